What follows belongs to an exercise in optimizing a design on an open flow for small area; a production flow would make more cautious choices. RTL that was checked went through simulation tests only; none was proved equivalent to the original. Order is by start time. A run may have started before the one above it ended, and the first run may already hold edits. The series may have gaps, and a smaller design here may also do less where the tests do not look. No functional check of the RTL was part of runs 5 and 6. Power is estimated from default activity; no workload was simulated.

==> flow/design.v <==
`timescale 1ns/1ps
module icache_l1_mem ( rst, clk, mem_en, rd_wr, addr, data_in, data_out);
parameter DEPTH=16;			 
parameter WIDTH=16;			 
parameter ADDR_WIDTH=32;	 
localparam AW = (DEPTH > 1) ? $clog2(DEPTH) : 1;
input						rst;
input						clk;
input						mem_en;		 
input						rd_wr;		 
input	[ADDR_WIDTH - 1:0]	addr;		 
input	[WIDTH-1:0]			data_in;	 
output 	[WIDTH-1:0]			data_out;	 
reg 	[WIDTH-1:0]			data_out;
reg 	[WIDTH-1:0]			mem [DEPTH-1:0];	 
integer i;
always @(posedge clk or negedge rst) begin
	if (~rst) begin
		for(i=0;i<DEPTH;i=i+1) begin
			mem[i] <= 0;
		end
	end
	else if (mem_en && rd_wr) begin  
		mem[addr[AW-1:0]] <= data_in;
	end
end
always @(posedge clk or negedge rst) begin
	if (~rst) begin
		data_out <= 0;
	end
	else if (mem_en && ~rd_wr) begin  
		data_out <= mem[addr[AW-1:0]];
	end
end
endmodule
`timescale 1ns/1ps
module mem_valid ( rst, clk, mem_en, rd_wr, addr, data_in, data_out);
input									rst;
input									clk;
input									mem_en;			 
input									rd_wr;			 
input	[31:0]							addr;			 
input	[4'd8 - 1:0]				data_in;		 
output	[4'd8 - 1:0]				data_out;		 
icache_l1_mem #(.DEPTH(1), .WIDTH(4'd8)) mem_valid ( rst, clk, mem_en, rd_wr, addr, data_in, data_out);
endmodule
`timescale 1ns/1ps
module mem_tag (rst, clk, mem_en, rd_wr, addr, data_in, data_out);
input								rst;
input								clk;
input								mem_en;			 
input								rd_wr;			 
input	[31:0]						addr;			 
input	[32*4'd8 - 1:0]			data_in;		 
output	[32*4'd8 - 1:0]			data_out;		 
genvar i;
generate
for(i = 0; i < 4'd8; i = i + 1)
	begin: mem_tag
		icache_l1_mem #(.DEPTH(1), .WIDTH(32)) mem_tag_0 (rst, clk, mem_en, rd_wr, addr, data_in[32*(i+1)-1:32*i], data_out[32*(i+1)-1:32*i]);
	end
endgenerate
endmodule
`timescale 1ns/1ps
module mem_dat ( 	rst, clk,
					mem_en,
					rd_wr,
					addr,
					data_in,
					data_out,
					way_index);
parameter DATA_WDT  = 64;
parameter LINE_SIZE = 512 / DATA_WDT;
parameter SET       = 1;	 
input								rst;
input								clk;
input								mem_en;			 
input								rd_wr;			 
input		[31 : 0]				addr;			 
input		[DATA_WDT-1 : 0]		data_in;		 
output	reg [DATA_WDT-1 : 0]		data_out;		 
input		[2 : 0]					way_index;		 
wire 	[DATA_WDT*8-1 : 0]			data_out_0;
reg 	[2 : 0]						way_index_reg;
always @(posedge clk or negedge rst) begin
	if(~rst) begin
		way_index_reg <= 0;
	end
	else begin
		way_index_reg <= way_index;
	end
end
always @(*) begin
	case (way_index_reg)
		3'd0 : data_out  = data_out_0[DATA_WDT*1-1:DATA_WDT*0];
		3'd1 : data_out  = data_out_0[DATA_WDT*2-1:DATA_WDT*1];
		3'd2 : data_out  = data_out_0[DATA_WDT*3-1:DATA_WDT*2];
		3'd3 : data_out  = data_out_0[DATA_WDT*4-1:DATA_WDT*3];
		3'd4 : data_out  = data_out_0[DATA_WDT*5-1:DATA_WDT*4];
		3'd5 : data_out  = data_out_0[DATA_WDT*6-1:DATA_WDT*5];
		3'd6 : data_out  = data_out_0[DATA_WDT*7-1:DATA_WDT*6];
		3'd7 : data_out  = data_out_0[DATA_WDT*8-1:DATA_WDT*7];
	 default : data_out  = data_out_0[DATA_WDT*1-1:DATA_WDT*0];
	endcase
end
generate
	genvar i;
	for(i = 0; i < 8; i = i + 1) begin: mem_dat_way
		icache_l1_mem #(.DEPTH(SET*LINE_SIZE), .WIDTH(DATA_WDT)) mem_dat_0 (rst, clk, mem_en && (way_index == i), rd_wr, addr, data_in, data_out_0[DATA_WDT*(i+1)-1:DATA_WDT*i]);
	end
endgenerate
endmodule
`timescale 1ns/10ps
module cache_l1
	#(
		parameter DATA_WDT  = 64,
		parameter LINE_SIZE = 512 / DATA_WDT
	)
	(
		input								clk, 					 
		input								rst_n, 					 
		input								th_cgra_cache_flush, 	 
		input		[32 - 1 : 0]			agent_req_addr, 		 
		input								agent_req_en, 			 
		input								agent_req_wr, 			 
		input		[DATA_WDT - 1 : 0]		agent_req_wr_data, 		 
		output reg 							agent_req_done, 		 
		output reg							agent_req_hit, 			 
		output reg							agent_req_miss, 		 
		output reg							agent_req_block, 		 
		output reg	[DATA_WDT - 1:0]		agent_req_data, 		 
		input								mem_read_valid, 		 
		input		[DATA_WDT - 1 : 0]		mem_read_data, 			 
		output reg							mem_req_en, 			 
		output 		[32 - 1 : 0]			mem_req_addr, 			 
		input		[31 : 0]				i_coherence_addr_1, i_coherence_addr_2, i_coherence_addr_3, 		 
		input 								i_coherence_valid_1, i_coherence_valid_2, i_coherence_valid_3, 		 
		output reg							o_coherence_valid_1, o_coherence_valid_2, o_coherence_valid_3, 		 
		input 								i_coherence_ack_1, i_coherence_ack_2, i_coherence_ack_3, 			 
		output reg							o_coherence_ack_1, o_coherence_ack_2, o_coherence_ack_3, 			 
		output reg 	[31 : 0]				o_coherence_addr 													 
	);
reg  [6 : 0]						mem_lru				[1-1 : 0];
wire [6 : 0]						lru_data_out;
reg  [6 : 0]						lru_in_reg;
reg  [6 : 0]						lru_out_reg;
reg  [32 -1 : 0]					agent_req_addr_reg;
reg  [32 -1 : 0]					agent_req_addr_reg_reg;
reg 								agent_req_en_reg;
reg 								agent_req_en_reg_reg;
reg 								agent_req_wr_reg;
reg 								agent_req_wr_reg_reg;
reg  [DATA_WDT - 1 : 0]				agent_req_wr_data_reg;
reg  [DATA_WDT - 1 : 0]				agent_req_wr_data_reg_reg;
wire [32 - 1 : 0]					i_coherence_addr;
reg  [32 - 1 : 0]					i_coherence_addr_reg;
reg  [32 - 1 : 0]					i_coherence_addr_reg_reg;
wire 								i_coherence_valid;
reg  								i_coherence_valid_reg;
reg  								i_coherence_valid_reg_reg;
reg  [2 : 0]						current_state;
reg  [2 : 0]						next_state;
integer 							i;
reg									cache_hit;
reg									cache_hit_reg;
reg 								cache_miss;
reg  [4'd8 : 0]					cache_hit_tmp;
reg  [2:0] 							cache_hit_index;
reg  [2:0] 							cache_hit_index_reg;
reg  [2:0]							cache_hit_index_tmp	[4'd8 : 0];
reg  [2:0]							way_index;
reg  [2:0]							way_index_reg;
reg  [2:0]							way_index_tmp		[4'd8 : 0];
wire								req_hit;
reg									req_hit_reg;
reg									req_hit_reg_reg;
wire								coherence_hit;
reg									coherence_hit_reg;
wire [31-6-0 : 0]			tag_index;	 
wire [31 : 0]						set_index;
wire [31 : 0]						data_addr;
wire [31 : 0]						data_wr_addr;
wire 								valid_mem_en;
wire 								valid_rd_wr;
wire [31 : 0]						valid_addr;
wire [4'd8 -1 : 0]				valid_data_in;
wire [4'd8 -1 : 0]				valid_data_out;
wire [4'd8 -1 : 0]				valid_out_w;
reg  [4'd8 -1 : 0]				valid_out_reg;
reg  [4'd8 -1 : 0]				valid_in_reg;
wire 								tag_mem_en;
wire 								tag_rd_wr;
wire [31 : 0]						tag_addr;
wire [4'd8*32 -1 : 0]			tag_data_in;
wire [4'd8*32 -1 : 0]			tag_data_out;
wire [32 -1 : 0]					tag_out_w 		[4'd8-1 : 0];
reg  [32 -1 : 0]					tag_out_reg		[4'd8-1 : 0];
reg  [32 -1 : 0]					tag_in_reg		[4'd8-1 : 0];
wire 								dat_mem_en;
wire 								dat_rd_wr;
wire [31 : 0]						dat_addr;
wire [DATA_WDT -1 : 0]				dat_data_in;
wire [DATA_WDT -1 : 0]				dat_data_out;
reg  [DATA_WDT -1 : 0]				dat_in_reg;
reg  [7 : 0]						reset_cnt;
reg  [2 : 0]						miss_valid_cnt;
reg  [2 : 0]						mem_req_addr_cnt;
always @(posedge clk or negedge rst_n) begin
	if(~rst_n) begin
		agent_req_en_reg <= 0;
		agent_req_en_reg_reg <= 0;
	end
	else begin
		agent_req_en_reg_reg <= agent_req_en_reg;
		agent_req_en_reg <= agent_req_en;
	end
end
always @(posedge clk or negedge rst_n) begin
	if(~rst_n) begin
		agent_req_addr_reg <= 0;
		agent_req_addr_reg_reg <= 0;
	end
	else begin
		agent_req_addr_reg_reg <= agent_req_addr_reg;
		if(agent_req_en)
			agent_req_addr_reg <= agent_req_addr;
		else
			agent_req_addr_reg <= agent_req_addr_reg;
	end
end
always @(posedge clk or negedge rst_n) begin
	if(~rst_n) begin
		agent_req_wr_reg <= 0;
		agent_req_wr_reg_reg <= 0;
	end
	else begin
		agent_req_wr_reg_reg <= agent_req_wr_reg;
		agent_req_wr_reg <= agent_req_wr;
	end
end
always @(posedge clk or negedge rst_n) begin
	if(~rst_n) begin
		agent_req_wr_data_reg <= 0;
		agent_req_wr_data_reg_reg <= 0;
	end
	else begin
		agent_req_wr_data_reg_reg <= agent_req_wr_data_reg;
		if(agent_req_wr)
			agent_req_wr_data_reg <= agent_req_wr_data;
		else
			agent_req_wr_data_reg <= agent_req_wr_data_reg;
	end
end
always @(posedge clk or negedge rst_n) begin
	if(~rst_n) begin
		i_coherence_addr_reg <= 0;
		i_coherence_addr_reg_reg <= 0;
	end
	else begin
		i_coherence_addr_reg_reg <= i_coherence_addr_reg;
		if(i_coherence_valid)
			i_coherence_addr_reg <= i_coherence_addr;
		else
			i_coherence_addr_reg <= i_coherence_addr_reg;
	end
end
always @(posedge clk or negedge rst_n) begin
	if(~rst_n) begin
		i_coherence_valid_reg <= 0;
		i_coherence_valid_reg_reg <= 0;
	end
	else begin
		i_coherence_valid_reg <= i_coherence_valid;
		i_coherence_valid_reg_reg <= i_coherence_valid_reg;
	end
end
always @(posedge clk or negedge rst_n) begin
	if(~rst_n) begin
		agent_req_miss <= 0;
	end
	else begin
		agent_req_miss <= current_state == 1 && agent_req_en_reg && cache_miss;  
	end
end
always @(posedge clk or negedge rst_n) begin
	if(~rst_n) begin
		agent_req_hit <= 0;
	end
	else begin
		agent_req_hit <= req_hit_reg_reg;
	end
end
always @(posedge clk or negedge rst_n) begin
	if(~rst_n) begin
		agent_req_block <= 0;
	end
	else begin
		agent_req_block <= next_state == 5 || next_state == 2 || next_state == 3;  
	end
end
always @(posedge clk or negedge rst_n) begin
	if(~rst_n) begin
		agent_req_data <= 0;
		agent_req_done <= 0;
	end
	else if(req_hit_reg_reg) begin
		agent_req_done <= 1;
		agent_req_data <= dat_data_out;
	end
	else if((current_state == 2) && mem_read_valid && (data_addr == data_wr_addr)) begin
		agent_req_data <= mem_read_data;
		agent_req_done <= 1;
	end
	else begin
		agent_req_data <= agent_req_data;
		agent_req_done <= 0;
	end
end
always @(posedge clk or negedge rst_n) begin
	if(~rst_n) begin
		mem_req_en <= 0;
	end
	else if(mem_req_addr_cnt == LINE_SIZE - 1) begin
		mem_req_en <= 0;
	end
	else begin
		mem_req_en <= (next_state == 2) || (next_state == 3);
	end
end
assign mem_req_addr = (agent_req_addr_reg / 64 * LINE_SIZE) + mem_req_addr_cnt;
always @(posedge clk or negedge rst_n) begin
	if(~rst_n) begin
		mem_req_addr_cnt <= 0;
	end
	else if(mem_req_en) begin
		mem_req_addr_cnt <= mem_req_addr_cnt + 1;
	end
	else if(mem_req_addr_cnt == LINE_SIZE - 1) begin
		mem_req_addr_cnt <= 0;
	end
	else begin
		mem_req_addr_cnt <= mem_req_addr_cnt;
	end
end
always @(posedge clk or negedge rst_n) begin
	if(~rst_n) begin
		o_coherence_valid_1 <= 0;
		o_coherence_valid_2 <= 0;
		o_coherence_valid_3 <= 0;
	end
	else begin
		if(agent_req_en && agent_req_wr) begin
			o_coherence_valid_1 <= 1;
			o_coherence_valid_2 <= 1;
			o_coherence_valid_3 <= 1;
		end
		else begin
			if(i_coherence_ack_1)
				o_coherence_valid_1 <= 0;
			else
				o_coherence_valid_1 <= o_coherence_valid_1;
			if(i_coherence_ack_2)
				o_coherence_valid_2 <= 0;
			else
				o_coherence_valid_2 <= o_coherence_valid_2;
			if(i_coherence_ack_3)
				o_coherence_valid_3 <= 0;
			else
				o_coherence_valid_3 <= o_coherence_valid_3;
		end
	end
end
always @(posedge clk or negedge rst_n)begin
	if(~rst_n) begin
		o_coherence_ack_1 <= 0;
		o_coherence_ack_2 <= 0;
		o_coherence_ack_3 <= 0;
	end
	else begin
		if(i_coherence_valid_1) begin
			o_coherence_ack_1 <= current_state == 5 && next_state == 0;
			o_coherence_ack_2 <= 0;
			o_coherence_ack_3 <= 0;
		end
		else if(i_coherence_valid_2) begin
			o_coherence_ack_1 <= 0;
			o_coherence_ack_2 <= current_state == 5 && next_state == 0;
			o_coherence_ack_3 <= 0;
		end
		else if(i_coherence_valid_3) begin
			o_coherence_ack_1 <= 0;
			o_coherence_ack_2 <= 0;
			o_coherence_ack_3 <= current_state == 5 && next_state == 0;
		end
		else begin
			o_coherence_ack_1 <= 0;
			o_coherence_ack_2 <= 0;
			o_coherence_ack_3 <= 0;
		end
	end
end
always @(posedge clk or negedge rst_n) begin
	if(~rst_n) begin
		o_coherence_addr <= 0;
	end
	else if(agent_req_en && agent_req_wr) begin
		o_coherence_addr <= agent_req_addr;
	end
	else begin
		o_coherence_addr <= o_coherence_addr;
	end
end
assign tag_index = agent_req_en_reg ? agent_req_addr_reg[31 : 6+0] : i_coherence_valid_reg ? i_coherence_addr_reg[31 : 6+0] : 0;  
assign set_index  = agent_req_en ? {31'b0, (1'b0)} : i_coherence_valid ? {31'b0, (1'b0)} : 0;  
assign data_addr  = agent_req_addr_reg_reg / (DATA_WDT/8) % (1*LINE_SIZE);
assign data_wr_addr = (1'b0) * LINE_SIZE + miss_valid_cnt;
assign i_coherence_valid = i_coherence_valid_1 || i_coherence_valid_2 || i_coherence_valid_3;
assign i_coherence_addr = i_coherence_valid_1 ? i_coherence_addr_1 : i_coherence_valid_2 ? i_coherence_addr_2 : i_coherence_valid_3 ? i_coherence_addr_3 : 0;
always @(*) begin
	if(agent_req_en_reg || (current_state == 5 && i_coherence_valid_reg)) begin
		cache_hit_tmp[0] = 0;
		cache_hit_index_tmp[0] = 0;
		for(i = 0; i < 4'd8; i = i + 1) begin
			if ((tag_index == tag_out_w[i][31 : 6+0]) && valid_data_out[i]) begin  
				cache_hit_tmp[i+1] = 1;
				cache_hit_index_tmp[i+1] = i;
			end
			else begin
				cache_hit_tmp[i+1] = 0;
				cache_hit_index_tmp[i+1] = cache_hit_index_tmp[i];
			end
		end
		cache_hit_index = cache_hit_index_tmp[4'd8];  
		cache_hit = |cache_hit_tmp;  
		cache_miss = ~cache_hit;  
	end
	else begin
		cache_miss = 0;
		cache_hit = 0;
		cache_hit_index = 0;
		for(i = 0;i < 4'd8 + 1;i = i + 1) begin
			cache_hit_tmp[i] = 0;
			cache_hit_index_tmp[i] = 0;
		end
	end
	if(agent_req_en_reg_reg || (current_state == 5 && i_coherence_valid_reg_reg)) begin
		for(i = 0;i < 4'd8 + 1;i = i + 1) begin
			way_index_tmp[i] = 0;
		end
		if(~cache_hit_reg) begin  
			way_index_tmp[0] = 0;
			if(&valid_out_reg) begin
				way_index = lru_out_reg[6] ?
							(lru_out_reg[5] ? (lru_out_reg[3] ? 7 : 6) : (lru_out_reg[2] ? 5 : 4)) :
							(lru_out_reg[4] ? (lru_out_reg[1] ? 3 : 2) : (lru_out_reg[0] ? 1 : 0));
			end
			else begin
				for(i = 0; i < 4'd8; i = i + 1) begin
					if(~valid_out_reg[i]) way_index_tmp[i+1] = i;
					else 				  way_index_tmp[i+1] = way_index_tmp[i];
				end
				way_index = way_index_tmp[4'd8];
			end
		end
		else begin  
			for(i = 0;i < 4'd8 + 1;i = i + 1) begin
				way_index_tmp[i] = 0;
			end
			way_index = cache_hit_index_reg;
		end
	end
	else begin
		for(i = 0;i < 4'd8 + 1;i = i + 1) begin
			way_index_tmp[i] = 0;
		end
		way_index  = 0;
	end
end
always @(posedge clk or negedge rst_n) begin
	if(~rst_n) begin
		way_index_reg <= 0;
	end
	else if(agent_req_en_reg_reg) begin
		way_index_reg <= way_index;
	end
	else begin
		way_index_reg <= way_index_reg;
	end
end
always @(posedge clk or negedge rst_n) begin
	if(~rst_n) begin
		cache_hit_reg <= 0;
		cache_hit_index_reg <= 0;
	end
	else begin
		cache_hit_reg <= cache_hit;
		cache_hit_index_reg <= cache_hit_index;
	end
end
assign req_hit = agent_req_en_reg && cache_hit;
always @(posedge clk or negedge rst_n) begin
	if(~rst_n) begin
		req_hit_reg <= 0;
		req_hit_reg_reg <= 0;
	end
	else begin
		req_hit_reg <= req_hit;
		req_hit_reg_reg <= req_hit_reg;
	end
end
assign coherence_hit = (current_state == 5) && cache_hit;
always @(posedge clk or negedge rst_n) begin
	if(~rst_n) begin
		coherence_hit_reg <= 0;
	end
	else begin
		coherence_hit_reg <= coherence_hit;
	end
end
always @(posedge clk or negedge rst_n) begin
	if (~rst_n) begin
		current_state <= 4;
	end
	else begin
		current_state <= next_state;
	end
end
always @(*) begin
	case (current_state)
		0: begin
			if(agent_req_en)
				next_state = 1;
			else if(i_coherence_valid)
				next_state = 5;
			else
				if(th_cgra_cache_flush) 
					next_state = 4;
				else	
					next_state = 0;
		end
		1: begin
			if(cache_miss)
				if (agent_req_wr_reg)
					next_state = 3;
				else
					next_state = 2;
			else
				next_state = 1;
		end
		2: begin
			if(miss_valid_cnt == LINE_SIZE - 1)
				next_state = 0;
			else
				next_state = 2;
		end
		3: begin
			if(miss_valid_cnt == LINE_SIZE - 1)
				next_state = 0;
			else
				next_state = 3;
		end
		4: begin
			if(reset_cnt == 1 - 1)
				next_state = 0;
			else
				next_state = 4;
		end
		5: begin
			if(i_coherence_valid_reg_reg) 
				next_state = 0;
			else if(cache_miss)
				next_state = 0;
			else
				next_state = 5;
		end
		default: begin
			next_state = 0;
		end
	endcase
end
mem_valid
u_mem_valid(
	.rst				(rst_n),
	.clk				(clk),
	.mem_en				(valid_mem_en),
	.rd_wr				(valid_rd_wr),
	.addr				(valid_addr),
	.data_in			(valid_data_in),
	.data_out			(valid_data_out)
);
mem_tag
u_mem_tag(
	.rst				(rst_n),
	.clk				(clk),
	.mem_en				(tag_mem_en),
	.rd_wr				(tag_rd_wr),
	.addr				(tag_addr),
	.data_in			(tag_data_in),
	.data_out			(tag_data_out)
);
mem_dat
	#(
	.DATA_WDT	(DATA_WDT),
	.LINE_SIZE	(LINE_SIZE)
	)
u_mem_dat(
	.rst		(rst_n),
	.clk		(clk),
	.mem_en		(dat_mem_en),
	.rd_wr		(dat_rd_wr),
	.addr		(dat_addr),
	.data_in	(dat_data_in),
	.data_out	(dat_data_out),
	.way_index	(mem_read_valid ? way_index_reg : way_index)
);
genvar k, j;
generate
	for(k = 0;k < 4'd8; k = k + 1) begin: data_out_w
		assign tag_out_w[k] = tag_data_out[32*(k+1)-1 : 32* k];
		assign valid_out_w[k] = valid_data_out[k];
	end
	for(k = 0;k < 4'd8;k = k + 1) begin: data_out_reg
		always @(posedge clk or negedge rst_n) begin
			if (~rst_n) begin
				tag_out_reg[k] <= 0;
				valid_out_reg[k] <= 0;
			end
			else begin
				tag_out_reg[k] <= tag_out_w[k];
				valid_out_reg[k] <= valid_out_w[k];
			end
		end
	end
endgenerate
always @(*) begin
	if(agent_req_wr_reg_reg && req_hit_reg) begin  
		for(i = 0; i < 4'd8; i = i + 1) begin
			valid_in_reg[i] = 0;
		 	tag_in_reg[i] 	= 0;
		end
		dat_in_reg = agent_req_wr_data_reg_reg;
	end
	else if(coherence_hit_reg) begin  
		for(i = 0; i < 4'd8; i = i + 1) begin
			valid_in_reg[i] = (way_index == i) ? 0 : valid_out_reg[i];
			tag_in_reg[i] 	= 0;
		end
		dat_in_reg 	= 0;
	end
	else if(current_state == 2 || current_state == 3) begin  
		for(i = 0; i < 4'd8; i = i + 1) begin
			valid_in_reg[i] = (way_index == i) ? 1 : valid_out_reg[i];
			tag_in_reg[i] 	= (way_index == i) ? agent_req_addr_reg_reg : tag_out_reg[i];
		end
		dat_in_reg 	= ((current_state == 2) || (mem_read_valid && (data_addr != data_wr_addr))) ? mem_read_data : agent_req_wr_data_reg_reg;
	end
	else begin
		for(i = 0; i < 4'd8; i = i + 1) begin
			valid_in_reg[i] = 0;
		 	tag_in_reg[i] 	= 0;
		end
		dat_in_reg 	= 0;
	end
end
always @(posedge clk or negedge rst_n) begin
	if(~rst_n) begin
		reset_cnt <= 0;
	end 
	else begin
		if(current_state == 4)
			if(reset_cnt != 1)
				reset_cnt <= reset_cnt + 1;
			else
				reset_cnt <= 0;
		else
			reset_cnt <= 0;
	end
end
assign valid_mem_en = current_state == 4 || agent_req_en || i_coherence_valid || valid_rd_wr;
assign valid_rd_wr = current_state == 4 || coherence_hit_reg || agent_req_miss;
assign valid_addr = current_state == 4 ? reset_cnt : coherence_hit_reg ? {31'b0, (1'b0)} : agent_req_miss ? {31'b0, (1'b0)} : set_index;
assign valid_data_in = current_state == 4 ? 0 : valid_in_reg;
assign tag_mem_en = agent_req_en || i_coherence_valid || agent_req_miss;
assign tag_rd_wr  = agent_req_miss;
assign tag_addr   = agent_req_miss ? {31'b0, (1'b0)} : set_index;
generate
	for(k = 0; k < 4'd8; k = k + 1) begin: data_in
		assign tag_data_in[32*(k+1)-1 : 32*k] = tag_in_reg[k];
	end
endgenerate
always @(posedge clk or negedge rst_n) begin
	if (~rst_n) begin
		miss_valid_cnt <= 0;
	end
	else if(miss_valid_cnt == LINE_SIZE - 1) begin
		miss_valid_cnt <= 0;
	end
	else if(mem_read_valid) begin
		miss_valid_cnt <= miss_valid_cnt + 1;
	end
	else begin
		miss_valid_cnt <= miss_valid_cnt;
	end
end
assign dat_mem_en = (current_state == 1 && agent_req_en_reg_reg) || mem_read_valid;
assign dat_rd_wr  = (current_state == 1 && agent_req_en_reg_reg && agent_req_wr_reg_reg) || mem_read_valid;
assign dat_addr   = mem_read_valid ? ((1'b0) * LINE_SIZE + miss_valid_cnt) : (agent_req_addr_reg_reg / (DATA_WDT/8) % (1*LINE_SIZE));
assign dat_data_in = dat_in_reg;
assign lru_data_out = (agent_req_en_reg_reg && ((1'b0) == (1'b0))) ? lru_in_reg : mem_lru[(1'b0)];  
always @(posedge clk or negedge rst_n) begin
	if(~rst_n) begin
		lru_out_reg <= 0;
	end
	else begin
		lru_out_reg <= lru_data_out;
	end
end
always @(*) begin
	case (way_index)
		3'd0 : begin lru_in_reg[6] = 1;
					 lru_in_reg[5] = lru_out_reg[5];
					 lru_in_reg[4] = 1;
					 lru_in_reg[3] = lru_out_reg[3];
					 lru_in_reg[2] = lru_out_reg[2];
					 lru_in_reg[1] = lru_out_reg[1];
					 lru_in_reg[0] = 1;
				end
		3'd1 : begin lru_in_reg[6] = 1;
					 lru_in_reg[5] = lru_out_reg[5];
					 lru_in_reg[4] = 1;
					 lru_in_reg[3] = lru_out_reg[3];
					 lru_in_reg[2] = lru_out_reg[2];
					 lru_in_reg[1] = lru_out_reg[1];
					 lru_in_reg[0] = 0;
				end
		3'd2 : begin lru_in_reg[6] = 1;
					 lru_in_reg[5] = lru_out_reg[5];
					 lru_in_reg[4] = 0;
					 lru_in_reg[3] = lru_out_reg[3];
					 lru_in_reg[2] = lru_out_reg[2];
					 lru_in_reg[1] = 1;
					 lru_in_reg[0] = lru_out_reg[0];
				end
		3'd3 : begin lru_in_reg[6] = 1;
					 lru_in_reg[5] = lru_out_reg[5];
					 lru_in_reg[4] = 0;
					 lru_in_reg[3] = lru_out_reg[3];
					 lru_in_reg[2] = lru_out_reg[2];
					 lru_in_reg[1] = 0;
					 lru_in_reg[0] = lru_out_reg[0];
				end
		3'd4 : begin lru_in_reg[6] = 0;
					 lru_in_reg[5] = 1;
					 lru_in_reg[4] = lru_out_reg[4];
					 lru_in_reg[3] = lru_out_reg[3];
					 lru_in_reg[2] = 1;
					 lru_in_reg[1] = lru_out_reg[1];
					 lru_in_reg[0] = lru_out_reg[0];
				end
		3'd5 : begin lru_in_reg[6] = 0;
					 lru_in_reg[5] = 1;
					 lru_in_reg[4] = lru_out_reg[4];
					 lru_in_reg[3] = lru_out_reg[3];
					 lru_in_reg[2] = 0;
					 lru_in_reg[1] = lru_out_reg[1];
					 lru_in_reg[0] = lru_out_reg[0];
				end
		3'd6 : begin lru_in_reg[6] = 0;
					 lru_in_reg[5] = 0;
					 lru_in_reg[4] = lru_out_reg[4];
					 lru_in_reg[3] = 1;
					 lru_in_reg[2] = lru_out_reg[2];
					 lru_in_reg[1] = lru_out_reg[1];
					 lru_in_reg[0] = lru_out_reg[0];
				end
		3'd7 : begin lru_in_reg[6] = 0;
					 lru_in_reg[5] = 0;
					 lru_in_reg[4] = lru_out_reg[4];
					 lru_in_reg[3] = 0;
					 lru_in_reg[2] = lru_out_reg[2];
					 lru_in_reg[1] = lru_out_reg[1];
					 lru_in_reg[0] = lru_out_reg[0];
				end
		default : begin lru_in_reg[6] = 0;
					 	lru_in_reg[5] = 0;
					 	lru_in_reg[4] = 0;
					 	lru_in_reg[3] = 0;
					 	lru_in_reg[2] = 0;
					 	lru_in_reg[1] = 0;
					 	lru_in_reg[0] = 0;
				end
	endcase
end
always @(posedge clk or negedge rst_n) begin
	if(~rst_n) begin
		for (i = 0; i < 1; i = i + 1) begin
			mem_lru[i] <= 0;
		end
	end
	else if(agent_req_en_reg_reg) begin
		mem_lru[(1'b0)] <= lru_in_reg;
	end
	else begin
		for (i = 0; i < 1; i = i + 1) begin
			mem_lru[i] <= mem_lru[i];
		end
	end
end
endmodule
==> flow/run.sh <==
#!/bin/bash
# synth_recipe.tcl (not shown) runs the flow's synth.tcl, then flattens the netlist and writes it again
# the make line also repeats each setting of config.mk as NAME=value (left out here)
make -C /OpenROAD-flow-scripts/flow DESIGN_CONFIG=/design/flow/config.mk WORK_HOME=/design/flow/orfs CLKGATE_MAP_FILE= SYNTH_SCRIPT=/design/flow/synth_recipe.tcl finish
==> flow/config.mk <==
export PLATFORM = sky130hd
export DESIGN_NAME = cache_l1
export DESIGN_NICKNAME = cache_l1
export VERILOG_FILES = /design/flow/design.v
export SDC_FILE = /design/flow/constraint.sdc
export NUM_CORES = 4
export LEC_CHECK = 0
export CAP_MARGIN = 20
export CORE_MARGIN = 2
export CORE_UTILIZATION = 45
export SLEW_MARGIN = 20
==> flow/constraint.sdc <==
create_clock -name core_clock -period 10.0 [get_ports {clk}]
set_input_delay 2.0000 -clock core_clock [delete_from_list [all_inputs] [get_ports {clk}]]
set_output_delay 2.0000 -clock core_clock [all_outputs]
set_load 0.01 [all_outputs]
==> results of run 1 <==
critical path, cell delays in order:
cell and delay, ps:
clkdlybuf4s50_1 470, buf_4 350, mux2_8 450, nand2_1 560
nor2_1 1090, nand2_4 950, buf_4 720, nand2_1 190
o21ai_0 100
cells in the final DEF (no fill, tap or decap), types with 150 or more instances in the layout:
master / instances
clkbuf_1: 152
a21oi_1: 3207
o32ai_1: 177
dfrtp_1: 5610
nand3_1: 173
and3_1: 184
a311oi_1: 232
inv_1: 298
o21ai_0: 2960
mux4_2: 150
mux2_2: 324
clkbuf_16: 613
buf_4: 367
nor2_1: 2769
clkdlybuf4s50_1: 382
o22ai_1: 522
nand2_1: 4873
mux2i_1: 336
kinds of logic after synthesis:
kind of cell | count (synthesis)
AOI/OAI and AO/OA | 7757
xor gates and xnor gates | 148
adders and majority gates | 7
buffers and inverters | 2713
DFF | 5618
muxes | 816
other | 1
and+or+nand+nor | 8293
routing by layer:
| metal | up-vias | part of all wire (%) | global-route usage (%) |
|---|---|---|---|
| li1 | 84440 | - | - |
| met1 | 96750 | 42 | 46.47 |
| met2 | 9285 | 44 | 49.61 |
| met3 | 1685 | 9.9 | 7.010 |
| met4 | 18 | 4.0 | 11.35 |
| met5 | - | 0.012 | 0 |
worst paths after layout:
check,startpoint,cells past startpoint,to
worst max-delay path,mem_read_valid,9,u_mem_dat.mem_dat_way[7].mem_dat_0.mem[2][28]
worst min-delay path,agent_req_wr_data_reg[43],0,agent_req_wr_data_reg_reg[43]
worst max register to register,lru_out_reg[6],12,u_mem_dat.mem_dat_way[7].mem_dat_0.mem[4][43]
worst min register to register,agent_req_wr_data_reg[43],0,agent_req_wr_data_reg_reg[43]
max in group asynchronous,rst_n,3,u_mem_dat.mem_dat_way[6].mem_dat_0.mem[3][11]
min in group asynchronous,rst_n,1,u_mem_dat.mem_dat_way[1].mem_dat_0.data_out[39]
power by group through the flow:
| stage | combinational [W] | sequential, W | clock (W) |
|---|---|---|---|
| after global routing | 0.0257 | 0.0355 | 0.0241 |
| final | 0.0236 | 0.0347 | 0.0230 |
| after global placement | 0.0227 | 0.0347 | 0 |
| after CTS | 0.0232 | 0.0346 | 0.0232 |
| after detailed placement | 0.0231 | 0.0349 | 0 |
| after floorplan | 0.0153 | 0.0335 | 0 |
area by class of cell:
| cell class | instances | share of cell area, % |
|---|---|---|
| antenna | 28 | 0.02615 |
| clock buffer | 913 | 6.697 |
| clock inverter | 171 | 0.8628 |
| inverter | 306 | 0.4314 |
| multi-input combinational | 17020 | 33.07 |
| sequential | 5618 | 52.47 |
| tap | 6994 | 3.265 |
| timing repair buffer | 846 | 3.173 |
metrics by stage:
step / worst slack [ps] / instance area, um^2 / total power, W / cells
2_1_floorplan: 5304 / 238500 / 0.04882 / 25360
3_3_place_gp: 3002 / 247600 / 0.05735 / 30790
3_5_place_dp: 2954 / 247600 / 0.05802 / 30790
4_1_cts: 4076 / 267800 / 0.08090 / 31870
5_1_grt: 3826 / 267900 / 0.08540 / 31870
6_report: 3867 / 268000 / 0.08126 / 31900
==> reports/summary.txt, run 1 <==
Final Cycle Share: 61.33%
io pins: 407
synthesized instance count: 25350
Syn Area/Cell: 9.408 um^2
dpl hpwl: 504.1 mm
CTS Buf Count: 607
Reg area: 0.1406 mm^2
max reg flops: 4096
Post-CTS Setup Repair Bufs: 0
Clock Power Share: 28.3%
Synth Area in XOR/XNOR: 0.5435%
Commonest cells post-synth: 5617 x dfrtp_1, 4913 x nand2_1, 3207 x a21oi_1, 2967 x o21ai_0, 2808 x nor2_1
crit path capture type: flip-flop
final setup vio count: 0
Longest Clk Path Bufs: 4
antenna-violating nets left: 0
CTS Hold Bufs: 0
WP data required: 10930 ps
largest net degree at the start of global routing: 187
count of different cell masters after synthesis: 87
crit-path max FO: 66
largest family of logic cells by synthesized area: compound AO/OA/AOI/OAI gates
Starting Density: 45.13%
status: complete, no violations
max_cap viols: 0
Area contributors post-synth: dfrtp_1 59%, nand2_1 7.7%, a21oi_1 6.7%
Slew Viols, Final: 0
simple-gate area share of the yosys netlist: 13.59%
WS Path Type: in -> reg
number of enable flip-flop cells after synthesis: 0
fmax: 163.0 MHz
share of layout cells above drive strength 1: 8.409%
die height: 732.0 um
hold crit path type: reg -> reg
Reg power frac: 42.8%
Avg WL per Cell: 28.01 um
Final min period: 6133 ps
headroom to the max-slew limit: 12.01%
post-synthesis compound-gate area fraction: 18.10%
sequential area share after synthesis: 58.94%
Setup crit start kind: input port
root buf cell: clkbuf_16
I/O Buffers: 385
power share of the combinational group: 29.0%
first-pass GRT wire length: 1298 mm
number of synthesized register bits: 5618
Yosys warning count: 13
Core Box Area: 0.5285 mm^2
H-tree lvl count: 6
Pleak: 117.3 nW
DRT Pass-1 Iters: 6
setup TNS: 0 ps
top_reg_cell synth: dfrtp_1
internal power: 0.05127 W
area grow syn2layout: 12.36%
multi-input logic area: 0.08863 mm^2
post-synthesis mux area share: 4.383%
pwr/cell area: 303.2 mW/mm^2
via-per-instance ratio: 6.024
crit path DAT: 7060 ps
DIE AREA: 0.5359 mm^2
Post-Synth Adder-Cell Area: 0.03672%
fin nets: 24680
grt ovf: 0
clock tree from TritonCTS: yes
Sw Share: 36.90%
fraction of registers with async set/reset: 100.0%
count leader, synth: dfrtp_1
Synth area leader: dfrtp_1
Die X-Extent: 732.0 um
# clock sinks: 5618
# fillers: 48540
Worst-Margin Slew: 1317 ps
Hold Worst Slack: 364.8 ps
setup slack, reg-to-reg: 4230 ps
Resize count post-CTS: 0
Reg clk slew, reported paths: 60 ps
cell area after synthesis: 0.2385 mm^2
DR iter-0 viols: 23970
unrepaired setup endpoints after global routing: no
Row Count: 267
number of global-route vias before repair: 180900
Max rail drop VDD: 219.7 uV
Worst Clk Skew: 86.44 ps
initial antenna violation count: 37
Synth top area share: 58.93%
clk latency of the worst-skew pair: 1140 ps
Vias: 192200
Layout Utilization: 50.71%
gr usage total: 32.64%
Switch Pwr: 0.02999 W
final hold violations: 0
gpl congestion: 0.9352
DRT Wirelength: 893.4 mm
DRC: 0
==> inputs of run 2 (changes only) <==
==> flow/design.v (replaced) <==
`timescale 1ns/10ps
module cache_l1
	#(
		parameter DATA_WDT  = 64,
		parameter LINE_SIZE = 512 / DATA_WDT
	)
	(
		input								clk,
		input								rst_n,
		input								th_cgra_cache_flush,
		input		[32 - 1 : 0]			agent_req_addr,
		input								agent_req_en,
		input								agent_req_wr,
		input		[DATA_WDT - 1 : 0]		agent_req_wr_data,
		output reg 							agent_req_done,
		output reg							agent_req_hit,
		output reg							agent_req_miss,
		output reg							agent_req_block,
		output 		[DATA_WDT - 1:0]		agent_req_data,
		input								mem_read_valid,
		input		[DATA_WDT - 1 : 0]		mem_read_data,
		output reg							mem_req_en,
		output 		[32 - 1 : 0]			mem_req_addr,
		input		[31 : 0]				i_coherence_addr_1, i_coherence_addr_2, i_coherence_addr_3,
		input 								i_coherence_valid_1, i_coherence_valid_2, i_coherence_valid_3,
		output reg							o_coherence_valid_1, o_coherence_valid_2, o_coherence_valid_3,
		input 								i_coherence_ack_1, i_coherence_ack_2, i_coherence_ack_3,
		output reg							o_coherence_ack_1, o_coherence_ack_2, o_coherence_ack_3,
		output reg 	[31 : 0]				o_coherence_addr
	);
integer i;
reg 			en1, en2;		 
reg 			wr1, wr2;		 
reg  [31:3]		req_addr;		 
reg  [63:0]		wr_data;		 
reg  [31:6]		coh_addr;		 
reg 			cv1, cv2;		 
wire 			i_coherence_valid = i_coherence_valid_1 || i_coherence_valid_2 || i_coherence_valid_3;
wire [31:6]		i_coherence_addr  = i_coherence_valid_1 ? i_coherence_addr_1[31:6] : i_coherence_valid_2 ? i_coherence_addr_2[31:6] : i_coherence_addr_3[31:6];
always @(posedge clk or negedge rst_n) begin
	if(~rst_n) begin
		en1 <= 0; en2 <= 0;
		wr1 <= 0; wr2 <= 0;
		cv1 <= 0; cv2 <= 0;
	end
	else begin
		en1 <= agent_req_en; en2 <= en1;
		wr1 <= agent_req_wr; wr2 <= wr1;
		cv1 <= i_coherence_valid; cv2 <= cv1;
	end
end
always @(posedge clk) begin
	if(agent_req_en)
		req_addr <= agent_req_addr[31:3];
	if(agent_req_wr)
		wr_data <= agent_req_wr_data;
	if(i_coherence_valid)
		coh_addr <= i_coherence_addr;
	if(agent_req_en && agent_req_wr)
		o_coherence_addr <= agent_req_addr;
end
reg  [2:0]		current_state;
reg  [2:0]		next_state;
reg  [2:0]		miss_valid_cnt;
reg  [2:0]		mem_req_addr_cnt;
reg  [7:0]		valid_mem;		 
reg  [7:0]		valid_dout;		 
reg  [7:0]		valid_out_reg;	 
reg  [6:0]		lru;			 
reg  [31:6]		tag [0:7];
reg  [63:0]		dat [0:63];		 
reg 			cache_hit_reg;
reg  [2:0]		cache_hit_index_reg;
reg  [2:0]		way_index_reg;
reg  [2:0]		rd_word;		 
reg 			req_hit_reg, req_hit_reg_reg;
reg 			coherence_hit_reg;
wire st_idle  = current_state == 0;
wire st_work  = current_state == 1;
wire st_rmiss = current_state == 2;
wire st_wmiss = current_state == 3;
wire st_reset = current_state == 4;
wire st_coh   = current_state == 5;
wire [31:6]		tag_index = en1 ? req_addr[31:6] : coh_addr;
wire 			lookup = en1 || (st_coh && cv1);
reg  [7:0]		match;
reg 			cache_hit;
reg  [2:0]		cache_hit_index;
always @(*) begin
	cache_hit_index = 0;
	for(i = 0; i < 8; i = i + 1) begin
		match[i] = lookup && valid_dout[i] && (tag[i] == tag_index);
		if(match[i]) cache_hit_index = i;
	end
	cache_hit = |match;
end
wire cache_miss = lookup && !cache_hit;
reg  [2:0]		way_index;
reg  [2:0]		inv_index;
always @(*) begin
	inv_index = 0;
	for(i = 0; i < 8; i = i + 1)
		if(~valid_out_reg[i]) inv_index = i;
	if(en2 || (st_coh && cv2)) begin
		if(~cache_hit_reg)
			way_index = (&valid_out_reg) ? (lru[6] ? (lru[5] ? (lru[3] ? 3'd7 : 3'd6) : (lru[2] ? 3'd5 : 3'd4)) :
			                                         (lru[4] ? (lru[1] ? 3'd3 : 3'd2) : (lru[0] ? 3'd1 : 3'd0)))
			                             : inv_index;
		else
			way_index = cache_hit_index_reg;
	end
	else
		way_index = 0;
end
always @(*) begin
	case (current_state)
		0:
			if(agent_req_en)                next_state = 1;
			else if(i_coherence_valid)      next_state = 5;
			else if(th_cgra_cache_flush)    next_state = 4;
			else                            next_state = 0;
		1:
			if(cache_miss)                  next_state = wr1 ? 3 : 2;
			else                            next_state = 1;
		2:                         next_state = (miss_valid_cnt == 7) ? 0 : 2;
		3:                        next_state = (miss_valid_cnt == 7) ? 0 : 3;
		5:
			if(cv2 || cache_miss)           next_state = 0;
			else                            next_state = 5;
		default:                            next_state = 0;
	endcase
end
wire next_ack = st_coh && (next_state == 0);
always @(posedge clk or negedge rst_n) begin
	if(~rst_n) begin
		current_state <= 4;
		agent_req_miss <= 0;
		agent_req_hit <= 0;
		agent_req_block <= 0;
		agent_req_done <= 0;
		mem_req_en <= 0;
		mem_req_addr_cnt <= 0;
		miss_valid_cnt <= 0;
		o_coherence_valid_1 <= 0; o_coherence_valid_2 <= 0; o_coherence_valid_3 <= 0;
		o_coherence_ack_1 <= 0; o_coherence_ack_2 <= 0; o_coherence_ack_3 <= 0;
		cache_hit_reg <= 0;
		cache_hit_index_reg <= 0;
		way_index_reg <= 0;
		req_hit_reg <= 0;
		req_hit_reg_reg <= 0;
		coherence_hit_reg <= 0;
		lru <= 0;
	end
	else begin
		current_state <= next_state;
		agent_req_miss <= st_work && en1 && cache_miss;
		agent_req_hit <= req_hit_reg_reg;
		agent_req_block <= next_state == 5 || next_state == 2 || next_state == 3;
		agent_req_done <= req_hit_reg_reg || (st_rmiss && mem_read_valid && (rd_word == miss_valid_cnt));
		if(mem_req_addr_cnt == 7)
			mem_req_en <= 0;
		else
			mem_req_en <= next_state == 2 || next_state == 3;
		if(mem_req_en)
			mem_req_addr_cnt <= mem_req_addr_cnt + 1;
		else if(mem_req_addr_cnt == 7)
			mem_req_addr_cnt <= 0;
		if(miss_valid_cnt == 7)
			miss_valid_cnt <= 0;
		else if(mem_read_valid)
			miss_valid_cnt <= miss_valid_cnt + 1;
		if(agent_req_en && agent_req_wr) begin
			o_coherence_valid_1 <= 1; o_coherence_valid_2 <= 1; o_coherence_valid_3 <= 1;
		end
		else begin
			if(i_coherence_ack_1) o_coherence_valid_1 <= 0;
			if(i_coherence_ack_2) o_coherence_valid_2 <= 0;
			if(i_coherence_ack_3) o_coherence_valid_3 <= 0;
		end
		o_coherence_ack_1 <= i_coherence_valid_1 && next_ack;
		o_coherence_ack_2 <= !i_coherence_valid_1 && i_coherence_valid_2 && next_ack;
		o_coherence_ack_3 <= !i_coherence_valid_1 && !i_coherence_valid_2 && i_coherence_valid_3 && next_ack;
		cache_hit_reg <= cache_hit;
		cache_hit_index_reg <= cache_hit_index;
		if(en2) way_index_reg <= way_index;
		req_hit_reg <= en1 && cache_hit;
		req_hit_reg_reg <= req_hit_reg;
		coherence_hit_reg <= st_coh && cache_hit;
		if(en2) lru <= lru_in;
	end
end
always @(posedge clk)
	if(en2) rd_word <= req_addr[5:3];
assign mem_req_addr = {3'b0, req_addr[31:6], mem_req_addr_cnt};
reg  [7:0]		valid_in;
always @(*) begin
	for(i = 0; i < 8; i = i + 1) begin
		if(st_reset || (wr2 && req_hit_reg))
			valid_in[i] = 0;
		else if(coherence_hit_reg)
			valid_in[i] = (way_index == i) ? 1'b0 : valid_out_reg[i];
		else if(st_rmiss || st_wmiss)
			valid_in[i] = (way_index == i) ? 1'b1 : valid_out_reg[i];
		else
			valid_in[i] = 0;
	end
end
wire valid_wr = st_reset || coherence_hit_reg || agent_req_miss;
wire valid_rd = (agent_req_en || i_coherence_valid) && !valid_wr;
always @(posedge clk or negedge rst_n) begin
	if(~rst_n) begin
		valid_mem <= 0;
		valid_dout <= 0;
		valid_out_reg <= 0;
	end
	else begin
		if(valid_wr) valid_mem <= valid_in;
		if(valid_rd) valid_dout <= valid_mem;
		valid_out_reg <= valid_dout;
	end
end
always @(posedge clk)
	for(i = 0; i < 8; i = i + 1)
		if(agent_req_miss && way_index == i)
			tag[i] <= req_addr[31:6];
wire 			dat_we   = (st_work && en2 && wr2) || mem_read_valid;
wire [2:0]		dat_way  = mem_read_valid ? way_index_reg : way_index;
wire [2:0]		dat_word = mem_read_valid ? miss_valid_cnt : req_addr[5:3];
wire [63:0]		dat_in   = (st_rmiss || (st_wmiss && miss_valid_cnt != req_addr[5:3])) ? mem_read_data : wr_data;
always @(posedge clk)
	if(dat_we)
		dat[{dat_way, dat_word}] <= dat_in;
assign agent_req_data = dat[{way_index_reg, rd_word}];
reg  [6:0]		lru_in;
always @(*) begin
	lru_in = lru;
	case (way_index)
		3'd0 : begin lru_in[6] = 1; lru_in[4] = 1; lru_in[0] = 1; end
		3'd1 : begin lru_in[6] = 1; lru_in[4] = 1; lru_in[0] = 0; end
		3'd2 : begin lru_in[6] = 1; lru_in[4] = 0; lru_in[1] = 1; end
		3'd3 : begin lru_in[6] = 1; lru_in[4] = 0; lru_in[1] = 0; end
		3'd4 : begin lru_in[6] = 0; lru_in[5] = 1; lru_in[2] = 1; end
		3'd5 : begin lru_in[6] = 0; lru_in[5] = 1; lru_in[2] = 0; end
		3'd6 : begin lru_in[6] = 0; lru_in[5] = 0; lru_in[3] = 1; end
		default : begin lru_in[6] = 0; lru_in[5] = 0; lru_in[3] = 0; end
	endcase
end
endmodule
==> reports/summary.txt, run 2 <==
initial antenna violation count: 10
M1 wire length: 181.2 mm
DRT Wirelength: 457.7 mm
largest net degree at the start of global routing: 145
Row Count: 227
H-tree lvl count: 5
unrepaired setup endpoints after global routing: no
pwr/cell area: 232.4 mW/mm^2
antenna-violating nets left: 0
RR Startpoint: current_state[0]
WP data required: 8000 ps
die height: 624.2 um
number of enable flip-flop cells after synthesis: 4458
dpl hpwl: 232.1 mm
cell area after synthesis: 0.1731 mm^2
setup TNS: 0 ps
grt ovf: 0
gr usage total: 23.40%
number of global-route vias before repair: 81630
max reg flops: 4096
# clock sinks: 4525
highest metal used: met4
count of different cell masters after synthesis: 60
fin cells: 13110
Worst Clk Skew: 56.39 ps
max_cap viols: 0
Die X-Extent: 624.2 um
Core Box Area: 0.3826 mm^2
hold path startpoint: cv1
biggest regs: dat x4096, tag x208, wr_data x64
met3 WL post-DR: 36.40 mm
most frequent cells in the layout: 4458 x edfxtp_1, 1344 x mux4_2, 459 x clkbuf_16, 382 x clkdlybuf4s50_1, 204 x xnor2_1
Area contributors post-synth: edfxtp_1 77%, mux4_2 17%, xnor2_1 1.0%
Reg clk slew, reported paths: 60 ps
Largest Register: dat
total design power: 0.04637 W
Placed Instance Area: 0.1845 mm^2
WS Path Type: reg -> out
headroom to the max-slew limit: 22.10%
crit path from: rd_word[1]
DRT Pass-1 Iters: 5
root buf cell: clkbuf_16
Resize count post-CTS: 0
crit-path max FO: 144
Worst-Margin Slew: 1168 ps
gpl congestion: 0.7762
CTS Buf Count: 457
area grow syn2layout: 15.26%
final hold violations: 0
Commonest cells post-synth: 4458 x edfxtp_1, 1344 x mux4_2, 229 x clkbuf_1, 204 x xnor2_1, 97 x nor2_1
DRC: 0
Synth area leader: edfxtp_1
first-pass GRT wire length: 636.8 mm
crit path capture type: output pin
count leader, synth: edfxtp_1
I/O Buffers: 385
via-per-instance ratio: 6.130
Yosys warning count: 2
Vias: 80340
# fillers: 28990
final setup vio count: 0
Design Area, Final: 0.1995 mm^2
setup slack, reg-to-reg: 4320 ps
Max rail drop VDD: 260.4 uV
Hold Path Stages: 0
commonest non-fill, non-tap cell in the layout: edfxtp_1
DR iter-0 viols: 9853
Synth top area share: 77.34%
top_reg_cell synth: edfxtp_1
met2 WL: 228.9 mm
RR Endpoint: dat[57][7]
CTS Hold Bufs: 0
clk latency of the worst-skew pair: 1000 ps
Post-CTS Setup Repair Bufs: 0
Final min period: 7174 ps
end of the worst hold path: cv2
status: complete, no violations
Layout Utilization: 52.15%
Final Cycle Share: 71.74%
clock tree from TritonCTS: yes
sequential area share after synthesis: 78.31%
fin nets: 7952
hold crit path type: reg -> reg
Starting Density: 45.24%
Slew Viols, Final: 0
share of layout cells above drive strength 1: 29.64%
number of synthesized register bits: 4525
Avg WL per Cell: 34.92 um
cell total after placement: 12250
io pins: 407
DIE AREA: 0.3896 mm^2
Longest Clk Path Bufs: 4
synthesized instance count: 6985
fraction of registers with async set/reset: 1.481%
fmax: 139.4 MHz
Worst R2R Path Depth: 7
crit path DAT: 5170 ps
Syn Area/Cell: 24.78 um^2
Setup crit start kind: flip-flop
Pleak: 61.62 nW
run 2: cell type report:
type	count	area, um^2	share of cell area [%]
clock inverter	295	2880	1.444
inverter	19	78.83	0.03951
tap	5038	6304	3.160
antenna	6	15.01	0.007526
multi-input combinational	2082	36630	18.36
timing repair buffer	595	6228	3.122
clock buffer	547	11820	5.923
sequential	4525	135600	67.95
run 2: metal layers:
layer / track usage [%] / vias up
li1: - / 31560
met1: 32.56 / 44430
met2: 38.99 / 3701
met3: 3.967 / 648
met4: 5.319 / 0
met5: 0 / -
run 2: worst max-delay path by stage:
stage / end / depth (start not counted)
detailed placement: dat[19][38] / 7
global placement: dat[37][10] / 7
global route: agent_req_data[28] / 6
CTS: agent_req_data[45] / 6
floorplan: dat[55][0] / 6
finish: agent_req_data[12] / 6
run 2: through the flow:
stage	hold WS [ps]	setup WS, ps
6_report	378.4	2826
3_3_place_gp	359.1	3035
5_1_grt	384.4	2680
3_5_place_dp	361.5	3142
2_1_floorplan	347.5	3848
4_1_cts	376.5	2601
run 2: critical path: stages (launching register included):
cell and delay (ps):
edfxtp_1 380, buf_12 680, buf_12 750, mux4_2 460, mux4_2 540, mux4_2 590
clkdlybuf4s50_1 520
run 2: kinds of logic (layout without fill, tap and decap cells):
family                   count (synthesis)  in the layout  synth area share, %
multiplexers                          1481           1481                18.50
XOR/XNOR                               215            215                1.088
AND/OR/NAND/NOR                        282            282               0.7937
AO/OA/AOI/OAI                           97             97               0.3492
buffers and inverters                  380           1456               0.9289
flip-flops                            4525           4525                78.31
adder cells (fa/ha/maj)                  4              4              0.02892
other                                    1              9             0.002167
run 2: report_power, final:
part,switching (W),internal (W)
sequential,0.000270,0.0234
clock,0.00724,0.00961
combinational,0.00397,0.00189
total,0.0115,0.0349
==> inputs of run 3 (changes only) <==
--- a/flow/design.v
+++ b/flow/design.v
@@ -68,7 +68,6 @@
 reg  [7:0]		valid_out_reg;	 
 reg  [6:0]		lru;			 
 reg  [31:6]		tag [0:7];
-reg  [63:0]		dat [0:63];		 
 reg 			cache_hit_reg;
 reg  [2:0]		cache_hit_index_reg;
 reg  [2:0]		way_index_reg;
@@ -223,14 +222,53 @@
 	for(i = 0; i < 8; i = i + 1)
 		if(agent_req_miss && way_index == i)
 			tag[i] <= req_addr[31:6];
-wire 			dat_we   = (st_work && en2 && wr2) || mem_read_valid;
-wire [2:0]		dat_way  = mem_read_valid ? way_index_reg : way_index;
-wire [2:0]		dat_word = mem_read_valid ? miss_valid_cnt : req_addr[5:3];
-wire [63:0]		dat_in   = (st_rmiss || (st_wmiss && miss_valid_cnt != req_addr[5:3])) ? mem_read_data : wr_data;
+reg 			tgl;				 
+reg  [7:0]		phase;				 
+reg  [63:0]		wr_data_d;			 
+reg 			wr_late;			 
+reg  [63:0]		pr0 [0:31];			 
+reg  [63:0]		pr1 [0:31];			 
+always @(posedge clk or negedge rst_n) begin
+	if(~rst_n) begin
+		tgl <= 0;
+		wr_late <= 0;
+	end
+	else begin
+		tgl <= ~tgl;
+		wr_late <= st_work && en2 && wr2 && !(tgl ^ phase[way_index] ^ req_addr[3]);
+	end
+end
+always @(posedge clk) begin
+	wr_data_d <= wr_data;
+	if(mem_read_valid && miss_valid_cnt == 0)
+		phase[way_index_reg] <= ~tgl;
+end
+wire 			wr_now   = st_work && en2 && wr2 && (tgl ^ phase[way_index] ^ req_addr[3]);
+wire 			dat_we   = wr_now || wr_late || mem_read_valid;
+wire [2:0]		dat_way  = wr_now ? way_index : way_index_reg;
+wire [2:1]		dat_pair = mem_read_valid ? miss_valid_cnt[2:1] : wr_now ? req_addr[5:4] : rd_word[2:1];
+wire [63:0]		dat_in   = wr_late ? wr_data_d :
+						   (st_rmiss || (st_wmiss && miss_valid_cnt != req_addr[5:3])) ? mem_read_data : wr_data;
+genvar g;
+generate
+	for(g = 0; g < 32; g = g + 1) begin: pair
+		always @(posedge clk) begin
+			pr1[g] <= pr0[g];
+			pr0[g] <= (dat_we && {dat_way, dat_pair} == g) ? dat_in : pr1[g];
+		end
+	end
+endgenerate
+wire [4:0]		rd_pair = {way_index_reg, rd_word[2:1]};
+reg  [63:0]		rd_data;
+reg  [63:0]		rd_cap;
+always @(*) begin
+	rd_data = 0;
+	for(i = 0; i < 32; i = i + 1)
+		rd_data = rd_data | ({64{rd_pair == i[4:0]}} & pr0[i]);
+end
 always @(posedge clk)
-	if(dat_we)
-		dat[{dat_way, dat_word}] <= dat_in;
-assign agent_req_data = dat[{way_index_reg, rd_word}];
+	rd_cap <= rd_data;
+assign agent_req_data = (tgl ^ phase[way_index_reg] ^ rd_word[0]) ? rd_cap : rd_data;
 reg  [6:0]		lru_in;
 always @(*) begin
 	lru_in = lru;
==> reports/summary.txt, run 3 <==
Syn Area/Cell: 14.43 um^2
DRT Wirelength: 432.9 mm
Worst R2R Path Depth: 13
Starting Density: 45.18%
cell total after placement: 13810
RR Startpoint: current_state[2]
grt ovf: 0
total design power: 0.05389 W
WP data required: 8000 ps
hold path startpoint: pr0[3][60]
I/O Buffers: 385
initial antenna violation count: 13
hold crit path type: reg -> reg
antenna-violating nets left: 0
Row Count: 205
gpl congestion: 0.7845
H-tree lvl count: 5
Setup crit start kind: flip-flop
fin nets: 10400
synthesized instance count: 9749
Resize count post-CTS: 0
unrepaired setup endpoints after global routing: no
Pleak: 65.38 nW
RR Endpoint: pr0[21][56]
most frequent cells in the layout: 4224 x dfxtp_1, 1881 x mux2_2, 605 x a22oi_1, 465 x clkbuf_16, 380 x clkdlybuf4s50_1
top_reg_cell synth: dfxtp_1
Placed Instance Area: 0.1497 mm^2
largest net degree at the start of global routing: 70
DRT Pass-1 Iters: 5
root buf cell: clkbuf_16
CTS Hold Bufs: 0
setup slack, reg-to-reg: 3710 ps
number of synthesized register bits: 4663
number of global-route vias before repair: 84940
Worst-Margin Slew: 1185 ps
area grow syn2layout: 17.54%
clk latency of the worst-skew pair: 980 ps
pwr/cell area: 325.9 mW/mm^2
Die X-Extent: 563.2 um
Area contributors post-synth: dfxtp_1 60%, mux2_2 15%, edfxtp_1 7.9%
Post-CTS Setup Repair Bufs: 0
Commonest cells post-synth: 4224 x dfxtp_1, 1881 x mux2_2, 605 x a22oi_1, 443 x clkbuf_1, 370 x edfxtp_1
status: complete, no violations
dpl hpwl: 220.7 mm
share of layout cells above drive strength 1: 28.39%
Synth top area share: 60.10%
crit-path max FO: 26
gr usage total: 26.58%
sequential area share after synthesis: 69.23%
crit path DAT: 5630 ps
Worst Clk Skew: 61.05 ps
commonest non-fill, non-tap cell in the layout: dfxtp_1
biggest regs: pr0 x2048, pr1 x2048, tag x208
first-pass GRT wire length: 612.3 mm
max_cap viols: 0
Final Cycle Share: 76.30%
via-per-instance ratio: 5.593
Avg WL per Cell: 29.54 um
CTS Buf Count: 449
Slew Viols, Final: 0
crit path capture type: output pin
Max rail drop VDD: 172.1 uV
io pins: 407
fraction of registers with async set/reset: 1.480%
Yosys warning count: 4
die height: 563.2 um
Design Area, Final: 0.1654 mm^2
Final min period: 7630 ps
end of the worst hold path: pr1[3][60]
number of enable flip-flop cells after synthesis: 370
Vias: 81950
DIE AREA: 0.3171 mm^2
DR iter-0 viols: 6900
setup TNS: 0 ps
# clock sinks: 4663
fmax: 131.1 MHz
WS Path Type: reg -> out
Reg clk slew, reported paths: 70 ps
cell area after synthesis: 0.1407 mm^2
fin cells: 14650
clock tree from TritonCTS: yes
Longest Clk Path Bufs: 4
count of different cell masters after synthesis: 74
count leader, synth: dfxtp_1
Core Box Area: 0.3114 mm^2
headroom to the max-slew limit: 20.63%
DRC: 0
final setup vio count: 0
Synth area leader: dfxtp_1
Hold Path Stages: 0
final hold violations: 0
run 3: cell types whose count changed in the layout (fill, tap and decap cells not counted), moves of 208 or more:
cell      previous run  this run
mux4_2            1344         2
mux2_2              34      1881
a221oi_1             2       210
edfxtp_1          4458       370
a22o_1               9       222
dfxtp_1              0      4224
a22oi_1              0       605
mux2_1               0       244
run 3: final cells by class:
| type | count | area (um^2) |
|---|---|---|
| Antenna cell | 7 | 17.52 |
| Clock buffer | 680 | 13480 |
| Clock inverter | 154 | 2043 |
| Fill cell | 25490 | 146000 |
| Inverter | 20 | 75.07 |
| Multi-Input combinational cell | 4384 | 41280 |
| Sequential cell | 4663 | 97400 |
| Tap cell | 4140 | 5180 |
| Timing Repair Buffer | 605 | 5891 |
run 3: layer usage:
metal | vias to the layer above | GRT usage (%) | routed length [um]
li1 | 35960 | - | -
met1 | 42670 | 36.68 | 194000
met2 | 2671 | 43.73 | 203000
met3 | 639 | 3.792 | 24510
met4 | 6 | 7.004 | 11350
met5 | - | 0 | 39
run 3: cells by family after synthesis:
group | synth area share, %
flops | 69.23
mux | 17.93
compound gates | 6.663
buf+inv | 2.081
simple gates | 2.638
xor+xnor | 1.382
fa+ha+maj | 0.08004
other cells | 0.002665
run 3: how the worst max path moves through the flow:
| stage | slack (ps) | cells after the start | endpoint | start |
|---|---|---|---|---|
| 2_1_floorplan | 5060 | 12 | agent_req_data[43] | way_index_reg[0] |
| 4_1_cts | 2290 | 12 | agent_req_data[59] | way_index_reg[1] |
| 3_3_place_gp | 3300 | 10 | agent_req_data[31] | way_index_reg[0] |
| 5_1_grt | 2150 | 12 | agent_req_data[59] | way_index_reg[1] |
| 6_report | 2370 | 12 | agent_req_data[18] | way_index_reg[1] |
| 3_5_place_dp | 3350 | 12 | agent_req_data[59] | way_index_reg[1] |
run 3: where the power goes:
part | leakage (nW) | internal, W | switching, W
clock network | 7.63 | 0.0102 | 0.00732
logic | 18.4 | 0.00380 | 0.00393
registers | 39.4 | 0.0259 | 0.00272
total | 65.4 | 0.0399 | 0.0140
run 3: critical path, stage by stage (launching register included):
cell and delay, ps:
dfrtp_1 500, inv_1 220, ha_1 270, nand2_1 270, nor2_4 570, buf_4 480
buf_4 680, a22o_1 240, a221oi_1 60, nand4_1 140, or3_1 410, mux2_2 250
clkdlybuf4s50_1 550
run 3: per-stage QoR:
stage / hold WS (ps) / utilization [%] / setup WS (ps)
after floorplan: 330.8 / - / 5060
after global placement: 336.1 / 48.02 / 3297
after detailed placement: 335.5 / 48.07 / 3349
after CTS: 302.1 / 53.05 / 2286
after global routing: 307.5 / 53.10 / 2149
final: 299.3 / 53.11 / 2370
==> inputs of run 4 (changes only) <==
--- a/flow/config.mk
+++ b/flow/config.mk
@@ -7,5 +7,7 @@
 export LEC_CHECK = 0
 export CAP_MARGIN = 20
 export CORE_MARGIN = 2
-export CORE_UTILIZATION = 45
+export CORE_UTILIZATION = 65
+export CTS_BUF_LIST = sky130_fd_sc_hd__clkbuf_4
+export CTS_CLUSTER_SIZE = 30
 export SLEW_MARGIN = 20
==> reports/summary.txt, run 4 <==
number of global-route vias before repair: 91300
Setup crit start kind: flip-flop
# fillers: 14040
end of the worst hold path: pr1[28][15]
io pins: 407
fraction of registers with async set/reset: 1.480%
post-synthesis mux area share: 17.93%
setup TNS: 0 ps
most frequent cells in the layout: 4224 x dfxtp_1, 1881 x mux2_2, 1583 x clkbuf_4, 605 x a22oi_1, 382 x clkdlybuf4s50_1
dpl hpwl: 218.8 mm
final setup vio count: 0
clock tree from TritonCTS: yes
simple-gate area share of the yosys netlist: 2.638%
slowest stage delay, CP: 870 ps
cell area after synthesis: 0.1407 mm^2
hold crit path type: reg -> reg
Post-Synth Adder-Cell Area: 0.08004%
via-per-instance ratio: 6.079
Row Count: 170
I/O Buffers: 385
Yosys warning count: 4
H-tree lvl count: 7
# clock sinks: 4663
DIE AREA: 0.2202 mm^2
Final min period: 8838 ps
count leader, synth: dfxtp_1
synthesized instance count: 9749
WP buf/inv: 4
WP data required: 8000 ps
crit-path max FO: 30
DRT Wirelength: 420.6 mm
Avg WL per Cell: 29.24 um
number of enable flip-flop cells after synthesis: 370
top_reg_cell synth: dfxtp_1
Area contributors post-synth: dfxtp_1 60%, mux2_2 15%, edfxtp_1 7.9%
Starting Density: 65.49%
Worst Clk Skew: 90.54 ps
RR Endpoint: pr0[20][4]
share of layout cells above drive strength 1: 34.17%
worst-path cell chain: inv_1 > ha_1 > nand2_1 > nor2_4 > buf_4 > buf_4 > a221oi_1 > nand4_1 > or3_1 > mux2_2 > clkdlybuf4s50_1
first-pass GRT wire length: 605.9 mm
final hold violations: 0
CTS Buf Count: 1127
Max rail drop VDD: 202.4 uV
area grow syn2layout: 14.82%
Reg clk slew, reported paths: 70 ps
die height: 469.2 um
Hold Path Stages: 0
Longest Clk Path Bufs: 4
post-synthesis compound-gate area fraction: 6.663%
largest family of logic cells by synthesized area: multiplexers
CTS Hold Bufs: 0
crit path DAT: 6840 ps
commonest non-fill, non-tap cell in the layout: dfxtp_1
initial antenna violation count: 6
Slowest-stage cell, CP: nor2_4
gr usage total: 37.29%
status: complete, no violations
DR iter-0 viols: 8261
Worst path most repeated cell: buf_4
CP top delay family: buffers and inverters
Layout Utilization: 75.20%
Worst-Margin Slew: 1239 ps
Synth area leader: dfxtp_1
Die X-Extent: 469.2 um
WS Path Type: reg -> out
hold path startpoint: pr0[28][15]
sequential area share after synthesis: 69.23%
largest net degree at the start of global routing: 62
Core Box Area: 0.2148 mm^2
Commonest cells post-synth: 4224 x dfxtp_1, 1881 x mux2_2, 605 x a22oi_1, 443 x clkbuf_1, 370 x edfxtp_1
DRC: 0
count of different cell masters after synthesis: 74
Slew Viols, Final: 0
Final Cycle Share: 88.38%
fmax: 113.1 MHz
DRT Pass-1 Iters: 7
antenna-violating nets left: 0
Resize count post-CTS: 0
max_cap viols: 0
crit path capture type: output pin
Post-CTS Setup Repair Bufs: 0
Vias: 87450
root buf cell: clkbuf_4
grt ovf: 0
RR Startpoint: current_state[2]
clk latency of the worst-skew pair: 1440 ps
pwr/cell area: 317.6 mW/mm^2
Worst R2R Path Depth: 13
number of synthesized register bits: 4663
gpl congestion: 0.8343
Pleak: 65.82 nW
headroom to the max-slew limit: 17.22%
unrepaired setup endpoints after global routing: no
biggest regs: pr0 x2048, pr1 x2048, tag x208
Synth top area share: 60.10%
Synth Area in XOR/XNOR: 1.382%
fin nets: 11100
setup slack, reg-to-reg: 3740 ps
Syn Area/Cell: 14.43 um^2
[run 4: cell types whose count changed in the layout (fill, tap and decap cells not counted), sizes merged]
cell and delta:
buf +24, bufinv -16, clkbuf +903, clkdlybuf4s50 +2, clkinv +89, clkinvlp +6, diode +4, inv +22
[run 4: report_power, final]
group	total, W	leakage [nW]	switching [W]	internal (W)
registers	0.0287	39.4	0.00278	0.0259
clock network	0.0150	8.03	0.00722	0.00775
logic	0.00769	18.4	0.00389	0.00380
total	0.0513	65.8	0.0139	0.0374
[run 4: worst reg2reg max path, delay by kind of cell, from the launching register on]
kind	cells	cell delay [ps]
and+or+nand+nor	7	2470
muxes	2	740
buffers and inverters	2	1550
DFF	1	660
AOI/OAI and AO/OA	2	720
[run 4: kinds of logic (layout without fill, tap and decap cells)]
kind of cell             count (synthesis)  after routing
flip-flops                            4663           4663
multiplexers                          2251           2251
AO/OA/AOI/OAI                         1217           1217
buffers and inverters                  704           2489
AND/OR/NAND/NOR                        682            682
XOR/XNOR                               222            222
adder cells (fa/ha/maj)                  9              9
other                                    1             14
[run 4: through the flow]
step | cell area [um^2] | power, W | hold slack (ps) | setup WS, ps | cells
2_1_floorplan | 140700 | 0.03299 | 330.8 | 5060 | 9751
3_3_place_gp | 147800 | 0.03557 | 335.2 | 2833 | 12530
3_5_place_dp | 148000 | 0.03635 | 335.6 | 2748 | 12540
4_1_cts | 161400 | 0.05126 | 281.7 | 1222 | 14370
5_1_grt | 161500 | 0.05346 | 310.8 | 1133 | 14380
6_report | 161600 | 0.05131 | 305.7 | 1162 | 14390
[run 4: layer usage]
layer	track usage, %	vias up	routed length, um
met1	50.46	44660	176600
li1	-	37910	-
met3	6.243	775	32510
met4	14.35	2	13130
met5	0	-	16
met2	60.31	4098	198300
[run 4: worst max-delay path by stage]
stage | start | to | slack (ps) | cells after the start
2_1_floorplan | way_index_reg[0] | agent_req_data[43] | 5060 | 12
3_3_place_gp | way_index_reg[0] | agent_req_data[35] | 2830 | 11
3_5_place_dp | way_index_reg[0] | agent_req_data[35] | 2750 | 11
4_1_cts | way_index_reg[0] | agent_req_data[35] | 1220 | 11
5_1_grt | way_index_reg[0] | agent_req_data[35] | 1130 | 11
6_report | way_index_reg[0] | agent_req_data[35] | 1160 | 11
[run 4: final cells by class]
type                    count  area [um^2]  share of cell area (%)
clock inverters           255         1568                  0.9704
repair buffers            631         5809                   3.596
inverters                  20        75.07                 0.04647
multi-input cells        4384        41230                   25.52
diodes                     11        27.53                 0.01704
well taps                2838         3551                   2.198
clock buffers            1583        11880                   7.356
flip-flops and latches   4663        97400                   60.29
==> inputs of run 5 (changes only) <==
--- a/flow/design.v
+++ b/flow/design.v
@@ -222,53 +222,73 @@
 	for(i = 0; i < 8; i = i + 1)
 		if(agent_req_miss && way_index == i)
 			tag[i] <= req_addr[31:6];
-reg 			tgl;				 
-reg  [7:0]		phase;				 
+reg  [1:0]		tcnt;				 
+reg  [1:0]		ph [0:7];			 
 reg  [63:0]		wr_data_d;			 
 reg 			wr_late;			 
 reg  [63:0]		pr0 [0:31];			 
 reg  [63:0]		pr1 [0:31];			 
+reg  [31:0]		ins_r;				 
+reg  [31:0]		keep_r;				 
+reg 			pol_r;				 
+reg 			late_r;				 
+wire [1:0]		aw    = tcnt - ph[way_index] - req_addr[4:3];
+wire 			wr_hit = st_work && en2 && wr2;
 always @(posedge clk or negedge rst_n) begin
 	if(~rst_n) begin
-		tgl <= 0;
+		tcnt <= 0;
 		wr_late <= 0;
 	end
 	else begin
-		tgl <= ~tgl;
-		wr_late <= st_work && en2 && wr2 && !(tgl ^ phase[way_index] ^ req_addr[3]);
-	end
-end
+		tcnt <= tcnt + 1'b1;
+		wr_late <= wr_hit && !aw[0];
+	end
+end
+wire [1:0]		nx_aw   = tcnt + 1'b1 - ph[cache_hit_index] - req_addr[4:3];
+wire 			nx_now  = (next_state == 1) && en1 && wr1 && nx_aw[0];
+wire 			nx_late = wr_hit && !aw[0];
+wire 			nx_fill = mem_req_en;
+wire [2:0]		nx_cnt  = (miss_valid_cnt == 7) ? 3'd0 : mem_read_valid ? miss_valid_cnt + 1'b1 : miss_valid_cnt;
+wire [4:0]		nx_pair = nx_fill ? {(en2 ? way_index : way_index_reg), nx_cnt[2:1]} :
+						  nx_now  ? {cache_hit_index, req_addr[5:4]} :
+						            {way_index, req_addr[5:4]};
+wire 			nx_we   = nx_fill || nx_now || nx_late;
 always @(posedge clk) begin
 	wr_data_d <= wr_data;
 	if(mem_read_valid && miss_valid_cnt == 0)
-		phase[way_index_reg] <= ~tgl;
-end
-wire 			wr_now   = st_work && en2 && wr2 && (tgl ^ phase[way_index] ^ req_addr[3]);
-wire 			dat_we   = wr_now || wr_late || mem_read_valid;
-wire [2:0]		dat_way  = wr_now ? way_index : way_index_reg;
-wire [2:1]		dat_pair = mem_read_valid ? miss_valid_cnt[2:1] : wr_now ? req_addr[5:4] : rd_word[2:1];
-wire [63:0]		dat_in   = wr_late ? wr_data_d :
-						   (st_rmiss || (st_wmiss && miss_valid_cnt != req_addr[5:3])) ? mem_read_data : wr_data;
+		ph[way_index_reg] <= tcnt + 1'b1;
+	for(i = 0; i < 32; i = i + 1) begin
+		ins_r[i]  <= nx_we && (nx_pair == i);
+		keep_r[i] <= !(nx_we && (nx_pair == i));
+	end
+	pol_r  <= nx_now ? (nx_aw != 2'd3) : nx_late ? (aw == 2'd0) : 1'b0;
+	late_r <= nx_late;
+end
+wire [63:0]		dat_in  = late_r ? wr_data_d :
+						  (st_rmiss || (st_wmiss && miss_valid_cnt != req_addr[5:3])) ? mem_read_data : wr_data;
+wire [63:0]		din_bus = dat_in ^ {64{pol_r}};
 genvar g;
 generate
 	for(g = 0; g < 32; g = g + 1) begin: pair
 		always @(posedge clk) begin
 			pr1[g] <= pr0[g];
-			pr0[g] <= (dat_we && {dat_way, dat_pair} == g) ? dat_in : pr1[g];
+			pr0[g] <= ~((pr1[g] | {64{ins_r[g]}}) & (din_bus | {64{keep_r[g]}}));
 		end
 	end
 endgenerate
 wire [4:0]		rd_pair = {way_index_reg, rd_word[2:1]};
-reg  [63:0]		rd_data;
+wire [1:0]		ra      = tcnt - ph[way_index_reg] - rd_word[1:0];
+reg  [63:0]		rd_raw;
 reg  [63:0]		rd_cap;
 always @(*) begin
-	rd_data = 0;
+	rd_raw = 0;
 	for(i = 0; i < 32; i = i + 1)
-		rd_data = rd_data | ({64{rd_pair == i[4:0]}} & pr0[i]);
-end
+		rd_raw = rd_raw | ({64{rd_pair == i[4:0]}} & pr0[i]);
+end
+wire [63:0]		rd_fix = rd_raw ^ {64{ra == 2'd0}};
 always @(posedge clk)
-	rd_cap <= rd_data;
-assign agent_req_data = (tgl ^ phase[way_index_reg] ^ rd_word[0]) ? rd_cap : rd_data;
+	rd_cap <= rd_fix;
+assign agent_req_data = ra[0] ? rd_cap : rd_fix;
 reg  [6:0]		lru_in;
 always @(*) begin
 	lru_in = lru;
--- a/flow/config.mk
+++ b/flow/config.mk
@@ -7,7 +7,8 @@
 export LEC_CHECK = 0
 export CAP_MARGIN = 20
 export CORE_MARGIN = 2
-export CORE_UTILIZATION = 65
-export CTS_BUF_LIST = sky130_fd_sc_hd__clkbuf_4
+export CORE_UTILIZATION = 45
+export CTS_BUF_LIST = sky130_fd_sc_hd__clkbuf_16
+export CTS_CLUSTER_DIAMETER = 60
 export CTS_CLUSTER_SIZE = 30
 export SLEW_MARGIN = 20
==> reports/summary.txt, run 5 <==
status: complete, no violations
Yosys warning count: 4
RR Startpoint: en1
number of global-route vias before repair: 92390
Max rail drop VDD: 187.1 uV
synthesized instance count: 10260
Die X-Extent: 551.0 um
dpl hpwl: 263.2 mm
Setup crit start kind: flip-flop
Avg WL per Cell: 36.44 um
I/O Buffers: 385
Pleak: 56.76 nW
area grow syn2layout: 13.26%
Final Cycle Share: 79.03%
# fillers: 24990
max_cap viols: 0
Reg clk slew, reported paths: 110 ps
pwr/cell area: 353.9 mW/mm^2
grt ovf: 0
WS Path Type: reg -> out
hold crit path type: reg -> reg
first-pass GRT wire length: 719.0 mm
crit path capture type: output pin
Vias: 95310
count of different cell masters after synthesis: 76
Worst R2R Path Depth: 19
Worst Clk Skew: 78.36 ps
Hold Path Stages: 0
Longest Clk Path Bufs: 4
largest net degree at the start of global routing: 71
crit-path max FO: 34
top_reg_cell synth: dfxtp_1
count leader, synth: dfxtp_1
power share of the combinational group: 18.9%
fraction of registers with async set/reset: 1.457%
clock tree from TritonCTS: yes
sequential area share after synthesis: 73.50%
Synth top area share: 63.79%
# clock sinks: 4737
Sw Share: 32.07%
Commonest cells post-synth: 4290 x dfxtp_1, 2049 x o22ai_1, 802 x clkbuf_1, 563 x a22oi_1, 378 x edfxtp_1
cell area after synthesis: 0.1346 mm^2
Core Box Area: 0.2973 mm^2
setup slack, reg-to-reg: 2320 ps
Clock Power Share: 24.2%
share of layout cells above drive strength 1: 9.789%
final hold violations: 0
Reg power frac: 56.9%
Layout Utilization: 51.29%
headroom to the max-slew limit: 11.95%
DIE AREA: 0.3036 mm^2
DRC: 0
Reg area: 0.09921 mm^2
Syn Area/Cell: 13.12 um^2
fin nets: 10500
initial antenna violation count: 15
final setup vio count: 0
DRT Wirelength: 524.0 mm
CTS Buf Count: 273
Synth area leader: dfxtp_1
hold path startpoint: pr0[16][37]
Post-CTS Setup Repair Bufs: 0
fmax: 126.5 MHz
WP data required: 8000 ps
root buf cell: clkbuf_16
end of the worst hold path: pr1[16][37]
DRT Pass-1 Iters: 6
number of enable flip-flop cells after synthesis: 378
gr usage total: 33.26%
Final Worst Setup Slack: 2097 ps
setup TNS: 0 ps
biggest regs: pr0 x2048, pr1 x2048, tag x208
crit path DAT: 5900 ps
multi-input logic area: 0.03270 mm^2
io pins: 407
via-per-instance ratio: 6.629
H-tree lvl count: 5
internal power: 0.03666 W
number of synthesized register bits: 4737
Resize count post-CTS: 0
Slew Viols, Final: 0
Worst-Margin Slew: 1321 ps
antenna-violating nets left: 0
DR iter-0 viols: 14780
Place WS: 2415 ps
Switch Pwr: 0.01730 W
commonest non-fill, non-tap cell in the layout: dfxtp_1
most frequent cells in the layout: 4224 x dfxtp_1, 2049 x o22ai_1, 563 x a22oi_1, 380 x clkdlybuf4s50_1, 378 x edfxtp_1
die height: 551.0 um
gpl congestion: 0.8094
CTS Hold Bufs: 0
Final min period: 7903 ps
Starting Density: 45.29%
clk latency of the worst-skew pair: 970 ps
unrepaired setup endpoints after global routing: no
Row Count: 200
RR Endpoint: keep_r[13]
Area contributors post-synth: dfxtp_1 64%, o22ai_1 9.5%, edfxtp_1 8.4%
run 5: changes by cell type after synthesis, moves of 66 or more:
cell      previous run  this run
o22ai_1              0      2049
xor2_1              25       141
clkbuf_1           443       802
buf_2               99         7
mux2_2            1881        81
dfxtp_1           4224      4290
mux2_1             244         0
run 5: cell families after synthesis:
logic type | count (synthesis) | synth area share [%]
AO/OA/AOI/OAI | 3263 | 16.55
XOR/XNOR | 355 | 2.309
buffers and inverters | 973 | 2.831
AND/OR/NAND/NOR | 706 | 2.739
multiplexers | 215 | 1.939
flip-flops | 4737 | 73.50
other | 1 | 0.002785
adder cells (fa/ha/maj) | 12 | 0.1282
run 5: how the worst max path moves through the flow:
stage,startpoint,end
floorplan,way_index_reg[0],agent_req_data[10]
global route,en1,keep_r[12]
global placement,en1,keep_r[15]
detailed placement,en1,keep_r[13]
CTS,rd_word[1],agent_req_data[42]
finish,rd_word[2],agent_req_data[17]
run 5: layout make-up:
| type | count | area share, % |
|---|---|---|
| Tap cell | 3939 | 3.232 |
| Antenna cell | 10 | 0.01641 |
| Clock inverter | 203 | 1.702 |
| Sequential cell | 4737 | 65.06 |
| Multi-Input combinational cell | 4554 | 21.44 |
| Clock buffer | 284 | 4.661 |
| Inverter | 26 | 0.06400 |
| Timing Repair Buffer | 626 | 3.819 |
run 5: power groups by stage:
stage / clock, W / combinational, W / sequential, W
final: 0.0130 / 0.0102 / 0.0307
after global routing: 0.0137 / 0.0108 / 0.0312
after CTS: 0.0131 / 0.0100 / 0.0304
after detailed placement: 0 / 0.00997 / 0.0308
after global placement: 0 / 0.00970 / 0.0304
after floorplan: 0 / 0.00643 / 0.0290
run 5: routing by layer:
metal / vias to the layer above / GRT usage (%) / share of wire (%)
met5: - / 0.2033 / 0.025
met4: 8 / 15.73 / 5.3
met3: 1617 / 8.144 / 12
met2: 7168 / 49.81 / 43
met1: 48300 / 45.24 / 39
li1: 38220 / - / -
run 5: per-stage QoR:
stage               power, W  area, um^2  hold WS (ps)  cells
floorplan            0.03545      134600         330.8  10260
global placement     0.04009      142700         334.3  13880
detailed placement   0.04073      142700         335.5  13880
CTS                  0.05354      152400         309.4  14370
global route         0.05566      152500         318.7  14370
finish               0.05396      152500         311.4  14380
run 5: critical path, stage by stage, from the launching register on:
cell and delay (ps):
edfxtp_1 550, nand2b_1 630, nor2_4 1050, buf_4 920, a22o_1 270, a221oi_1 60, nand4_1 250, nor3_1 70
buf_4 170, xnor2_1 140, mux2_2 310, clkdlybuf4s50_1 520
==> inputs of run 6 (changes only) <==
--- a/flow/config.mk
+++ b/flow/config.mk
@@ -8,7 +8,7 @@
 export CAP_MARGIN = 20
 export CORE_MARGIN = 2
 export CORE_UTILIZATION = 45
-export CTS_BUF_LIST = sky130_fd_sc_hd__clkbuf_16
-export CTS_CLUSTER_DIAMETER = 60
-export CTS_CLUSTER_SIZE = 30
+export CTS_BUF_LIST = sky130_fd_sc_hd__clkbuf_8
+export CTS_CLUSTER_DIAMETER = 50
+export CTS_CLUSTER_SIZE = 20
 export SLEW_MARGIN = 20
==> reports/summary.txt, run 6 <==
status: complete, no violations
Row Count: 200
Pleak: 56.84 nW
gr usage total: 33.41%
Final Cycle Share: 81.29%
Max rail drop VDD: 184.8 uV
synthesized instance count: 10260
DR iter-0 viols: 14310
commonest non-fill, non-tap cell in the layout: dfxtp_1
first-pass GRT wire length: 723.2 mm
hold crit path type: reg -> reg
Avg WL per Cell: 36.01 um
fin cells: 14630
cell total after placement: 13880
Post-CTS Setup Repair Bufs: 0
Design Area, Final: 0.1522 mm^2
final setup vio count: 0
final hold violations: 0
die height: 551.0 um
setup slack, reg-to-reg: 2340 ps
antenna-violating nets left: 0
count leader, synth: dfxtp_1
clock tree from TritonCTS: yes
root buf cell: clkbuf_8
grt ovf: 0
via-per-instance ratio: 6.567
crit path capture type: output pin
pwr/cell area: 351.9 mW/mm^2
slowest stage delay, CP: 990 ps
WP buf/inv: 2
CTS Buf Count: 401
DRT Wirelength: 526.9 mm
fin nets: 10630
Hold Path Stages: 0
Setup crit start kind: flip-flop
Slowest-stage cell, CP: nor3_1
number of enable flip-flop cells after synthesis: 378
# clock sinks: 4737
Slew Viols, Final: 0
I/O Buffers: 385
dpl hpwl: 263.2 mm
number of synthesized register bits: 4737
CP top delay family: simple AND/OR/NAND/NOR gates
DRC: 0
Resize count post-CTS: 0
critical path depth: 10
clk latency of the worst-skew pair: 1180 ps
Yosys warning count: 4
Longest Clk Path Bufs: 4
Syn Area/Cell: 13.12 um^2
number of global-route vias before repair: 93900
initial antenna violation count: 11
cell area after synthesis: 0.1346 mm^2
DIE AREA: 0.3036 mm^2
Worst Clk Skew: 113.9 ps
Area contributors post-synth: dfxtp_1 64%, o22ai_1 9.5%, edfxtp_1 8.4%
worst-path cell chain: nand2b_1 > nor2_4 > buf_4 > a22o_1 > a221oi_1 > nand4_1 > nor3_1 > xnor2_1 > mux2_2 > clkdlybuf4s50_1
Worst-Margin Slew: 1340 ps
Reg clk slew, reported paths: 100 ps
WP data required: 8000 ps
Starting Density: 45.29%
Placed Instance Area: 0.1427 mm^2
Worst R2R Path Depth: 19
Final min period: 8129 ps
area grow syn2layout: 13.05%
crit-path max FO: 34
Synth area leader: dfxtp_1
most frequent cells in the layout: 4224 x dfxtp_1, 2049 x o22ai_1, 563 x a22oi_1, 417 x clkbuf_8, 380 x clkdlybuf4s50_1
top_reg_cell synth: dfxtp_1
setup TNS: 0 ps
headroom to the max-slew limit: 10.64%
WS Path Type: reg -> out
DRT Pass-1 Iters: 8
Synth top area share: 63.79%
max_cap viols: 0
largest net degree at the start of global routing: 71
Die X-Extent: 551.0 um
gpl congestion: 0.8094
CTS Hold Bufs: 0
biggest regs: pr0 x2048, pr1 x2048, tag x208
Commonest cells post-synth: 4290 x dfxtp_1, 2049 x o22ai_1, 802 x clkbuf_1, 563 x a22oi_1, 378 x edfxtp_1
share of layout cells above drive strength 1: 11.96%
H-tree lvl count: 5
unrepaired setup endpoints after global routing: no
sequential area share after synthesis: 73.50%
count of different cell masters after synthesis: 76
Vias: 96080
Core Box Area: 0.2973 mm^2
# fillers: 25160
fraction of registers with async set/reset: 1.457%
fmax: 123.0 MHz
io pins: 407
crit path DAT: 6130 ps
==> run 6: kinds of logic (layout without fill, tap and decap cells) <==
logic type / Yosys count / count (layout) / synth area share (%)
muxes: 215 / 215 / 1.939
AOI/OAI and AO/OA: 3263 / 3263 / 16.55
buffers and inverters: 973 / 1395 / 2.831
DFF: 4737 / 4737 / 73.50
xor gates and xnor gates: 355 / 355 / 2.309
other: 1 / 10 / 0.002785
adders and majority gates: 12 / 12 / 0.1282
and+or+nand+nor: 706 / 706 / 2.739
==> run 6: through the flow <==
| stage | hold slack [ps] | utilization, % | total power [W] | setup slack (ps) |
|---|---|---|---|---|
| final | 296.2 | 51.20 | 0.05355 | 1871 |
| after global routing | 298.1 | 51.19 | 0.05527 | 1878 |
| after CTS | 285.8 | 51.16 | 0.05309 | 1996 |
| after detailed placement | 335.5 | 47.99 | 0.04073 | 2415 |
| after global placement | 334.3 | 47.99 | 0.04009 | 2459 |
| after floorplan | 330.8 | - | 0.03545 | 4346 |
==> run 6: area by class of cell <==
type,instances,area (um^2),area share [%]
Inverter,26,97.59,0.06412
Multi-Input combinational cell,4554,32690,21.48
Clock inverter,326,3684,2.420
Antenna cell,7,17.52,0.01151
Sequential cell,4737,99210,65.18
Timing Repair Buffer,626,5831,3.831
Clock buffer,417,5739,3.771
Tap cell,3939,4928,3.238
==> run 6: worst reg2reg max path: stages (launching register included) <==
cell and delay [ps]:
dfrtp_4 930, buf_4 400, mux2i_2 770, xnor2_1 140
nor4_1 590, nand4_1 200, or2_2 310, a21o_1 240
a21oi_2 320, o21ai_0 130, o211ai_1 120, o211ai_1 110
a2bb2oi_1 290, fa_1 520, or4_1 560, a21oi_1 330
nor4b_1 480, o31a_1 940, nor2_1 170, nand2_1 120
==> run 6: path summary, 6_finish.rpt <==
path,start,to
max,rd_word[2],agent_req_data[42]
min,pr0[28][18],pr1[28][18]
max reg2reg,en1,keep_r[13]
min reg2reg,pr0[28][18],pr1[28][18]
max in group asynchronous,rst_n,en1
min in group asynchronous,rst_n,mem_req_addr_cnt[2]
==> run 6: report_power, final <==
part | switching [W] | internal (W)
logic | 0.00607 | 0.00416
clock network | 0.00746 | 0.00515
registers | 0.00398 | 0.0267
total | 0.0175 | 0.0360
==> run 6: per-layer routing <==
layer	wire length, um	GRT usage [%]
met5	96	0
met4	28390	16.02
met3	64470	8.610
met2	227400	49.99
met1	206600	45.14
==> inputs of run 7 (changes only) <==
--- a/flow/design.v
+++ b/flow/design.v
@@ -67,7 +67,7 @@
 reg  [7:0]		valid_dout;		 
 reg  [7:0]		valid_out_reg;	 
 reg  [6:0]		lru;			 
-reg  [31:6]		tag [0:7];
+reg  [31:6]		tagp [0:7];		 
 reg 			cache_hit_reg;
 reg  [2:0]		cache_hit_index_reg;
 reg  [2:0]		way_index_reg;
@@ -83,12 +83,15 @@
 wire [31:6]		tag_index = en1 ? req_addr[31:6] : coh_addr;
 wire 			lookup = en1 || (st_coh && cv1);
 reg  [7:0]		match;
+reg  [7:0]		mpos;			 
 reg 			cache_hit;
 reg  [2:0]		cache_hit_index;
 always @(*) begin
 	cache_hit_index = 0;
+	for(i = 0; i < 8; i = i + 1)
+		mpos[i] = tagp[i] == tag_index;
 	for(i = 0; i < 8; i = i + 1) begin
-		match[i] = lookup && valid_dout[i] && (tag[i] == tag_index);
+		match[i] = lookup && valid_dout[i] && mpos[(i + trot) % 8];
 		if(match[i]) cache_hit_index = i;
 	end
 	cache_hit = |match;
@@ -218,13 +221,30 @@
 		valid_out_reg <= valid_dout;
 	end
 end
-always @(posedge clk)
-	for(i = 0; i < 8; i = i + 1)
-		if(agent_req_miss && way_index == i)
-			tag[i] <= req_addr[31:6];
+reg  [2:0]		trot;
+reg 			tpend;		 
+reg  [2:0]		tway;		 
+wire [2:0]		tw      = agent_req_miss ? way_index : tway;
+wire 			tins    = (agent_req_miss || tpend) && (tw + trot == 3'd7);
+always @(posedge clk or negedge rst_n) begin
+	if(~rst_n) begin
+		trot <= 0;
+		tpend <= 0;
+	end
+	else begin
+		trot <= trot + 1'b1;
+		tpend <= (agent_req_miss || tpend) && !tins;
+	end
+end
+always @(posedge clk) begin
+	if(agent_req_miss)
+		tway <= way_index;
+	for(i = 1; i < 8; i = i + 1)
+		tagp[i] <= tagp[i-1];
+	tagp[0] <= tins ? req_addr[31:6] : tagp[7];
+end
 reg  [1:0]		tcnt;				 
 reg  [1:0]		ph [0:7];			 
-reg  [63:0]		wr_data_d;			 
 reg 			wr_late;			 
 reg  [63:0]		pr0 [0:31];			 
 reg  [63:0]		pr1 [0:31];			 
@@ -232,6 +252,7 @@
 reg  [31:0]		keep_r;				 
 reg 			pol_r;				 
 reg 			late_r;				 
+reg  [63:0]		rd_cap;				 
 wire [1:0]		aw    = tcnt - ph[way_index] - req_addr[4:3];
 wire 			wr_hit = st_work && en2 && wr2;
 always @(posedge clk or negedge rst_n) begin
@@ -254,7 +275,6 @@
 						            {way_index, req_addr[5:4]};
 wire 			nx_we   = nx_fill || nx_now || nx_late;
 always @(posedge clk) begin
-	wr_data_d <= wr_data;
 	if(mem_read_valid && miss_valid_cnt == 0)
 		ph[way_index_reg] <= tcnt + 1'b1;
 	for(i = 0; i < 32; i = i + 1) begin
@@ -264,7 +284,7 @@
 	pol_r  <= nx_now ? (nx_aw != 2'd3) : nx_late ? (aw == 2'd0) : 1'b0;
 	late_r <= nx_late;
 end
-wire [63:0]		dat_in  = late_r ? wr_data_d :
+wire [63:0]		dat_in  = late_r ? rd_cap :
 						  (st_rmiss || (st_wmiss && miss_valid_cnt != req_addr[5:3])) ? mem_read_data : wr_data;
 wire [63:0]		din_bus = dat_in ^ {64{pol_r}};
 genvar g;
@@ -279,7 +299,6 @@
 wire [4:0]		rd_pair = {way_index_reg, rd_word[2:1]};
 wire [1:0]		ra      = tcnt - ph[way_index_reg] - rd_word[1:0];
 reg  [63:0]		rd_raw;
-reg  [63:0]		rd_cap;
 always @(*) begin
 	rd_raw = 0;
 	for(i = 0; i < 32; i = i + 1)
@@ -287,7 +306,7 @@
 end
 wire [63:0]		rd_fix = rd_raw ^ {64{ra == 2'd0}};
 always @(posedge clk)
-	rd_cap <= rd_fix;
+	rd_cap <= nx_late ? wr_data : rd_fix;
 assign agent_req_data = ra[0] ? rd_cap : rd_fix;
 reg  [6:0]		lru_in;
 always @(*) begin
--- a/flow/config.mk
+++ b/flow/config.mk
@@ -8,7 +8,7 @@
 export CAP_MARGIN = 20
 export CORE_MARGIN = 2
 export CORE_UTILIZATION = 45
-export CTS_BUF_LIST = sky130_fd_sc_hd__clkbuf_8
-export CTS_CLUSTER_DIAMETER = 50
-export CTS_CLUSTER_SIZE = 20
+export CTS_BUF_LIST = sky130_fd_sc_hd__clkbuf_8 sky130_fd_sc_hd__clkbuf_16
+export CTS_CLUSTER_DIAMETER = 55
+export CTS_CLUSTER_SIZE = 25
 export SLEW_MARGIN = 20
==> reports/summary.txt, run 7 <==
total design power: 0.05732 W
crit path capture type: flip-flop
synthesized instance count: 10540
Synth top area share: 66.66%
count leader, synth: dfxtp_1
biggest regs: pr0 x2048, pr1 x2048, tagp x208
die height: 548.2 um
number of global-route vias before repair: 95840
initial antenna violation count: 13
count of different cell masters after synthesis: 86
gr usage total: 33.84%
hold crit path type: reg -> reg
Pleak: 57.80 nW
CTS Hold Bufs: 0
DRC: 0
clock tree from TritonCTS: yes
dpl hpwl: 265.4 mm
cell area after synthesis: 0.1333 mm^2
Yosys warning count: 4
fmax: 116.7 MHz
DR iter-0 viols: 13970
commonest non-fill, non-tap cell in the layout: dfxtp_1
DIE AREA: 0.3005 mm^2
grt ovf: 0
final hold violations: 0
Reg clk slew, reported paths: 100 ps
pwr/cell area: 373.9 mW/mm^2
WS Path Type: reg -> reg
sequential area share after synthesis: 71.86%
crit-path max FO: 23
largest net degree at the start of global routing: 65
Commonest cells post-synth: 4437 x dfxtp_1, 2050 x o22ai_1, 831 x clkbuf_1, 434 x a22oi_1, 305 x a22o_1
status: complete, no violations
Worst Clk Skew: 103.1 ps
cell total after placement: 14100
Slew Viols, Final: 0
area grow syn2layout: 15.04%
gpl congestion: 0.8749
unrepaired setup endpoints after global routing: no
io pins: 407
final setup vio count: 0
DRT Wirelength: 529.5 mm
setup TNS: 0 ps
fraction of registers with async set/reset: 1.560%
Area contributors post-synth: dfxtp_1 67%, o22ai_1 9.6%, edfxtp_1 3.8%
via-per-instance ratio: 6.604
I/O Buffers: 385
CTS Buf Count: 332
max_cap viols: 0
Resize count post-CTS: 0
Syn Area/Cell: 12.65 um^2
fin cells: 14720
crit path DAT: 9390 ps
share of layout cells above drive strength 1: 10.37%
fin nets: 10800
root buf cell: clkbuf_16
Setup crit start kind: flip-flop
Final Cycle Share: 85.68%
Hold Worst Slack: 287.7 ps
Max rail drop VDD: 192.2 uV
headroom to the max-slew limit: 10.29%
H-tree lvl count: 5
Vias: 97190
WP data required: 10820 ps
Core Box Area: 0.2943 mm^2
Worst-Margin Slew: 1342 ps
Layout Utilization: 52.09%
Avg WL per Cell: 35.98 um
Post-CTS Setup Repair Bufs: 0
Longest Clk Path Bufs: 4
Starting Density: 45.28%
Die X-Extent: 548.2 um
top_reg_cell synth: dfxtp_1
DRT Pass-1 Iters: 8
Row Count: 199
number of synthesized register bits: 4680
first-pass GRT wire length: 731.4 mm
Final min period: 8568 ps
number of enable flip-flop cells after synthesis: 170
antenna-violating nets left: 0
clk latency of the worst-skew pair: 990 ps
# clock sinks: 4680
most frequent cells in the layout: 4371 x dfxtp_1, 2050 x o22ai_1, 434 x a22oi_1, 380 x clkdlybuf4s50_1, 335 x clkbuf_16
Synth area leader: dfxtp_1
==> run 7: report_power, final <==
part / total (W) / switching [W] / internal, W
Sequential: 0.0314 / 0.00452 / 0.0269
Combinational: 0.0111 / 0.00663 / 0.00447
Clock: 0.0148 / 0.00780 / 0.00700
Total: 0.0573 / 0.0189 / 0.0384
==> run 7: routing by layer <==
layer / vias up / track usage, % / part of all wire, %
li1: 39280 / - / -
met1: 49060 / 44.89 / 39
met2: 7171 / 51.68 / 44
met3: 1662 / 8.453 / 11
met4: 12 / 16.33 / 5.6
met5: - / 0 / 0.015
==> run 7: stage by stage <==
| stage | setup WS, ps | cell area [um^2] |
|---|---|---|
| detailed placement | 1508 | 141300 |
| global route | 931.3 | 153300 |
| floorplan | 3912 | 133300 |
| global placement | 1342 | 141200 |
| CTS | 1465 | 153300 |
| finish | 1432 | 153300 |
==> run 7: layout make-up <==
| cell class | instances | area (um^2) |
|---|---|---|
| multi-input combinational | 4846 | 34390 |
| clock inverter | 258 | 3437 |
| fill | 24810 | 141000 |
| sequential | 4680 | 96010 |
| clock buffer | 349 | 8576 |
| antenna | 7 | 17.52 |
| timing repair buffer | 626 | 5841 |
| tap | 3919 | 4903 |
| inverter | 31 | 116.4 |
==> run 7: worst paths after layout <==
check	depth (start not counted)	end	from	slack (ps)
max	23	keep_r[18]	en1	1430
min	0	pr1[16][21]	pr0[16][21]	290
max reg2reg	23	keep_r[18]	en1	1430
min reg2reg	0	pr1[16][21]	pr0[16][21]	290
max in group asynchronous	2	valid_out_reg[6]	rst_n	7990
min in group asynchronous	1	trot[1]	rst_n	1070
==> run 7: kinds of logic after synthesis <==
group                      after synthesis  share of synthesized area, %
AOI/OAI and AO/OA                     3411                         17.48
xor gates and xnor gates               360                         2.366
adders and majority gates               16                        0.1728
buffers and inverters                 1014                         2.958
DFF                                   4680                         71.86
muxes                                  188                         1.804
other                                    1                      0.002814
and+or+nand+nor                        868                         3.360
==> run 7: critical path, stage by stage, from the launching register on <==
cell and delay [ps]:
dfrtp_4 980, mux2i_4 620, xnor2_1 160, nor4_1 620
nand4_1 370, nor4_1 680, nor3_1 190, o32ai_2 560
nor2b_1 130, a211oi_1 470, nor2_1 220, and3_1 230
a311oi_1 230, mux2_2 190, a21oi_1 80, fa_1 500
nor2_1 60, o21a_1 90, a32o_2 230, o211ai_4 180
mux2i_1 400, o211ai_1 420, buf_4 320, or4_1 490
==> inputs of run 8 (changes only) <==
==> flow/flow/run.sh (new file) <==
#!/bin/bash
# Standard layout, but with a small buffer on every input and output port.
set -e
export BUFFER_PORTS_ARGS="-buffer_cell sky130_fd_sc_hd__buf_1"
bash standard.sh > standard.log 2>&1
==> flow/standard.sh (new file) <==
#!/bin/bash
# synth_recipe.tcl (not shown) runs the flow's synth.tcl, then flattens the netlist and writes it again
# the make line also repeats each setting of config.mk as NAME=value (left out here)
make -C /OpenROAD-flow-scripts/flow DESIGN_CONFIG=/design/flow/config.mk WORK_HOME=/design/flow/orfs CLKGATE_MAP_FILE= SYNTH_SCRIPT=/design/flow/synth_recipe.tcl "${@:-finish}"
--- a/flow/config.mk
+++ b/flow/config.mk
@@ -8,7 +8,7 @@
 export CAP_MARGIN = 20
 export CORE_MARGIN = 2
 export CORE_UTILIZATION = 45
-export CTS_BUF_LIST = sky130_fd_sc_hd__clkbuf_8 sky130_fd_sc_hd__clkbuf_16
-export CTS_CLUSTER_DIAMETER = 55
-export CTS_CLUSTER_SIZE = 25
+export CTS_BUF_LIST = sky130_fd_sc_hd__clkbuf_16
+export CTS_CLUSTER_DIAMETER = 60
+export CTS_CLUSTER_SIZE = 30
 export SLEW_MARGIN = 20
removed: flow/run.sh
==> reports/summary.txt, run 8 <==
DRT Wirelength: 526.4 mm
DRC: 0
Vias: 96380
unrepaired setup endpoints after global routing: no
largest net degree at the start of global routing: 130
pwr/cell area: 370.7 mW/mm^2
worst-path cell chain: buf_4 > mux2i_4 > xnor2_1 > nor4_1 > nand3_1 > nor3_1 > o311ai_1 > a2111oi_0 > nor2_1 > a211oi_1 > nor2_1 > and3_1 > a311oi_1 > mux2_2 > a21oi_1 > fa_1 > nor2_1 > o21a_1 > a32o_2 > o211ai_4 > mux2i_1 > and4bb_1 > or4b_1
# clock sinks: 4680
DR iter-0 viols: 14180
crit-path max FO: 17
gr usage total: 33.63%
CP Capture Point: keep_r[22]
fin nets: 10740
area grow syn2layout: 11.54%
post-synthesis compound-gate area fraction: 17.48%
Post-Synth Adder-Cell Area: 0.1728%
crit path capture type: flip-flop
clk latency of the worst-skew pair: 960 ps
biggest regs: pr0 x2048, pr1 x2048, tagp x208
largest family of logic cells by synthesized area: compound AO/OA/AOI/OAI gates
cell total after placement: 14100
crit path from: en1
total design power: 0.05510 W
fin cells: 14590
RR Endpoint: keep_r[22]
Starting Density: 45.28%
initial antenna violation count: 18
Worst path most repeated cell: nor2_1
Longest Clk Path Bufs: 4
Final min period: 8719 ps
Post-CTS Setup Repair Bufs: 0
final setup vio count: 0
commonest non-fill, non-tap cell in the layout: dfxtp_1
clock tree from TritonCTS: yes
Placed Instance Area: 0.1389 mm^2
CP top delay family: simple AND/OR/NAND/NOR gates
CTS Buf Count: 267
CTS Hold Bufs: 0
antenna-violating nets left: 0
status: complete, no violations
Worst-Margin Slew: 1287 ps
first-pass GRT wire length: 726.7 mm
fmax: 114.7 MHz
setup TNS: 0 ps
Synth top area share: 66.66%
Final Cycle Share: 87.19%
top_reg_cell synth: dfxtp_1
Design Area, Final: 0.1486 mm^2
final hold violations: 0
critical path depth: 23
die height: 548.2 um
number of enable flip-flop cells after synthesis: 170
max_cap viols: 0
gpl congestion: 0.8590
Core Box Area: 0.2943 mm^2
fraction of registers with async set/reset: 1.560%
share of layout cells above drive strength 1: 9.309%
Synth area leader: dfxtp_1
crit path DAT: 9510 ps
slowest stage delay, CP: 860 ps
number of synthesized register bits: 4680
Synth Area in XOR/XNOR: 2.366%
Pleak: 55.67 nW
synthesized instance count: 10540
Avg WL per Cell: 36.08 um
Reg clk slew, reported paths: 110 ps
io pins: 407
WP buf/inv: 1
RR Startpoint: en1
Slowest-stage cell, CP: dfrtp_4
H-tree lvl count: 5
WS Path Type: reg -> reg
I/O Buffers: 385
count of different cell masters after synthesis: 86
post-synthesis mux area share: 1.804%
hold crit path type: reg -> reg
setup slack, reg-to-reg: 1280 ps
Yosys warning count: 4
Area contributors post-synth: dfxtp_1 67%, o22ai_1 9.6%, edfxtp_1 3.8%
cell area after synthesis: 0.1333 mm^2
Die X-Extent: 548.2 um
number of global-route vias before repair: 94250
DRT Pass-1 Iters: 6
sequential area share after synthesis: 71.86%
headroom to the max-slew limit: 14.17%
count leader, synth: dfxtp_1
Worst Clk Skew: 81.72 ps
Syn Area/Cell: 12.65 um^2
# fillers: 25180
Setup crit start kind: flip-flop
Worst R2R Path Depth: 23
Layout Utilization: 50.50%
root buf cell: clkbuf_16
WP data required: 10790 ps
Resize count post-CTS: 0
Commonest cells post-synth: 4437 x dfxtp_1, 2050 x o22ai_1, 831 x clkbuf_1, 434 x a22oi_1, 305 x a22o_1
DIE AREA: 0.3005 mm^2
most frequent cells in the layout: 4371 x dfxtp_1, 2050 x o22ai_1, 434 x a22oi_1, 380 x buf_1, 305 x a22o_1
Slew Viols, Final: 0
via-per-instance ratio: 6.606
Max rail drop VDD: 203.6 uV
dpl hpwl: 268.2 mm
Row Count: 199
grt ovf: 0
simple-gate area share of the yosys netlist: 3.360%
==> run 8: stage by stage <==
stage / hold slack, ps / setup WS, ps
6_report: 314.0 / 1281
5_1_grt: 316.3 / 892.2
4_1_cts: 313.6 / 1426
3_5_place_dp: 335.5 / 1511
3_3_place_gp: 334.7 / 1347
2_1_floorplan: 330.8 / 3912
==> run 8: where the power goes <==
group | internal (W) | leakage, nW | switching, W
Sequential | 0.0269 | 39.6 | 0.00442
Combinational | 0.00408 | 11.4 | 0.00669
Clock | 0.00586 | 4.70 | 0.00716
==> run 8: worst min-delay path by stage <==
stage	depth (start not counted)	slack [ps]	start	endpoint
after floorplan	0	330	pr0[0][14]	pr1[0][14]
after global placement	0	330	pr0[0][9]	pr1[0][9]
after detailed placement	0	340	pr0[12][15]	pr1[12][15]
after CTS	0	310	pr0[18][32]	pr1[18][32]
after global routing	0	320	pr0[18][32]	pr1[18][32]
final	0	310	pr0[18][32]	pr1[18][32]
==> run 8: per-layer routing <==
| metal | up-vias | wire length [um] | global-route usage, % |
|---|---|---|---|
| met5 | - | 54 | 0 |
| met4 | 8 | 32480 | 18.00 |
| met3 | 1721 | 59450 | 7.875 |
| met2 | 6978 | 230800 | 51.48 |
| met1 | 48610 | 203600 | 44.18 |
| li1 | 39070 | - | - |
==> run 8: kinds of logic after synthesis <==
family | Yosys count
AOI/OAI and AO/OA | 3411
xor gates and xnor gates | 360
buffers and inverters | 1014
adders and majority gates | 16
and+or+nand+nor | 868
DFF | 4680
other | 1
muxes | 188
==> run 8: area by class of cell <==
type | count | area, um^2 | area share, %
Antenna cell | 5 | 12.51 | 0.008418
Tap cell | 3919 | 4903 | 3.299
Inverter | 31 | 116.4 | 0.07829
Clock buffer | 275 | 6882 | 4.630
Multi-Input combinational cell | 4846 | 34440 | 23.17
Timing Repair Buffer | 629 | 3461 | 2.328
Clock inverter | 206 | 2803 | 1.886
Sequential cell | 4680 | 96010 | 64.60
==> inputs of run 9 (changes only) <==
==> flow/run.sh (new file) <==
#!/bin/bash
# synth_recipe.tcl (not shown) runs the flow's synth.tcl, then flattens the netlist and writes it again
# the make line also repeats each setting of config.mk as NAME=value (left out here)
make -C /OpenROAD-flow-scripts/flow DESIGN_CONFIG=/design/flow/config.mk WORK_HOME=/design/flow/orfs CLKGATE_MAP_FILE= SYNTH_SCRIPT=/design/flow/synth_recipe.tcl finish
--- a/flow/config.mk
+++ b/flow/config.mk
@@ -7,8 +7,9 @@
 export LEC_CHECK = 0
 export CAP_MARGIN = 20
 export CORE_MARGIN = 2
-export CORE_UTILIZATION = 45
+export CORE_UTILIZATION = 60
 export CTS_BUF_LIST = sky130_fd_sc_hd__clkbuf_16
 export CTS_CLUSTER_DIAMETER = 60
 export CTS_CLUSTER_SIZE = 30
+export PLACE_DENSITY = 0.75
 export SLEW_MARGIN = 20
removed: flow/flow/run.sh
removed: flow/standard.sh
==> reports/summary.txt, run 9 <==
pwr/cell area: 360.6 mW/mm^2
cell area after synthesis: 0.1333 mm^2
Layout Utilization: 66.65%
first-pass GRT wire length: 681.8 mm
Worst-Margin Slew: 1306 ps
headroom to the max-slew limit: 12.91%
commonest non-fill, non-tap cell in the layout: dfxtp_1
grt ovf: 0
initial antenna violation count: 15
antenna-violating nets left: 0
sequential area share after synthesis: 71.86%
clock tree from TritonCTS: yes
top_reg_cell synth: dfxtp_1
Area contributors post-synth: dfxtp_1 67%, o22ai_1 9.6%, edfxtp_1 3.8%
DRT Pass-1 Iters: 10
RR Startpoint: en1
max_cap viols: 0
CTS Hold Bufs: 0
number of enable flip-flop cells after synthesis: 170
Post-CTS Setup Repair Bufs: 0
DIE AREA: 0.2259 mm^2
Setup crit start kind: flip-flop
Reg clk slew, reported paths: 110 ps
H-tree lvl count: 4
Slew Viols, Final: 0
final hold violations: 0
die height: 475.3 um
number of synthesized register bits: 4680
io pins: 407
CTS Buf Count: 205
crit path from: en1
Worst path most repeated cell: nor2_1
Vias: 98010
fraction of registers with async set/reset: 1.560%
Synth top area share: 66.66%
WS Path Type: reg -> reg
Core Box Area: 0.2202 mm^2
biggest regs: pr0 x2048, pr1 x2048, tagp x208
count of different cell masters after synthesis: 86
Starting Density: 60.53%
crit path DAT: 9340 ps
unrepaired setup endpoints after global routing: no
worst-path cell chain: buf_4 > mux2i_4 > xnor2_1 > nor4_1 > nand4_1 > nor3_2 > o32ai_1 > a2111oi_0 > nor2_1 > a211oi_1 > nor2_1 > and3_1 > a311oi_1 > mux2_2 > a21oi_1 > fa_1 > nor2_1 > o21a_1 > a32o_2 > o211ai_4 > mux2i_1 > and4bb_1 > or4b_1
Final min period: 8535 ps
number of global-route vias before repair: 94880
area grow syn2layout: 10.12%
fin nets: 10660
fmax: 117.2 MHz
crit-path max FO: 22
Longest Clk Path Bufs: 3
gr usage total: 41.82%
clk latency of the worst-skew pair: 950 ps
Yosys warning count: 4
DRC: 0
count leader, synth: dfxtp_1
Slowest-stage cell, CP: dfrtp_4
Avg WL per Cell: 36.29 um
I/O Buffers: 385
largest net degree at the start of global routing: 74
# clock sinks: 4680
Pleak: 55.19 nW
root buf cell: clkbuf_16
hold path startpoint: pr0[18][50]
gpl congestion: 0.8698
Syn Area/Cell: 12.65 um^2
Commonest cells post-synth: 4437 x dfxtp_1, 2050 x o22ai_1, 831 x clkbuf_1, 434 x a22oi_1, 305 x a22o_1
Synth area leader: dfxtp_1
dpl hpwl: 247.6 mm
Row Count: 172
hold crit path type: reg -> reg
share of layout cells above drive strength 1: 7.809%
status: complete, no violations
final setup vio count: 0
Max rail drop VDD: 274.5 uV
slowest stage delay, CP: 880 ps
WP data required: 10810 ps
DRT Wirelength: 488.3 mm
synthesized instance count: 10540
setup TNS: 0 ps
Worst Clk Skew: 60.21 ps
via-per-instance ratio: 7.285
crit path capture type: flip-flop
Final Cycle Share: 85.35%
DR iter-0 viols: 16800
Die X-Extent: 475.3 um
most frequent cells in the layout: 4371 x dfxtp_1, 2050 x o22ai_1, 434 x a22oi_1, 380 x clkdlybuf4s50_1, 305 x a22o_1
Resize count post-CTS: 0
## run 9: logic make-up (layout without fill, tap and decap cells)
| kind of cell | Yosys count | in the layout | synth area share, % |
|---|---|---|---|
| fa+ha+maj | 16 | 16 | 0.1728 |
| xor+xnor | 360 | 360 | 2.366 |
| other cells | 1 | 11 | 0.002814 |
| flops | 4680 | 4680 | 71.86 |
| buf+inv | 1014 | 962 | 2.958 |
| compound gates | 3411 | 3411 | 17.48 |
| simple gates | 868 | 868 | 3.360 |
| mux | 188 | 188 | 1.804 |
## run 9: path summary, 6_finish.rpt
| kind | endpoint | slack (ps) | cells past startpoint |
|---|---|---|---|
| hold / removal | pr1[18][50] | 310 | 0 |
| max in group asynchronous | en1 | 8350 | 1 |
| setup reg to reg | keep_r[20] | 1460 | 23 |
| hold reg to reg | pr1[18][50] | 310 | 0 |
| min in group asynchronous | mem_req_addr_cnt[1] | 1080 | 1 |
| setup / recovery | keep_r[20] | 1460 | 23 |
## run 9: metal layers
metal,vias up,GRT usage (%),share of wire [%]
li1,38750,-,-
met1,47900,54.10,36
met2,8873,60.05,41
met3,2467,14.49,15
met4,20,26.13,7.7
met5,-,0.1493,0.031
## run 9: power breakdown
part	switching [W]	internal, W
logic	0.00672	0.00446
registers	0.00444	0.0269
clock network	0.00620	0.00422
## run 9: per-stage QoR
step	total power, W	hold slack [ps]	cell area [um^2]	instances	setup slack (ps)
after floorplan	0.03657	330.8	133300	10540	3912
after global placement	0.04113	335.1	139900	13120	1472
after detailed placement	0.04195	336.2	139900	13120	1478
after CTS	0.05209	314.0	146600	13440	1424
after global routing	0.05440	310.0	146700	13450	1012
final	0.05292	308.7	146700	13450	1465
## run 9: worst max-delay path, delay by kind of cell, from the launching register on
family | cells | cell delay, ps
AOI/OAI and AO/OA | 8 | 2290
adders and majority gates | 1 | 540
muxes | 3 | 1100
and+or+nand+nor | 9 | 2940
buffers and inverters | 1 | 380
xor gates and xnor gates | 1 | 230
DFF | 1 | 880
## run 9: cell type report
class                   instances  area, um^2
inverters                      31       116.4
clock inverters               110        1425
clock buffers                 211        5280
flip-flops and latches       4680       96010
fillers                     15490       73420
multi-input cells            4846       34400
repair buffers                610        5779
diodes                          8       20.02
well taps                    2958        3701
==> inputs of run 10 (changes only) <==
--- a/flow/config.mk
+++ b/flow/config.mk
@@ -7,9 +7,9 @@
 export LEC_CHECK = 0
 export CAP_MARGIN = 20
 export CORE_MARGIN = 2
-export CORE_UTILIZATION = 60
+export CORE_UTILIZATION = 72
 export CTS_BUF_LIST = sky130_fd_sc_hd__clkbuf_16
 export CTS_CLUSTER_DIAMETER = 60
 export CTS_CLUSTER_SIZE = 30
-export PLACE_DENSITY = 0.75
+export PLACE_DENSITY = 0.85
 export SLEW_MARGIN = 20
==> reports/summary.txt, run 10 <==
dpl hpwl: 250.4 mm
DRC: 0
Placed Instance Area: 0.1392 mm^2
slowest stage delay, CP: 1120 ps
pwr/cell area: 363.9 mW/mm^2
status: complete, no violations
Vias: 101500
fin nets: 10660
# clock sinks: 4680
Longest Clk Path Bufs: 3
crit path DAT: 9370 ps
WS Path Type: reg -> reg
fraction of registers with async set/reset: 1.560%
largest net degree at the start of global routing: 71
Area contributors post-synth: dfxtp_1 67%, o22ai_1 9.6%, edfxtp_1 3.8%
Post-CTS Setup Repair Bufs: 0
Max rail drop VDD: 255.1 uV
worst-path cell chain: mux2i_4 > xnor2_1 > nor4_1 > nand4_1 > nor3_1 > a211oi_1 > o32ai_2 > nor2b_1 > a211oi_1 > nor2_1 > and3_1 > a311oi_1 > mux2_2 > a21oi_1 > fa_1 > nor2_1 > o21a_1 > a32o_2 > o211ai_4 > mux2i_1 > o211ai_1 > or4_1
Design Area, Final: 0.1458 mm^2
most frequent cells in the layout: 4371 x dfxtp_1, 2050 x o22ai_1, 434 x a22oi_1, 380 x clkdlybuf4s50_1, 305 x a22o_1
top_reg_cell synth: dfxtp_1
Starting Density: 72.63%
headroom to the max-slew limit: 8.884%
I/O Buffers: 385
biggest regs: pr0 x2048, pr1 x2048, tagp x208
crit-path max FO: 30
max_cap viols: 0
Worst-Margin Slew: 1367 ps
via-per-instance ratio: 7.818
setup TNS: 0 ps
Synth area leader: dfxtp_1
DRT Pass-1 Iters: 12
Worst Clk Skew: 60.41 ps
fmax: 116.4 MHz
Avg WL per Cell: 37.52 um
multi-input logic area: 0.03439 mm^2
Slew Viols, Final: 0
Setup crit start kind: flip-flop
final setup vio count: 0
DRT Wirelength: 487.0 mm
Final min period: 8592 ps
Yosys warning count: 4
Die X-Extent: 434.2 um
CTS Hold Bufs: 0
Syn Area/Cell: 12.65 um^2
H-tree lvl count: 4
DIE AREA: 0.1885 mm^2
crit path capture type: flip-flop
hold crit path type: reg -> reg
RR Startpoint: en1
RR Endpoint: keep_r[18]
CP Capture Point: keep_r[18]
area grow syn2layout: 9.393%
io pins: 407
initial antenna violation count: 28
number of enable flip-flop cells after synthesis: 170
number of global-route vias before repair: 98760
# fillers: 10190
Core Box Area: 0.1835 mm^2
Row Count: 157
clk latency of the worst-skew pair: 950 ps
clock tree from TritonCTS: yes
Reg area: 0.09601 mm^2
count leader, synth: dfxtp_1
share of layout cells above drive strength 1: 7.730%
DR iter-0 viols: 20550
final hold violations: 0
commonest non-fill, non-tap cell in the layout: dfxtp_1
first-pass GRT wire length: 681.7 mm
antenna-violating nets left: 0
unrepaired setup endpoints after global routing: no
Slowest-stage cell, CP: dfrtp_4
Resize count post-CTS: 0
gr usage total: 50.18%
cell area after synthesis: 0.1333 mm^2
synthesized instance count: 10540
Reg clk slew, reported paths: 110 ps
WP data required: 10780 ps
Commonest cells post-synth: 4437 x dfxtp_1, 2050 x o22ai_1, 831 x clkbuf_1, 434 x a22oi_1, 305 x a22o_1
gpl congestion: 0.8947
grt ovf: 0
Final Cycle Share: 85.92%
root buf cell: clkbuf_16
count of different cell masters after synthesis: 86
setup slack, reg-to-reg: 1410 ps
Worst R2R Path Depth: 22
Synth top area share: 66.66%
die height: 434.2 um
crit path from: en1
number of synthesized register bits: 4680
Pleak: 55.10 nW
CTS Buf Count: 197
sequential area share after synthesis: 71.86%
[run 10: cell counts after synthesis]
Identical to the previous run, type by type.
[run 10: final cells by class]
class	count	share of cell area [%]
clock buffer	205	3.519
multi-input combinational	4846	23.59
clock inverter	114	0.8884
timing repair buffer	616	3.898
antenna	25	0.04292
inverter	31	0.07983
sequential	4680	65.86
tap	2464	2.115
[run 10: power by group]
| part | internal, W | total, W | switching, W |
|---|---|---|---|
| combinational | 0.00446 | 0.0114 | 0.00689 |
| sequential | 0.0269 | 0.0315 | 0.00462 |
| clock | 0.00413 | 0.0102 | 0.00604 |
| total | 0.0355 | 0.0530 | 0.0176 |
[run 10: logic make-up (layout without fill, tap and decap cells)]
group | count (synthesis) | after routing | share of synthesized area [%]
flip-flops | 4680 | 4680 | 71.86
AO/OA/AOI/OAI | 3411 | 3411 | 17.48
buffers and inverters | 1014 | 966 | 2.958
AND/OR/NAND/NOR | 868 | 868 | 3.360
XOR/XNOR | 360 | 360 | 2.366
multiplexers | 188 | 188 | 1.804
adder cells (fa/ha/maj) | 16 | 16 | 0.1728
other | 1 | 28 | 0.002814
[run 10: layer usage]
metal  wire [um]  vias to the layer above  global-route usage (%)  share of wire, %
li1            -                    38760                       -                 -
met1      159100                    48090                   61.94                33
met2      194800                    10990                   69.38                40
met3       86330                     3630                   22.78                18
met4       46500                       22                   36.09               9.5
met5         222                        -                  0.1561             0.046
[run 10: critical path: cells and delay by family, from the launching register on]
| family | cells | cell delay [ps] |
|---|---|---|
| simple gates | 8 | 2890 |
| compound gates | 9 | 2640 |
| mux | 3 | 1190 |
| xor+xnor | 1 | 130 |
| fa+ha+maj | 1 | 490 |
| flops | 1 | 1120 |
[run 10: metrics by stage]
stage	cells	util, %	worst slack (ps)	hold slack, ps	power, W
2_1_floorplan	10540	-	3912	330.8	0.03657
3_3_place_gp	12630	75.86	1695	335.1	0.04092
3_5_place_dp	12640	75.89	1548	336.0	0.04198
4_1_cts	12960	79.39	1489	336.9	0.05195
5_1_grt	12960	79.42	973.6	337.8	0.05421
6_report	12980	79.45	1408	326.3	0.05304
[run 10: worst min path at each step]
stage	start	end	slack, ps	cells after the start
global route	pr0[21][44]	pr1[21][44]	340	0
CTS	pr0[21][44]	pr1[21][44]	340	0
detailed placement	pr0[27][16]	pr1[27][16]	340	0
floorplan	pr0[0][14]	pr1[0][14]	330	0
finish	pr0[2][49]	pr1[2][49]	330	0
global placement	pr0[26][8]	pr1[26][8]	340	0
==> inputs of run 11 (changes only) <==
==> flow/config.mk (replaced) <==
export PLATFORM = sky130hd
export DESIGN_NAME = cache_l1
export DESIGN_NICKNAME = cache_l1
export VERILOG_FILES = /design/flow/design.v
export SDC_FILE = /design/flow/constraint.sdc
export NUM_CORES = 4
export LEC_CHECK = 0
export CAP_MARGIN = 5
export CORE_MARGIN = 2
export CORE_UTILIZATION = 60
export CTS_BUF_LIST = sky130_fd_sc_hd__clkbuf_16
export CTS_CLUSTER_DIAMETER = 60
export CTS_CLUSTER_SIZE = 30
export PLACE_DENSITY = 0.75
export SLEW_MARGIN = 5
==> reports/summary.txt, run 11 <==
largest net degree at the start of global routing: 74
# clock sinks: 4680
via-per-instance ratio: 7.271
setup slack, reg-to-reg: 1310 ps
Clock Power Share: 19.7%
H-tree lvl count: 4
Final Worst Setup Slack: 1312 ps
DIE AREA: 0.2259 mm^2
cell total after placement: 13120
DRT Wirelength: 486.9 mm
slowest stage delay, CP: 870 ps
most frequent cells in the layout: 4371 x dfxtp_1, 2050 x o22ai_1, 434 x a22oi_1, 380 x clkdlybuf4s50_1, 305 x a22o_1
grt ovf: 0
Yosys warning count: 4
CTS Hold Bufs: 0
biggest regs: pr0 x2048, pr1 x2048, tagp x208
fin nets: 10650
DRT Pass-1 Iters: 9
commonest non-fill, non-tap cell in the layout: dfxtp_1
max_cap viols: 0
Starting Density: 60.53%
Max rail drop VDD: 249.6 uV
power share of the combinational group: 21.1%
Place WS: 1545 ps
dpl hpwl: 247.5 mm
synthesized instance count: 10540
Final Cycle Share: 86.88%
Slew Viols, Final: 0
final setup vio count: 0
io pins: 407
top_reg_cell synth: dfxtp_1
Synth area leader: dfxtp_1
Syn Area/Cell: 12.65 um^2
initial antenna violation count: 17
CP top delay family: compound AO/OA/AOI/OAI gates
crit path capture type: flip-flop
number of synthesized register bits: 4680
fraction of registers with async set/reset: 1.560%
count of different cell masters after synthesis: 86
WP data required: 10780 ps
Die X-Extent: 475.3 um
share of layout cells above drive strength 1: 7.760%
WP buf/inv: 1
Pleak: 55.16 nW
gr usage total: 41.72%
DRC: 0
Slowest-stage cell, CP: dfrtp_4
Longest Clk Path Bufs: 3
WS Path Type: reg -> reg
crit path DAT: 9470 ps
fmax: 115.1 MHz
Layout Utilization: 66.62%
Vias: 97910
setup TNS: 0 ps
Reg clk slew, reported paths: 110 ps
I/O Buffers: 385
DR iter-0 viols: 17000
Reg power frac: 59.2%
count leader, synth: dfxtp_1
number of enable flip-flop cells after synthesis: 170
Switch Pwr: 0.01735 W
crit-path max FO: 22
Commonest cells post-synth: 4437 x dfxtp_1, 2050 x o22ai_1, 831 x clkbuf_1, 434 x a22oi_1, 305 x a22o_1
sequential area share after synthesis: 71.86%
Area contributors post-synth: dfxtp_1 67%, o22ai_1 9.6%, edfxtp_1 3.8%
Resize count post-CTS: 0
CTS Buf Count: 204
Worst path most repeated cell: nor2_1
unrepaired setup endpoints after global routing: no
Core Box Area: 0.2202 mm^2
Worst Clk Skew: 47.67 ps
status: complete, no violations
number of global-route vias before repair: 94400
Worst-Margin Slew: 1392 ps
clock tree from TritonCTS: yes
internal power: 0.03552 W
fin cells: 13470
Sw Share: 32.81%
die height: 475.3 um
final hold violations: 0
antenna-violating nets left: 0
Synth top area share: 66.66%
clk latency of the worst-skew pair: 930 ps
cell area after synthesis: 0.1333 mm^2
first-pass GRT wire length: 680.4 mm
Row Count: 172
Avg WL per Cell: 36.16 um
Setup crit start kind: flip-flop
headroom to the max-slew limit: 6.987%
hold crit path type: reg -> reg
pwr/cell area: 360.5 mW/mm^2
gpl congestion: 0.8698
Final min period: 8688 ps
Post-CTS Setup Repair Bufs: 0
worst-path cell chain: buf_4 > mux2i_4 > xnor2_1 > nor4_1 > nand4_1 > nor3_2 > o32ai_1 > a2111oi_0 > nor2_1 > a211oi_1 > nor2_1 > and3_1 > a311oi_1 > mux2_2 > a21oi_1 > fa_1 > nor2_1 > o21a_1 > a32o_2 > o211ai_4 > mux2i_1 > o211ai_1 > or4_1
root buf cell: clkbuf_16
total design power: 0.05287 W
area grow syn2layout: 10.07%
run 11: cell count changes in the layout (fill, tap and decap cells not counted), moves of 3 or more:
cell,before,now
bufinv_16,9,5
inv_1,47,41
inv_12,8,14
inv_16,3,10
clkbuf_16,205,210
buf_4,223,207
clkinv_8,9,13
inv_6,16,13
clkinv_4,9,4
buf_6,3,0
buf_12,5,16
diode_2,25,17
run 11: worst paths after layout:
| check | cells after the start | startpoint | to |
|---|---|---|---|
| max | 23 | en1 | keep_r[17] |
| min | 0 | pr0[26][39] | pr1[26][39] |
| max reg2reg | 23 | en1 | keep_r[17] |
| min reg2reg | 0 | pr0[26][39] | pr1[26][39] |
| max in group asynchronous | 1 | rst_n | en1 |
| min in group asynchronous | 1 | rst_n | mem_req_addr_cnt[1] |
run 11: area by class of cell:
cell class / count / area, um^2
diodes: 17 / 42.54
clock buffers: 210 / 5255
clock inverters: 117 / 1464
fillers: 15590 / 73490
inverters: 31 / 116.4
multi-input cells: 4846 / 34390
flip-flops and latches: 4680 / 96010
well taps: 2958 / 3701
repair buffers: 606 / 5693
run 11: cell families after synthesis:
| logic type | after synthesis | share of synthesized area [%] |
|---|---|---|
| AOI/OAI and AO/OA | 3411 | 17.48 |
| buffers and inverters | 1014 | 2.958 |
| adders and majority gates | 16 | 0.1728 |
| muxes | 188 | 1.804 |
| xor gates and xnor gates | 360 | 2.366 |
| other | 1 | 0.002814 |
| DFF | 4680 | 71.86 |
| and+or+nand+nor | 868 | 3.360 |
run 11: per-stage QoR:
step                      instance area, um^2  hold WS (ps)
after floorplan                        133300         330.8
after global placement                 139900         335.1
after detailed placement               139900         335.5
after CTS                              146600         332.8
after global routing                   146600         338.5
final                                  146700         324.9
run 11: power by group through the flow:
stage | registers (W) | logic (W) | clock network [W]
after detailed placement | 0.0312 | 0.0107 | 0
after floorplan | 0.0294 | 0.00720 | 0
final | 0.0313 | 0.0111 | 0.0104
after global routing | 0.0317 | 0.0117 | 0.0110
after global placement | 0.0308 | 0.0103 | 0
after CTS | 0.0309 | 0.0108 | 0.0103
run 11: worst reg2reg max path, delay by kind of cell, from the launching register on:
family | cells | cell delay, ps
flip-flops | 1 | 870
AND/OR/NAND/NOR | 8 | 2540
multiplexers | 3 | 1100
XOR/XNOR | 1 | 230
AO/OA/AOI/OAI | 9 | 2850
adder cells (fa/ha/maj) | 1 | 550
buffers and inverters | 1 | 420
run 11: routing by layer:
layer / wire, um / share of wire, % / up-vias / track usage [%]
met3: 73840 / 15 / 2367 / 14.25
met4: 36660 / 7.5 / 18 / 25.22
met2: 200200 / 41 / 9121 / 59.73
li1: - / - / 38790 / -
met5: 390 / 0.080 / - / 0
met1: 175700 / 36 / 47620 / 54.62
==> inputs of run 12 (changes only) <==
==> flow/flow/run.sh (new file) <==
#!/bin/bash
# Standard layout, but with a small buffer on every input and output port.
set -e
export BUFFER_PORTS_ARGS="-buffer_cell sky130_fd_sc_hd__buf_1"
bash standard.sh > standard.log 2>&1
==> flow/standard.sh (new file) <==
#!/bin/bash
# synth_recipe.tcl (not shown) runs the flow's synth.tcl, then flattens the netlist and writes it again
# the make line also repeats each setting of config.mk as NAME=value (left out here)
make -C /OpenROAD-flow-scripts/flow DESIGN_CONFIG=/design/flow/config.mk WORK_HOME=/design/flow/orfs CLKGATE_MAP_FILE= SYNTH_SCRIPT=/design/flow/synth_recipe.tcl "${@:-finish}"
--- a/flow/config.mk
+++ b/flow/config.mk
@@ -5,11 +5,11 @@
 export SDC_FILE = /design/flow/constraint.sdc
 export NUM_CORES = 4
 export LEC_CHECK = 0
-export CAP_MARGIN = 5
+export CAP_MARGIN = 20
 export CORE_MARGIN = 2
 export CORE_UTILIZATION = 60
 export CTS_BUF_LIST = sky130_fd_sc_hd__clkbuf_16
 export CTS_CLUSTER_DIAMETER = 60
 export CTS_CLUSTER_SIZE = 30
 export PLACE_DENSITY = 0.75
-export SLEW_MARGIN = 5
+export SLEW_MARGIN = 20
removed: flow/run.sh
==> reports/summary.txt, run 12 <==
share of layout cells above drive strength 1: 7.697%
number of enable flip-flop cells after synthesis: 170
DIE AREA: 0.2259 mm^2
Reg area: 0.09601 mm^2
H-tree lvl count: 4
root buf cell: clkbuf_16
fin cells: 13460
Area contributors post-synth: dfxtp_1 67%, o22ai_1 9.6%, edfxtp_1 3.8%
Place WS: 1510 ps
cell area after synthesis: 0.1333 mm^2
largest net degree at the start of global routing: 74
final setup vio count: 0
# fillers: 15750
Placed Instance Area: 0.1376 mm^2
Final Worst Setup Slack: 1334 ps
biggest regs: pr0 x2048, pr1 x2048, tagp x208
WP buf/inv: 2
Row Count: 172
I/O Buffers: 385
pwr/cell area: 363.7 mW/mm^2
area grow syn2layout: 8.391%
Starting Density: 60.53%
Worst path most repeated cell: nor2_1
first-pass GRT wire length: 684.5 mm
Slowest-stage cell, CP: dfrtp_4
Synth area leader: dfxtp_1
most frequent cells in the layout: 4371 x dfxtp_1, 2050 x o22ai_1, 434 x a22oi_1, 380 x buf_1, 305 x a22o_1
clk latency of the worst-skew pair: 960 ps
total design power: 0.05253 W
DRT Pass-1 Iters: 10
multi-input logic area: 0.03442 mm^2
WS Path Type: reg -> reg
simple-gate area share of the yosys netlist: 3.360%
Worst-Margin Slew: 1367 ps
Die X-Extent: 475.3 um
top_reg_cell synth: dfxtp_1
fraction of registers with async set/reset: 1.560%
# clock sinks: 4680
Synth Area in XOR/XNOR: 2.366%
status: complete, no violations
crit path capture type: flip-flop
cell total after placement: 13120
headroom to the max-slew limit: 8.883%
Pleak: 54.17 nW
DRC: 0
Yosys warning count: 4
fmax: 115.4 MHz
Resize count post-CTS: 0
number of global-route vias before repair: 95400
count of different cell masters after synthesis: 86
dpl hpwl: 248.5 mm
Synth top area share: 66.66%
Design Area, Final: 0.1444 mm^2
post-synthesis mux area share: 1.804%
grt ovf: 0
Final Cycle Share: 86.66%
max_cap viols: 0
slowest stage delay, CP: 890 ps
gr usage total: 42.03%
via-per-instance ratio: 7.305
Post-CTS Setup Repair Bufs: 0
setup TNS: 0 ps
Avg WL per Cell: 36.54 um
worst-path cell chain: buf_4 > buf_4 > mux2i_4 > xnor2_1 > nor4_1 > nand2_1 > nor3_2 > o32ai_1 > a2111oi_0 > nor2_1 > a211oi_1 > nor2_1 > and3_1 > a311oi_1 > mux2_2 > a21oi_1 > fa_1 > nor2_1 > o21a_1 > a32o_2 > o211ai_4 > mux2i_1 > and4bb_1 > or4b_1
commonest non-fill, non-tap cell in the layout: dfxtp_1
Commonest cells post-synth: 4437 x dfxtp_1, 2050 x o22ai_1, 831 x clkbuf_1, 434 x a22oi_1, 305 x a22o_1
io pins: 407
number of synthesized register bits: 4680
CP top delay family: simple AND/OR/NAND/NOR gates
post-synthesis compound-gate area fraction: 17.48%
Worst Clk Skew: 90.85 ps
largest family of logic cells by synthesized area: compound AO/OA/AOI/OAI gates
Setup crit start kind: flip-flop
Syn Area/Cell: 12.65 um^2
DR iter-0 viols: 17080
gpl congestion: 0.9168
Slew Viols, Final: 0
Max rail drop VDD: 215.8 uV
Longest Clk Path Bufs: 3
initial antenna violation count: 22
antenna-violating nets left: 0
die height: 475.3 um
WP data required: 10790 ps
clock tree from TritonCTS: yes
Final min period: 8666 ps
Reg clk slew, reported paths: 110 ps
hold crit path type: reg -> reg
DRT Wirelength: 491.7 mm
fin nets: 10650
synthesized instance count: 10540
sequential area share after synthesis: 71.86%
crit path DAT: 9460 ps
crit-path max FO: 21
final hold violations: 0
unrepaired setup endpoints after global routing: no
Vias: 98310
Post-Synth Adder-Cell Area: 0.1728%
count leader, synth: dfxtp_1
CTS Buf Count: 203
Core Box Area: 0.2202 mm^2
CTS Hold Bufs: 0
[run 12: changes by cell type in the layout (fill, tap and decap cells not counted), sizes merged]
| cell | delta |
|---|---|
| buf | +375 |
| clkbuf | +3 |
| diode | -1 |
| inv | +1 |
| clkinv | -5 |
| clkdlybuf4s50 | -380 |
[run 12: cell families after synthesis]
kind of cell               count (synthesis)
AOI/OAI and AO/OA                       3411
muxes                                    188
DFF                                     4680
buffers and inverters                   1014
other                                      1
and+or+nand+nor                          868
xor gates and xnor gates                 360
adders and majority gates                 16
[run 12: per-stage QoR]
step                      util, %  hold WS, ps
final                       65.61        316.4
after global routing        65.59        327.0
after CTS                   65.54        322.1
after detailed placement    62.48        335.6
after global placement      62.46        334.7
after floorplan                 -        330.8
[run 12: power by group]
group | total, W | internal (W) | switching (W)
registers | 0.0313 | 0.0269 | 0.00445
clock network | 0.0104 | 0.00416 | 0.00626
logic | 0.0108 | 0.00408 | 0.00670
[run 12: worst paths after layout]
| check | cells after the start | endpoint | start | slack (ps) |
|---|---|---|---|---|
| worst max-delay path | 24 | keep_r[21] | en1 | 1330 |
| worst min register to register | 0 | pr1[11][11] | pr0[11][11] | 320 |
| worst min-delay path | 0 | pr1[11][11] | pr0[11][11] | 320 |
| min in group asynchronous | 2 | o_coherence_ack_3 | rst_n | 1040 |
| worst max register to register | 24 | keep_r[21] | en1 | 1330 |
| max in group asynchronous | 3 | current_state[2] | rst_n | 8330 |
[run 12: cell type report]
cell class                      instances  share of cell area, %
Clock inverter                        113                  1.076
Tap cell                             2958                  2.562
Inverter                               31                0.08056
Clock buffer                          207                  3.586
Antenna cell                           16                0.02772
Sequential cell                      4680                  66.47
Timing Repair Buffer                  607                  2.368
Multi-Input combinational cell       4846                  23.83
[run 12: per-layer routing]
metal / vias to the layer above / share of wire (%) / global-route usage, % / wire length (um)
met3: 2575 / 15 / 14.29 / 74560
met4: 26 / 8.1 / 28.02 / 39670
met1: 47780 / 36 / 54.14 / 175300
li1: 38750 / - / - / -
met2: 9174 / 41 / 60.01 / 201900
met5: - / 0.049 / 0.3838 / 241
==> inputs of run 13 (changes only) <==
==> flow/run.sh (new file) <==
#!/bin/bash
# synth_recipe.tcl (not shown) runs the flow's synth.tcl, then flattens the netlist and writes it again
# the make line also repeats each setting of config.mk as NAME=value (left out here)
make -C /OpenROAD-flow-scripts/flow DESIGN_CONFIG=/design/flow/config.mk WORK_HOME=/design/flow/orfs CLKGATE_MAP_FILE= SYNTH_SCRIPT=/design/flow/synth_recipe.tcl finish
--- a/flow/config.mk
+++ b/flow/config.mk
@@ -8,8 +8,8 @@
 export CAP_MARGIN = 20
 export CORE_MARGIN = 2
 export CORE_UTILIZATION = 60
-export CTS_BUF_LIST = sky130_fd_sc_hd__clkbuf_16
-export CTS_CLUSTER_DIAMETER = 60
-export CTS_CLUSTER_SIZE = 30
+export CTS_BUF_LIST = sky130_fd_sc_hd__clkbuf_8
+export CTS_CLUSTER_DIAMETER = 40
+export CTS_CLUSTER_SIZE = 20
 export PLACE_DENSITY = 0.75
 export SLEW_MARGIN = 20
removed: flow/flow/run.sh
removed: flow/standard.sh
==> reports/summary.txt, run 13 <==
status: complete, no violations
Syn Area/Cell: 12.65 um^2
I/O Buffers: 385
CTS Buf Count: 451
pwr/cell area: 370.3 mW/mm^2
number of enable flip-flop cells after synthesis: 170
H-tree lvl count: 5
clock tree from TritonCTS: yes
Area contributors post-synth: dfxtp_1 67%, o22ai_1 9.6%, edfxtp_1 3.8%
DRC: 0
fin nets: 10900
biggest regs: pr0 x2048, pr1 x2048, tagp x208
antenna-violating nets left: 0
Design Area, Final: 0.1506 mm^2
DR iter-0 viols: 16650
most frequent cells in the layout: 4371 x dfxtp_1, 2050 x o22ai_1, 484 x clkbuf_8, 434 x a22oi_1, 380 x clkdlybuf4s50_1
area grow syn2layout: 12.99%
Setup crit start kind: flip-flop
Placed Instance Area: 0.1399 mm^2
final hold violations: 0
largest net degree at the start of global routing: 74
DRT Pass-1 Iters: 12
Die X-Extent: 475.3 um
top_reg_cell synth: dfxtp_1
CTS Hold Bufs: 0
count of different cell masters after synthesis: 86
Yosys warning count: 4
root buf cell: clkbuf_8
Final min period: 8613 ps
DIE AREA: 0.2259 mm^2
headroom to the max-slew limit: 13.13%
Reg clk slew, reported paths: 110 ps
share of layout cells above drive strength 1: 12.06%
max_cap viols: 0
grt ovf: 0
WS Path Type: reg -> reg
synthesized instance count: 10540
simple-gate area share of the yosys netlist: 3.360%
first-pass GRT wire length: 691.2 mm
crit-path max FO: 22
Slew Viols, Final: 0
Synth top area share: 66.66%
crit path DAT: 9580 ps
gpl congestion: 0.8698
gr usage total: 42.30%
via-per-instance ratio: 7.164
cell area after synthesis: 0.1333 mm^2
largest family of logic cells by synthesized area: compound AO/OA/AOI/OAI gates
post-synthesis compound-gate area fraction: 17.48%
Worst Clk Skew: 119.2 ps
Resize count post-CTS: 0
# clock sinks: 4680
clk latency of the worst-skew pair: 1180 ps
Post-Synth Adder-Cell Area: 0.1728%
Worst-Margin Slew: 1303 ps
dpl hpwl: 247.6 mm
Synth Area in XOR/XNOR: 2.366%
final setup vio count: 0
fraction of registers with async set/reset: 1.560%
hold crit path type: reg -> reg
Max rail drop VDD: 223.2 uV
Starting Density: 60.53%
initial antenna violation count: 14
number of synthesized register bits: 4680
Synth area leader: dfxtp_1
fmax: 116.1 MHz
setup TNS: 0 ps
Commonest cells post-synth: 4437 x dfxtp_1, 2050 x o22ai_1, 831 x clkbuf_1, 434 x a22oi_1, 305 x a22o_1
Longest Clk Path Bufs: 4
sequential area share after synthesis: 71.86%
Row Count: 172
count leader, synth: dfxtp_1
Pleak: 57.23 nW
commonest non-fill, non-tap cell in the layout: dfxtp_1
number of global-route vias before repair: 97490
Core Box Area: 0.2202 mm^2
Post-CTS Setup Repair Bufs: 0
Avg WL per Cell: 35.37 um
DRT Wirelength: 494.2 mm
Vias: 100100
io pins: 407
post-synthesis mux area share: 1.804%
die height: 475.3 um
WP data required: 10970 ps
Final Cycle Share: 86.13%
unrepaired setup endpoints after global routing: no
crit path capture type: flip-flop
[run 13: layout make-up]
| class | instances | area [um^2] |
|---|---|---|
| Multi-Input combinational cell | 4846 | 34410 |
| Clock inverter | 345 | 3839 |
| Timing Repair Buffer | 610 | 5781 |
| Sequential cell | 4680 | 96010 |
| Fill cell | 15080 | 69590 |
| Clock buffer | 484 | 6661 |
| Tap cell | 2958 | 3701 |
| Inverter | 31 | 116.4 |
| Antenna cell | 19 | 47.55 |
[run 13: per-stage QoR]
stage | total power, W | cells | worst slack, ps | util [%] | hold WS, ps
after floorplan | 0.03657 | 10540 | 3912 | - | 330.8
after CTS | 0.05489 | 13950 | 1344 | 68.33 | 270.4
final | 0.05575 | 13970 | 1387 | 68.39 | 254.8
after global placement | 0.04113 | 13120 | 1472 | 63.55 | 335.1
after detailed placement | 0.04195 | 13120 | 1478 | 63.56 | 336.2
after global routing | 0.05727 | 13960 | 932.7 | 68.37 | 270.8
[run 13: report_power, final]
group          switching (W)  internal [W]
combinational        0.00674       0.00446
sequential           0.00445        0.0269
clock                0.00747       0.00575
total                 0.0187        0.0371
[run 13: path summary, 6_finish.rpt]
check | end | slack [ps] | cells past startpoint | from
setup reg to reg | keep_r[21] | 1390 | 23 | en1
max in group asynchronous | way_index_reg[2] | 8590 | 2 | rst_n
setup / recovery | keep_r[21] | 1390 | 23 | en1
hold reg to reg | pr1[28][6] | 250 | 0 | pr0[28][6]
min in group asynchronous | o_coherence_ack_3 | 720 | 1 | rst_n
hold / removal | pr1[28][6] | 250 | 0 | pr0[28][6]
[run 13: routing by layer]
layer / up-vias / track usage (%) / part of all wire (%)
li1: 39560 / - / -
met3: 2641 / 15.16 / 15
met1: 48520 / 54.45 / 36
met5: - / 0.3198 / 0.040
met4: 20 / 26.45 / 7.6
met2: 9367 / 60.62 / 41
[run 13: worst max-delay path, cell delays in order, from the launching register on]
cell       delay, ps
dfrtp_4          870
buf_4            370
mux2i_4          480
xnor2_1          240
nor4_1           310
nand4_1          300
nor3_2           580
o32ai_1          250
a2111oi_0        750
nor2_1           120
a211oi_1         500
nor2_1           230
and3_1           240
a311oi_1         240
mux2_2           190
a21oi_1           90
fa_1             550
nor2_1            70
o21a_1           100
a32o_2           230
o211ai_4         180
mux2i_1          410
and4bb_1         620
or4b_1           470
[run 13: cell families (layout without fill, tap and decap cells)]
kind of cell               after synthesis  in the layout
DFF                                   4680           4680
AOI/OAI and AO/OA                     3411           3411
buffers and inverters                 1014           1470
and+or+nand+nor                        868            868
xor gates and xnor gates               360            360
muxes                                  188            188
adders and majority gates               16             16
other                                    1             22

[separate check: timing with driven ports]
How much do the figures lean on ideal ports? The routed layouts below were timed once more, with nothing changed but the port constraints.
Step 1 assumes that a clkbuf_16 drives the clock port and a buf_2 every other input.
Step 2 moves the port delays by t, midway between the first and last clock arrival at a register: inputs arrive t later, outputs are due t later. That takes back most of the time a late clock gives input paths.
a / b / c = ideal / step 1 / step 2; a / b = the first two.
run | t (ns) | slack for setup (ns) | hold WS [ns] | slew at the worst register clock pin (ns) | cell pins on the clock port's net
run 1 | 1.239 | 3.867 / 3.924 / 2.685 | 0.365 / 0.365 / 0.365 | 0.07 / 0.07 | 1
run 2 | 1.082 | 2.826 / 2.712 / 2.846 | 0.378 / 0.378 / 0.378 | 0.07 / 0.07 | 1
run 3 | 1.047 | 2.370 / 2.272 / 3.319 | 0.299 / 0.299 / 0.299 | 0.07 / 0.07 | 1
run 4 | 1.489 | 1.162 / 1.073 / 2.561 | 0.306 / 0.306 / 0.306 | 0.08 / 0.08 | 1
run 5 | 1.040 | 2.097 / 1.989 / 2.322 | 0.311 / 0.311 / 0.311 | 0.11 / 0.11 | 1
run 6 | 1.216 | 1.871 / 1.772 / 2.336 | 0.296 / 0.296 / 0.296 | 0.12 / 0.12 | 1
run 7 | 1.039 | 1.432 / 1.432 / 1.432 | 0.288 / 0.288 / 0.288 | 0.10 / 0.10 | 1
run 8 | 1.022 | 1.281 / 1.281 / 1.281 | 0.314 / 0.314 / 0.314 | 0.11 / 0.11 | 1
run 9 | 1.009 | 1.465 / 1.465 / 1.465 | 0.309 / 0.309 / 0.309 | 0.12 / 0.12 | 1
run 10 | 1.002 | 1.408 / 1.408 / 1.408 | 0.326 / 0.326 / 0.326 | 0.12 / 0.12 | 1
run 11 | 1.003 | 1.312 / 1.312 / 1.312 | 0.325 / 0.325 / 0.325 | 0.12 / 0.12 | 1
run 12 | 0.999 | 1.334 / 1.334 / 1.334 | 0.316 / 0.316 / 0.316 | 0.11 / 0.11 | 1
run 13 | 1.241 | 1.387 / 1.387 / 1.387 | 0.255 / 0.255 / 0.255 | 0.12 / 0.12 | 1
After both steps setup and hold are still met in every run listed. For run 1, which loses most, drivers alone change the setup slack by +0.057 ns; drivers and shift together by -1.182 ns.
